Background: an optimization exercise with open tools, aiming at small area, a short achievable clock period and few clock cycles. Do not read the settings as production practice. RTL that was checked went through simulation tests only; none was proved equivalent to the original. The runs stand in the order in which they began. Some may have run side by side, so a run need not build on the results above it, and the first need not be the original design. Some runs may be left out. An edit can pass the tests and still lose a function that they never use. For runs 5 to 9 and 19, only the layout was checked, not whether the RTL still works. Power figures rest on the tool's default switching activity, not on a simulated workload.

### design/flow/run.sh
#!/bin/bash
# synth_recipe.tcl (not shown) runs the flow's synth.tcl, then flattens the netlist and writes it again
# the make line also repeats each setting of config.mk as NAME=value (left out here)
make -C /OpenROAD-flow-scripts/flow DESIGN_CONFIG=/design/flow/config.mk WORK_HOME=/design/flow/orfs CLKGATE_MAP_FILE= SYNTH_SCRIPT=/design/flow/synth_recipe.tcl finish
### design/flow/config.mk
export PLATFORM = sky130hd
export DESIGN_NAME = int_calc
export DESIGN_NICKNAME = int_calc
export VERILOG_FILES = /design/flow/design.v
export SDC_FILE = /design/flow/constraint.sdc
export NUM_CORES = 4
export LEC_CHECK = 0
export CAP_MARGIN = 20
export CORE_MARGIN = 2
export CORE_UTILIZATION = 40
export SETUP_SLACK_MARGIN = 1.5
export SLEW_MARGIN = 20
### design/flow/constraint.sdc
create_clock -name core_clock -period 21.0 [get_ports {clk}]
set_input_delay 4.2000 -clock core_clock [delete_from_list [all_inputs] [get_ports {clk}]]
set_output_delay 4.2000 -clock core_clock [all_outputs]
set_load 0.01 [all_outputs]
### design/flow/design.v
`timescale 1ns / 1ps
module adder_1bit(a, b, ci, s, co);
	input wire a,b,ci;
	output wire s,co;
	and (c1,a,b), (c2,b,ci), (c3,a,ci);
	xor (s1,a,b), (s,s1,ci);
	or (co,c1,c2,c3);
endmodule
`timescale 1ns / 1ps
module adder_32bits(A, B, Ctr, S, Co,Cy);
	parameter size=32;
   input [size:1] A;
   input [size:1] B;
   input Ctr;
   output [size:1] S;
   output Co;
	output Cy;
	wire[size-1:1]  Ctemp;
	wire[size:1]    Bo;
	assign Bo={32{Ctr}}^B;
adder_1bit 	A1(.a(A[1]),.b(Bo[1]),.ci(Ctr),.s(S[1]),.co(Ctemp[1])),
		A2(A[2],Bo[2],Ctemp[1],S[2],Ctemp[2]),
		A3(A[3],Bo[3],Ctemp[2],S[3],Ctemp[3]),
		A4(A[4],Bo[4],Ctemp[3],S[4],Ctemp[4]),
		A5(A[5],Bo[5],Ctemp[4],S[5],Ctemp[5]),
		A6(A[6],Bo[6],Ctemp[5],S[6],Ctemp[6]),
		A7(A[7],Bo[7],Ctemp[6],S[7],Ctemp[7]),
		A8(A[8],Bo[8],Ctemp[7],S[8],Ctemp[8]),
		A9(A[9],Bo[9],Ctemp[8],S[9],Ctemp[9]),
		A10(A[10],Bo[10],Ctemp[9],S[10],Ctemp[10]),
		A11(A[11],Bo[11],Ctemp[10],S[11],Ctemp[11]),
		A12(A[12],Bo[12],Ctemp[11],S[12],Ctemp[12]),
		A13(A[13],Bo[13],Ctemp[12],S[13],Ctemp[13]),
		A14(A[14],Bo[14],Ctemp[13],S[14],Ctemp[14]),
		A15(A[15],Bo[15],Ctemp[14],S[15],Ctemp[15]),
		A16(A[16],Bo[16],Ctemp[15],S[16],Ctemp[16]),
		A17(A[17],Bo[17],Ctemp[16],S[17],Ctemp[17]),
		A18(A[18],Bo[18],Ctemp[17],S[18],Ctemp[18]),
		A19(A[19],Bo[19],Ctemp[18],S[19],Ctemp[19]),
		A20(A[20],Bo[20],Ctemp[19],S[20],Ctemp[20]),
		A21(A[21],Bo[21],Ctemp[20],S[21],Ctemp[21]),
		A22(A[22],Bo[22],Ctemp[21],S[22],Ctemp[22]),
		A23(A[23],Bo[23],Ctemp[22],S[23],Ctemp[23]),
		A24(A[24],Bo[24],Ctemp[23],S[24],Ctemp[24]),
		A25(A[25],Bo[25],Ctemp[24],S[25],Ctemp[25]),
		A26(A[26],Bo[26],Ctemp[25],S[26],Ctemp[26]),
		A27(A[27],Bo[27],Ctemp[26],S[27],Ctemp[27]),
		A28(A[28],Bo[28],Ctemp[27],S[28],Ctemp[28]),
		A29(A[29],Bo[29],Ctemp[28],S[29],Ctemp[29]),
		A30(A[30],Bo[30],Ctemp[29],S[30],Ctemp[30]),
		A31(A[31],Bo[31],Ctemp[30],S[31],Ctemp[31]),
		A32(A[32],Bo[32],Ctemp[31],S[32],Co);
		assign Cy=(!(A[32]^Bo[32]))*(A[32]^S[32]);
endmodule
module mul_32_32_64(clk, rst, start, a, b, out, idle);
   input clk;
   input rst;
   input start;
   input [31:0] a, b;
   output reg [63:0] out;
   output idle;
   reg [63:0]        out_r;
   parameter START = 1'b0, CALC = 1'b1;
   reg [4:0]         count;
   reg               state;
   reg               last;
   wire [33:0]       tmp_sum;
   wire [33:0]       a_ext;
   wire [33:0]       addend;
   wire [2:0]        booth;
   assign idle = (state == START);
   assign a_ext = {{2{a[31]}}, a};
   assign booth = {out_r[1:0], last};
   assign addend = (booth[1] ^ booth[0]) ? a_ext : {a_ext[32:0], 1'b0} & {34{booth[2] ^ booth[0]}};
   assign tmp_sum = {{2{out_r[63]}}, out_r[63:32]} + (addend ^ {34{booth[2]}}) + {33'b0, booth[2]};
   always @(posedge clk) begin
      if (rst) begin
         state <= START;
         count <= 5'b00000;
      end else begin
      case (state)
        START: begin
           if (start) begin
              out_r <= {32'b0, b};
              last <= 1'b0;
              count <= 5'b00000;
              state <= CALC;
           end
        end
        CALC: begin
           if (~count[4]) begin
              count <= count + 1;
              out_r[63:30] <= tmp_sum[33:0];
              out_r[29:0] <= out_r[31:2];
              last <= out_r[1];
           end  
           else begin
              out <= out_r;
              state <= START;
              count <= 5'b00000;
           end
        end  
        default:;
      endcase  
      end
   end  
endmodule  
module div_64_32_32(clk, rst, start, a, b, quo, mod, idle);
   input clk;
   input rst;
   input start;
   input [63:0] a;
   input [31:0] b;
   output reg [31:0] quo, mod;
   output idle;
   reg [31:0]        quo_r;
   reg [33:0]        mod_r;
   parameter START = 2'b00, CALC = 2'b01, FIN = 2'b11;
   reg [1:0]         state;
   reg [4:0]         count;
   wire [33:0]       b_ext;
   wire [33:0]       tmp_sum;
   reg               op;
   assign idle = (state == START);
   assign b_ext = {2'b00, b};
   assign tmp_sum = mod_r + (b_ext ^ {34{op}}) + {33'b0, op};
   always @(posedge clk) begin
      if (rst) begin
         state <= START;
         count <= 5'b00000;
      end else begin
      case (state)
        START: begin
           if (start) begin
              mod_r <= {1'b0, a[63:31]};
              quo_r <= {a[30:0], 1'b0};
              op <= 1;     
              count <= 5'b00000;
              state <= CALC;
           end
        end
        CALC: begin
           if (count != 5'b11111) begin
              mod_r <= {tmp_sum[32:0], quo_r[31]};
              quo_r <= {quo_r[30:0], ~tmp_sum[33]};
              op <= ~tmp_sum[33];
              count <= count + 1;
           end
           else begin
              quo_r <= {quo_r[30:0], ~tmp_sum[33]};
              mod_r <= tmp_sum[33] ? tmp_sum + b_ext : tmp_sum;
              state <= FIN;
              count <= 5'b00000;
           end
        end
        FIN: begin
           quo <= quo_r;
           mod <= mod_r[31:0];
           state <= START;
           count <= 5'b00000;
        end
        default: state <= START;
      endcase  
      end
   end  
endmodule  
module int_calc(clk, rst, start, A, B, done, int_add, int_sub, int_mul, int_div, int_mod, addCo, addCy, subCo, subCy);
   input clk;
   input rst;
   input start;
   input [63:0] A;
   input [31:0] B;
   output done;
   output [31:0] int_add;
   output [31:0] int_sub;
   output [63:0] int_mul;
   output [31:0] int_div;
   output [31:0] int_mod;
	output addCo;
	output addCy;
	output subCo;
	output subCy;
   reg [31:0] a_r;
   reg [31:0] b_r;
   reg        busy;
   wire       mul_idle;
   wire       div_idle;
   assign done = busy & mul_idle & div_idle;
   always @(posedge clk) begin
      if (start) begin
         a_r <= A[31:0];
         b_r <= B;
      end
      if (rst) busy <= 1'b0;
      else if (start) busy <= 1'b1;
      else if (done) busy <= 1'b0;
   end
   adder_32bits adder(.A(a_r),
                      .B(b_r),
                      .Ctr(1'b0),
                      .S(int_add),
                      .Co(addCo),
                      .Cy(addCy));
   adder_32bits suber(.A(a_r),
                      .B(b_r),
                      .Ctr(1'b1),
                      .S(int_sub),
                      .Co(subCo),
                      .Cy(subCy));
   mul_32_32_64 muler(.clk(clk),
                      .rst(rst),
                      .start(start),
                      .a(a_r),
                      .b(B),
                      .out(int_mul),
                      .idle(mul_idle));
   div_64_32_32 diver(.clk(clk),
                      .rst(rst),
                      .start(start),
                      .a(A),
                      .b(b_r),
                      .quo(int_div),
                      .mod(int_mod),
                      .idle(div_idle));
endmodule  
==> summary.txt, run 1 <==
run status complete, no violations; vias in the first global route 15800; initial antenna violation count 2; Async SR Flop Fraction 0%; clock root cell clkbuf_16; Worst path top cell family by delay adder cells; Net Sw Frac 35.7%; H-tree levels 2; site row count 83; Post-route DRC 0; Peak Freq 52.4 MHz; Worst Reg2Reg Path Length in Cells 19; crit share post-route 90.9%; Final Hold Viols 0; hold buffers post-CTS 0; syn nets 2192; area of the multi-input gates 9750 um^2; Top-Level Pins 296; Die H 232 um; final setup TNS 0 ns; Clk pwr share 26.6%; critical path fanouts, max 2; fill cell count 4687; Leakage Power 9.55 nW; CTS buffer count 39; hold path start muler.out_r[7]; NetSw 0.868 mW; worst setup path startpoint a_r[0]; Worst-Margin Slew 1.02 ns; Initial Utilization 40.5%; Min Clock Period, post-route 19.08 ns; YS warnings 7; Pre-antenna DRT Iters 6; fin area 25400 um^2; Required @ worst endpoint 16.80 ns; clock latency on the worst-skew pair 0.56 ns; sequential share of power 34.0%; register cell area after layout 10000 um^2; Avg Inst Size Synth 10.8 um^2; Die X 232 um; hold depth 0; Comb power frac 39.4%; Worst setup EP type output pin; Pins Over Slew Limit 0; worst clock skew 0.0267 ns; Synth cell types 76; placed inst area 24000 um^2; PortBufs 295; Peak VDD IR 53.6 uV; Int Power 1.56 mW; GRT Residual Overflow 0; DP HPWL 48.4 mm; slew margin rel. 31.6%; # diodes 0; DP Cell Count 2776; RSZ-0062 raised after global routing no; GRT Total Usage 23.8%; number of synthesized flops with an enable pin 324; Seq/Total Area, Yosys 48.2%; maxcap violations 0; startpoint types flop; Power Dens Cells 95.8 nW/um^2; vias after detailed routing 15900; Finished Layout Cells 2850; Detail Route Antenna Nets 0; slowest CP cell clkdlybuf4s50_1; Yosys reg bits 338; CP dominant cell by count fa_2; clk buf depth 3; worst path arrival time 14.88 ns; Critical R2R Launch diver.op; HP Class flop to flop; first-pass GRT wire length 96.4 mm; Die Area 53800 um^2; fin nets 2412; initial DRC count 1161; gpl congestion 0.963; CP max stage delay 0.54 ns; final WL 64.7 mm; CTS tree done; CTS Sinks 338; Via density 5.56; Primary FF master, synth edfxtp_1; Finish-stage setup viols 0; CORE AREA 51300 um^2; Gate Count Post-Synth 1926; Clk pin slew, worst setup/hold paths 0.06 ns; Netlist Area Pre-Place 20800 um^2; Setup CP Type flop to output pin; WP buf/inv 4; largest net degree at the start of global routing 62; routed length per instance 22.7 um; Crit path depth 36; P&R area growth vs syn 22.2%; ratio of cells with drive above 1 in the final layout 9.45%
## worst reg2reg max path: stages (launching register included)
cell       delay, ns
edfxtp_1        0.32
buf_4           0.48
mux2i_1         0.35
fa_1            0.49
nand2b_1        0.18
a21oi_1         0.26
o21ai_1         0.16
a2111oi_0       0.82
o211ai_1        0.26
nand3_1         0.17
xor2_1          0.33
ha_1            0.40
a21o_1          0.21
a31o_2          0.21
a221o_1         0.36
or4b_4          0.50
a31oi_2         0.23
o311ai_1        0.13
nor4bb_1        0.16
or3_1           0.37
## per-layer routing
layer	part of all wire, %	vias up	global-route usage [%]
li1	-	7426	-
met1	45	7751	33.0
met2	46	557	37.6
met3	6.6	115	4.57
met4	3.1	4	7.53
met5	0.042	-	0
## final timing paths
check | end | slack (ns)
worst max-delay path | int_add[31] | 1.92
worst min-delay path | muler.out[7] | 0.44
worst max register to register | diver.mod_r[32] | 14.33
worst min register to register | muler.out[7] | 0.44
## cells in the final DEF (no fill, tap or decap), types with 53 or more instances in the layout
cell / instances
a21oi_1: 152
clkdlybuf4s50_1: 291
edfxtp_1: 324
fa_2: 54
ha_1: 101
inv_1: 108
nand2_1: 208
nor2_1: 137
o21ai_0: 107
xnor2_1: 53
xor2_1: 59
## stage by stage
step           power, mW  setup WS, ns  hold WS [ns]  util [%]
6_report            2.43          1.92         0.440      49.5
5_1_grt             2.56          1.55         0.442      49.5
4_1_cts             2.44          1.54         0.439      49.4
3_5_place_dp        1.77         0.464         0.431      46.7
3_3_place_gp        1.77         0.757         0.426      46.7
2_1_floorplan       1.51          1.77         0.420         -
## synth_stat cells (4+ instances only)
master,instances,area [um^2]
a211oi_1,34,255
fa_1,65,1300
nor2_1,140,526
nand2b_1,16,100
o21a_1,16,120
a22oi_1,5,37.5
edfxtp_1,324,9730
o21bai_1,10,75.1
dfxtp_1,14,280
a31o_2,6,52.6
o21ai_1,5,25.0
clkbuf_1,73,274
a221oi_1,33,289
nand3_1,20,100
and3_1,13,81.3
nor3_1,23,115
o211ai_1,16,120
a211o_1,5,43.8
a21boi_0,6,45.0
or3_1,5,31.3
nor3b_1,4,30.0
and2_1,10,62.6
xor2_1,59,517
mux2i_1,6,60.1
o21ai_0,107,536
nand2_1,209,785
a21o_1,48,360
xnor2_1,54,473
a31oi_1,17,106
a21oi_1,153,766
nor2b_1,10,62.6
inv_1,108,405
o31ai_1,5,37.5
o22ai_1,22,138
buf_4,65,488
nand4_1,17,106
nand3b_1,4,30.0
a2111oi_0,4,35.0
ha_1,102,1280
mux2_2,31,349
## layout make-up
class                      instances  area share, %
sequential                       338           39.4
multi-input combinational       1334           38.4
timing repair buffer             325           12.6
clock buffer                      48           4.14
tap                              680           3.35
inverter                         108           1.60
clock inverter                    17          0.478
## state kept, by name (all words and copies together), names as in the netlist, 5 cells and up
signal and cells:
a_r 32, b_r 32, diver.count 5, diver.mod 32, diver.mod_r 34, diver.quo 32
diver.quo_r 32, muler.count 5, muler.out 64, muler.out_r 64
## power groups by stage
stage / Clock (mW) / Combinational (mW) / Sequential (mW)
global route: 0.682 / 1.05 / 0.832
finish: 0.647 / 0.958 / 0.827
detailed placement: 0 / 0.928 / 0.840
floorplan: 0 / 0.688 / 0.824
CTS: 0.663 / 0.945 / 0.827
global placement: 0 / 0.927 / 0.839
## logic make-up (layout without fill, tap and decap cells)
family                     Yosys count  after routing  share of synthesized area [%]
AOI/OAI and AO/OA                  531            531                           16.5
xor gates and xnor gates           113            113                           4.76
adders and majority gates          167            167                           12.4
muxes                               37             37                           1.97
DFF                                338            338                           48.2
buffers and inverters              254            498                           5.85
and+or+nand+nor                    486            486                           10.4
## repair_timing
| item | in CTS | in global routing |
|---|---|---|
| setup buffers | 6 | 2 |
| setup endpoints to repair | 10 | 4 |
| pin swaps | 3 | 2 |
| resized for setup | 50 | 11 |
Testbench counts, summed over its fixed seeds: cycles 108,808.
==> run 2, diff against run 1 <==
==> design/flow/design.v (replaced) <==
module int_calc(clk, rst, start, A, B, done, int_add, int_sub, int_mul, int_div, int_mod, addCo, addCy, subCo, subCy);
   input clk;
   input rst;
   input start;
   input [63:0] A;
   input [31:0] B;
   output done;
   output [31:0] int_add;
   output [31:0] int_sub;
   output [63:0] int_mul;
   output [31:0] int_div;
   output [31:0] int_mod;
   output addCo;
   output addCy;
   output subCo;
   output subCy;
   localparam K  = 4;           
   localparam M  = K / 2;       
   localparam NC = 32 / K;      
   localparam CW = 3;           
   reg [31:0] a_r;              
   reg [31:0] b_r;              
   reg [63:0] p_r;              
   reg        last;             
   reg [31:0] r_r;              
   reg [31:0] q_r;              
   reg [CW-1:0] cnt;
   reg        busy;
   reg        done_r;
   assign done = done_r;
   assign int_mul = p_r;
   assign int_div = q_r;
   assign int_mod = r_r;
   wire [32:0] s_add = {1'b0, a_r} + {1'b0, b_r};
   wire [32:0] s_sub = {1'b0, a_r} + {1'b0, ~b_r} + 33'd1;
   assign int_add = s_add[31:0];
   assign addCo   = s_add[32];
   assign addCy   = (a_r[31] == b_r[31]) & (s_add[31] ^ a_r[31]);
   assign int_sub = s_sub[31:0];
   assign subCo   = s_sub[32];
   assign subCy   = (a_r[31] ^ b_r[31]) & (s_sub[31] ^ a_r[31]);
   localparam W = 34 + 2 * M;
   wire [33:0] a_ext = {{2{a_r[31]}}, a_r};
   wire [2*M:0] bw = {p_r[2*M-1:0], last};
   reg  [W-1:0] macc;
   integer i;
   reg [2:0]  bd;
   reg [33:0] pp;
   always @(*) begin
      macc = {{(W-32){p_r[63]}}, p_r[63:32]};
      for (i = 0; i < M; i = i + 1) begin
         bd = bw[2*i +: 3];
         pp = ((bd[1] ^ bd[0]) ? a_ext : (bd[2] ^ bd[0]) ? {a_ext[32:0], 1'b0} : 34'd0)
              ^ {34{bd[2]}};
         macc = macc + ({{(W-34){pp[33]}}, pp} << (2 * i)) + ({{(W-1){1'b0}}, bd[2]} << (2 * i));
      end
   end
   wire [63:0] p_next = {macc[2*M+31:2*M], macc[2*M-1:0], p_r[31:2*M]};
   reg [31:0] r_n;
   reg [31:0] q_n;
   reg [32:0] rr;
   reg [33:0] t;
   integer j;
   always @(*) begin
      r_n = r_r;
      q_n = q_r;
      for (j = 0; j < K; j = j + 1) begin
         rr = {r_n, q_n[31]};
         t = {1'b0, rr} - {2'b00, b_r};
         q_n = {q_n[30:0], ~t[33]};
         r_n = t[33] ? rr[31:0] : t[31:0];
      end
   end
   always @(posedge clk) begin
      if (start) begin
         a_r <= A[31:0];
         b_r <= B;
      end
      if (start) begin
         p_r  <= {32'd0, B};
         last <= 1'b0;
         r_r  <= A[63:32];
         q_r  <= A[31:0];
      end else begin
         p_r  <= p_next;
         last <= p_r[2*M-1];
         r_r  <= r_n;
         q_r  <= q_n;
      end
      if (rst) begin
         busy   <= 1'b0;
         done_r <= 1'b0;
         cnt    <= 0;
      end else if (start) begin
         busy   <= 1'b1;
         done_r <= 1'b0;
         cnt    <= 0;
      end else begin
         cnt    <= cnt + 1'b1;
         done_r <= busy & (cnt == NC - 1);
         if (cnt == NC - 1) busy <= 1'b0;
      end
   end
endmodule  
==> run 2 against run 1 <==
Compared with the run above:
- still clean on timing, DRC and antenna
- utilization decreased by 2.0 points
- synthesized area increased by 9.8%
- hold slack got worse by 0.010 ns
- clock skew decreased by 0.0057 ns
- critical endpoint is now r_r[0]
- largest cell class is now multi-input combinational cells
==> summary.txt, run 2 <==
run status complete, no violations; Initial Utilization 40.5%; worst path arrival time 14.36 ns; Post-CTS Setup Inserts 0; CTS buffer count 17; Via density 5.89; final setup TNS 0 ns; count leader, synth a21oi_1; Post-route DRC 0; Min Clock Period, post-route 13.96 ns; vias in the first global route 21400; slowest CP cell edfxtp_1; Post-CTS Resized 0; CTS tree done; largest net degree at the start of global routing 131; most frequent cells after synthesis a21oi_1, nand2_1, ha_1, nor2_1, o21ai_0; Pins Over Slew Limit 0; hold buffers post-CTS 0; RSZ-0062 raised after global routing no; CTS Sinks 198; area of the multi-input gates 17000 um^2; DP HPWL 66.6 mm; vias after detailed routing 22400; routed length per instance 21.8 um; clock latency on the worst-skew pair 0.51 ns; Worst setup EP type flop; P&R area growth vs syn 17.4%; crit share post-route 66.5%; Netlist Area Pre-Place 22800 um^2; Clk pin slew, worst setup/hold paths 0.09 ns; initial DRC count 1742; gpl congestion 0.963; Synth area leaders ha_1, dfxtp_1, edfxtp_1, a21oi_1, xnor2_1; final WL 82.6 mm; max reg flops 64; Finish-stage setup viols 0; H-tree levels 4; maxcap violations 0; largest area contributor in the netlist ha_1; DP Cell Count 3761; Finished Layout Cells 3795; PortBufs 295; slew margin rel. 36.7%; Gate Count Post-Synth 2872; Synth cell types 88; Async SR Flop Fraction 0%; worst clock skew 0.0210 ns; Peak Freq 71.6 MHz; clock root cell clkbuf_16; critical path fanouts, max 55; GRT Residual Overflow 0; met3 Track Usage GR 3.56%; first-pass GRT wire length 125 mm; number of synthesized flops with an enable pin 64; Top-Level Pins 296; site row count 87; Seq/Total Area, Yosys 20.2%; Final Hold Viols 0; Pre-antenna DRT Iters 6; Die X 243 um; fill cell count 5543; ratio of cells with drive above 1 in the final layout 5.63%; largest register by flop count p_r; Yosys reg bits 198; leading cell type in the layout, fill and taps excluded a21oi_1; Primary FF master, synth dfxtp_1; CP max stage delay 0.65 ns; GR Util met2 46.6%; most frequent cells in the layout a21oi_1, clkdlybuf4s50_1, nand2_1, ha_1, nor2_1; GRT Total Usage 27.3%; most used routing layer met2; CORE AREA 56400 um^2; Detail Route Antenna Nets 0; initial antenna violation count 6; met1 Use GR 35.2%; Die Area 59000 um^2; startpoint types flop; Worst-Margin Slew 0.940 ns; Avg Inst Size Synth 7.95 um^2; Required @ worst endpoint 21.40 ns; WHS 0.430 ns; Die H 243 um; YS warnings 1; HP Class flop to flop; share of the synthesized area in the top cell type 14.3%; fin nets 3425; clk buf depth 2; syn nets 3273; register cell area after layout 4620 um^2; Setup CP Type flop to flop
[run 2: kinds of logic after synthesis]
group	after synthesis	synth area share [%]
buf+inv	315	5.49
fa+ha+maj	362	20.5
mux	109	5.29
xor+xnor	197	7.56
simple gates	754	15.1
compound gates	937	25.9
flops	198	20.2
[run 2: final timing paths]
kind              startpoint      to  slack (ns)  cells after the start
hold / removal        cnt[0]  cnt[0]        0.43                      1
setup / recovery      b_r[1]  r_r[0]        7.04                     45
setup reg to reg      b_r[1]  r_r[0]        7.04                     45
hold reg to reg       cnt[0]  cnt[0]        0.43                      1
[run 2: routing by layer]
metal / routed length, um / vias to the layer above
met1: 35900 / 10800
li1: - / 10700
met3: 4750 / 117
met5: 40 / -
met2: 39600 / 751
met4: 2370 / 6
[run 2: through the flow]
step | cell area [um^2] | worst slack (ns) | util, %
3_3_place_gp | 26100 | 7.70 | 46.3
2_1_floorplan | 22800 | 10.14 | -
6_report | 26800 | 7.04 | 47.5
4_1_cts | 26800 | 7.12 | 47.5
5_1_grt | 26800 | 6.15 | 47.5
3_5_place_dp | 26100 | 7.15 | 46.3
[run 2: final cells by class]
type	count	share of cell area, %
clock buffer	17	1.59
antenna	2	0.0187
sequential	198	17.2
inverter	136	1.91
multi-input combinational	2359	63.3
clock inverter	15	0.855
tap	756	3.53
timing repair buffer	312	11.5
[run 2: critical path, delay by kind of cell, from the launching register on]
family | cells | cell delay, ns
DFF | 1 | 0.65
and+or+nand+nor | 8 | 2.42
muxes | 4 | 1.30
adders and majority gates | 4 | 1.46
buffers and inverters | 4 | 1.35
AOI/OAI and AO/OA | 25 | 6.55
Testbench counts for the RTL of run 2, summed over its fixed seeds: cycles 28,808.
Power of run 2 is left out: the tool's default activity adds up to more than one toggle a clock period on the data nets, which glitch-free logic cannot reach.
==> run 3, diff against run 2 <==
==> design/flow/design.v (replaced) <==
module pfx_add(a, b, ci, s, co);
   parameter W = 32;
   parameter T = 1;
   input  [W-1:0] a, b;
   input          ci;
   output [W-1:0] s;
   output         co;
   reg [W-1:0] p, g, pp, gg;
   reg [W:0]   c;
   integer i, j;
   always @(*) begin
      p = a ^ b;
      g = a & b;
      g[0] = g[0] | (p[0] & ci);
      pp = p;
      gg = g;
      if (T == 0) begin
         for (i = 1; i < W; i = i + 1)
            gg[i] = g[i] | (p[i] & gg[i-1]);
      end else if (T == 1) begin
         for (i = 0; i < 7; i = i + 1)
            for (j = 2 * (1 << i) - 1; j < W; j = j + 2 * (1 << i)) begin
               gg[j] = gg[j] | (pp[j] & gg[j - (1 << i)]);
               pp[j] = pp[j] & pp[j - (1 << i)];
            end
         for (i = 6; i >= 0; i = i - 1)
            for (j = 3 * (1 << i) - 1; j < W; j = j + 2 * (1 << i)) begin
               gg[j] = gg[j] | (pp[j] & gg[j - (1 << i)]);
               pp[j] = pp[j] & pp[j - (1 << i)];
            end
      end else if (T == 2) begin
         for (i = 0; i < 7; i = i + 1)
            for (j = 0; j < W; j = j + 1)
               if ((j >> i) % 2 == 1) begin
                  gg[j] = gg[j] | (pp[j] & gg[((j >> i) << i) - 1]);
                  pp[j] = pp[j] & pp[((j >> i) << i) - 1];
               end
      end else begin
         for (i = 0; i < 7; i = i + 1)
            for (j = W - 1; j >= (1 << i); j = j - 1) begin
               gg[j] = gg[j] | (pp[j] & gg[j - (1 << i)]);
               pp[j] = pp[j] & pp[j - (1 << i)];
            end
      end
      c = {gg, ci};
   end
   assign s  = p ^ c[W-1:0];
   assign co = c[W];
endmodule
module int_calc(clk, rst, start, A, B, done, int_add, int_sub, int_mul, int_div, int_mod, addCo, addCy, subCo, subCy);
   input clk;
   input rst;
   input start;
   input [63:0] A;
   input [31:0] B;
   output done;
   output [31:0] int_add;
   output [31:0] int_sub;
   output [63:0] int_mul;
   output [31:0] int_div;
   output [31:0] int_mod;
   output addCo;
   output addCy;
   output subCo;
   output subCy;
   localparam K  = 2;           
   localparam M  = K / 2;       
   localparam NC = 32 / K;      
   localparam CW = 4;           
   localparam TD = 1;           
   localparam TM = 1;           
   localparam TA = 1;           
   reg [31:0] a_r;              
   reg [31:0] b_r;              
   reg [63:0] p_r;              
   reg        last;             
   reg [31:0] r_r;              
   reg [31:0] q_r;              
   reg [CW-1:0] cnt;
   reg        busy;
   reg        done_r;
   reg        add_co, add_cy, sub_co, sub_cy;
   wire       fin = busy & (cnt == NC - 1);    
   assign done    = done_r;
   assign int_mul = p_r;
   assign int_div = q_r;
   assign int_mod = r_r;
   wire [31:0] s_add, s_sub;
   wire        s_add_co, s_sub_co;
   pfx_add #(.W(32), .T(TA)) u_add(.a(a_r), .b(b_r),  .ci(1'b0), .s(s_add), .co(s_add_co));
   pfx_add #(.W(32), .T(TA)) u_sub(.a(a_r), .b(~b_r), .ci(1'b1), .s(s_sub), .co(s_sub_co));
   assign int_add = a_r;
   assign int_sub = b_r;
   assign addCo   = add_co;
   assign addCy   = add_cy;
   assign subCo   = sub_co;
   assign subCy   = sub_cy;
   wire [33:0] a_ext = {{2{a_r[31]}}, a_r};
   wire [31:0] mh [0:M];
   wire [2*M-1:0] ml;
   assign mh[0] = p_r[63:32];
   genvar gi;
   generate for (gi = 0; gi < M; gi = gi + 1) begin : g_mul
      wire [2:0]  bd = (gi == 0) ? {p_r[1:0], last} : {p_r[2*gi+1:2*gi-1]};
      wire [33:0] pp = ((bd[1] ^ bd[0]) ? a_ext : (bd[2] ^ bd[0]) ? {a_ext[32:0], 1'b0} : 34'd0)
                       ^ {34{bd[2]}};
      wire [33:0] t;
      wire        co_unused;
      pfx_add #(.W(34), .T(TM)) u(.a({{2{mh[gi][31]}}, mh[gi]}), .b(pp), .ci(bd[2]), .s(t), .co(co_unused));
      assign mh[gi+1] = t[33:2];
      assign ml[2*gi +: 2] = t[1:0];
   end endgenerate
   wire [63:0] p_next = {mh[M], ml, p_r[31:2*M]};
   wire [31:0] dr [0:K];
   wire [31:0] dq [0:K];
   assign dr[0] = r_r;
   assign dq[0] = q_r;
   generate for (gi = 0; gi < K; gi = gi + 1) begin : g_div
      wire [32:0] rr = {dr[gi], dq[gi][31]};
      wire [32:0] t;
      wire        nb;        
      pfx_add #(.W(33), .T(TD)) u(.a(rr), .b({1'b1, ~b_r}), .ci(1'b1), .s(t), .co(nb));
      assign dr[gi+1] = nb ? t[31:0] : rr[31:0];
      assign dq[gi+1] = {dq[gi][30:0], nb};
   end endgenerate
   always @(posedge clk) begin
      if (!busy) begin
         a_r <= A[31:0];
         b_r <= B;
      end else if (fin) begin
         a_r <= s_add;
         b_r <= s_sub;
      end
      add_co <= s_add_co;
      add_cy <= (a_r[31] == b_r[31]) & (s_add[31] ^ a_r[31]);
      sub_co <= s_sub_co;
      sub_cy <= (a_r[31] ^ b_r[31]) & (s_sub[31] ^ a_r[31]);
      if (!busy) begin
         p_r  <= {32'd0, B};
         last <= 1'b0;
         r_r  <= A[63:32];
         q_r  <= A[31:0];
      end else begin
         p_r  <= p_next;
         last <= p_r[2*M-1];
         r_r  <= dr[K];
         q_r  <= dq[K];
      end
      if (rst) begin
         busy   <= 1'b0;
         done_r <= 1'b0;
         cnt    <= 0;
      end else begin
         busy   <= start | (busy & ~fin);
         done_r <= fin;
         cnt    <= busy ? cnt + 1'b1 : 0;
      end
   end
endmodule  
==> run 3 against run 2 <==
Compared with the run above:
- still clean on timing, DRC and antenna
- register-to-register slack gained 6.9 ns
- synthesized cell count shrank 43%
- synthesized area shrank 35%
- critical path type unchanged
- critical endpoint is now r_r[31]
- largest cell class unchanged
- highest routed layer unchanged
==> summary.txt, run 3 <==
run status complete, no violations; Min Clock Period, post-route 7.07 ns; Detail Route Antenna Nets 0; fill cell count 3477; syn nets 1984; Die H 197 um; final setup margin 13.93 ns; final setup TNS 0 ns; area of the multi-input gates 9330 um^2; YS warnings 4; largest register by flop count p_r; pre-CTS setup slack 14.01 ns; max reg flops 64; GRT Total Usage 25.2%; crit share post-route 33.7%; largest area contributor in the netlist dfxtp_1; hold path start p_r[4]; most frequent cells in the layout clkdlybuf4s50_1, nand2_1, ha_1, nor2_1, dfxtp_1; Post-route DRC 0; Final Hold Viols 0; Avg Inst Size Synth 9.00 um^2; Peak Freq 141 MHz; Synth cell types 65; Critical R2R Launch b_r[0]; Die X 197 um; DP HPWL 38.5 mm; register-to-register setup slack 13.93 ns; Synth area leaders dfxtp_1, ha_1, edfxtp_1, fa_1, nand2_1; largest net degree at the start of global routing 98; initial antenna violation count 2; Worst Hold Endpoint p_r[2]; Netlist Area Pre-Place 14800 um^2; Clk pin slew, worst setup/hold paths 0.06 ns; Finish-stage setup viols 0; Via density 5.38; Worst Reg2Reg Path Length in Cells 22; most frequent cells after synthesis nand2_1, ha_1, nor2_1, dfxtp_1, inv_1; CTS tree done; CORE AREA 36500 um^2; Post-CTS Setup Inserts 0; fin nets 2238; H-tree levels 1; PortBufs 295; Async SR Flop Fraction 0%; HP Class flop to flop; Top-Level Pins 296; Yosys reg bits 203; GRT Residual Overflow 0; count leader, synth nand2_1; Worst setup EP type flop; Pre-antenna DRT Iters 5; share of the synthesized area in the top cell type 18.8%; gpl congestion 0.891; WHS 0.450 ns; clk buf depth 3; register cell area after layout 4710 um^2; RSZ-0062 raised after global routing no; number of synthesized flops with an enable pin 64; worst setup path startpoint b_r[0]; final WL 49.4 mm; Gate Count Post-Synth 1648; clock root cell clkbuf_16; hold depth 2; site row count 70; first-pass GRT wire length 75.2 mm; r2r endpoint r_r[31]; critical path fanouts, max 20; Setup CP Type flop to flop; Seq/Total Area, Yosys 31.7%; maxcap violations 0; startpoint types flop; vias in the first global route 12800; Required @ worst endpoint 21.44 ns; Worst-Margin Slew 0.988 ns; CTS Sinks 203; hold buffers post-CTS 0; Primary FF master, synth dfxtp_1; routed length per instance 20.7 um; Die Area 38600 um^2; initial DRC count 731; slew margin rel. 34.2%; worst clock skew 0.0162 ns; Initial Utilization 40.6%; worst path arrival time 7.51 ns; Post-CTS Resized 0; Pins Over Slew Limit 0; clock latency on the worst-skew pair 0.56 ns; CTS buffer count 26; ratio of cells with drive above 1 in the final layout 5.25%; P&R area growth vs syn 28.1%; vias after detailed routing 12900; leading cell type in the layout, fill and taps excluded clkdlybuf4s50_1
[run 3: per-stage QoR]
stage	cells	utilization (%)	cell area, um^2
6_report	2391	52.0	19000
5_1_grt	2391	52.0	19000
2_1_floorplan	1648	-	14800
4_1_cts	2390	52.0	19000
3_3_place_gp	2342	49.7	18200
3_5_place_dp	2342	49.7	18200
[run 3: final cells by class]
class / instances / share of cell area (%)
multi-input cells: 1231 / 49.1
clock inverters: 10 / 0.296
clock buffers: 38 / 4.09
repair buffers: 305 / 15.9
inverters: 135 / 2.68
well taps: 468 / 3.08
diodes: 1 / 0.0132
flip-flops and latches: 203 / 24.8
[run 3: metal layers]
metal | wire length [um] | track usage (%) | vias to the layer above
li1 | - | - | 6229
met2 | 24400 | 43.7 | 426
met5 | 13 | 0 | -
met4 | 1770 | 8.78 | 2
met3 | 2650 | 4.16 | 87
met1 | 20600 | 31.7 | 6131
[run 3: cell families after synthesis]
family                     count (synthesis)  share of synthesized area [%]
and+or+nand+nor                          511                           14.6
AOI/OAI and AO/OA                        367                           16.5
adders and majority gates                237                           24.2
buffers and inverters                    214                           5.55
DFF                                      203                           31.7
xor gates and xnor gates                  81                           4.79
muxes                                     35                           2.62
[run 3: worst max-delay path by stage]
stage | endpoint | slack, ns
after global placement | r_r[31] | 14.09
after floorplan | r_r[31] | 15.00
after detailed placement | r_r[31] | 14.01
final | r_r[31] | 13.93
after global routing | r_r[31] | 13.47
after CTS | r_r[31] | 13.96
[run 3: worst max-delay path: stages (launching register included)]
cell and delay, ns:
edfxtp_1 0.44, ha_1 0.18, inv_1 0.05, fa_1 0.48, a211oi_1 0.37, o211ai_1 0.17, nor4b_1 0.20, o31a_1 0.33
o21ai_4 0.60, buf_4 0.37, mux2_2 0.40, ha_1 0.32, a211oi_1 0.27, o21a_1 0.32, a2111oi_2 0.14, or2_2 0.33
a21oi_1 0.43, o21ai_0 0.32, a21o_1 0.25, a21o_1 0.19, fa_1 0.41, xnor2_1 0.14, o311ai_0 0.25
Testbench counts for the RTL of run 3, summed over its fixed seeds: cycles 54,408.
Power of run 3 is not shown: the default activity estimate is doubtful for this run.
==> run 4, diff against run 3 <==
==> design/flow/flow/run.sh (new file) <==
#!/bin/bash
# Standard synthesis, then the ORFS layout with two changes: ports are
# buffered with buf_1 cells, and timing repair aims at a larger setup slack
# margin (the clock period and all constraints are unchanged).
set -euo pipefail
W=$(pwd)
MARGIN=${MARGIN:-14}
bash standard.sh synth > synth.log 2>&1
make -C "$FLOW_HOME" DESIGN_CONFIG="$FLOW_CONFIG" WORK_HOME="$W/orfs" CLKGATE_MAP_FILE= \
  SYNTH_SCRIPT="$W/synth_recipe.tcl" CAP_MARGIN=20 CORE_MARGIN=2 CORE_UTILIZATION=40 \
  SETUP_SLACK_MARGIN=$MARGIN SLEW_MARGIN=20 \
  BUFFER_PORTS_ARGS="-buffer_cell sky130_fd_sc_hd__buf_1" finish > layout.log 2>&1
R="$W/orfs/results/$FLOW_PLATFORM/int_calc/base"
: # left out here: write the final layout as DEF
==> design/flow/standard.sh (new file) <==
#!/bin/bash
# synth_recipe.tcl (not shown) runs the flow's synth.tcl, then flattens the netlist and writes it again
# the make line also repeats each setting of config.mk as NAME=value (left out here)
make -C /OpenROAD-flow-scripts/flow DESIGN_CONFIG=/design/flow/config.mk WORK_HOME=/design/flow/orfs CLKGATE_MAP_FILE= SYNTH_SCRIPT=/design/flow/synth_recipe.tcl "${@:-finish}"
removed: design/flow/run.sh
==> run 4 against run 3 <==
Compared with the run above:
- still clean on timing, DRC and antenna
- utilization fell by 5.0 points
- die area did not move
- non-clock buffer count increased by 1
- clock skew up 0.021 ns
==> summary.txt, run 4 <==
run status complete, no violations; syn nets 1984; HP Class flop to flop; largest register by flop count p_r; Finish-stage setup viols 0; clock latency on the worst-skew pair 0.56 ns; largest area contributor in the netlist dfxtp_1; CTS Sinks 203; Synth cell types 65; Critical R2R Launch b_r[0]; fin nets 2239; leading cell type in the layout, fill and taps excluded buf_1; initial DRC count 614; RSZ-0062 raised after global routing yes; GR Util met2 41.6%; YS warnings 4; largest net degree at the start of global routing 77; worst clock skew 0.0368 ns; Async SR Flop Fraction 0%; Final Hold Viols 0; max reg flops 64; count leader, synth nand2_1; PortBufs 295; Worst-Margin Slew 0.991 ns; CTS tree done; Primary FF master, synth dfxtp_1; CTS buffer count 26; GRT Total Usage 24.5%; vias in the first global route 12500; final setup TNS 0 ns; worst path arrival time 7.09 ns; Pre-antenna DRT Iters 7; number of synthesized flops with an enable pin 64; CORE AREA 36500 um^2; most used routing layer met2; Post-CTS Setup Inserts 0; clk buf depth 3; routed length per instance 20.0 um; worst setup path startpoint b_r[0]; DP HPWL 37.6 mm; Synth area leaders dfxtp_1, ha_1, edfxtp_1, fa_1, nand2_1; Min Clock Period, post-route 6.63 ns; clock root cell clkbuf_16; final WL 47.9 mm; hold path start q_r[13]; Initial Utilization 40.6%; Required @ worst endpoint 21.46 ns; gpl congestion 0.924; initial antenna violation count 0; Die X 197 um; Top-Level Pins 296; vias after detailed routing 12800; Yosys reg bits 203; most frequent cells in the layout buf_1, nand2_1, ha_1, nor2_1, dfxtp_1; Clk pin slew, worst setup/hold paths 0.06 ns; Peak Freq 151 MHz; Worst setup EP type flop; P&R area growth vs syn 15.8%; slew margin rel. 33.9%; critical path fanouts, max 25; H-tree levels 1; Avg Inst Size Synth 9.00 um^2; met1 Use GR 31.2%; Die Area 38600 um^2; Netlist Area Pre-Place 14800 um^2; site row count 70; Detail Route Antenna Nets 0; met3 Track Usage GR 3.51%; # diodes 0; GRT Residual Overflow 0; Pins Over Slew Limit 0; Die H 197 um; first-pass GRT wire length 73.0 mm; Seq/Total Area, Yosys 31.7%; crit share post-route 31.6%; startpoint types flop; ratio of cells with drive above 1 in the final layout 5.25%; Setup CP Type flop to flop; Via density 5.36; maxcap violations 0; Post-route DRC 0; Gate Count Post-Synth 1648; most frequent cells after synthesis nand2_1, ha_1, nor2_1, dfxtp_1, inv_1; share of the synthesized area in the top cell type 18.8%
-- run 4: final timing paths --
check | endpoint | cells past startpoint | slack [ns]
min | q_r[15] | 2 | 0.45
max reg2reg | r_r[22] | 21 | 14.37
max | r_r[22] | 21 | 14.37
min reg2reg | q_r[15] | 2 | 0.45
-- run 4: metal layers --
layer / routed length, um / share of wire, %
met5: 0 / 0
met4: 2160 / 4.5
met3: 2310 / 4.8
met2: 22900 / 48
met1: 20400 / 43
-- run 4: layout make-up --
cell class	instances	area, um^2
Tap cell	468	586
Inverter	135	509
Multi-Input combinational cell	1231	9330
Fill cell	3586	19400
Sequential cell	203	4710
Timing Repair Buffer	306	1190
Clock inverter	10	53.8
Clock buffer	38	787
-- run 4: what timing repair did --
action,in CTS,in global routing
endpoints found under the hold margin,0,0
hold buffers,0,0
setup endpoints to repair,0,28
resized for setup,0,3
-- run 4: worst max-delay path, cell delays in order (launching register included) --
cell and delay (ns):
edfxtp_1 0.46, ha_1 0.19, inv_1 0.05, fa_1 0.49, a211oi_2 0.31, o211ai_1 0.14, nor4b_1 0.19, o31a_1 0.33
o21ai_4 0.41, buf_4 0.43, mux2_2 0.42, ha_1 0.31, a211oi_1 0.29, o21a_1 0.30, a2111oi_2 0.13, o311ai_0 0.57
a21boi_0 0.16, o21ai_0 0.28, a21oi_1 0.16, nor2_1 0.16, fa_1 0.44, o311ai_0 0.30
-- run 4: cells by family after synthesis --
logic type,share of synthesized area [%]
simple gates,14.6
compound gates,16.5
mux,2.62
buf+inv,5.55
fa+ha+maj,24.2
flops,31.7
xor+xnor,4.79
-- run 4: stage by stage --
step | cell area (um^2) | cells | hold WS, ns | utilization, % | setup WS (ns)
floorplan | 14800 | 1648 | 0.418 | - | 15.00
global placement | 16300 | 2343 | 0.432 | 44.7 | 14.29
detailed placement | 16300 | 2343 | 0.442 | 44.7 | 14.09
CTS | 17200 | 2391 | 0.454 | 47.0 | 14.04
global route | 17200 | 2391 | 0.464 | 47.0 | 13.91
finish | 17200 | 2391 | 0.452 | 47.0 | 14.37
Power of run 4 is not shown: the default activity estimate is doubtful for this run.
==> run 5, diff against run 4 <==
==> design/flow/design.v (replaced) <==
module pfx_add(a, b, ci, s, co);
   parameter W = 32;
   parameter T = 1;
   input  [W-1:0] a, b;
   input          ci;
   output [W-1:0] s;
   output         co;
   reg [W-1:0] p, g, pp, gg;
   reg [W:0]   c;
   integer i, j;
   always @(*) begin
      p = a ^ b;
      g = a & b;
      g[0] = g[0] | (p[0] & ci);
      pp = p;
      gg = g;
      if (T == 0) begin
         for (i = 1; i < W; i = i + 1)
            gg[i] = g[i] | (p[i] & gg[i-1]);
      end else if (T == 1) begin
         for (i = 0; i < 7; i = i + 1)
            for (j = 2 * (1 << i) - 1; j < W; j = j + 2 * (1 << i)) begin
               gg[j] = gg[j] | (pp[j] & gg[j - (1 << i)]);
               pp[j] = pp[j] & pp[j - (1 << i)];
            end
         for (i = 6; i >= 0; i = i - 1)
            for (j = 3 * (1 << i) - 1; j < W; j = j + 2 * (1 << i)) begin
               gg[j] = gg[j] | (pp[j] & gg[j - (1 << i)]);
               pp[j] = pp[j] & pp[j - (1 << i)];
            end
      end else if (T == 2) begin
         for (i = 0; i < 7; i = i + 1)
            for (j = 0; j < W; j = j + 1)
               if ((j >> i) % 2 == 1) begin
                  gg[j] = gg[j] | (pp[j] & gg[((j >> i) << i) - 1]);
                  pp[j] = pp[j] & pp[((j >> i) << i) - 1];
               end
      end else begin
         for (i = 0; i < 7; i = i + 1)
            for (j = W - 1; j >= (1 << i); j = j - 1) begin
               gg[j] = gg[j] | (pp[j] & gg[j - (1 << i)]);
               pp[j] = pp[j] & pp[j - (1 << i)];
            end
      end
      c = {gg, ci};
   end
   assign s  = p ^ c[W-1:0];
   assign co = c[W];
endmodule
module int_calc(clk, rst, start, A, B, done, int_add, int_sub, int_mul, int_div, int_mod, addCo, addCy, subCo, subCy);
   input clk;
   input rst;
   input start;
   input [63:0] A;
   input [31:0] B;
   output done;
   output [31:0] int_add;
   output [31:0] int_sub;
   output [63:0] int_mul;
   output [31:0] int_div;
   output [31:0] int_mod;
   output addCo;
   output addCy;
   output subCo;
   output subCy;
   localparam TD = 1;           
   localparam TM = 1;           
   reg [31:0] b_r;              
   reg [63:0] p_r;              
   reg        last;             
   reg [31:0] r_r;              
   reg [31:0] q_r;              
   reg [31:0] sum_r;            
   reg [31:0] dif_r;            
   reg        add_c, sub_c;     
   reg        add_v, sub_v;     
   reg [3:0]  cnt;
   reg        busy;
   reg        done_r;
   wire       fin = busy & (cnt == 4'd15);    
   assign done    = done_r;
   assign int_mul = p_r;
   assign int_div = q_r;
   assign int_mod = r_r;
   assign int_add = sum_r;
   assign int_sub = dif_r;
   assign addCo   = add_c;
   assign addCy   = add_v;
   assign subCo   = sub_c;
   assign subCy   = sub_v;
   wire [1:0] sa = p_r[1:0];                   
   wire [1:0] sb = b_r[{cnt, 1'b0} +: 2];      
   wire       ac1 = (sa[0] & sb[0]) | (sa[0] & add_c) | (sb[0] & add_c);
   wire       ac2 = (sa[1] & sb[1]) | (sa[1] & ac1) | (sb[1] & ac1);
   wire [1:0] as = {sa[1] ^ sb[1] ^ ac1, sa[0] ^ sb[0] ^ add_c};
   wire       sc1 = (sa[0] & ~sb[0]) | (sa[0] & sub_c) | (~sb[0] & sub_c);
   wire       sc2 = (sa[1] & ~sb[1]) | (sa[1] & sc1) | (~sb[1] & sc1);
   wire [1:0] ds = {sa[1] ^ ~sb[1] ^ sc1, sa[0] ^ ~sb[0] ^ sub_c};
   wire [33:0] m_ext = {{2{b_r[31]}}, b_r};
   wire [2:0]  bd = {p_r[1:0], last};
   wire [33:0] pp = ((bd[1] ^ bd[0]) ? m_ext : (bd[2] ^ bd[0]) ? {m_ext[32:0], 1'b0} : 34'd0)
                    ^ {34{bd[2]}};
   wire [33:0] mt;
   wire        mco_unused;
   pfx_add #(.W(34), .T(TM)) u_mul(.a({{2{p_r[63]}}, p_r[63:32]}), .b(pp), .ci(bd[2]), .s(mt), .co(mco_unused));
   wire [63:0] p_next = {mt, p_r[31:2]};
   wire [33:0] R = {r_r, q_r[31:30]};
   wire [33:0] s1;              
   wire        c1;              
   pfx_add #(.W(34), .T(TD)) u_d1(.a(R), .b(~{2'b00, b_r}), .ci(1'b1), .s(s1), .co(c1));
   wire [32:0] s2;              
   wire        c2;              
   pfx_add #(.W(33), .T(TD)) u_d2(.a(R[33:1]), .b(~{1'b0, b_r}), .ci(1'b1), .s(s2), .co(c2));
   wire [35:0] x3 = {2'b00, R};
   wire [35:0] y3 = ~{4'b0000, b_r};
   wire [35:0] z3 = ~{3'b000, b_r, 1'b0};
   wire [35:0] cs_s = x3 ^ y3 ^ z3;
   wire [35:0] cs_c = (x3 & y3) | (x3 & z3) | (y3 & z3);
   wire [35:0] s3;              
   wire        co3_unused;
   pfx_add #(.W(36), .T(TD)) u_d3(.a(cs_s), .b({cs_c[34:0], 1'b1}), .ci(1'b1), .s(s3), .co(co3_unused));
   wire        c3 = ~s3[35];    
   wire        sel0 = ~c1;
   wire        sel1 = c1 & ~c2;
   wire        sel2 = c2 & ~c3;
   wire        sel3 = c3;
   wire [31:0] r_n = ({32{sel0}} & R[31:0]) | ({32{sel1}} & s1[31:0]) |
                     ({32{sel2}} & {s2[30:0], R[0]}) | ({32{sel3}} & s3[31:0]);
   wire [31:0] q_n = {q_r[29:0], c2, sel1 | sel3};
   always @(posedge clk) begin
      if (!busy) begin
         b_r  <= B;
         p_r  <= {32'd0, A[31:0]};
         last <= 1'b0;
         r_r  <= A[63:32];
         q_r  <= A[31:0];
      end else begin
         p_r  <= p_next;
         last <= p_r[1];
         r_r  <= r_n;
         q_r  <= q_n;
      end
      sum_r <= {as, sum_r[31:2]};
      dif_r <= {ds, dif_r[31:2]};
      add_c <= busy ? ac2 : 1'b0;
      sub_c <= busy ? sc2 : 1'b1;
      add_v <= ac1 ^ ac2;
      sub_v <= sc1 ^ sc2;
      if (rst) begin
         busy   <= 1'b0;
         done_r <= 1'b0;
         cnt    <= 4'd0;
      end else begin
         busy   <= start | (busy & ~fin);
         done_r <= fin;
         cnt    <= busy ? cnt + 4'd1 : 4'd0;
      end
   end
endmodule  
--- a/design/flow/flow/run.sh
+++ b/design/flow/flow/run.sh
@@ -4,7 +4,7 @@
 # margin (the clock period and all constraints are unchanged).
 set -euo pipefail
 W=$(pwd)
-MARGIN=${MARGIN:-14}
+MARGIN=${MARGIN:-1.5}
 bash standard.sh synth > synth.log 2>&1
 make -C "$FLOW_HOME" DESIGN_CONFIG="$FLOW_CONFIG" WORK_HOME="$W/orfs" CLKGATE_MAP_FILE= \
   SYNTH_SCRIPT="$W/synth_recipe.tcl" CAP_MARGIN=20 CORE_MARGIN=2 CORE_UTILIZATION=40 \
==> run 5 against run 4 <==
Compared with the run above:
- still clean on timing, DRC and antenna
- final area down 0.82%
- utilization down 0.16 points
- synthesized cell count down 7.7%
- critical path depth down 20
- register-to-register slack better by 1.3 ns
- cell count down 4.6%
- die area down 1.2%
- highest routed layer is now met5
==> summary.txt, run 5 <==
CTS Sinks 235; slowest CP cell dfxtp_1; Leakage Power 7.41 nW; WP buf/inv 1; vias in the first global route 12000; gpl congestion 0.915; Detail Route Antenna Nets 0; register-to-register setup slack 15.68 ns; Worst setup EP type output pin; startpoint types flop; Die Area 38200 um^2; worst setup path startpoint p_r[0]; Avg Inst Size Synth 9.63 um^2; CP max stage delay 0.71 ns; RSZ-0062 raised after global routing no; Worst-Margin Slew 1.00 ns; Post-route DRC 0; critical path fanouts, max 16; final setup margin 15.18 ns; GRT Total Usage 22.5%; Required @ worst endpoint 16.80 ns; Yosys reg bits 235; Setup CP Type flop to output pin; initial DRC count 636; Gate Count Post-Synth 1521; largest area contributor in the netlist dfxtp_1; Die H 195 um; largest net degree at the start of global routing 88; share of the synthesized area in the top cell type 27.8%; Clk pin slew, worst setup/hold paths 0.06 ns; Worst Reg2Reg Path Length in Cells 15; Power Dens Cells 155 nW/um^2; CTS buffer count 28; Via density 5.28; leading cell type in the layout, fill and taps excluded buf_1; H-tree levels 1; syn nets 1847; hold buffers post-CTS 0; PortBufs 295; max reg flops 64; Pre-antenna DRT Iters 6; Netlist Area Pre-Place 14600 um^2; YS warnings 4; crit share post-route 27.7%; r2r endpoint p_r[62]; clock root cell clkbuf_16; Final Hold Viols 0; routed length per instance 19.0 um; hold depth 0; count leader, synth nand2_1; run status complete, no violations; Seq/Total Area, Yosys 34.3%; P&R area growth vs syn 16.3%; CP cell instances buf_1; GRT Residual Overflow 0; Top-Level Pins 296; Min Clock Period, post-route 5.82 ns; vias after detailed routing 12000; Synth cell types 65; PnR Total Power 2.65 mW; Worst Hold Endpoint sum_r[19]; pre-CTS setup slack 15.43 ns; CTS tree done; Pins Over Slew Limit 0; site row count 70; maxcap violations 0; initial antenna violation count 1; DP HPWL 33.9 mm; hold path start sum_r[21]; Worst path top cell family by delay flip-flops; CORE AREA 36300 um^2; Async SR Flop Fraction 0%; Peak VDD IR 77.5 uV; fin nets 2115; Die X 195 um; Synth area leaders dfxtp_1, fa_1, ha_1, edfxtp_1, nand2_1; worst path arrival time 1.62 ns; Post-CTS Setup Inserts 0; HP Class flop to flop; final WL 43.2 mm; Post-CTS Resized 0; ratio of cells with drive above 1 in the final layout 5.30%; Initial Utilization 40.3%; number of synthesized flops with an enable pin 32; most frequent cells after synthesis nand2_1, dfxtp_1, inv_1, ha_1, a21oi_1; largest register by flop count p_r; clock latency on the worst-skew pair 0.59 ns; Finish-stage setup viols 0; placed inst area 16100 um^2; slew margin rel. 33.1%; Critical R2R Launch last; clk buf depth 3; worst clock skew 0.0375 ns; most frequent cells in the layout buf_1, nand2_1, dfxtp_1, inv_1, ha_1; WHS 0.348 ns; Primary FF master, synth dfxtp_1; first-pass GRT wire length 66.9 mm; Peak Freq 172 MHz; final setup TNS 0 ns; fin area 17000 um^2
==> run 5: cell types whose count changed after synthesis, moves of 18 or more <==
cell and change:
dfxtp_1 +64, o21ai_0 -48, nor2_1 -47, nand2_1 -46, a21oi_1 +33, edfxtp_1 -32
a211oi_1 -31, ha_1 -27, mux2_2 -23, clkbuf_1 -22, a21o_1 +21, nand4_1 -21
xor2_1 -18
==> run 5: kinds of logic (layout without fill, tap and decap cells) <==
kind of cell / Yosys count / count (layout) / synth area share, %
AND/OR/NAND/NOR: 406 / 406 / 12.1
AO/OA/AOI/OAI: 357 / 357 / 17.1
flip-flops: 235 / 235 / 34.3
adder cells (fa/ha/maj): 227 / 227 / 24.5
buffers and inverters: 209 / 499 / 5.70
XOR/XNOR: 66 / 66 / 3.95
multiplexers: 21 / 21 / 2.32
other: 0 / 1 / 0
==> run 5: final cells by class <==
class,instances,area [um^2]
clock buffers,37,754
clock inverters,15,164
diodes,1,2.50
multi-input cells,1077,8790
well taps,468,586
repair buffers,301,1150
flip-flops and latches,235,5030
fillers,3540,19300
inverters,146,549
==> run 5: report_power, final <==
group	internal (mW)	total, mW	switching, mW
logic	0.592	1.45	0.862
clock network	0.271	0.478	0.207
registers	0.572	0.713	0.141
==> run 5: worst max-delay path by stage <==
stage                 end  cells after the start
2_1_floorplan  int_mod[0]                      0
3_3_place_gp      p_r[62]                     17
3_5_place_dp      p_r[62]                     17
4_1_cts        int_mul[0]                      1
5_1_grt        int_mul[0]                      1
6_report       int_mul[0]                      1
==> run 5: layer usage <==
| metal | vias up | track usage (%) | routed length, um |
|---|---|---|---|
| li1 | 5831 | - | - |
| met1 | 5740 | 26.7 | 17300 |
| met2 | 412 | 40.9 | 21900 |
| met3 | 61 | 4.63 | 2820 |
| met4 | 2 | 6.56 | 1180 |
| met5 | - | 0 | 13 |
==> run 5: per-stage QoR <==
stage / std cells / utilization, %
6_report: 2280 / 46.8
5_1_grt: 2279 / 46.8
4_1_cts: 2279 / 46.8
3_5_place_dp: 2227 / 44.3
3_3_place_gp: 2227 / 44.3
2_1_floorplan: 1521 / -
==> run 6, diff against run 5 <==
--- a/design/flow/flow/run.sh
+++ b/design/flow/flow/run.sh
@@ -4,7 +4,7 @@
 # margin (the clock period and all constraints are unchanged).
 set -euo pipefail
 W=$(pwd)
-MARGIN=${MARGIN:-1.5}
+MARGIN=${MARGIN:-15.5}
 bash standard.sh synth > synth.log 2>&1
 make -C "$FLOW_HOME" DESIGN_CONFIG="$FLOW_CONFIG" WORK_HOME="$W/orfs" CLKGATE_MAP_FILE= \
   SYNTH_SCRIPT="$W/synth_recipe.tcl" CAP_MARGIN=20 CORE_MARGIN=2 CORE_UTILIZATION=40 \
==> run 6 against run 5 <==
Compared with the run above:
- still clean
- utilization grew 0.32 points
- hold slack about the same
- power is 0.48% higher
- critical path depth unchanged
- combinational power hardly changed
- via count increased by 0.42%
- clock skew shrank 0.00096 ns
- clock power barely moved
- sequential cell count stayed put
- setup slack better by 0.37 ns
- critical path type unchanged
- critical endpoint is now int_mod[24]
- largest power group unchanged
==> summary.txt, run 6 <==
RSZ-0062 raised after global routing yes; CTS buffer count 28; sequential share of power 27.1%; share of the synthesized area in the top cell type 27.8%; largest net degree at the start of global routing 88; Netlist Area Pre-Place 14600 um^2; slowest CP cell dfxtp_1; Pins Over Slew Limit 0; worst clock skew 0.0365 ns; syn nets 1847; WL met1 17.6 mm; Synth area leaders dfxtp_1, fa_1, ha_1, edfxtp_1, nand2_1; GRT Residual Overflow 0; mux share of post-synthesis cell area 2.32%; vias in the first global route 12100; Synth Area in XOR/XNOR 3.95%; critical path fanouts, max 5; fill cell count 3519; clock root cell clkbuf_16; Worst-Margin Slew 0.950 ns; startpoint types flop; Int Power 1.45 mW; Gate Count Post-Synth 1521; initial antenna violation count 1; number of synthesized flops with an enable pin 32; leading cell type in the layout, fill and taps excluded buf_1; largest area contributor in the netlist dfxtp_1; CP cell instances buf_1; Async SR Flop Fraction 0%; Worst setup EP type output pin; first-pass GRT wire length 67.3 mm; Primary FF master, synth dfxtp_1; count leader, synth nand2_1; max reg flops 64; gpl congestion 0.915; vias after detailed routing 12100; largest register by flop count p_r; Peak VDD IR 77.8 uV; Comb power frac 54.9%; Detail Route met3 WL 2.70 mm; WHS 0.348 ns; GRT Total Usage 22.7%; Leakage Power 7.47 nW; Net Sw Frac 45.6%; Yosys reg bits 235; Top-Level Pins 296; WP buf/inv 1; Clk pin slew, worst setup/hold paths 0.06 ns; Initial Utilization 40.3%; area share of and/or/nand/nor cells after synthesis 12.1%; most frequent cells in the layout buf_1, nand2_1, dfxtp_1, inv_1, ha_1; complex-gate fraction of the synthesized area 17.1%; Worst path top cell family by delay flip-flops; crit share post-route 26.0%; Clk pwr share 18.0%; run status complete, no violations; Via density 5.30; Die H 195 um; CTS Sinks 235; most frequent cells after synthesis nand2_1, dfxtp_1, inv_1, ha_1, a21oi_1; CTS tree done; DP HPWL 33.9 mm; Post-route DRC 0; H-tree levels 1; Min Clock Period, post-route 5.45 ns; Setup CP Type flop to output pin; final setup TNS 0 ns; Die X 195 um; P&R area growth vs syn 17.1%; Final Hold Viols 0; worst path arrival time 1.25 ns; Pre-antenna DRT Iters 5; CORE AREA 36300 um^2; max layer used met5; Power Dens Cells 155 nW/um^2; Die Area 38200 um^2; Detail Route Antenna Nets 0; YS warnings 4; Finish-stage setup viols 0; clk buf depth 3; maxcap violations 0; PortBufs 295; NetSw 1.21 mW; site row count 70; Required @ worst endpoint 16.80 ns; ratio of cells with drive above 1 in the final layout 7.44%; fin nets 2119; largest family of logic cells by synthesized area adder cells; Synth cell types 65; Seq/Total Area, Yosys 34.3%; CP max stage delay 0.48 ns; initial DRC count 648; area share of fa/ha/maj cells after synthesis 24.5%; Avg Inst Size Synth 9.63 um^2; clock latency on the worst-skew pair 0.59 ns; Peak Freq 183 MHz; routed length per instance 19.1 um; slew margin rel. 36.6%; HP Class flop to flop; final WL 43.6 mm; met2 WL 22.0 mm
==> run 6: cell counts after synthesis <==
No cell type changed its count.
==> run 6: cell type report <==
cell class / count / area, um^2 / share of cell area (%)
Multi-Input combinational cell: 1077 / 8790 / 51.3
Sequential cell: 235 / 5070 / 29.6
Timing Repair Buffer: 305 / 1220 / 7.14
Clock buffer: 37 / 754 / 4.40
Tap cell: 468 / 586 / 3.42
Inverter: 146 / 549 / 3.20
Clock inverter: 15 / 164 / 0.956
Antenna cell: 1 / 2.50 / 0.0146
==> run 6: power groups by stage <==
stage,sequential [mW],clock [mW],combinational [mW]
floorplan,0.727,0,1.05
global placement,0.722,0,1.43
detailed placement,0.724,0,1.45
CTS,0.721,0.492,1.47
global route,0.737,0.509,1.66
finish,0.720,0.478,1.46
==> run 6: cells by family (layout without fill, tap and decap cells) <==
| group | after synthesis | count (layout) |
|---|---|---|
| xor gates and xnor gates | 66 | 66 |
| buffers and inverters | 209 | 503 |
| DFF | 235 | 235 |
| muxes | 21 | 21 |
| adders and majority gates | 227 | 227 |
| other | 0 | 1 |
| AOI/OAI and AO/OA | 357 | 357 |
| and+or+nand+nor | 406 | 406 |
==> run 6: repair_timing <==
action / 4_1_cts / 5_1_grt
gates resized for setup: 29 / 13
cloned: 1 / 0
endpoints found under the setup margin: 22 / 21
setup buffers: 1 / 2
hold buffers: 0 / 0
==> run 6: path summary, 6_finish.rpt <==
kind	startpoint	to	slack [ns]	cells past startpoint
max	r_r[24]	int_mod[24]	15.55	1
min	sum_r[21]	sum_r[19]	0.35	0
max reg2reg	last	p_r[62]	15.99	15
min reg2reg	sum_r[21]	sum_r[19]	0.35	0
==> run 6: routing by layer <==
metal  global-route usage, %  vias to the layer above
met4                    6.45                        2
met3                    4.78                       65
met1                    26.8                     5796
met5                       0                        -
li1                        -                     5836
met2                    41.3                      398
==> run 6: stage by stage <==
| step | setup WS, ns | power [mW] | util (%) | instance area (um^2) | instances |
|---|---|---|---|---|---|
| detailed placement | 15.43 | 2.18 | 44.3 | 16100 | 2227 |
| CTS | 15.50 | 2.68 | 47.1 | 17100 | 2281 |
| floorplan | 16.30 | 1.78 | - | 14600 | 1521 |
| global route | 15.47 | 2.90 | 47.2 | 17100 | 2283 |
| finish | 15.55 | 2.66 | 47.2 | 17100 | 2284 |
| global placement | 15.65 | 2.15 | 44.3 | 16100 | 2227 |
==> run 7, diff against run 6 <==
==> design/flow/flow/run.sh (replaced) <==
#!/bin/bash
# Standard synthesis, then the ORFS layout with these changes: ports are
# buffered with buf_1 cells, timing repair aims at a larger setup slack
# margin, and the settings in params.sh (the clock period and all
# constraints are unchanged).
set -euo pipefail
W=$(pwd)
MARGIN=15.5
EXTRA=()
source flow/params.sh
bash standard.sh synth > synth.log 2>&1
make -C "$FLOW_HOME" DESIGN_CONFIG="$FLOW_CONFIG" WORK_HOME="$W/orfs" CLKGATE_MAP_FILE= \
  SYNTH_SCRIPT="$W/synth_recipe.tcl" CAP_MARGIN=20 CORE_MARGIN=2 CORE_UTILIZATION=40 \
  SETUP_SLACK_MARGIN=$MARGIN SLEW_MARGIN=20 \
  BUFFER_PORTS_ARGS="-buffer_cell sky130_fd_sc_hd__buf_1" "${EXTRA[@]}" finish > layout.log 2>&1
R="$W/orfs/results/$FLOW_PLATFORM/int_calc/base"
: # left out here: write the final layout as DEF
==> design/flow/flow/params.sh (new file) <==
MARGIN=16.0
EXTRA=( )
==> run 7 against run 6 <==
Compared with the run above:
- still clean
- setup slack gained 0.10 ns
- global-route usage grew 1.6 points
- power rose by 12%
- die area stayed put
- critical path depth rose by 1
- via count rose by 5.8%
- first-iteration DRC count rose by 12%
- final area rose by 15%
- wire length up 8.5%
- sequential share of layout area fell by 2.3 points
- sequential cell count stayed put
- highest routed layer is now met4
==> summary.txt, run 7 <==
RSZ-0062 raised after global routing yes; share of the synthesized area in the top cell type 27.8%; Worst Reg2Reg Path Length in Cells 12; Yosys reg bits 235; CTS Sinks 235; fin area 19800 um^2; largest area contributor in the netlist dfxtp_1; clock latency on the worst-skew pair 0.59 ns; placed inst area 16100 um^2; Setup CP Type flop to output pin; Final Hold Viols 0; mux share of post-synthesis cell area 2.32%; Peak Freq 187 MHz; Worst setup EP type output pin; Net Sw Frac 42.8%; Finish-stage setup viols 0; fin nets 2233; register-to-register setup slack 16.37 ns; vias in the first global route 12900; Finished Layout Cells 2398; Clk pin slew, worst setup/hold paths 0.07 ns; site row count 70; Peak VDD IR 90.9 uV; CP max stage delay 0.35 ns; Gate Count Post-Synth 1521; vias after detailed routing 12800; final setup margin 15.65 ns; Pre-antenna DRT Iters 5; worst setup path startpoint p_r[1]; most frequent cells in the layout nand2_1, buf_6, inv_1, dfxtp_2, ha_1; maxcap violations 0; Synth area leaders dfxtp_1, fa_1, ha_1, edfxtp_1, nand2_1; Pins Over Slew Limit 0; worst path arrival time 1.15 ns; largest register by flop count p_r; count leader, synth nand2_1; Synth Area in XOR/XNOR 3.95%; syn nets 1847; most frequent cells after synthesis nand2_1, dfxtp_1, inv_1, ha_1, a21oi_1; Top-Level Pins 296; WP buf/inv 2; Via density 5.34; Power Dens Cells 150 nW/um^2; GRT Residual Overflow 0; crit share post-route 25.5%; CORE AREA 36300 um^2; leading cell type in the layout, fill and taps excluded nand2_1; Detail Route Antenna Nets 0; Worst path top cell family by delay flip-flops; Die X 195 um; Required @ worst endpoint 16.80 ns; HP Class flop to flop; clk buf depth 3; Seq/Total Area, Yosys 34.3%; NetSw 1.27 mW; YS warnings 4; slew margin rel. 36.1%; critical path fanouts, max 2; DP Cell Count 2227; Die H 195 um; final WL 47.3 mm; P&R area growth vs syn 35.1%; fill cell count 3143; r2r endpoint r_r[10]; Die Area 38200 um^2; gpl congestion 0.915; Post-route DRC 0; CP cell instances buf_12, buf_6; CTS buffer count 28; initial DRC count 724; register cell area after layout 5390 um^2; first-pass GRT wire length 72.1 mm; startpoint types flop; max reg flops 64; Primary FF master, synth dfxtp_1; CTS tree done; Avg Inst Size Synth 9.63 um^2; Min Clock Period, post-route 5.35 ns; Int Power 1.70 mW; clock root cell clkbuf_16; PortBufs 295; hold buffers post-CTS 0; Netlist Area Pre-Place 14600 um^2; Worst-Margin Slew 0.959 ns; Comb power frac 59.9%; Async SR Flop Fraction 0%; pre-CTS setup slack 15.43 ns; final setup TNS 0 ns; largest net degree at the start of global routing 88; GRT Total Usage 24.3%; largest family of logic cells by synthesized area adder cells; complex-gate fraction of the synthesized area 17.1%; Crit path depth 2; area share of fa/ha/maj cells after synthesis 24.5%; Initial Utilization 40.3%; run status complete, no violations; worst clock skew 0.0351 ns; routed length per instance 19.7 um; DP HPWL 33.9 mm; number of synthesized flops with an enable pin 32; area share of and/or/nand/nor cells after synthesis 12.1%; H-tree levels 1; Synth cell types 65; slowest CP cell dfxtp_4; ratio of cells with drive above 1 in the final layout 31.5%; Leakage Power 9.00 nW; initial antenna violation count 0; Critical R2R Launch b_r[8]; Critical Path End int_mul[1]; sequential share of power 23.9%; area of the multi-input gates 8810 um^2; Clk pwr share 16.2%
==> run 7: changes by cell type in the layout (fill, tap and decap cells not counted), sizes merged <==
| cell | change |
|---|---|
| clkbuf | -1 |
| buf | +114 |
| and2 | +1 |
==> run 7: worst min path at each step <==
stage                   start        end  slack, ns  cells after the start
floorplan            dif_r[2]   dif_r[0]       0.38                      0
global placement    sum_r[19]  sum_r[17]       0.33                      0
detailed placement  sum_r[19]  sum_r[17]       0.33                      0
CTS                 sum_r[19]  sum_r[17]       0.34                      0
global route        sum_r[12]  sum_r[10]       0.36                      0
finish              sum_r[19]  sum_r[17]       0.36                      0
==> run 7: cell type report <==
cell class,count,area share [%]
clock buffer,37,3.81
antenna,1,0.0127
multi-input combinational,1078,44.5
clock inverter,15,0.829
sequential,235,27.3
inverter,146,2.78
timing repair buffer,418,17.8
tap,468,2.96
==> run 7: what timing repair did <==
item | CTS | global route
pin swaps | 0 | 1
hold endpoints to repair | 0 | 0
cloned | 1 | 1
setup endpoints to repair | 208 | 199
gates resized for setup | 646 | 13
setup buffers | 90 | 26
==> run 7: power by group through the flow <==
stage               clock network [mW]  logic, mW  registers, mW
finish                           0.482       1.78          0.710
global route                     0.511       1.98          0.721
CTS                              0.492       1.76          0.706
detailed placement                   0       1.45          0.724
global placement                     0       1.43          0.722
floorplan                            0       1.05          0.727
==> run 7: cell families (layout without fill, tap and decap cells) <==
logic type | Yosys count | in the layout
flops | 235 | 235
other cells | 0 | 1
simple gates | 406 | 407
compound gates | 357 | 357
xor+xnor | 66 | 66
fa+ha+maj | 227 | 227
mux | 21 | 21
buf+inv | 209 | 616
==> run 7: metal layers <==
layer / global-route usage [%] / share of wire [%]
met3: 5.11 / 6.8
met1: 28.0 / 38
met5: 0 / 0
met4: 9.19 / 4.0
met2: 44.1 / 51
==> run 7: per-stage QoR <==
step	util (%)	power (mW)	hold slack (ns)
floorplan	-	1.78	0.382
global placement	44.3	2.15	0.330
detailed placement	44.3	2.18	0.334
CTS	53.7	2.96	0.338
global route	54.4	3.21	0.358
finish	54.4	2.97	0.356
==> run 8, diff against run 7 <==
==> design/flow/flow/params.sh (replaced) <==
MARGIN=15.5
EXTRA=( CORE_UTILIZATION=75 )
==> run 8 against run 7 <==
Compared with the run above:
- synthesized cell count unchanged
- largest cell class unchanged
- largest power group unchanged
- hold slack lost 0.014 ns
- clock skew decreased by 0.0090 ns
- highest routed layer unchanged
- still clean on timing, DRC and antenna
- final area is 16% lower
- count of clock-buffer cells in the layout decreased by 3
- non-clock buffer count shrank 117
- sequential power increased by 1%
- sequential share of layout area increased by 3.0 points
==> summary.txt, run 8 <==
fill cell count 1092; Via density 6.34; area share of fa/ha/maj cells after synthesis 24.5%; vias in the first global route 13000; P&R area growth vs syn 13.9%; Synth cell types 65; met3 Track Usage GR 10.0%; Setup CP Type flop to output pin; vias after detailed routing 13100; share of the synthesized area in the top cell type 27.8%; fin nets 2111; Int Power 1.42 mW; most frequent cells after synthesis nand2_1, dfxtp_1, inv_1, ha_1, a21oi_1; NetSw 1.24 mW; worst clock skew 0.0261 ns; critical path fanouts, max 5; Initial Utilization 75.7%; Required @ worst endpoint 16.80 ns; CP cell instances buf_1; Post-route DRC 0; Pre-antenna DRT Iters 7; pre-CTS setup slack 15.42 ns; GR Util met2 71.7%; H-tree levels 1; hold buffers post-CTS 0; WP buf/inv 1; routed length per instance 21.6 um; Detail Route Antenna Nets 0; final setup margin 15.55 ns; CP max stage delay 0.44 ns; Worst path top cell family by delay flip-flops; Gate Count Post-Synth 1521; Die X 144 um; clock latency on the worst-skew pair 0.54 ns; leading cell type in the layout, fill and taps excluded buf_1; area share of and/or/nand/nor cells after synthesis 12.1%; crit share post-route 25.9%; worst path arrival time 1.25 ns; number of synthesized flops with an enable pin 32; DP HPWL 31.5 mm; Top-Level Pins 296; syn nets 1847; HP Class flop to flop; Netlist Area Pre-Place 14600 um^2; CORE AREA 19300 um^2; Primary FF master, synth dfxtp_1; run status complete, no violations; Die H 144 um; Clk pwr share 16.3%; Peak VDD IR 123 uV; Pins Over Slew Limit 0; CTS buffer count 24; slew margin rel. 35.3%; complex-gate fraction of the synthesized area 17.1%; Die Area 20700 um^2; largest net degree at the start of global routing 93; startpoint types flop; maxcap violations 0; final WL 44.6 mm; CTS Sinks 235; Clk pin slew, worst setup/hold paths 0.07 ns; Worst-Margin Slew 0.971 ns; initial DRC count 1172; clk buf depth 3; Leakage Power 7.37 nW; CTS tree done; largest area contributor in the netlist dfxtp_1; GRT Total Usage 42.8%; Peak Freq 184 MHz; max reg flops 64; site row count 51; first-pass GRT wire length 68.2 mm; GRT Residual Overflow 0; Power Dens Cells 160 nW/um^2; Avg Inst Size Synth 9.63 um^2; ratio of cells with drive above 1 in the final layout 5.71%; most frequent cells in the layout buf_1, nand2_1, dfxtp_1, inv_1, ha_1; Worst setup EP type output pin; Synth area leaders dfxtp_1, fa_1, ha_1, edfxtp_1, nand2_1; Min Clock Period, post-route 5.45 ns; met1 Use GR 48.3%; Net Sw Frac 46.6%; gpl congestion 0.943; Async SR Flop Fraction 0%; Finish-stage setup viols 0; RSZ-0062 raised after global routing yes; Yosys reg bits 235; Synth Area in XOR/XNOR 3.95%; sequential share of power 26.9%; Post-CTS Setup Inserts 0; slowest CP cell dfxtp_1; Comb power frac 56.8%; PnR Total Power 2.67 mW; Final Hold Viols 0; initial antenna violation count 1; most used routing layer met2; largest family of logic cells by synthesized area adder cells; Seq/Total Area, Yosys 34.3%; YS warnings 4; mux share of post-synthesis cell area 2.32%; clock root cell clkbuf_16; PortBufs 295; count leader, synth nand2_1; final setup TNS 0 ns; largest register by flop count p_r
## run 8: layer usage
| metal | part of all wire, % | wire (um) |
|---|---|---|
| met5 | 0 | 0 |
| met3 | 9.9 | 4400 |
| met4 | 7.4 | 3320 |
| met2 | 48 | 21500 |
| met1 | 34 | 15300 |
## run 8: logic make-up (layout without fill, tap and decap cells)
| group | Yosys count | after routing |
|---|---|---|
| xor gates and xnor gates | 66 | 66 |
| other | 0 | 1 |
| buffers and inverters | 209 | 491 |
| adders and majority gates | 227 | 227 |
| DFF | 235 | 235 |
| AOI/OAI and AO/OA | 357 | 357 |
| muxes | 21 | 21 |
| and+or+nand+nor | 406 | 406 |
## run 8: what timing repair did
item	in CTS	in global routing
resized for setup	3	13
setup endpoints to repair	4	13
cloned	0	0
## run 8: layout make-up
cell class,instances,area [um^2],share of cell area [%]
multi-input cells,1077,8800,52.7
clock inverters,10,106,0.638
well taps,265,332,1.99
inverters,146,549,3.29
flip-flops and latches,235,5050,30.3
clock buffers,34,691,4.14
diodes,1,2.50,0.0150
repair buffers,301,1150,6.92
## run 8: final timing paths
kind | slack, ns | end | cells past startpoint | startpoint
setup / recovery | 15.55 | int_mod[29] | 1 | r_r[29]
hold / removal | 0.34 | dif_r[27] | 0 | dif_r[29]
setup reg to reg | 15.84 | p_r[62] | 15 | last
hold reg to reg | 0.34 | dif_r[27] | 0 | dif_r[29]
## run 8: worst register-to-register path: stages (launching register included)
cell and delay (ns):
dfxtp_2 0.59, xor2_1 0.16, and2_2 0.42, a221oi_1 0.52, ha_1 0.32, nor2b_1 0.13
o21a_1 0.18, o21a_1 0.17, o21ai_0 0.25, a21boi_0 0.22, a41oi_1 0.42, o21a_1 0.26
o21ai_0 0.17, a221oi_1 0.61, fa_1 0.53, nor2_1 0.12
## run 8: metrics by stage
| step | util (%) | hold WS, ns | instance area (um^2) | std cells |
|---|---|---|---|---|
| global route | 86.2 | 0.353 | 16700 | 2069 |
| CTS | 86.1 | 0.344 | 16600 | 2068 |
| global placement | 82.0 | 0.331 | 15800 | 2024 |
| detailed placement | 82.0 | 0.335 | 15800 | 2024 |
| finish | 86.2 | 0.342 | 16700 | 2069 |
| floorplan | - | 0.382 | 14600 | 1521 |
## run 8: power groups by stage
stage | clock (mW) | sequential (mW) | combinational [mW]
after floorplan | 0 | 0.727 | 1.05
after global placement | 0 | 0.708 | 1.39
after detailed placement | 0 | 0.713 | 1.46
after CTS | 0.435 | 0.708 | 1.49
after global routing | 0.453 | 0.730 | 1.67
final | 0.435 | 0.717 | 1.51
==> run 9, diff against run 8 <==
==> design/flow/flow/params.sh (replaced) <==
MARGIN=15.5
EXTRA=( CORE_UTILIZATION=65 CTS_CLUSTER_SIZE=25 CTS_CLUSTER_DIAMETER=60 )
==> run 9 against run 8 <==
Compared with the run above:
- largest power group unchanged
- synthesized area stayed put
- die area rose by 15%
- combinational power is essentially flat
- still clean
- wire length shrank 11%
- non-clock buffer count unchanged
- setup slack improved by 0.0025 ns
- first-iteration DRC count shrank 23%
- power decreased by 3.4%
==> summary.txt, run 9 <==
fill cell count 1654; hold path start dif_r[14]; CTS Sinks 235; YS warnings 4; clk buf depth 3; P&R area growth vs syn 13.3%; Gate Count Post-Synth 1521; slew margin rel. 30.8%; largest area contributor in the netlist dfxtp_1; Avg Inst Size Synth 9.63 um^2; clock latency on the worst-skew pair 0.52 ns; largest net degree at the start of global routing 89; Required @ worst endpoint 16.80 ns; hold depth 0; Die H 154 um; Async SR Flop Fraction 0%; count leader, synth nand2_1; hold buffers post-CTS 0; Die Area 23700 um^2; max reg flops 64; Pins Over Slew Limit 0; Worst Reg2Reg Path Length in Cells 15; Final Hold Viols 0; most frequent cells after synthesis nand2_1, dfxtp_1, inv_1, ha_1, a21oi_1; syn nets 1847; Finish-stage setup viols 0; fin nets 2107; Top-Level Pins 296; worst setup path startpoint r_r[29]; initial antenna violation count 0; Clk pin slew, worst setup/hold paths 0.09 ns; Netlist Area Pre-Place 14600 um^2; slowest CP cell dfxtp_1; worst clock skew 0.0230 ns; Peak VDD IR 122 uV; most frequent cells in the layout buf_1, nand2_1, dfxtp_1, inv_1, ha_1; GRT Residual Overflow 0; Worst setup EP type output pin; ratio of cells with drive above 1 in the final layout 5.07%; first-pass GRT wire length 63.3 mm; # diodes 0; site row count 54; WP buf/inv 1; CTS tree done; run status complete, no violations; met3 Track Usage GR 5.72%; critical path fanouts, max 5; GRT Total Usage 33.5%; share of the synthesized area in the top cell type 27.8%; CTS buffer count 20; initial DRC count 904; Worst Hold Endpoint dif_r[12]; worst path arrival time 1.25 ns; Critical R2R Launch last; final setup TNS 0 ns; met1 Use GR 40.6%; Worst path top cell family by delay flip-flops; GR Util met2 59.4%; CP cell instances buf_1; Synth area leaders dfxtp_1, fa_1, ha_1, edfxtp_1, nand2_1; Worst-Margin Slew 1.04 ns; maxcap violations 0; Yosys reg bits 235; gpl congestion 0.937; Post-route DRC 0; Detail Route Antenna Nets 0; Peak Freq 184 MHz; Setup CP Type flop to output pin; r2r endpoint p_r[62]; vias after detailed routing 12300; clock root cell clkbuf_16; vias in the first global route 12000; CORE AREA 22000 um^2; Initial Utilization 66.7%; routed length per instance 19.2 um; DP HPWL 30.6 mm; Die X 154 um; Power Dens Cells 155 nW/um^2; Min Clock Period, post-route 5.45 ns; startpoint types flop; Via density 5.92; leading cell type in the layout, fill and taps excluded buf_1; largest register by flop count p_r; Seq/Total Area, Yosys 34.3%; Pre-antenna DRT Iters 6; final WL 39.8 mm; Post-CTS Setup Inserts 0; register-to-register setup slack 15.93 ns; most used routing layer met2; Leakage Power 7.30 nW; HP Class flop to flop; CP max stage delay 0.47 ns; Synth cell types 65; PortBufs 295; crit share post-route 25.9%; H-tree levels 1; number of synthesized flops with an enable pin 32; RSZ-0062 raised after global routing no; Primary FF master, synth dfxtp_1; fin util 75.5%
run 9: cell families after synthesis:
logic type      synth area share [%]
xor+xnor                        3.95
mux                             2.32
compound gates                  17.1
buf+inv                         5.70
flops                           34.3
simple gates                    12.1
fa+ha+maj                       24.5
run 9: layout make-up:
class	count	area, um^2	area share (%)
multi-input cells	1077	8800	53.0
repair buffers	301	1150	6.96
clock buffers	24	541	3.26
clock inverters	11	156	0.943
well taps	280	350	2.11
flip-flops and latches	235	5040	30.4
inverters	146	549	3.31
run 9: metal layers:
metal | vias to the layer above | share of wire, %
met4 | 0 | 4.4
li1 | 5801 | -
met1 | 5840 | 38
met3 | 95 | 7.3
met5 | - | 0
met2 | 540 | 50
run 9: where the power goes:
group          internal [mW]  switching (mW)
Sequential             0.572           0.130
Combinational          0.600           0.881
Clock                  0.199           0.192
run 9: worst max path at each step:
stage | to | depth (start not counted)
floorplan | int_mod[0] | 0
global placement | p_r[62] | 17
detailed placement | p_r[62] | 17
CTS | int_mod[0] | 1
global route | p_r[62] | 15
finish | int_mod[29] | 1
run 9: what timing repair did:
item,in CTS,in global routing
gates resized for setup,4,6
setup endpoints to repair,2,12
endpoints found under the hold margin,0,0
run 9: stage by stage:
step | total power, mW | worst slack, ns | hold WS (ns) | instance area, um^2 | std cells
6_report | 2.57 | 15.55 | 0.347 | 16600 | 2074
2_1_floorplan | 1.78 | 16.30 | 0.382 | 14600 | 1521
4_1_cts | 2.57 | 15.51 | 0.346 | 16600 | 2074
3_5_place_dp | 2.17 | 15.55 | 0.334 | 15900 | 2039
3_3_place_gp | 2.12 | 15.75 | 0.331 | 15900 | 2039
5_1_grt | 2.79 | 15.50 | 0.356 | 16600 | 2074
==> run 10, diff against run 9 <==
--- a/design/flow/design.v
+++ b/design/flow/design.v
@@ -67,7 +67,7 @@
    localparam TM = 1;           
    reg [31:0] b_r;              
    reg [63:0] p_r;              
-   reg        last;             
+   reg        one_x, two_x;     
    reg [31:0] r_r;              
    reg [31:0] q_r;              
    reg [31:0] sum_r;            
@@ -97,12 +97,11 @@
    wire       sc2 = (sa[1] & ~sb[1]) | (sa[1] & sc1) | (~sb[1] & sc1);
    wire [1:0] ds = {sa[1] ^ ~sb[1] ^ sc1, sa[0] ^ ~sb[0] ^ sub_c};
    wire [33:0] m_ext = {{2{b_r[31]}}, b_r};
-   wire [2:0]  bd = {p_r[1:0], last};
-   wire [33:0] pp = ((bd[1] ^ bd[0]) ? m_ext : (bd[2] ^ bd[0]) ? {m_ext[32:0], 1'b0} : 34'd0)
-                    ^ {34{bd[2]}};
+   wire        neg = p_r[1];
+   wire [33:0] pp = (({34{one_x}} & m_ext) | ({34{two_x}} & {m_ext[32:0], 1'b0})) ^ {34{neg}};
    wire [33:0] mt;
    wire        mco_unused;
-   pfx_add #(.W(34), .T(TM)) u_mul(.a({{2{p_r[63]}}, p_r[63:32]}), .b(pp), .ci(bd[2]), .s(mt), .co(mco_unused));
+   pfx_add #(.W(34), .T(TM)) u_mul(.a({{2{p_r[63]}}, p_r[63:32]}), .b(pp), .ci(neg), .s(mt), .co(mco_unused));
    wire [63:0] p_next = {mt, p_r[31:2]};
    wire [33:0] R = {r_r, q_r[31:30]};
    wire [33:0] s1;              
@@ -131,12 +130,14 @@
       if (!busy) begin
          b_r  <= B;
          p_r  <= {32'd0, A[31:0]};
-         last <= 1'b0;
+         one_x <= A[0];
+         two_x <= A[1] & ~A[0];
          r_r  <= A[63:32];
          q_r  <= A[31:0];
       end else begin
          p_r  <= p_next;
-         last <= p_r[1];
+         one_x <= p_r[2] ^ p_r[1];
+         two_x <= (p_r[3] ^ p_r[1]) & ~(p_r[2] ^ p_r[1]);
          r_r  <= r_n;
          q_r  <= q_n;
       end
==> design/flow/flow/params.sh (replaced) <==
MARGIN=1.5
EXTRA=( CORE_UTILIZATION=65 CTS_CLUSTER_SIZE=25 CTS_CLUSTER_DIAMETER=60 )
==> run 10 against run 9 <==
Compared with the run above:
- highest routed layer unchanged
- utilization is 0.79 points higher
- synthesized area decreased by 3.4%
- die area decreased by 3.3%
- final area shrank 2.3%
- largest power group unchanged
- via count decreased by 5.6%
- wire length is 6.5% lower
==> summary.txt, run 10 <==
Seq/Total Area, Yosys 35.7%; NetSw 1.20 mW; clock root cell clkbuf_16; final setup margin 15.04 ns; Die Area 23000 um^2; Pre-antenna DRT Iters 5; pre-CTS setup slack 15.58 ns; Die X 152 um; CTS Sinks 236; Worst setup EP type output pin; final setup TNS 0 ns; largest family of logic cells by synthesized area adder cells; fill cell count 1574; largest register by flop count p_r; Primary FF master, synth dfxtp_1; Int Power 1.40 mW; Final Hold Viols 0; Finish-stage setup viols 0; maxcap violations 0; Synth Area in XOR/XNOR 6.07%; area of the multi-input gates 8370 um^2; Synth area leaders dfxtp_1, fa_1, ha_1, edfxtp_1, nand2_1; HP Class flop to flop; number of synthesized flops with an enable pin 32; Min Clock Period, post-route 5.96 ns; Gate Count Post-Synth 1446; Post-CTS Resized 0; GRT Residual Overflow 0; CTS tree done; routed length per instance 18.6 um; DP HPWL 28.3 mm; Async SR Flop Fraction 0%; CTS buffer count 21; first-pass GRT wire length 57.7 mm; CP max stage delay 1.02 ns; Die H 152 um; worst clock skew 0.0188 ns; Initial Utilization 66.7%; leading cell type in the layout, fill and taps excluded buf_1; area share of fa/ha/maj cells after synthesis 25.3%; register cell area after layout 5050 um^2; share of the synthesized area in the top cell type 28.9%; critical path fanouts, max 38; WHS 0.354 ns; largest net degree at the start of global routing 88; slowest CP cell dfxtp_2; Via density 5.79; run status complete, no violations; site row count 53; Yosys reg bits 236; clk buf depth 3; worst path arrival time 1.76 ns; PortBufs 295; Power Dens Cells 160 nW/um^2; vias in the first global route 11300; Peak Freq 168 MHz; count leader, synth dfxtp_1; initial antenna violation count 1; Top-Level Pins 296; Post-route DRC 0; H-tree levels 1; Netlist Area Pre-Place 14100 um^2; sequential share of power 27.8%; most frequent cells after synthesis dfxtp_1, nand2_1, inv_1, ha_1, fa_1; Worst path top cell family by delay flip-flops; syn nets 1772; Pins Over Slew Limit 0; RSZ-0062 raised after global routing no; WP buf/inv 1; Avg Inst Size Synth 9.78 um^2; Peak VDD IR 98.1 uV; clock latency on the worst-skew pair 0.53 ns; Required @ worst endpoint 16.80 ns; GRT Total Usage 32.0%; Clk pwr share 16.6%; max reg flops 64; hold buffers post-CTS 0; CP cell instances buf_1; Setup CP Type flop to output pin; Leakage Power 7.10 nW; final WL 37.2 mm; initial DRC count 594; gpl congestion 0.887; hold path start dif_r[9]; Net Sw Frac 46.3%; vias after detailed routing 11600; slew margin rel. 29.2%; Critical R2R Launch b_r[6]; largest area contributor in the netlist dfxtp_1; startpoint types flop; worst setup path startpoint p_r[1]; crit share post-route 28.4%; area share of and/or/nand/nor cells after synthesis 10.9%; Detail Route Antenna Nets 0; P&R area growth vs syn 14.5%; Comb power frac 55.6%; fin util 76.3%; complex-gate fraction of the synthesized area 14.9%; YS warnings 4; fin nets 2039; ratio of cells with drive above 1 in the final layout 4.11%; Synth cell types 59; mux share of post-synthesis cell area 1.89%; PnR Total Power 2.60 mW; Post-CTS Setup Inserts 0; most frequent cells in the layout buf_1, nand2_1, dfxtp_1, inv_1, ha_1; Clk pin slew, worst setup/hold paths 0.09 ns; Worst-Margin Slew 1.06 ns; CORE AREA 21200 um^2
==> run 10: cell count changes after synthesis, sizes merged, moves of 27 or more <==
cell and change:
a31oi +28, nor2 -27, a22oi +30, a21oi -37
xnor2 +33, a221oi -29
==> run 10: path summary, 6_finish.rpt <==
kind	to	slack (ns)	depth (start not counted)
max	int_mul[1]	15.04	1
min	dif_r[7]	0.35	0
max reg2reg	r_r[22]	16.39	15
min reg2reg	dif_r[7]	0.35	0
==> run 10: logic make-up (layout without fill, tap and decap cells) <==
logic type               Yosys count  count (layout)
AND/OR/NAND/NOR                  366             366
AO/OA/AOI/OAI                    319             319
flip-flops                       236             236
adder cells (fa/ha/maj)          227             227
buffers and inverters            186             467
XOR/XNOR                          98              98
multiplexers                      14              14
other                              0               1
==> run 10: metrics by stage <==
step / std cells / cell area (um^2)
floorplan: 1446 / 14100
global placement: 1965 / 15400
detailed placement: 1965 / 15400
CTS: 2002 / 16200
global route: 2003 / 16200
finish: 2003 / 16200
==> run 10: layout make-up <==
class                           count  share of cell area [%]
Multi-Input combinational cell   1024                    51.7
Sequential cell                   236                    31.2
Timing Repair Buffer              300                    7.07
Clock buffer                       22                    3.33
Inverter                          130                    3.02
Tap cell                          275                    2.12
Clock inverter                     15                    1.54
Antenna cell                        1                  0.0155
==> run 10: metal layers <==
metal / wire length [um] / part of all wire, % / global-route usage (%)
met1: 14500 / 39 / 39.3
met2: 18600 / 50 / 56.5
met3: 2610 / 7.0 / 5.21
met4: 1440 / 3.9 / 12.4
met5: 0 / 0 / 0
==> run 10: worst reg2reg max path: cells and delay by family (launching register included) <==
kind | cells | cell delay, ns
adder cells (fa/ha/maj) | 3 | 1.27
AO/OA/AOI/OAI | 8 | 1.94
buffers and inverters | 1 | 0.30
AND/OR/NAND/NOR | 3 | 0.53
flip-flops | 1 | 0.48
==> run 10: power groups by stage <==
| stage | clock network, mW | logic [mW] | registers (mW) |
|---|---|---|---|
| final | 0.432 | 1.44 | 0.721 |
| after detailed placement | 0 | 1.42 | 0.730 |
| after global placement | 0 | 1.38 | 0.726 |
| after CTS | 0.438 | 1.44 | 0.722 |
| after global routing | 0.454 | 1.63 | 0.745 |
| after floorplan | 0 | 1.01 | 0.750 |
Testbench counts for the RTL of run 10, summed over its fixed seeds: cycles 54,408.
==> run 11, diff against run 10 <==
==> design/flow/flow/params.sh (replaced) <==
MARGIN=15.5
EXTRA=( CORE_UTILIZATION=65 CTS_CLUSTER_SIZE=25 CTS_CLUSTER_DIAMETER=60 )
==> run 11 against run 10 <==
Compared with the run above:
- synthesized cell count unchanged
- synthesized area unchanged
- sequential power about the same
- die area unchanged
- global-route usage increased by 0.33 points
- hold slack about the same
- critical path type unchanged
- critical endpoint is now int_mod[28]
==> summary.txt, run 11 <==
vias after detailed routing 11600; Worst-Margin Slew 1.08 ns; Required @ worst endpoint 16.80 ns; vias in the first global route 11400; CP cell instances buf_1; fin util 76.6%; worst clock skew 0.0171 ns; DP HPWL 28.3 mm; share of the synthesized area in the top cell type 28.9%; Critical R2R Launch b_r[6]; PortBufs 295; Netlist Area Pre-Place 14100 um^2; hold depth 0; Synth Area in XOR/XNOR 6.07%; area share of fa/ha/maj cells after synthesis 25.3%; CTS buffer count 21; initial antenna violation count 1; area share of and/or/nand/nor cells after synthesis 10.9%; clock root cell clkbuf_16; YS warnings 4; Primary FF master, synth dfxtp_1; final setup TNS 0 ns; most frequent cells in the layout buf_1, nand2_1, dfxtp_1, inv_1, ha_1; slew margin rel. 28.3%; ratio of cells with drive above 1 in the final layout 4.57%; number of synthesized flops with an enable pin 32; Leakage Power 7.12 nW; GRT Total Usage 32.3%; Initial Utilization 66.7%; leading cell type in the layout, fill and taps excluded buf_1; site row count 53; hold path start dif_r[9]; Synth area leaders dfxtp_1, fa_1, ha_1, edfxtp_1, nand2_1; maxcap violations 0; most frequent cells after synthesis dfxtp_1, nand2_1, inv_1, ha_1, fa_1; Worst setup EP type output pin; clk buf depth 3; RSZ-0062 raised after global routing no; routed length per instance 18.8 um; GRT Residual Overflow 0; Final Hold Viols 0; r2r endpoint r_r[22]; Avg Inst Size Synth 9.78 um^2; Die Area 23000 um^2; final WL 37.7 mm; max reg flops 64; Power Dens Cells 160 nW/um^2; Worst Hold Endpoint dif_r[7]; H-tree levels 1; Pre-antenna DRT Iters 5; WHS 0.353 ns; slowest CP cell dfxtp_1; critical path fanouts, max 6; Peak Freq 183 MHz; initial DRC count 610; Worst path top cell family by delay flip-flops; crit share post-route 26.0%; CORE AREA 21200 um^2; Setup CP Type flop to output pin; mux share of post-synthesis cell area 1.89%; hold buffers post-CTS 0; largest family of logic cells by synthesized area adder cells; CP max stage delay 0.48 ns; first-pass GRT wire length 58.2 mm; Synth cell types 59; Yosys reg bits 236; Clk pin slew, worst setup/hold paths 0.09 ns; Top-Level Pins 296; Worst Reg2Reg Path Length in Cells 15; worst path arrival time 1.25 ns; Finish-stage setup viols 0; CTS tree done; largest net degree at the start of global routing 88; Peak VDD IR 98.0 uV; Via density 5.80; run status complete, no violations; fin nets 2041; Seq/Total Area, Yosys 35.7%; largest area contributor in the netlist dfxtp_1; startpoint types flop; Gate Count Post-Synth 1446; Die X 152 um; CTS Sinks 236; WP buf/inv 1; count leader, synth dfxtp_1; HP Class flop to flop; register-to-register setup slack 16.39 ns; P&R area growth vs syn 14.9%; syn nets 1772; Detail Route Antenna Nets 0; Die H 152 um; Pins Over Slew Limit 0; Min Clock Period, post-route 5.45 ns; Async SR Flop Fraction 0%; complex-gate fraction of the synthesized area 14.9%; Post-route DRC 0; clock latency on the worst-skew pair 0.53 ns; largest register by flop count p_r; gpl congestion 0.887
[run 11: worst max path at each step]
stage / from / endpoint / slack (ns) / depth (start not counted)
after global placement: p_r[1] / int_mul[1] / 15.59 / 1
after CTS: r_r[4] / int_mod[4] / 15.52 / 1
final: r_r[28] / int_mod[28] / 15.55 / 1
after global routing: r_r[5] / int_mod[5] / 15.50 / 1
after floorplan: r_r[0] / int_mod[0] / 16.30 / 0
after detailed placement: p_r[1] / int_mul[1] / 15.58 / 1
[run 11: layout make-up]
| type | count | area, um^2 |
|---|---|---|
| timing repair buffer | 302 | 1190 |
| multi-input combinational | 1024 | 8370 |
| tap | 275 | 344 |
| antenna | 1 | 2.50 |
| inverter | 130 | 489 |
| clock buffer | 22 | 539 |
| clock inverter | 15 | 249 |
| fill | 1558 | 4970 |
| sequential | 236 | 5060 |
[run 11: kinds of logic after synthesis]
logic type               Yosys count
XOR/XNOR                          98
flip-flops                       236
AO/OA/AOI/OAI                    319
AND/OR/NAND/NOR                  366
multiplexers                      14
adder cells (fa/ha/maj)          227
buffers and inverters            186
[run 11: layer usage]
layer / global-route usage [%] / wire, um / up-vias
li1: - / - / 5500
met1: 39.7 / 14500 / 5580
met2: 57.2 / 18800 / 468
met3: 5.36 / 2910 / 82
met4: 12.3 / 1430 / 0
met5: 0 / 0 / -
[run 11: timing repair]
item / CTS / global route
setup endpoints to repair: 1 / 6
setup buffers: 2 / 0
endpoints found under the hold margin: 0 / 0
resized for setup: 1 / 6
[run 11: metrics by stage]
step	cell area, um^2	std cells	setup slack [ns]	power [mW]
after detailed placement	15400	1965	15.58	2.15
after floorplan	14100	1446	16.30	1.76
after global placement	15400	1965	15.59	2.11
after CTS	16200	2004	15.52	2.60
final	16200	2005	15.55	2.60
after global routing	16200	2005	15.50	2.83
[run 11: where the power goes]
part	leakage (nW)	internal (mW)	switching, mW
clock network	0.379	0.221	0.212
logic	4.71	0.595	0.854
registers	2.04	0.583	0.138
[run 11: worst register-to-register path, cell delays in order (launching register included)]
cell and delay (ns):
edfxtp_1 0.48, inv_1 0.30, fa_1 0.48, ha_1 0.34
a2111o_1 0.44, o2111ai_1 0.23, and2_1 0.22, o21ai_0 0.17
nor2_1 0.20, nor2_1 0.11, a31o_2 0.26, a21boi_0 0.32
fa_1 0.45, o21ai_0 0.21, a31oi_1 0.09, a31oi_1 0.22
==> run 12, diff against run 11 <==
==> design/flow/flow/params.sh (replaced) <==
MARGIN=15.65
EXTRA=( CORE_UTILIZATION=65 CTS_CLUSTER_SIZE=25 CTS_CLUSTER_DIAMETER=60 )
==> run 12 against run 11 <==
Compared with the run above:
- power increased by 0.78%
- count of clock-buffer cells in the layout unchanged
- still clean
- die area unchanged
- wire length increased by 0.42%
- non-clock buffer count increased by 1
- synthesized area unchanged
- highest routed layer unchanged
- sequential power increased by 2%
- final area increased by 0.67%
- sequential share of layout area increased by 0.31 points
- via count decreased by 0.31%
- synthesized cell count unchanged
- largest cell class unchanged
- maximum frequency increased by 2.7%
==> summary.txt, run 12 <==
Required @ worst endpoint 16.80 ns; Worst path top cell family by delay flip-flops; ratio of cells with drive above 1 in the final layout 7.23%; share of the synthesized area in the top cell type 28.9%; Worst-Margin Slew 1.05 ns; Leakage Power 7.17 nW; Peak Freq 188 MHz; Final Hold Viols 0; Clk pin slew, worst setup/hold paths 0.09 ns; largest register by flop count p_r; hold path start sum_r[3]; Avg Inst Size Synth 9.78 um^2; Seq/Total Area, Yosys 35.7%; worst path arrival time 1.11 ns; count leader, synth dfxtp_1; WP buf/inv 1; Setup CP Type flop to output pin; Initial Utilization 66.7%; site row count 53; final setup margin 15.69 ns; Post-route DRC 0; leading cell type in the layout, fill and taps excluded buf_1; sequential share of power 28.0%; routed length per instance 18.9 um; maxcap violations 0; gpl congestion 0.887; syn nets 1772; clock latency on the worst-skew pair 0.53 ns; DP HPWL 28.3 mm; CP max stage delay 0.41 ns; run status complete, no violations; Finished Layout Cells 2006; PnR Total Power 2.62 mW; first-pass GRT wire length 58.3 mm; CP cell instances buf_2; H-tree levels 1; final setup TNS 0 ns; crit share post-route 25.3%; HP Class flop to flop; DP Cell Count 1965; Yosys reg bits 236; Synth area leaders dfxtp_1, fa_1, ha_1, edfxtp_1, nand2_1; Min Clock Period, post-route 5.31 ns; most frequent cells in the layout buf_1, nand2_1, dfxtp_1, inv_1, ha_1; PortBufs 295; worst setup path startpoint r_r[28]; slowest CP cell dfxtp_2; largest area contributor in the netlist dfxtp_1; Peak VDD IR 103 uV; Die Area 23000 um^2; largest net degree at the start of global routing 88; Via density 5.78; number of synthesized flops with an enable pin 32; Top-Level Pins 296; slew margin rel. 30.2%; initial antenna violation count 1; Comb power frac 55.5%; pre-CTS setup slack 15.58 ns; CTS tree done; critical path fanouts, max 6; fin nets 2042; P&R area growth vs syn 15.6%; Die X 152 um; GRT Residual Overflow 0; Finish-stage setup viols 0; clock root cell clkbuf_16; Pre-antenna DRT Iters 5; Pins Over Slew Limit 0; worst clock skew 0.0165 ns; Net Sw Frac 46.0%; Worst setup EP type output pin; CTS Sinks 236; Clk pwr share 16.5%; Critical R2R Launch b_r[6]; Gate Count Post-Synth 1446; initial DRC count 644; Synth cell types 59; CORE AREA 21200 um^2; Detail Route Antenna Nets 0; fill cell count 1536; GRT Total Usage 32.4%; Int Power 1.42 mW; RSZ-0062 raised after global routing no; Power Dens Cells 160 nW/um^2; YS warnings 4; clk buf depth 3; Async SR Flop Fraction 0%; vias after detailed routing 11600; max reg flops 64; NetSw 1.21 mW; Netlist Area Pre-Place 14100 um^2; Primary FF master, synth dfxtp_1; CTS buffer count 21; final WL 37.8 mm; Die H 152 um; most frequent cells after synthesis dfxtp_1, nand2_1, inv_1, ha_1, fa_1; vias in the first global route 11400; startpoint types flop
==> run 12: cell families (layout without fill, tap and decap cells) <==
| kind of cell | Yosys count | in the layout | synth area share [%] |
|---|---|---|---|
| AOI/OAI and AO/OA | 319 | 319 | 14.9 |
| other | 0 | 1 | 0 |
| buffers and inverters | 186 | 470 | 5.17 |
| DFF | 236 | 236 | 35.7 |
| adders and majority gates | 227 | 227 | 25.3 |
| and+or+nand+nor | 366 | 366 | 10.9 |
| muxes | 14 | 14 | 1.89 |
| xor gates and xnor gates | 98 | 98 | 6.07 |
==> run 12: worst paths after layout <==
check	cells past startpoint	end	slack (ns)
worst min-delay path	0	sum_r[1]	0.35
worst max register to register	15	r_r[22]	16.37
worst min register to register	0	sum_r[1]	0.35
worst max-delay path	1	int_mod[28]	15.69
==> run 12: power by group through the flow <==
stage	logic (mW)	clock network [mW]	registers [mW]
2_1_floorplan	1.01	0	0.750
3_3_place_gp	1.38	0	0.726
3_5_place_dp	1.42	0	0.730
4_1_cts	1.45	0.438	0.729
5_1_grt	1.64	0.455	0.758
6_report	1.46	0.433	0.734
==> run 12: area by class of cell <==
type                            instances  area (um^2)  area share (%)
Clock inverter                         15          249            1.52
Timing Repair Buffer                  303         1210            7.40
Clock buffer                           22          539            3.30
Antenna cell                            1         2.50          0.0153
Tap cell                              275          344            2.10
Sequential cell                       236         5150            31.5
Inverter                              130          489            2.99
Multi-Input combinational cell       1024         8370            51.2
==> run 12: through the flow <==
step                      hold slack (ns)  util [%]  instance area (um^2)
after floorplan                     0.382         -                 14100
after global placement              0.332      72.6                 15400
after detailed placement            0.335      72.6                 15400
after CTS                           0.353      76.8                 16300
after global routing                0.360      77.1                 16400
final                               0.353      77.1                 16400
==> run 12: routing by layer <==
metal / part of all wire, % / global-route usage [%] / routed length [um]
met1: 39 / 40.0 / 14600
met2: 50 / 56.7 / 18900
met3: 7.4 / 5.51 / 2810
met4: 3.9 / 12.5 / 1460
met5: 0 / 0 / 0
==> run 12: what timing repair did <==
| item | 4_1_cts | 5_1_grt |
|---|---|---|
| endpoints found under the hold margin | 0 | 0 |
| hold buffers | 0 | 0 |
| resized for setup | 43 | 27 |
| endpoints found under the setup margin | 34 | 27 |
| pin swaps | 0 | 0 |
| buffers inserted | 2 | 1 |
==> run 13, diff against run 12 <==
==> design/flow/flow/params.sh (replaced) <==
MARGIN=15.8
EXTRA=( CORE_UTILIZATION=65 CTS_CLUSTER_SIZE=25 CTS_CLUSTER_DIAMETER=60 )
==> run 13 against run 12 <==
Compared with the run above:
- cell count grew 4.4%
- clock power grew 4%
- largest cell class unchanged
- hold slack gained 0.0093 ns
- non-clock buffer count grew 85
- final area grew 13%
- die area is the same
- power grew 17%
- via count grew 16%
==> summary.txt, run 13 <==
largest net degree at the start of global routing 88; register-to-register setup slack 16.24 ns; fill cell count 1020; count leader, synth dfxtp_1; run status complete, no violations; Critical R2R Launch b_r[6]; clock root cell clkbuf_16; most frequent cells after synthesis dfxtp_1, nand2_1, inv_1, ha_1, fa_1; critical path fanouts, max 2; final setup TNS 0 ns; r2r endpoint r_r[2]; WP buf/inv 1; sequential share of power 24.1%; Required @ worst endpoint 16.80 ns; crit share post-route 25.4%; Final Hold Viols 0; Post-route DRC 0; max reg flops 64; Synth area leaders dfxtp_1, fa_1, ha_1, edfxtp_1, nand2_1; largest area contributor in the netlist dfxtp_1; initial antenna violation count 5; Clk pwr share 14.7%; maxcap violations 0; P&R area growth vs syn 30.6%; clock latency on the worst-skew pair 0.55 ns; Power Dens Cells 166 nW/um^2; leading cell type in the layout, fill and taps excluded nand2_1; Setup CP Type flop to output pin; Initial Utilization 66.7%; YS warnings 4; ratio of cells with drive above 1 in the final layout 29.8%; gpl congestion 0.887; HP Class flop to flop; hold path start sum_r[15]; Peak VDD IR 125 uV; Async SR Flop Fraction 0%; Detail Route Antenna Nets 0; fin nets 2127; fin util 87.1%; Seq/Total Area, Yosys 35.7%; Primary FF master, synth dfxtp_1; clk buf depth 3; most frequent cells in the layout nand2_1, buf_6, dfxtp_2, inv_1, ha_1; CP max stage delay 0.45 ns; syn nets 1772; hold depth 0; GRT Residual Overflow 0; Pins Over Slew Limit 0; slew margin rel. 16.5%; Worst setup EP type output pin; Comb power frac 61.2%; site row count 53; register cell area after layout 5370 um^2; Net Sw Frac 45.5%; Die Area 23000 um^2; Clk pin slew, worst setup/hold paths 0.10 ns; Peak Freq 188 MHz; hold buffers post-CTS 0; Leakage Power 8.47 nW; CORE AREA 21200 um^2; PortBufs 295; NetSw 1.39 mW; worst clock skew 0.0320 ns; area of the multi-input gates 8370 um^2; Die H 152 um; RSZ-0062 raised after global routing yes; vias after detailed routing 13500; Worst path top cell family by delay flip-flops; Avg Inst Size Synth 9.78 um^2; Synth cell types 59; Die X 152 um; Top-Level Pins 296; final WL 52.6 mm; Netlist Area Pre-Place 14100 um^2; Worst Reg2Reg Path Length in Cells 12; routed length per instance 25.1 um; worst path arrival time 1.12 ns; Worst-Margin Slew 1.25 ns; number of synthesized flops with an enable pin 32; Min Clock Period, post-route 5.32 ns; first-pass GRT wire length 63.3 mm; Pre-antenna DRT Iters 12; Yosys reg bits 236; Via density 6.44; initial DRC count 1475; CTS Sinks 236; Gate Count Post-Synth 1446; startpoint types flop; DP HPWL 28.3 mm; CP cell instances buf_6; largest register by flop count p_r; H-tree levels 1; Finish-stage setup viols 0; Int Power 1.67 mW; slowest CP cell dfxtp_2; CTS tree done; vias in the first global route 12200; share of the synthesized area in the top cell type 28.9%; GRT Total Usage 35.3%; CTS buffer count 21; Worst Hold Endpoint sum_r[13]
-- run 13: cell types whose count changed in the layout (fill, tap and decap cells not counted) --
cell | previous run | this run
buf_1 | 282 | 98
buf_6 | 0 | 161
dfxtp_1 | 162 | 15
dfxtp_2 | 22 | 153
buf_4 | 6 | 92
buf_2 | 5 | 34
dfxtp_4 | 20 | 36
clkbuf_2 | 8 | 0
diode_2 | 1 | 5
buf_8 | 1 | 2
-- run 13: repair_timing --
item | 4_1_cts | 5_1_grt
gates resized for setup | 428 | 178
buffers inserted | 63 | 24
setup endpoints to repair | 193 | 169
-- run 13: metrics by stage --
stage / hold slack [ns] / std cells / total power, mW / area (um^2) / worst slack [ns]
after detailed placement: 0.335 / 1965 / 2.15 / 15400 / 15.58
after global placement: 0.332 / 1965 / 2.11 / 15400 / 15.59
after global routing: 0.367 / 2094 / 3.24 / 18500 / 15.67
after floorplan: 0.382 / 1446 / 1.76 / 14100 / 16.30
final: 0.362 / 2095 / 3.06 / 18500 / 15.68
after CTS: 0.347 / 2065 / 2.80 / 17600 / 15.77
-- run 13: layout make-up --
| cell class | instances | area share (%) |
|---|---|---|
| Multi-Input combinational cell | 1024 | 45.3 |
| Sequential cell | 236 | 29.1 |
| Timing Repair Buffer | 388 | 16.8 |
| Clock buffer | 22 | 2.92 |
| Inverter | 130 | 2.65 |
| Tap cell | 275 | 1.86 |
| Clock inverter | 15 | 1.35 |
| Antenna cell | 5 | 0.0677 |
-- run 13: cells by family (layout without fill, tap and decap cells) --
group	Yosys count	count (layout)	share of synthesized area [%]
buf+inv	186	555	5.17
flops	236	236	35.7
mux	14	14	1.89
compound gates	319	319	14.9
other cells	0	5	0
simple gates	366	366	10.9
fa+ha+maj	227	227	25.3
xor+xnor	98	98	6.07
-- run 13: worst max-delay path by stage --
stage                     startpoint     endpoint  cells after the start
after detailed placement      p_r[1]   int_mul[1]                      1
after CTS                    p_r[42]  int_mul[42]                      1
after floorplan               r_r[0]   int_mod[0]                      0
after global placement        p_r[1]   int_mul[1]                      1
final                        q_r[12]  int_div[12]                      1
after global routing       sum_r[12]  int_add[12]                      1
-- run 13: power groups by stage --
stage | clock network, mW | logic (mW) | registers [mW]
after CTS | 0.438 | 1.67 | 0.697
after global placement | 0 | 1.38 | 0.726
after floorplan | 0 | 1.01 | 0.750
final | 0.451 | 1.87 | 0.737
after detailed placement | 0 | 1.42 | 0.730
after global routing | 0.464 | 2.03 | 0.744
-- run 13: layer usage --
layer  wire length, um  GRT usage [%]  part of all wire [%]  up-vias
met5                14              0                 0.027        -
met2             24400           64.1                    46     1094
met1             17700           41.2                    34     6344
met4              4310           15.1                   8.2        2
met3              6200           5.93                    12      365
li1                  -              -                     -     5677
==> run 14, diff against run 13 <==
==> design/flow/flow/params.sh (replaced) <==
MARGIN=15.65
EXTRA=( CORE_UTILIZATION=65 GPL_TIMING_DRIVEN=1 CTS_ARGS=-sink_clustering_enable\ -repair_clock_nets\ -sink_clustering_size\ 25\ -sink_clustering_max_diameter\ 60\ -dont_use_dummy_load )
==> run 14 against run 13 <==
Compared with the run above:
- register-to-register slack gained 0.14 ns
- critical endpoint is now int_mod[31]
- highest routed layer is now met4
- critical path depth is the same
- still clean on timing, DRC and antenna
- setup slack lost 0.0089 ns
- largest power group unchanged
- clock skew grew 0.026 ns
==> summary.txt, run 14 <==
Power Dens Cells 156 nW/um^2; Int Power 1.37 mW; first-pass GRT wire length 57.2 mm; most frequent cells in the layout buf_1, nand2_1, dfxtp_1, inv_1, ha_1; slew margin rel. 30.7%; CP cell instances buf_1; site row count 53; syn nets 1772; GRT Residual Overflow 0; H-tree levels 1; Die X 152 um; gpl congestion 0.887; Required @ worst endpoint 16.80 ns; initial antenna violation count 2; clock latency on the worst-skew pair 0.52 ns; fill cell count 1592; Gate Count Post-Synth 1446; run status complete, no violations; final setup margin 15.67 ns; most frequent cells after synthesis dfxtp_1, nand2_1, inv_1, ha_1, fa_1; pre-CTS setup slack 15.58 ns; Leakage Power 7.03 nW; Finished Layout Cells 1991; clk buf depth 3; CTS buffer count 21; ratio of cells with drive above 1 in the final layout 5.78%; Async SR Flop Fraction 0%; Pre-antenna DRT Iters 5; Min Clock Period, post-route 5.33 ns; Die H 152 um; largest net degree at the start of global routing 88; final WL 37.1 mm; leading cell type in the layout, fill and taps excluded buf_1; crit share post-route 25.4%; Peak Freq 187 MHz; Avg Inst Size Synth 9.78 um^2; Comb power frac 57.7%; sequential share of power 29.1%; YS warnings 4; startpoint types flop; Clk pwr share 13.1%; Setup CP Type flop to output pin; final setup TNS 0 ns; max reg flops 64; largest register by flop count p_r; Post-route DRC 0; register cell area after layout 5120 um^2; number of synthesized flops with an enable pin 32; CTS tree done; Net Sw Frac 45.5%; worst clock skew 0.0579 ns; Via density 5.78; Worst path top cell family by delay flip-flops; Seq/Total Area, Yosys 35.7%; CP max stage delay 0.43 ns; Peak VDD IR 109 uV; routed length per instance 18.6 um; Synth cell types 59; Primary FF master, synth dfxtp_1; Final Hold Viols 0; vias after detailed routing 11500; Synth area leaders dfxtp_1, fa_1, ha_1, edfxtp_1, nand2_1; share of the synthesized area in the top cell type 28.9%; clock root cell clkbuf_16; Worst-Margin Slew 1.04 ns; RSZ-0062 raised after global routing no; Worst setup EP type output pin; CORE AREA 21200 um^2; Top-Level Pins 296; Yosys reg bits 236; HP Class flop to flop; Finish-stage setup viols 0; vias in the first global route 11200; maxcap violations 0; NetSw 1.14 mW; Clk pin slew, worst setup/hold paths 0.09 ns; Die Area 23000 um^2; hold buffers post-CTS 0; critical path fanouts, max 5; Initial Utilization 66.7%; PnR Total Power 2.51 mW; initial DRC count 678; count leader, synth dfxtp_1; Netlist Area Pre-Place 14100 um^2; DP HPWL 28.3 mm; Detail Route Antenna Nets 0; PortBufs 295; CTS Sinks 236; fin nets 2042; DP Cell Count 1965; Pins Over Slew Limit 0; P&R area growth vs syn 13.6%; slowest CP cell dfxtp_1; worst path arrival time 1.13 ns; GRT Total Usage 31.8%; WP buf/inv 1; largest area contributor in the netlist dfxtp_1; area of the multi-input gates 8370 um^2
-- run 14: changes by cell type in the layout (fill, tap and decap cells not counted), moves of 4 or more --
cell | previous run | this run
buf_6 | 161 | 0
buf_1 | 98 | 287
buf_4 | 92 | 6
buf_2 | 34 | 3
inv_12 | 7 | 0
dfxtp_1 | 15 | 167
dfxtp_4 | 36 | 13
dfxtp_2 | 153 | 24
clkinv_8 | 4 | 0
clkbuf_2 | 0 | 5
-- run 14: what timing repair did --
item	CTS	global route
buffers inserted	2	1
gates resized for setup	33	20
setup endpoints to repair	27	20
gates cloned	0	0
-- run 14: layout make-up --
| type | count | share of cell area, % |
|---|---|---|
| inverter | 130 | 3.04 |
| antenna | 2 | 0.0312 |
| multi-input combinational | 1024 | 52.1 |
| sequential | 236 | 31.9 |
| tap | 275 | 2.14 |
| clock buffer | 21 | 3.27 |
| timing repair buffer | 303 | 7.50 |
-- run 14: cells by family (layout without fill, tap and decap cells) --
family                   count (synthesis)  count (layout)  share of synthesized area, %
AND/OR/NAND/NOR                        366             366                          10.9
multiplexers                            14              14                          1.89
buffers and inverters                  186             454                          5.17
adder cells (fa/ha/maj)                227             227                          25.3
XOR/XNOR                                98              98                          6.07
flip-flops                             236             236                          35.7
AO/OA/AOI/OAI                          319             319                          14.9
other                                    0               2                             0
-- run 14: layer usage --
metal / up-vias / track usage [%] / routed length (um)
met5: - / 0 / 0
li1: 5488 / - / -
met3: 86 / 5.36 / 2730
met1: 5524 / 39.2 / 14500
met2: 416 / 55.4 / 18100
met4: 0 / 13.7 / 1720
-- run 14: power by group through the flow --
stage / logic, mW / registers (mW) / clock network (mW)
4_1_cts: 1.44 / 0.727 / 0.336
3_3_place_gp: 1.38 / 0.726 / 0
5_1_grt: 1.64 / 0.753 / 0.350
3_5_place_dp: 1.42 / 0.730 / 0
2_1_floorplan: 1.01 / 0.750 / 0
6_report: 1.45 / 0.731 / 0.329
-- run 14: path summary, 6_finish.rpt --
path         startpoint          end  slack [ns]  depth (start not counted)
min           sum_r[13]    sum_r[11]        0.33                          0
min reg2reg   sum_r[13]    sum_r[11]        0.33                          0
max reg2reg      b_r[6]      r_r[22]       16.38                         15
max             r_r[31]  int_mod[31]       15.67                          1
-- run 14: through the flow --
| stage | util [%] | hold slack [ns] | instance area, um^2 |
|---|---|---|---|
| global placement | 72.6 | 0.332 | 15400 |
| finish | 75.7 | 0.332 | 16100 |
| detailed placement | 72.6 | 0.335 | 15400 |
| CTS | 75.5 | 0.333 | 16000 |
| floorplan | - | 0.382 | 14100 |
| global route | 75.7 | 0.347 | 16100 |
==> run 15, diff against run 14 <==
==> design/flow/flow/params.sh (replaced) <==
MARGIN=15.65
EXTRA=( CORE_UTILIZATION=75 CTS_ARGS=-sink_clustering_enable\ -repair_clock_nets\ -sink_clustering_size\ 25\ -sink_clustering_max_diameter\ 60\ -dont_use_dummy_load )
==> run 15 against run 14 <==
Compared with the run above:
- cell count shrank 2.2%
- non-clock buffer count grew 1
- sequential share of layout area grew 0.15 points
- largest power group unchanged
- critical endpoint unchanged
- largest cell class unchanged
- still clean
==> summary.txt, run 15 <==
vias in the first global route 12000; Seq/Total Area, Yosys 35.7%; largest register by flop count p_r; CP cell instances buf_1; Netlist Area Pre-Place 14100 um^2; Avg Inst Size Synth 9.78 um^2; Finish-stage setup viols 0; Net Sw Frac 46.6%; routed length per instance 19.8 um; most frequent cells in the layout buf_1, nand2_1, dfxtp_1, inv_1, ha_1; Comb power frac 59.0%; fill cell count 1072; Pins Over Slew Limit 0; clock latency on the worst-skew pair 0.51 ns; final WL 38.5 mm; vias after detailed routing 11900; Yosys reg bits 236; Synth cell types 59; Peak VDD IR 111 uV; Primary FF master, synth dfxtp_1; CTS tree done; PortBufs 295; max reg flops 64; worst clock skew 0.0545 ns; Leakage Power 6.99 nW; count leader, synth dfxtp_1; Clk pin slew, worst setup/hold paths 0.09 ns; final setup TNS 0 ns; fin nets 2040; ratio of cells with drive above 1 in the final layout 5.08%; CTS buffer count 18; DP HPWL 29.0 mm; clk buf depth 3; PnR Total Power 2.52 mW; GRT Residual Overflow 0; Worst path top cell family by delay flip-flops; initial antenna violation count 2; Die H 141 um; Required @ worst endpoint 16.80 ns; Clk pwr share 12.1%; Top-Level Pins 296; site row count 50; sequential share of power 29.0%; startpoint types flop; Die X 141 um; P&R area growth vs syn 12.5%; largest area contributor in the netlist dfxtp_1; Final Hold Viols 0; fin area 15900 um^2; crit share post-route 25.4%; slowest CP cell dfxtp_1; Post-route DRC 0; Power Dens Cells 158 nW/um^2; initial DRC count 898; CTS Sinks 236; Worst-Margin Slew 1.11 ns; Async SR Flop Fraction 0%; Pre-antenna DRT Iters 6; GRT Total Usage 38.5%; CP max stage delay 0.42 ns; most frequent cells after synthesis dfxtp_1, nand2_1, inv_1, ha_1, fa_1; slew margin rel. 26.0%; YS warnings 4; Via density 6.10; NetSw 1.17 mW; maxcap violations 0; first-pass GRT wire length 60.7 mm; critical path fanouts, max 5; number of synthesized flops with an enable pin 32; Synth area leaders dfxtp_1, fa_1, ha_1, edfxtp_1, nand2_1; leading cell type in the layout, fill and taps excluded buf_1; RSZ-0062 raised after global routing no; syn nets 1772; gpl congestion 0.940; worst path arrival time 1.13 ns; placed inst area 15300 um^2; clock root cell clkbuf_16; H-tree levels 1; largest net degree at the start of global routing 112; Setup CP Type flop to output pin; Initial Utilization 76.1%; Int Power 1.34 mW; run status complete, no violations; Gate Count Post-Synth 1446; Die Area 20000 um^2; Min Clock Period, post-route 5.33 ns; hold buffers post-CTS 0; CORE AREA 18600 um^2; Detail Route Antenna Nets 0; Worst setup EP type output pin; WP buf/inv 1; Peak Freq 188 MHz; share of the synthesized area in the top cell type 28.9%; HP Class flop to flop
[run 15: kinds of logic (layout without fill, tap and decap cells)]
family,count (synthesis),count (layout),synth area share (%)
flip-flops,236,236,35.7
buffers and inverters,186,452,5.17
multiplexers,14,14,1.89
XOR/XNOR,98,98,6.07
adder cells (fa/ha/maj),227,227,25.3
other,0,2,0
AND/OR/NAND/NOR,366,366,10.9
AO/OA/AOI/OAI,319,319,14.9
[run 15: metrics by stage]
step / cells / util, % / setup slack, ns / hold WS (ns)
finish: 1948 / 85.7 / 15.67 / 0.307
global route: 1948 / 85.7 / 15.65 / 0.314
CTS: 1944 / 85.4 / 15.59 / 0.309
detailed placement: 1924 / 82.6 / 15.57 / 0.333
global placement: 1924 / 82.6 / 15.60 / 0.333
floorplan: 1446 / - / 16.30 / 0.382
[run 15: power by group through the flow]
| stage | clock network, mW | logic (mW) | registers, mW |
|---|---|---|---|
| 2_1_floorplan | 0 | 1.01 | 0.750 |
| 3_3_place_gp | 0 | 1.37 | 0.723 |
| 3_5_place_dp | 0 | 1.44 | 0.729 |
| 4_1_cts | 0.306 | 1.47 | 0.724 |
| 5_1_grt | 0.322 | 1.65 | 0.749 |
| 6_report | 0.304 | 1.49 | 0.729 |
[run 15: final cells by class]
class / instances / area, um^2 / share of cell area, %
tap: 234 / 293 / 1.84
antenna: 2 / 5.00 / 0.0314
sequential: 236 / 5100 / 32.0
timing repair buffer: 304 / 1200 / 7.57
multi-input combinational: 1024 / 8370 / 52.6
inverter: 130 / 489 / 3.07
clock buffer: 18 / 450 / 2.83
[run 15: per-layer routing]
layer  share of wire, %  track usage, %
met2                 49            65.8
met4                6.9            23.8
met5                  0               0
met3                7.2            6.31
met1                 37            45.5
[run 15: repair_timing]
item	CTS	global route
endpoints found under the hold margin	0	0
buffers inserted	2	2
endpoints found under the setup margin	22	16
pin swaps	0	0
resized for setup	24	15
[run 15: path summary, 6_finish.rpt]
check	start	to	slack [ns]	cells past startpoint
worst max-delay path	r_r[31]	int_mod[31]	15.67	1
worst min-delay path	sum_r[8]	sum_r[6]	0.31	0
worst max register to register	one_x	p_r[53]	16.36	14
worst min register to register	sum_r[8]	sum_r[6]	0.31	0
==> run 16, diff against run 15 <==
==> design/flow/flow/params.sh (replaced) <==
MARGIN=15.65
EXTRA=( CORE_UTILIZATION=65 CTS_ARGS=-sink_clustering_enable\ -repair_clock_nets\ -sink_clustering_size\ 25\ -sink_clustering_max_diameter\ 60\ -dont_use_dummy_load )
==> run 16 against run 15 <==
Compared with the run above:
- critical path depth stayed put
- still clean
- first-iteration DRC count is 24% lower
- clock power is 8.2% higher
- critical endpoint unchanged
==> summary.txt, run 16 <==
run status complete, no violations; Detail Route Antenna Nets 0; Gate Count Post-Synth 1446; area share of and/or/nand/nor cells after synthesis 10.9%; initial antenna violation count 2; hold buffers post-CTS 0; YS warnings 4; initial DRC count 678; Setup CP Type flop to output pin; PortBufs 295; final setup TNS 0 ns; Synth area leaders dfxtp_1, fa_1, ha_1, edfxtp_1, nand2_1; WHS 0.332 ns; PnR Total Power 2.51 mW; share of the synthesized area in the top cell type 28.9%; Final Hold Viols 0; met1 Use GR 39.2%; Post-route DRC 0; H-tree levels 1; largest register by flop count p_r; Pre-antenna DRT Iters 5; DP HPWL 28.3 mm; Worst-Margin Slew 1.04 ns; hold depth 0; pre-CTS setup slack 15.58 ns; Clk pin slew, worst setup/hold paths 0.09 ns; largest area contributor in the netlist dfxtp_1; RSZ-0062 raised after global routing no; CTS buffer count 21; Leakage Power 7.03 nW; complex-gate fraction of the synthesized area 14.9%; Avg Inst Size Synth 9.78 um^2; Worst Hold Endpoint sum_r[11]; Critical R2R Launch b_r[6]; fin nets 2042; final WL 37.1 mm; Synth Area in XOR/XNOR 6.07%; Pins Over Slew Limit 0; Die H 152 um; GRT Total Usage 31.8%; HP Class flop to flop; GR Util met2 55.4%; most frequent cells after synthesis dfxtp_1, nand2_1, inv_1, ha_1, fa_1; critical path fanouts, max 5; Synth cell types 59; Peak VDD IR 109 uV; hold path start sum_r[13]; Worst setup EP type output pin; clk buf depth 3; area of the multi-input gates 8370 um^2; register-to-register setup slack 16.38 ns; crit share post-route 25.4%; site row count 53; vias in the first global route 11200; first-pass GRT wire length 57.2 mm; Power Dens Cells 156 nW/um^2; Async SR Flop Fraction 0%; Seq/Total Area, Yosys 35.7%; CTS Sinks 236; Die Area 23000 um^2; WP buf/inv 1; Netlist Area Pre-Place 14100 um^2; ratio of cells with drive above 1 in the final layout 5.78%; worst path arrival time 1.13 ns; Primary FF master, synth dfxtp_1; max reg flops 64; most frequent cells in the layout buf_1, nand2_1, dfxtp_1, inv_1, ha_1; fill cell count 1592; met3 Track Usage GR 5.36%; final setup margin 15.67 ns; clock latency on the worst-skew pair 0.52 ns; worst clock skew 0.0579 ns; mux share of post-synthesis cell area 1.89%; area share of fa/ha/maj cells after synthesis 25.3%; clock root cell clkbuf_16; vias after detailed routing 11500; CTS tree done; slowest CP cell dfxtp_1; leading cell type in the layout, fill and taps excluded buf_1; CP max stage delay 0.43 ns; Via density 5.78; Yosys reg bits 236; most used routing layer met2; number of synthesized flops with an enable pin 32; count leader, synth dfxtp_1; gpl congestion 0.887; syn nets 1772; P&R area growth vs syn 13.6%; maxcap violations 0; startpoint types flop; Worst Reg2Reg Path Length in Cells 15; routed length per instance 18.6 um; r2r endpoint r_r[22]; Initial Utilization 66.7%; Top-Level Pins 296; GRT Residual Overflow 0; CP cell instances buf_1; Worst path top cell family by delay flip-flops; largest net degree at the start of global routing 88; Die X 152 um; register cell area after layout 5120 um^2; Finish-stage setup viols 0; slew margin rel. 30.7%; Peak Freq 187 MHz; largest family of logic cells by synthesized area adder cells; Min Clock Period, post-route 5.33 ns; Required @ worst endpoint 16.80 ns; CORE AREA 21200 um^2
[run 16: cell counts after synthesis]
Identical to the previous run, type by type.
[run 16: logic make-up after synthesis]
family | after synthesis
buf+inv | 186
simple gates | 366
fa+ha+maj | 227
compound gates | 319
xor+xnor | 98
flops | 236
mux | 14
[run 16: cell type report]
cell class | instances | share of cell area, %
sequential | 236 | 31.9
tap | 275 | 2.14
antenna | 2 | 0.0312
clock buffer | 21 | 3.27
inverter | 130 | 3.04
timing repair buffer | 303 | 7.50
multi-input combinational | 1024 | 52.1
[run 16: worst register-to-register path, stage by stage (launching register included)]
cell	delay, ns
edfxtp_1	0.47
inv_1	0.30
fa_1	0.48
ha_1	0.34
a2111o_1	0.44
o2111ai_1	0.23
and2_1	0.22
o21ai_0	0.18
nor2_1	0.21
nor2_1	0.11
a31o_2	0.26
a21boi_0	0.32
fa_1	0.45
o21ai_0	0.22
a31oi_1	0.09
a31oi_1	0.22
[run 16: power breakdown]
part           internal [mW]  switching [mW]  total [mW]
combinational          0.596           0.852        1.45
clock                  0.176           0.154       0.329
sequential             0.594           0.136       0.731
total                   1.37            1.14        2.51
[run 16: stage by stage]
step           cells  area [um^2]  util [%]
2_1_floorplan   1446        14100         -
3_3_place_gp    1965        15400      72.6
3_5_place_dp    1965        15400      72.6
4_1_cts         1988        16000      75.5
5_1_grt         1991        16100      75.7
6_report        1991        16100      75.7
[run 16: how the worst max path moves through the flow]
stage / to / depth (start not counted) / slack, ns / from
after CTS: int_mul[1] / 1 / 15.63 / p_r[1]
final: int_mod[31] / 1 / 15.67 / r_r[31]
after global placement: int_mul[1] / 1 / 15.59 / p_r[1]
after global routing: int_mod[25] / 1 / 15.65 / r_r[25]
after floorplan: int_mod[0] / 0 / 16.30 / r_r[0]
after detailed placement: int_mul[1] / 1 / 15.58 / p_r[1]
[run 16: routing by layer]
layer / vias up / routed length [um]
met2: 416 / 18100
met3: 86 / 2730
met5: - / 0
li1: 5488 / -
met4: 0 / 1720
met1: 5524 / 14500
[run 16: what timing repair did]
action                     in CTS  in global routing
pin swaps                       0                  0
setup buffers                   2                  1
setup endpoints to repair      27                 20
gates resized for setup        33                 20
==> run 17, diff against run 16 <==
==> design/flow/flow/params.sh (replaced) <==
MARGIN=15.65
EXTRA=( CORE_UTILIZATION=75 CAP_MARGIN=5 SLEW_MARGIN=5 CTS_ARGS=-sink_clustering_enable\ -repair_clock_nets\ -sink_clustering_size\ 25\ -sink_clustering_max_diameter\ 60\ -dont_use_dummy_load )
==> run 17 against run 16 <==
Compared with the run above:
- still clean on timing, DRC and antenna
- sequential share of layout area up 0.15 points
- combinational power rose by 3%
- utilization grew 9.9 points
- critical path depth stayed put
- synthesized cell count unchanged
- cell count down 2.2%
- final area decreased by 0.94%
- first-iteration DRC count is 33% higher
- critical path type unchanged
- critical endpoint unchanged
- largest power group unchanged
==> summary.txt, run 17 <==
run status complete, no violations; Power Dens Cells 158 nW/um^2; Peak VDD IR 111 uV; Die X 141 um; critical path fanouts, max 5; Comb power frac 59.0%; H-tree levels 1; first-pass GRT wire length 60.7 mm; CP cell instances buf_1; Synth cell types 59; leading cell type in the layout, fill and taps excluded buf_1; Net Sw Frac 46.6%; clock root cell clkbuf_16; Die H 141 um; Avg Inst Size Synth 9.78 um^2; WHS 0.307 ns; fin area 15900 um^2; final setup margin 15.67 ns; Initial Utilization 76.1%; CTS tree done; YS warnings 4; CP max stage delay 0.42 ns; most frequent cells after synthesis dfxtp_1, nand2_1, inv_1, ha_1, fa_1; largest net degree at the start of global routing 112; Pre-antenna DRT Iters 6; largest area contributor in the netlist dfxtp_1; CTS Sinks 236; Async SR Flop Fraction 0%; slowest CP cell dfxtp_1; Primary FF master, synth dfxtp_1; worst clock skew 0.0525 ns; Netlist Area Pre-Place 14100 um^2; fin util 85.7%; Synth area leaders dfxtp_1, fa_1, ha_1, edfxtp_1, nand2_1; PnR Total Power 2.52 mW; DP Cell Count 1924; Required @ worst endpoint 16.80 ns; site row count 50; Yosys reg bits 236; Detail Route Antenna Nets 0; count leader, synth dfxtp_1; NetSw 1.17 mW; number of synthesized flops with an enable pin 32; HP Class flop to flop; Seq/Total Area, Yosys 35.7%; startpoint types flop; Finish-stage setup viols 0; initial DRC count 900; Gate Count Post-Synth 1446; final setup TNS 0 ns; Peak Freq 188 MHz; placed inst area 15300 um^2; fin nets 2040; sequential share of power 28.9%; final WL 38.6 mm; Worst setup EP type output pin; maxcap violations 0; Final Hold Viols 0; crit share post-route 25.4%; Min Clock Period, post-route 5.33 ns; ratio of cells with drive above 1 in the final layout 5.02%; CORE AREA 18600 um^2; PortBufs 295; Via density 6.12; GRT Total Usage 38.5%; Pins Over Slew Limit 0; Worst-Margin Slew 1.26 ns; Leakage Power 6.99 nW; hold buffers post-CTS 0; DP HPWL 29.0 mm; clock latency on the worst-skew pair 0.51 ns; max reg flops 64; Clk pwr share 12.0%; initial antenna violation count 2; vias after detailed routing 11900; WP buf/inv 1; Post-route DRC 0; pre-CTS setup slack 15.57 ns; syn nets 1772; Top-Level Pins 296; most frequent cells in the layout buf_1, nand2_1, dfxtp_1, inv_1, ha_1; worst path arrival time 1.13 ns; Finished Layout Cells 1948; gpl congestion 0.940; Setup CP Type flop to output pin; GRT Residual Overflow 0; routed length per instance 19.8 um; RSZ-0062 raised after global routing no; Die Area 20000 um^2; share of the synthesized area in the top cell type 28.9%; clk buf depth 3; largest register by flop count p_r; Int Power 1.35 mW; vias in the first global route 12000; P&R area growth vs syn 12.5%; CTS buffer count 18; Clk pin slew, worst setup/hold paths 0.09 ns; slew margin rel. 16.1%; Worst path top cell family by delay flip-flops
==> run 17: final cells by class <==
class / instances / area, um^2
multi-input combinational: 1024 / 8370
inverter: 130 / 489
timing repair buffer: 304 / 1200
clock buffer: 18 / 450
antenna: 2 / 5.00
sequential: 236 / 5100
tap: 234 / 293
fill: 1073 / 2670
==> run 17: power groups by stage <==
stage	clock [mW]	combinational [mW]	sequential, mW
after global routing	0.322	1.65	0.749
final	0.304	1.49	0.729
after floorplan	0	1.01	0.750
after detailed placement	0	1.44	0.729
after global placement	0	1.37	0.723
after CTS	0.306	1.47	0.724
==> run 17: path summary, 6_finish.rpt <==
path	startpoint	to	slack [ns]	depth (start not counted)
max	r_r[31]	int_mod[31]	15.67	1
min	sum_r[8]	sum_r[6]	0.31	0
max reg2reg	one_x	p_r[53]	16.36	14
min reg2reg	sum_r[8]	sum_r[6]	0.31	0
==> run 17: what timing repair did <==
item | in CTS | in global routing
resized for setup | 24 | 15
buffers inserted | 2 | 2
endpoints found under the setup margin | 22 | 16
pin swaps | 0 | 0
==> run 17: kinds of logic (layout without fill, tap and decap cells) <==
group | after synthesis | in the layout | synth area share, %
XOR/XNOR | 98 | 98 | 6.07
AO/OA/AOI/OAI | 319 | 319 | 14.9
flip-flops | 236 | 236 | 35.7
buffers and inverters | 186 | 452 | 5.17
other | 0 | 2 | 0
adder cells (fa/ha/maj) | 227 | 227 | 25.3
AND/OR/NAND/NOR | 366 | 366 | 10.9
multiplexers | 14 | 14 | 1.89
==> run 17: per-layer routing <==
| metal | wire length (um) | up-vias | global-route usage [%] |
|---|---|---|---|
| met5 | 0 | - | 0 |
| met3 | 2770 | 161 | 6.31 |
| met2 | 18800 | 563 | 65.8 |
| met1 | 14300 | 5717 | 45.5 |
| met4 | 2660 | 0 | 23.8 |
| li1 | - | 5475 | - |
==> run 17: worst reg2reg max path, cell delays in order, from the launching register on <==
cell	delay [ns]
dfxtp_1	1.05
a22oi_1	0.29
xnor2_1	0.22
fa_1	0.37
inv_1	0.10
a21o_1	0.11
a21oi_1	0.10
o21ai_0	0.41
a41o_1	0.38
a21boi_0	0.23
o41ai_1	0.45
nor2_1	0.12
fa_1	0.41
xor2_1	0.16
nor2_1	0.06
==> run 18, diff against run 17 <==
==> design/flow/flow/params.sh (replaced) <==
MARGIN=15.65
EXTRA=( CORE_UTILIZATION=85 CTS_ARGS=-sink_clustering_enable\ -repair_clock_nets\ -sink_clustering_size\ 25\ -sink_clustering_max_diameter\ 60\ -dont_use_dummy_load )
==> run 18 against run 17 <==
Compared with the run above:
- the flow now stops in 5_1_grt
- synthesized cell count is the same
- synthesized area is the same
==> summary.txt, run 18 <==
area share of fa/ha/maj cells after synthesis 25.3%; number of synthesized flops with an enable pin 32; CTS Sinks 236; share of the synthesized area in the top cell type 28.9%; syn nets 1772; Initial Utilization 86.2%; area share of and/or/nand/nor cells after synthesis 10.9%; run status did not finish; stage reached 5_1_grt; Die X 133 um; largest family of logic cells by synthesized area adder cells; site row count 47; Synth cell types 59; Gate Count Post-Synth 1446; CTS buffer count 17; Async SR Flop Fraction 0%; Run Error [ERROR GRT-0116] Global routing finished with congestion. Check the congestion regions in the DRC Viewer.; most frequent cells after synthesis dfxtp_1, nand2_1, inv_1, ha_1, fa_1; clk buf depth 3; clock root cell clkbuf_16; PortBufs 295; Netlist Area Pre-Place 14100 um^2; Primary FF master, synth dfxtp_1; Die H 133 um; DP HPWL 34.2 mm; gpl congestion 0.982; mux share of post-synthesis cell area 1.89%; vias in the first global route 18400; Top-Level Pins 296; largest net degree at the start of global routing 95; first-pass GRT wire length 120 mm; GRT Total Usage 89.9%; GRT Residual Overflow 330; count leader, synth dfxtp_1; YS warnings 4; Synth Area in XOR/XNOR 6.07%; Avg Inst Size Synth 9.78 um^2; Synth area leaders dfxtp_1, fa_1, ha_1, edfxtp_1, nand2_1; Yosys reg bits 236; largest area contributor in the netlist dfxtp_1; complex-gate fraction of the synthesized area 14.9%; H-tree levels 1; Seq/Total Area, Yosys 35.7%; hold buffers post-CTS 0
run 18: through the flow:
stage	cell area, um^2	setup WS [ns]	instances	utilization [%]	hold WS [ns]
global placement	15300	15.59	1910	93.4	0.333
floorplan	14100	16.30	1446	-	0.382
CTS	15800	15.57	1929	96.4	0.328
detailed placement	15300	15.54	1910	93.4	0.337
run 18: repair_timing:
action                     CTS
setup endpoints to repair   24
resized for setup           26
setup buffers                2
run 18: cell families after synthesis:
group	count (synthesis)
muxes	14
AOI/OAI and AO/OA	319
DFF	236
xor gates and xnor gates	98
adders and majority gates	227
and+or+nand+nor	366
buffers and inverters	186
run 18: worst max-delay path by stage:
stage | from | slack [ns] | cells after the start | to
after detailed placement | p_r[1] | 15.54 | 1 | int_mul[1]
after CTS | p_r[1] | 15.57 | 1 | int_mul[1]
after global placement | p_r[1] | 15.59 | 1 | int_mul[1]
after floorplan | r_r[0] | 16.30 | 0 | int_mod[0]
run 18: metal layers:
metal	GRT usage (%)	overflow
met1	86.4	4
met2	101	145
met3	80.5	9
met4	99.3	172
met5	39.2	0
==> run 19, diff against run 18 <==
--- a/design/flow/design.v
+++ b/design/flow/design.v
@@ -63,7 +63,7 @@
    output addCy;
    output subCo;
    output subCy;
-   localparam TD = 1;           
+   localparam TD = 3;           
    localparam TM = 1;           
    reg [31:0] b_r;              
    reg [63:0] p_r;              
@@ -103,29 +103,17 @@
    wire        mco_unused;
    pfx_add #(.W(34), .T(TM)) u_mul(.a({{2{p_r[63]}}, p_r[63:32]}), .b(pp), .ci(neg), .s(mt), .co(mco_unused));
    wire [63:0] p_next = {mt, p_r[31:2]};
-   wire [33:0] R = {r_r, q_r[31:30]};
-   wire [33:0] s1;              
-   wire        c1;              
-   pfx_add #(.W(34), .T(TD)) u_d1(.a(R), .b(~{2'b00, b_r}), .ci(1'b1), .s(s1), .co(c1));
-   wire [32:0] s2;              
-   wire        c2;              
-   pfx_add #(.W(33), .T(TD)) u_d2(.a(R[33:1]), .b(~{1'b0, b_r}), .ci(1'b1), .s(s2), .co(c2));
-   wire [35:0] x3 = {2'b00, R};
-   wire [35:0] y3 = ~{4'b0000, b_r};
-   wire [35:0] z3 = ~{3'b000, b_r, 1'b0};
-   wire [35:0] cs_s = x3 ^ y3 ^ z3;
-   wire [35:0] cs_c = (x3 & y3) | (x3 & z3) | (y3 & z3);
-   wire [35:0] s3;              
-   wire        co3_unused;
-   pfx_add #(.W(36), .T(TD)) u_d3(.a(cs_s), .b({cs_c[34:0], 1'b1}), .ci(1'b1), .s(s3), .co(co3_unused));
-   wire        c3 = ~s3[35];    
-   wire        sel0 = ~c1;
-   wire        sel1 = c1 & ~c2;
-   wire        sel2 = c2 & ~c3;
-   wire        sel3 = c3;
-   wire [31:0] r_n = ({32{sel0}} & R[31:0]) | ({32{sel1}} & s1[31:0]) |
-                     ({32{sel2}} & {s2[30:0], R[0]}) | ({32{sel3}} & s3[31:0]);
-   wire [31:0] q_n = {q_r[29:0], c2, sel1 | sel3};
+   wire [32:0] rr1 = {r_r, q_r[31]};
+   wire [32:0] t1;
+   wire        nb1;             
+   pfx_add #(.W(33), .T(TD)) u_d1(.a(rr1), .b({1'b1, ~b_r}), .ci(1'b1), .s(t1), .co(nb1));
+   wire [31:0] r1 = nb1 ? t1[31:0] : rr1[31:0];
+   wire [32:0] rr2 = {r1, q_r[30]};
+   wire [32:0] t2;
+   wire        nb2;             
+   pfx_add #(.W(33), .T(TD)) u_d2(.a(rr2), .b({1'b1, ~b_r}), .ci(1'b1), .s(t2), .co(nb2));
+   wire [31:0] r_n = nb2 ? t2[31:0] : rr2[31:0];
+   wire [31:0] q_n = {q_r[29:0], nb1, nb2};
    always @(posedge clk) begin
       if (!busy) begin
          b_r  <= B;
==> design/flow/flow/params.sh (replaced) <==
MARGIN=15.1
EXTRA=( CORE_UTILIZATION=75 CTS_ARGS=-sink_clustering_enable\ -repair_clock_nets\ -sink_clustering_size\ 25\ -sink_clustering_max_diameter\ 60\ -dont_use_dummy_load )
==> run 19 against run 18 <==
Compared with the run above:
- now clean on timing, DRC and antenna
- synthesized cell count down 1.6%
- synthesized area down 9.3%
==> summary.txt, run 19 <==
run status complete, no violations; DP HPWL 29.2 mm; RSZ-0062 raised after global routing no; worst path arrival time 6.25 ns; crit share post-route 27.9%; CTS tree done; first-pass GRT wire length 64.5 mm; routed length per instance 23.4 um; Seq/Total Area, Yosys 39.3%; Die Area 18200 um^2; Avg Inst Size Synth 9.02 um^2; YS warnings 3; worst clock skew 0.105 ns; most frequent cells in the layout buf_1, nand2_1, dfxtp_1, nor2_1, a21oi_1; Finished Layout Cells 1910; syn nets 1641; Peak Freq 171 MHz; largest area contributor in the netlist dfxtp_1; clk buf depth 3; Initial Utilization 77.1%; Clk pin slew, worst setup/hold paths 0.10 ns; ratio of cells with drive above 1 in the final layout 4.51%; final WL 44.6 mm; Yosys reg bits 236; Setup CP Type flop to flop; Final Hold Viols 0; clock latency on the worst-skew pair 0.54 ns; clock root cell clkbuf_16; most frequent cells after synthesis nand2_1, dfxtp_1, nor2_1, a21oi_1; largest register by flop count p_r; H-tree levels 1; Finish-stage setup viols 0; maxcap violations 0; Primary FF master, synth dfxtp_1; Synth cell types 74; GRT Total Usage 45.3%; fin area 14500 um^2; max layer used met4; DP Cell Count 1883; largest net degree at the start of global routing 80; Worst-Margin Slew 0.953 ns; Synth area leaders dfxtp_1, ha_1, edfxtp_1, nand2_1, xnor2_1; placed inst area 14000 um^2; Required @ worst endpoint 21.38 ns; met2 WL 20.5 mm; site row count 47; leading cell type in the layout, fill and taps excluded buf_1; CTS buffer count 16; Async SR Flop Fraction 0%; Worst setup EP type flop; number of synthesized flops with an enable pin 32; vias in the first global route 12400; fin nets 1906; Pre-antenna DRT Iters 9; PortBufs 295; Die X 135 um; GRT Residual Overflow 0; Detail Route Antenna Nets 0; hold buffers post-CTS 0; Via density 6.70; max reg flops 64; gpl congestion 0.977; fill cell count 858; Gate Count Post-Synth 1423; WL met1 14.7 mm; final setup TNS 0 ns; slew margin rel. 36.3%; Netlist Area Pre-Place 12800 um^2; share of the synthesized area in the top cell type 31.8%; HP Class flop to flop; count leader, synth nand2_1; CORE AREA 16600 um^2; CTS Sinks 236; startpoint types flop; initial DRC count 1668; Die H 135 um; Post-route DRC 0; critical path fanouts, max 19; Top-Level Pins 296; Pins Over Slew Limit 0; initial antenna violation count 3; P&R area growth vs syn 13.1%; Detail Route met3 WL 5.18 mm; vias after detailed routing 12800; Min Clock Period, post-route 5.86 ns
[run 19: cell types whose count changed after synthesis, moves of 13 or more]
cell,change
a31oi_1,-34
nand2b_1,+13
ha_1,-33
nor2_1,+37
mux2i_1,+30
a21oi_1,+35
inv_1,-35
nand2_1,+14
fa_1,-75
[run 19: layout make-up]
cell class                      count  area [um^2]  share of cell area, %
Clock buffer                       16          400                   2.76
Sequential cell                   236         5050                   34.8
Tap cell                          220          275                   1.90
Timing Repair Buffer              303         1190                   8.24
Inverter                           95          358                   2.47
Antenna cell                        4         10.0                 0.0690
Multi-Input combinational cell   1036         7210                   49.7
[run 19: metal layers]
metal | global-route usage, % | vias to the layer above
li1 | - | 5424
met1 | 51.8 | 5801
met2 | 75.9 | 1182
met3 | 10.1 | 389
met4 | 30.5 | 0
met5 | 0 | -
[run 19: kinds of logic after synthesis]
group           synth area share (%)
fa+ha+maj                       13.0
buf+inv                         4.99
mux                             3.81
simple gates                    14.7
compound gates                  16.8
flops                           39.3
xor+xnor                        7.30
[run 19: worst paths after layout]
path	slack (ns)	endpoint	from	depth (start not counted)
worst max-delay path	15.14	r_r[2]	b_r[4]	21
worst min-delay path	0.35	sum_r[9]	sum_r[11]	0
worst max register to register	15.14	r_r[2]	b_r[4]	21
worst min register to register	0.35	sum_r[9]	sum_r[11]	0
[run 19: critical path, cell delays in order (launching register included)]
cell and delay (ns):
edfxtp_1 0.47, inv_1 0.13, ha_1 0.30, a21o_1 0.22, or3_4 0.35, o21bai_4 0.18
o2111ai_2 0.21, a211oi_2 0.33, nand3b_4 0.32, mux2_2 0.40, ha_1 0.38, o211ai_1 0.31
a21o_1 0.19, a211oi_2 0.11, o21ai_1 0.32, o21ai_2 0.14, a21bo_2 0.22, and3_1 0.20
a31oi_4 0.25, buf_12 0.23, mux2i_1 0.31, a21oi_1 0.15
[run 19: through the flow]
stage	util, %	hold WS, ns	setup WS, ns
finish	87.2	0.350	15.14
global placement	83.9	0.330	15.17
CTS	86.5	0.352	15.17
floorplan	-	0.382	16.02
detailed placement	83.9	0.333	14.96
global route	87.1	0.357	15.05
[run 19: timing repair]
item,4_1_cts,5_1_grt
buffers inserted,0,3
gates cloned,2,1
pin swaps,0,2
resized for setup,4,13
endpoints found under the hold margin,0,0
endpoints found under the setup margin,33,32
Power of run 19 is not shown: the default activity estimate is doubtful for this run.
==> run 20, diff against run 19 <==
--- a/design/flow/design.v
+++ b/design/flow/design.v
@@ -63,7 +63,7 @@
    output addCy;
    output subCo;
    output subCy;
-   localparam TD = 3;           
+   localparam TD = 2;           
    localparam TM = 1;           
    reg [31:0] b_r;              
    reg [63:0] p_r;              
@@ -103,17 +103,29 @@
    wire        mco_unused;
    pfx_add #(.W(34), .T(TM)) u_mul(.a({{2{p_r[63]}}, p_r[63:32]}), .b(pp), .ci(neg), .s(mt), .co(mco_unused));
    wire [63:0] p_next = {mt, p_r[31:2]};
-   wire [32:0] rr1 = {r_r, q_r[31]};
-   wire [32:0] t1;
-   wire        nb1;             
-   pfx_add #(.W(33), .T(TD)) u_d1(.a(rr1), .b({1'b1, ~b_r}), .ci(1'b1), .s(t1), .co(nb1));
-   wire [31:0] r1 = nb1 ? t1[31:0] : rr1[31:0];
-   wire [32:0] rr2 = {r1, q_r[30]};
-   wire [32:0] t2;
-   wire        nb2;             
-   pfx_add #(.W(33), .T(TD)) u_d2(.a(rr2), .b({1'b1, ~b_r}), .ci(1'b1), .s(t2), .co(nb2));
-   wire [31:0] r_n = nb2 ? t2[31:0] : rr2[31:0];
-   wire [31:0] q_n = {q_r[29:0], nb1, nb2};
+   wire [33:0] R = {r_r, q_r[31:30]};
+   wire [33:0] s1;              
+   wire        c1;              
+   pfx_add #(.W(34), .T(TD)) u_d1(.a(R), .b(~{2'b00, b_r}), .ci(1'b1), .s(s1), .co(c1));
+   wire [32:0] s2;              
+   wire        c2;              
+   pfx_add #(.W(33), .T(TD)) u_d2(.a(R[33:1]), .b(~{1'b0, b_r}), .ci(1'b1), .s(s2), .co(c2));
+   wire [34:0] x3 = {1'b0, R};
+   wire [34:0] y3 = ~{3'b000, b_r};
+   wire [34:0] z3 = ~{2'b00, b_r, 1'b0};
+   wire [34:0] cs_s = x3 ^ y3 ^ z3;
+   wire [34:0] cs_c = (x3 & y3) | (x3 & z3) | (y3 & z3);
+   wire [34:0] s3;              
+   wire        co3_unused;
+   pfx_add #(.W(35), .T(TD)) u_d3(.a(cs_s), .b({cs_c[33:0], 1'b1}), .ci(1'b1), .s(s3), .co(co3_unused));
+   wire        c3 = ~s3[34];    
+   wire        sel0 = ~c1;
+   wire        sel1 = c1 & ~c2;
+   wire        sel2 = c2 & ~c3;
+   wire        sel3 = c3;
+   wire [31:0] r_n = ({32{sel0}} & R[31:0]) | ({32{sel1}} & s1[31:0]) |
+                     ({32{sel2}} & {s2[30:0], R[0]}) | ({32{sel3}} & s3[31:0]);
+   wire [31:0] q_n = {q_r[29:0], c2, sel1 | sel3};
    always @(posedge clk) begin
       if (!busy) begin
          b_r  <= B;
==> design/flow/flow/params.sh (replaced) <==
MARGIN=15.65
EXTRA=( CORE_UTILIZATION=75 CTS_ARGS=-sink_clustering_enable\ -repair_clock_nets\ -sink_clustering_size\ 25\ -sink_clustering_max_diameter\ 60\ -dont_use_dummy_load )
==> run 20 against run 19 <==
Compared with the run above:
- clock skew is 0.042 ns lower
- via count is 2.3% lower
- synthesized cell count is 1.5% higher
- maximum frequency is 10% higher
- wire length is 7.6% lower
- hold slack worse by 0.026 ns
- non-clock buffer count stayed put
- count of clock-buffer cells in the layout is 3 higher
- critical path depth is 20 lower
- sequential cell count stayed put
- die area is 8.7% higher
- largest cell class unchanged
- highest routed layer unchanged
==> summary.txt, run 20 <==
run status complete, no violations; worst clock skew 0.0636 ns; number of synthesized flops with an enable pin 32; DP HPWL 30.8 mm; CP cell instances buf_1; worst path arrival time 1.13 ns; gpl congestion 0.985; ratio of cells with drive above 1 in the final layout 5.82%; RSZ-0062 raised after global routing no; H-tree levels 1; slowest CP cell dfxtp_2; Pre-antenna DRT Iters 6; fin util 86.7%; max reg flops 64; Post-CTS Setup Inserts 0; clock root cell clkbuf_16; maxcap violations 0; Top-Level Pins 296; max layer used met4; Required @ worst endpoint 16.80 ns; largest area contributor in the netlist dfxtp_1; Net Sw Frac 47.2%; startpoint types flop; Final Hold Viols 0; met2 WL 19.1 mm; WL met1 15.5 mm; placed inst area 15200 um^2; Synth cell types 72; largest register by flop count p_r; Initial Utilization 77.1%; Finish-stage setup viols 0; Peak Freq 188 MHz; clock latency on the worst-skew pair 0.52 ns; Critical R2R Launch b_r[4]; clk buf depth 3; Post-CTS Resized 16; WHS 0.323 ns; Yosys reg bits 236; GRT Total Usage 41.1%; vias in the first global route 12300; final setup TNS 0 ns; Synth area leaders dfxtp_1, ha_1, fa_1, edfxtp_1, nand2_1; share of the synthesized area in the top cell type 29.2%; CTS Sinks 236; Crit path depth 1; NetSw 1.25 mW; CTS tree done; Leakage Power 6.84 nW; WP buf/inv 1; Pins Over Slew Limit 0; most frequent cells in the layout buf_1, nand2_1, dfxtp_1, ha_1, nor2_1; Worst Reg2Reg Path Length in Cells 13; register-to-register setup slack 16.09 ns; critical path fanouts, max 3; Via density 6.42; r2r endpoint r_r[28]; worst setup path startpoint q_r[30]; Power Dens Cells 168 nW/um^2; P&R area growth vs syn 12.6%; final WL 41.2 mm; Seq/Total Area, Yosys 36.1%; sequential share of power 27.0%; Async SR Flop Fraction 0%; slew margin rel. 32.3%; CP max stage delay 0.44 ns; Detail Route Antenna Nets 0; Peak VDD IR 107 uV; routed length per instance 21.2 um; YS warnings 5; # diodes 0; area of the multi-input gates 8360 um^2; Min Clock Period, post-route 5.33 ns; fill cell count 981; Post-route DRC 0; Critical Path End int_div[30]; fin nets 2014; initial antenna violation count 0; Int Power 1.40 mW; crit share post-route 25.4%; vias after detailed routing 12500; Comb power frac 61.0%; final setup margin 15.67 ns; Die Area 19800 um^2; syn nets 1738; hold buffers post-CTS 0; Die H 141 um; initial DRC count 1168; most frequent cells after synthesis dfxtp_1, nand2_1, ha_1, nor2_1, inv_1; Setup CP Type flop to output pin; PortBufs 295; site row count 49; Netlist Area Pre-Place 14000 um^2; largest net degree at the start of global routing 83; HP Class flop to flop; Avg Inst Size Synth 9.68 um^2; first-pass GRT wire length 64.7 mm; Die X 141 um; Worst path top cell family by delay flip-flops; pre-CTS setup slack 16.08 ns; leading cell type in the layout, fill and taps excluded buf_1; count leader, synth dfxtp_1; CTS buffer count 19; fin area 15700 um^2; GRT Residual Overflow 0; register cell area after layout 5080 um^2; Worst setup EP type output pin; Primary FF master, synth dfxtp_1; Gate Count Post-Synth 1445; Clk pwr share 12.0%; CORE AREA 18100 um^2; Detail Route met3 WL 4.37 mm; Clk pin slew, worst setup/hold paths 0.09 ns; Worst-Margin Slew 1.01 ns
==> run 20: cell types whose count changed after synthesis, sizes merged, moves of 16 or more <==
cell | before | now
a22oi | 33 | 55
fa | 24 | 66
mux2i | 32 | 1
nor2 | 115 | 99
nand2 | 218 | 201
a221oi | 2 | 23
o21ai | 64 | 38
ha | 95 | 128
a21oi | 106 | 90
==> run 20: kinds of logic (layout without fill, tap and decap cells) <==
group | Yosys count | after routing | synth area share (%)
buf+inv | 145 | 419 | 4.17
flops | 236 | 236 | 36.1
compound gates | 340 | 340 | 17.1
mux | 13 | 13 | 1.84
xor+xnor | 116 | 116 | 7.27
fa+ha+maj | 194 | 194 | 20.9
simple gates | 401 | 401 | 12.6
==> run 20: power by group through the flow <==
stage / Combinational, mW / Sequential [mW] / Clock [mW]
floorplan: 1.11 / 0.740 / 0
global placement: 1.50 / 0.703 / 0
detailed placement: 1.56 / 0.713 / 0
CTS: 1.58 / 0.707 / 0.316
global route: 1.77 / 0.729 / 0.333
finish: 1.62 / 0.715 / 0.318
==> run 20: layer usage <==
| metal | vias up | GRT usage, % |
|---|---|---|
| met5 | - | 0 |
| met4 | 0 | 18.5 |
| met3 | 189 | 8.55 |
| met2 | 787 | 67.8 |
| met1 | 5910 | 52.7 |
| li1 | 5611 | - |
==> run 20: layout make-up <==
type,count,share of cell area [%]
clock buffer,19,3.02
inverter,97,2.33
multi-input combinational,1064,53.1
sequential,236,32.3
tap,229,1.82
timing repair buffer,303,7.48
==> run 20: stage by stage <==
stage                     power, mW  std cells
final                          2.65       1948
after global routing           2.83       1948
after CTS                      2.60       1948
after detailed placement       2.27       1929
after global placement         2.20       1929
after floorplan                1.85       1445
==> run 20: how the worst min path moves through the flow <==
stage | startpoint | to | slack, ns | cells past startpoint
6_report | dif_r[25] | dif_r[23] | 0.32 | 0
3_3_place_gp | dif_r[4] | dif_r[2] | 0.33 | 0
5_1_grt | sum_r[24] | sum_r[22] | 0.33 | 0
4_1_cts | dif_r[25] | dif_r[23] | 0.32 | 0
2_1_floorplan | dif_r[2] | dif_r[0] | 0.38 | 0
3_5_place_dp | sum_r[19] | sum_r[17] | 0.34 | 0
Testbench counts for the RTL of run 20, summed over its fixed seeds: cycles 54,408.
==> run 21, diff against run 20 <==
==> design/flow/flow/params.sh (replaced) <==
MARGIN=15.75
EXTRA=( CORE_UTILIZATION=75 CTS_ARGS=-sink_clustering_enable\ -repair_clock_nets\ -sink_clustering_size\ 25\ -sink_clustering_max_diameter\ 60\ -dont_use_dummy_load )
==> run 21 against run 20 <==
Compared with the run above:
- utilization up 1.8 points
- still clean on timing, DRC and antenna
- register-to-register slack worse by 0.14 ns
- clock power about the same
- sequential cell count unchanged
- cell count up 0.67%
- hold slack better by 0.0038 ns
- final area up 2.1%
- highest routed layer unchanged
- first-iteration DRC count up 5.5%
- combinational power up 5%
==> summary.txt, run 21 <==
clock root cell clkbuf_16; Die X 141 um; worst clock skew 0.0571 ns; Setup CP Type flop to output pin; worst path arrival time 1.09 ns; P&R area growth vs syn 15.0%; most frequent cells after synthesis dfxtp_1, nand2_1, ha_1, nor2_1, inv_1; Power Dens Cells 171 nW/um^2; number of synthesized flops with an enable pin 32; most frequent cells in the layout nand2_1, buf_1, dfxtp_1, ha_1, nor2_1; final WL 44.6 mm; area of the multi-input gates 8360 um^2; CTS tree done; Worst-Margin Slew 1.02 ns; Worst Reg2Reg Path Length in Cells 13; routed length per instance 22.7 um; CP max stage delay 0.35 ns; sequential share of power 26.5%; CP cell instances buf_1; Peak Freq 189 MHz; crit share post-route 25.2%; worst setup path startpoint dif_r[27]; CORE AREA 18100 um^2; clock latency on the worst-skew pair 0.52 ns; clk buf depth 3; largest register by flop count p_r; Pins Over Slew Limit 0; HP Class flop to flop; register-to-register setup slack 15.95 ns; startpoint types flop; initial antenna violation count 0; Int Power 1.45 mW; GRT Total Usage 42.7%; CTS buffer count 19; maxcap violations 0; Post-route DRC 0; DP HPWL 30.8 mm; slew margin rel. 31.9%; Yosys reg bits 236; fill cell count 896; DP Cell Count 1929; Initial Utilization 77.1%; Min Clock Period, post-route 5.29 ns; WHS 0.327 ns; vias after detailed routing 12900; site row count 49; leading cell type in the layout, fill and taps excluded nand2_1; max reg flops 64; Worst path top cell family by delay flip-flops; register cell area after layout 5180 um^2; Peak VDD IR 105 uV; YS warnings 5; Worst setup EP type output pin; Primary FF master, synth dfxtp_1; Comb power frac 61.8%; Crit path depth 1; gpl congestion 0.985; critical path fanouts, max 2; CTS Sinks 236; PortBufs 295; WP buf/inv 1; initial DRC count 1232; share of the synthesized area in the top cell type 29.2%; fin area 16100 um^2; Clk pin slew, worst setup/hold paths 0.10 ns; Leakage Power 7.22 nW; Synth area leaders dfxtp_1, ha_1, fa_1, edfxtp_1, nand2_1; Via density 6.55; Net Sw Frac 47.3%; largest area contributor in the netlist dfxtp_1; Finished Layout Cells 1961; r2r endpoint r_r[28]; Critical Path End int_sub[27]; final setup TNS 0 ns; GRT Residual Overflow 0; Pre-antenna DRT Iters 7; Required @ worst endpoint 16.80 ns; vias in the first global route 12500; Die H 141 um; Gate Count Post-Synth 1445; RSZ-0062 raised after global routing yes; Finish-stage setup viols 0; Netlist Area Pre-Place 14000 um^2; H-tree levels 1; ratio of cells with drive above 1 in the final layout 14.2%; Detail Route Antenna Nets 0; count leader, synth dfxtp_1; largest net degree at the start of global routing 83; syn nets 1738; Final Hold Viols 0; Avg Inst Size Synth 9.68 um^2; placed inst area 15200 um^2; Synth cell types 72; slowest CP cell dfxtp_1; Die Area 19800 um^2; PnR Total Power 2.75 mW; run status complete, no violations; Seq/Total Area, Yosys 36.1%; NetSw 1.30 mW; hold buffers post-CTS 0; Top-Level Pins 296; Async SR Flop Fraction 0%; first-pass GRT wire length 66.9 mm; Clk pwr share 11.7%; Critical R2R Launch b_r[4]; fin nets 2025
==> run 21: final cells by class <==
cell class	count	share of cell area (%)
inverters	97	2.28
multi-input cells	1064	52.0
clock buffers	19	2.96
well taps	229	1.78
repair buffers	314	8.78
flip-flops and latches	236	32.2
diodes	2	0.0311
==> run 21: how the worst min path moves through the flow <==
stage	from	to	slack, ns	depth (start not counted)
global route	sum_r[24]	sum_r[22]	0.32	0
CTS	dif_r[25]	dif_r[23]	0.32	0
global placement	dif_r[4]	dif_r[2]	0.33	0
floorplan	dif_r[2]	dif_r[0]	0.38	0
detailed placement	sum_r[19]	sum_r[17]	0.34	0
finish	sum_r[24]	sum_r[22]	0.33	0
==> run 21: cells by family (layout without fill, tap and decap cells) <==
family	after synthesis	after routing	synth area share, %
flip-flops	236	236	36.1
other	0	2	0
AO/OA/AOI/OAI	340	340	17.1
buffers and inverters	145	430	4.17
multiplexers	13	13	1.84
adder cells (fa/ha/maj)	194	194	20.9
AND/OR/NAND/NOR	401	401	12.6
XOR/XNOR	116	116	7.27
==> run 21: power groups by stage <==
stage	clock, mW	sequential [mW]	combinational, mW
floorplan	0	0.740	1.11
global placement	0	0.703	1.50
detailed placement	0	0.713	1.56
CTS	0.316	0.716	1.59
global route	0.334	0.739	1.84
finish	0.321	0.728	1.70
==> run 21: through the flow <==
| step | worst slack [ns] | utilization [%] |
|---|---|---|
| detailed placement | 16.08 | 83.9 |
| CTS | 15.68 | 87.3 |
| global placement | 16.08 | 83.9 |
| global route | 15.67 | 88.6 |
| floorplan | 16.31 | - |
| finish | 15.71 | 88.6 |
==> run 21: routing by layer <==
| metal | routed length [um] | up-vias | GRT usage, % |
|---|---|---|---|
| li1 | - | 5639 | - |
| met5 | 0 | - | 0 |
| met2 | 20900 | 1039 | 70.2 |
| met3 | 5160 | 234 | 9.40 |
| met1 | 15800 | 5940 | 53.7 |
| met4 | 2720 | 0 | 21.5 |
==> run 21: repair_timing <==
item	CTS	global route
endpoints found under the setup margin	64	91
gates resized for setup	101	97
setup buffers	0	11
==> run 22, diff against run 21 <==
==> design/flow/flow/params.sh (replaced) <==
MARGIN=15.65
EXTRA=( CORE_UTILIZATION=80 CTS_ARGS=-sink_clustering_enable\ -repair_clock_nets\ -sink_clustering_size\ 25\ -sink_clustering_max_diameter\ 60\ -dont_use_dummy_load )
==> run 22 against run 21 <==
Compared with the run above:
- maximum frequency fell by 1.5%
- critical path depth stayed put
- setup slack worse by 0.079 ns
- largest cell class unchanged
- non-clock buffer count is 11 lower
==> summary.txt, run 22 <==
run status complete, no violations; site row count 48; share of the synthesized area in the top cell type 29.2%; met3 Track Usage GR 23.2%; slowest CP cell dfxtp_1; Comb power frac 63.1%; Min Clock Period, post-route 5.37 ns; Finish-stage setup viols 0; crit share post-route 25.6%; fin area 15700 um^2; Synth area leaders dfxtp_1, ha_1, fa_1, edfxtp_1, nand2_1; Clk pwr share 10.6%; GRT Total Usage 54.4%; slew margin rel. 37.0%; Critical R2R Launch one_x; fin nets 2011; count leader, synth dfxtp_1; Avg Inst Size Synth 9.68 um^2; Net Sw Frac 50.0%; syn nets 1738; NetSw 1.39 mW; Pre-antenna DRT Iters 9; pre-CTS setup slack 15.59 ns; hold buffers post-CTS 0; register cell area after layout 5090 um^2; P&R area growth vs syn 12.3%; H-tree levels 1; Top-Level Pins 296; Pins Over Slew Limit 0; final setup TNS 0 ns; Peak Freq 186 MHz; final setup margin 15.63 ns; vias in the first global route 14200; critical path fanouts, max 3; Die Area 18600 um^2; worst setup path startpoint p_r[38]; Final Hold Viols 0; RSZ-0062 raised after global routing yes; Clk pin slew, worst setup/hold paths 0.09 ns; CTS Sinks 236; Setup CP Type flop to output pin; WP buf/inv 1; sequential share of power 26.3%; Worst-Margin Slew 0.945 ns; DP Cell Count 1922; met1 Use GR 58.0%; area of the multi-input gates 8360 um^2; Worst setup EP type output pin; Via density 7.16; clock latency on the worst-skew pair 0.52 ns; ratio of cells with drive above 1 in the final layout 6.24%; Finished Layout Cells 1941; leading cell type in the layout, fill and taps excluded buf_1; Leakage Power 6.82 nW; clk buf depth 3; Die X 136 um; Initial Utilization 81.4%; Async SR Flop Fraction 0%; HP Class flop to flop; max reg flops 64; DP HPWL 32.1 mm; maxcap violations 0; routed length per instance 26.1 um; Int Power 1.39 mW; initial DRC count 2317; placed inst area 15200 um^2; number of synthesized flops with an enable pin 32; hold path start dif_r[23]; Primary FF master, synth dfxtp_1; YS warnings 5; clock root cell clkbuf_16; fin util 91.4%; Power Dens Cells 177 nW/um^2; CP cell instances buf_1; startpoint types flop; fill cell count 682; CP max stage delay 0.47 ns; Worst path top cell family by delay flip-flops; Seq/Total Area, Yosys 36.1%; GRT Residual Overflow 0; worst clock skew 0.0379 ns; Post-route DRC 0; Netlist Area Pre-Place 14000 um^2; most used routing layer met2; Detail Route Antenna Nets 0; CTS buffer count 16; Required @ worst endpoint 16.80 ns; most frequent cells in the layout buf_1, nand2_1, dfxtp_1, ha_1, nor2_1; PortBufs 295; worst path arrival time 1.17 ns; gpl congestion 0.940; Synth cell types 72; largest net degree at the start of global routing 78; initial antenna violation count 1; vias after detailed routing 13900; largest area contributor in the netlist dfxtp_1; first-pass GRT wire length 76.7 mm; Yosys reg bits 236; CTS tree done; largest register by flop count p_r; most frequent cells after synthesis dfxtp_1, nand2_1, ha_1, nor2_1, inv_1; Die H 136 um; final WL 50.7 mm; # diodes 0; GR Util met2 84.5%; Peak VDD IR 154 uV; Gate Count Post-Synth 1445; CORE AREA 17200 um^2
[run 22: worst paths after layout]
check,endpoint,slack (ns),cells after the start
min,dif_r[21],0.32,0
max,int_mul[38],15.63,1
min reg2reg,dif_r[21],0.32,0
max reg2reg,p_r[62],15.76,14
[run 22: power by group through the flow]
stage | Combinational [mW] | Clock [mW] | Sequential [mW]
6_report | 1.76 | 0.296 | 0.732
5_1_grt | 1.86 | 0.304 | 0.741
4_1_cts | 1.64 | 0.284 | 0.716
3_5_place_dp | 1.57 | 0 | 0.722
3_3_place_gp | 1.47 | 0 | 0.708
2_1_floorplan | 1.11 | 0 | 0.740
[run 22: area by class of cell]
class                      count  share of cell area (%)
multi-input combinational   1064                    53.2
sequential                   236                    32.4
timing repair buffer         303                    7.66
clock buffer                  16                    2.55
inverter                      97                    2.33
tap                          225                    1.79
[run 22: cell families (layout without fill, tap and decap cells)]
kind of cell / Yosys count / in the layout / share of synthesized area, %
AO/OA/AOI/OAI: 340 / 340 / 17.1
XOR/XNOR: 116 / 116 / 7.27
AND/OR/NAND/NOR: 401 / 401 / 12.6
adder cells (fa/ha/maj): 194 / 194 / 20.9
flip-flops: 236 / 236 / 36.1
multiplexers: 13 / 13 / 1.84
buffers and inverters: 145 / 416 / 4.17
[run 22: metrics by stage]
stage                     hold WS [ns]  power, mW
final                            0.321       2.78
after global routing             0.323       2.90
after CTS                        0.323       2.64
after detailed placement         0.335       2.29
after global placement           0.330       2.18
after floorplan                  0.382       1.85
[run 22: routing by layer]
metal  part of all wire [%]  vias up
li1                       -     5602
met1                     31     6300
met2                     45     1491
met3                     14      501
met4                     10        0
met5                      0        -
[run 22: timing repair]
| action | CTS | global route |
|---|---|---|
| resized for setup | 14 | 29 |
| setup buffers | 2 | 1 |
| setup endpoints to repair | 14 | 32 |
==> run 23, diff against run 22 <==
==> design/flow/flow/params.sh (replaced) <==
MARGIN=15.6
EXTRA=( CORE_UTILIZATION=75 CTS_ARGS=-sink_clustering_enable\ -repair_clock_nets\ -sink_clustering_size\ 25\ -sink_clustering_max_diameter\ 60\ -dont_use_dummy_load )
==> run 23 against run 22 <==
Compared with the run above:
- synthesized area unchanged
- via count decreased by 11%
- setup slack got worse by 0.032 ns
- first-iteration DRC count decreased by 48%
- register-to-register slack improved by 0.35 ns
- critical path depth unchanged
- critical path type unchanged
- still clean on timing, DRC and antenna
- wire length decreased by 19%
- sequential cell count unchanged
- utilization decreased by 4.8 points
- clock skew increased by 0.026 ns
==> summary.txt, run 23 <==
run status complete, no violations; final WL 41.0 mm; HP Class flop to flop; Power Dens Cells 168 nW/um^2; Detail Route Antenna Nets 0; Pre-antenna DRT Iters 5; syn nets 1738; ratio of cells with drive above 1 in the final layout 4.54%; WHS 0.326 ns; Gate Count Post-Synth 1445; first-pass GRT wire length 64.7 mm; Initial Utilization 77.1%; WP buf/inv 1; Top-Level Pins 296; Clk pin slew, worst setup/hold paths 0.09 ns; Synth cell types 72; hold buffers post-CTS 0; initial antenna violation count 0; Final Hold Viols 0; clock latency on the worst-skew pair 0.52 ns; Worst path top cell family by delay flip-flops; critical path fanouts, max 5; leading cell type in the layout, fill and taps excluded buf_1; count leader, synth dfxtp_1; Leakage Power 6.83 nW; largest register by flop count p_r; r2r endpoint r_r[13]; Finished Layout Cells 1948; YS warnings 5; Seq/Total Area, Yosys 36.1%; number of synthesized flops with an enable pin 32; worst setup path startpoint r_r[17]; Post-CTS Resized 2; DP Cell Count 1929; Post-route DRC 0; P&R area growth vs syn 12.4%; vias in the first global route 12300; Worst setup EP type output pin; Die X 141 um; fin util 86.6%; Worst Hold Endpoint dif_r[23]; final setup TNS 0 ns; Setup CP Type flop to output pin; most frequent cells in the layout buf_1, nand2_1, dfxtp_1, ha_1, nor2_1; GRT Total Usage 41.1%; CP cell instances buf_1; register-to-register setup slack 16.11 ns; share of the synthesized area in the top cell type 29.2%; CTS buffer count 19; # diodes 0; most frequent cells after synthesis dfxtp_1, nand2_1, ha_1, nor2_1, inv_1; Critical R2R Launch b_r[4]; site row count 49; CTS Sinks 236; startpoint types flop; max reg flops 64; PnR Total Power 2.64 mW; H-tree levels 1; Post-CTS Setup Inserts 0; Async SR Flop Fraction 0%; Yosys reg bits 236; CP max stage delay 0.46 ns; gpl congestion 0.985; maxcap violations 0; Peak VDD IR 107 uV; Die Area 19800 um^2; CORE AREA 18100 um^2; Peak Freq 185 MHz; Pins Over Slew Limit 0; initial DRC count 1210; slew margin rel. 31.7%; worst clock skew 0.0643 ns; Die H 141 um; CTS tree done; clock root cell clkbuf_16; Worst Reg2Reg Path Length in Cells 13; vias after detailed routing 12400; Worst-Margin Slew 1.02 ns; worst path arrival time 1.20 ns; crit share post-route 25.7%; clk buf depth 3; hold depth 0; routed length per instance 21.0 um; largest net degree at the start of global routing 83; Netlist Area Pre-Place 14000 um^2; PortBufs 295; fin nets 2014; Synth area leaders dfxtp_1, ha_1, fa_1, edfxtp_1, nand2_1; Primary FF master, synth dfxtp_1; Required @ worst endpoint 16.80 ns; slowest CP cell dfxtp_1; hold path start dif_r[25]; DP HPWL 30.8 mm; RSZ-0062 raised after global routing no; Avg Inst Size Synth 9.68 um^2; GRT Residual Overflow 0; Finish-stage setup viols 0; Min Clock Period, post-route 5.40 ns; Via density 6.36; largest area contributor in the netlist dfxtp_1; fill cell count 985
-- run 23: cell counts after synthesis --
No cell type changed its count.
-- run 23: worst max-delay path by stage --
stage	endpoint	slack (ns)	cells past startpoint
6_report	int_mod[17]	15.60	1
5_1_grt	int_mod[28]	15.60	1
4_1_cts	int_mod[0]	15.61	1
3_5_place_dp	int_div[30]	16.08	1
3_3_place_gp	int_div[30]	16.08	1
2_1_floorplan	int_mod[0]	16.31	0
-- run 23: metal layers --
| metal | GRT usage (%) | vias up | wire length, um |
|---|---|---|---|
| met2 | 67.5 | 792 | 19100 |
| met3 | 8.34 | 177 | 4140 |
| li1 | - | 5609 | - |
| met1 | 53.1 | 5820 | 15600 |
| met4 | 18.6 | 0 | 2180 |
| met5 | 0 | - | 0 |
-- run 23: area by class of cell --
class	instances	area, um^2	share of cell area [%]
clock buffers	19	475	3.03
inverters	97	367	2.33
multi-input cells	1064	8360	53.2
flip-flops and latches	236	5060	32.2
well taps	229	287	1.82
repair buffers	303	1170	7.45
-- run 23: report_power, final --
part | internal, mW | total [mW] | switching [mW]
clock network | 0.160 | 0.318 | 0.158
logic | 0.651 | 1.61 | 0.964
registers | 0.583 | 0.710 | 0.127
total | 1.39 | 2.64 | 1.25
-- run 23: kinds of logic after synthesis --
family                   Yosys count  share of synthesized area, %
AO/OA/AOI/OAI                    340                          17.1
adder cells (fa/ha/maj)          194                          20.9
flip-flops                       236                          36.1
AND/OR/NAND/NOR                  401                          12.6
XOR/XNOR                         116                          7.27
multiplexers                      13                          1.84
buffers and inverters            145                          4.17
-- run 23: stage by stage --
stage	setup slack, ns	area (um^2)
2_1_floorplan	16.31	14000
3_3_place_gp	16.08	15200
3_5_place_dp	16.08	15200
4_1_cts	15.61	15700
5_1_grt	15.60	15700
6_report	15.60	15700
==> run 24, diff against run 23 <==
==> design/flow/flow/params.sh (replaced) <==
MARGIN=15.65
EXTRA=( CORE_UTILIZATION=75 PLACE_DENSITY=0.85 CTS_ARGS=-sink_clustering_enable\ -repair_clock_nets\ -sink_clustering_size\ 25\ -sink_clustering_max_diameter\ 60\ -dont_use_dummy_load )
==> run 24 against run 23 <==
Compared with the run above:
- synthesized cell count unchanged
- non-clock buffer count increased by 1
- synthesized area unchanged
- sequential power about the same
- clock power decreased by 4%
- first-iteration DRC count decreased by 2.1%
- cell count about the same
- global-route usage decreased by 3.1 points
- critical path depth unchanged
- clock skew increased by 0.025 ns
==> summary.txt, run 24 <==
largest net degree at the start of global routing 88; largest register by flop count p_r; fill cell count 989; Detail Route Antenna Nets 0; Worst path top cell family by delay flip-flops; CP max stage delay 0.39 ns; max reg flops 64; share of the synthesized area in the top cell type 29.2%; Setup CP Type flop to output pin; Peak Freq 187 MHz; max layer used met4; Power Dens Cells 165 nW/um^2; Peak VDD IR 110 uV; Via density 6.27; Initial Utilization 77.1%; Pins Over Slew Limit 0; initial DRC count 1184; Die H 141 um; Final Hold Viols 0; YS warnings 5; first-pass GRT wire length 60.7 mm; GRT Total Usage 38.1%; Synth area leaders dfxtp_1, ha_1, fa_1, edfxtp_1, nand2_1; routed length per instance 19.5 um; Yosys reg bits 236; Critical R2R Launch one_x; CTS Sinks 236; HP Class flop to flop; most frequent cells in the layout buf_1, nand2_1, dfxtp_1, ha_1, nor2_1; register-to-register setup slack 16.05 ns; Min Clock Period, post-route 5.35 ns; Top-Level Pins 296; PnR Total Power 2.60 mW; Avg Inst Size Synth 9.68 um^2; fin nets 2014; worst clock skew 0.0889 ns; WP buf/inv 1; slowest CP cell dfxtp_1; Synth cell types 72; crit share post-route 25.5%; Leakage Power 6.83 nW; site row count 49; number of synthesized flops with an enable pin 32; leading cell type in the layout, fill and taps excluded buf_1; vias after detailed routing 12200; critical path fanouts, max 3; maxcap violations 0; most frequent cells after synthesis dfxtp_1, nand2_1, ha_1, nor2_1, inv_1; met2 WL 18.4 mm; initial antenna violation count 1; clock root cell clkbuf_16; Finished Layout Cells 1949; PortBufs 295; H-tree levels 1; Die Area 19800 um^2; hold buffers post-CTS 0; worst setup path startpoint p_r[60]; syn nets 1738; CTS buffer count 18; Seq/Total Area, Yosys 36.1%; final WL 38.1 mm; count leader, synth dfxtp_1; gpl congestion 0.958; Netlist Area Pre-Place 14000 um^2; CTS tree done; Async SR Flop Fraction 0%; Pre-antenna DRT Iters 5; fin util 86.8%; clk buf depth 3; WHS 0.335 ns; ratio of cells with drive above 1 in the final layout 5.70%; Worst-Margin Slew 1.13 ns; run status complete, no violations; Clk pin slew, worst setup/hold paths 0.09 ns; GRT Residual Overflow 0; Primary FF master, synth dfxtp_1; clock latency on the worst-skew pair 0.53 ns; final setup TNS 0 ns; P&R area growth vs syn 12.6%; CORE AREA 18100 um^2; CP cell instances buf_1; Detail Route met3 WL 3.92 mm; slew margin rel. 24.9%; Required @ worst endpoint 16.80 ns; startpoint types flop; Gate Count Post-Synth 1445; vias in the first global route 12100; worst path arrival time 1.15 ns; largest area contributor in the netlist dfxtp_1; Finish-stage setup viols 0; DP Cell Count 1927; hold path start dif_r[7]; WL met1 14.4 mm; RSZ-0062 raised after global routing no; Worst setup EP type output pin; Post-route DRC 0; DP HPWL 28.0 mm; Die X 141 um
[run 24: metrics by stage]
stage               area, um^2  setup WS (ns)
floorplan                14000          16.31
CTS                      15700          15.58
finish                   15700          15.65
global route             15700          15.65
global placement         15200          15.58
detailed placement       15200          15.56
[run 24: layout make-up]
class / count / area [um^2] / area share [%]
diodes: 1 / 2.50 / 0.0159
clock buffers: 18 / 450 / 2.86
inverters: 97 / 365 / 2.32
multi-input cells: 1064 / 8360 / 53.1
flip-flops and latches: 236 / 5080 / 32.3
well taps: 229 / 287 / 1.82
repair buffers: 304 / 1200 / 7.65
[run 24: worst reg2reg max path, delay by kind of cell (launching register included)]
family                     cells  cell delay, ns
adders and majority gates      2            0.74
AOI/OAI and AO/OA              8            2.19
DFF                            1            1.06
xor gates and xnor gates       1            0.41
and+or+nand+nor                3            0.48
[run 24: cell families after synthesis]
logic type	after synthesis	share of synthesized area, %
simple gates	401	12.6
mux	13	1.84
xor+xnor	116	7.27
buf+inv	145	4.17
fa+ha+maj	194	20.9
flops	236	36.1
compound gates	340	17.1
[run 24: timing repair]
action                                  in CTS  in global routing
endpoints found under the setup margin      11                 21
setup buffers                                2                  1
endpoints found under the hold margin        0                  0
resized for setup                           11                 20
[run 24: path summary, 6_finish.rpt]
kind | end | cells past startpoint
worst max register to register | p_r[62] | 14
worst min register to register | dif_r[5] | 0
worst max-delay path | int_mul[60] | 1
worst min-delay path | dif_r[5] | 0
[run 24: per-layer routing]
| metal | up-vias | global-route usage [%] |
|---|---|---|
| li1 | 5606 | - |
| met2 | 692 | 64.9 |
| met5 | - | 0 |
| met1 | 5796 | 48.4 |
| met3 | 127 | 7.90 |
| met4 | 0 | 13.6 |
[run 24: power breakdown]
group	total, mW	switching, mW	internal (mW)
registers	0.712	0.125	0.587
clock network	0.306	0.154	0.152
logic	1.58	0.935	0.649
==> run 25, diff against run 24 <==
==> design/flow/flow/params.sh (replaced) <==
MARGIN=15.65
EXTRA=( CORE_UTILIZATION=75 CTS_ARGS=-sink_clustering_enable\ -repair_clock_nets\ -sink_clustering_size\ 20\ -sink_clustering_max_diameter\ 50\ -dont_use_dummy_load\ -root_buf\ sky130_fd_sc_hd__clkbuf_16\ -buf_list\ sky130_fd_sc_hd__clkbuf_8\ sky130_fd_sc_hd__clkbuf_16 )
==> run 25 against run 24 <==
Compared with the run above:
- the run now fails in 4_1_cts
- synthesized area is the same
- synthesized cell count stayed put
==> summary.txt, run 25 <==
syn nets 1738; Yosys reg bits 236; placed inst area 15200 um^2; Top-Level Pins 296; most frequent cells after synthesis dfxtp_1, nand2_1, ha_1, nor2_1, inv_1; Die X 141 um; number of synthesized flops with an enable pin 32; stage reached 4_1_cts; Synth area leaders dfxtp_1, ha_1, fa_1, edfxtp_1, nand2_1; YS warnings 5; Gate Count Post-Synth 1445; DP HPWL 30.8 mm; DP Cell Count 1929; count leader, synth dfxtp_1; Seq/Total Area, Yosys 36.1%; Avg Inst Size Synth 9.68 um^2; Primary FF master, synth dfxtp_1; Async SR Flop Fraction 0%; Synth cell types 72; Netlist Area Pre-Place 14000 um^2; Initial Utilization 77.1%; PortBufs 295; largest area contributor in the netlist dfxtp_1; site row count 49; Die H 141 um; run status did not finish; gpl congestion 0.985; Run Error [ERROR STA-0564] clock_tree_synthesis positional arguments not supported.; share of the synthesized area in the top cell type 29.2%
==> run 25: cell counts after synthesis <==
No cell type changed its count.
==> run 25: stage by stage <==
step,setup slack (ns),hold WS (ns)
after detailed placement,16.08,0.336
after global placement,16.08,0.332
after floorplan,16.31,0.382
==> run 25: how the worst min path moves through the flow <==
stage	from	to	slack, ns	depth (start not counted)
2_1_floorplan	dif_r[2]	dif_r[0]	0.38	0
3_3_place_gp	dif_r[4]	dif_r[2]	0.33	0
3_5_place_dp	sum_r[19]	sum_r[17]	0.34	0
==> run 25: cell families after synthesis <==
family                     after synthesis  share of synthesized area, %
and+or+nand+nor                        401                          12.6
adders and majority gates              194                          20.9
muxes                                   13                          1.84
buffers and inverters                  145                          4.17
AOI/OAI and AO/OA                      340                          17.1
xor gates and xnor gates               116                          7.27
DFF                                    236                          36.1
==> run 26, diff against run 25 <==
==> design/flow/flow/params.sh (replaced) <==
MARGIN=15.65
EXTRA=( CORE_UTILIZATION=75 CTS_ARGS=-sink_clustering_enable\ -repair_clock_nets\ -sink_clustering_size\ 15\ -sink_clustering_max_diameter\ 45\ -dont_use_dummy_load\ -root_buf\ sky130_fd_sc_hd__clkbuf_16\ -buf_list\ sky130_fd_sc_hd__clkbuf_8 )
==> run 26 against run 25 <==
Compared with the run above:
- the run now finishes clean
- synthesized cell count is the same
- synthesized area stayed put
==> summary.txt, run 26 <==
vias in the first global route 12300; Via density 6.33; max reg flops 64; most frequent cells after synthesis dfxtp_1, nand2_1, ha_1, nor2_1, inv_1; fin area 15700 um^2; r2r endpoint r_r[13]; Primary FF master, synth dfxtp_1; maxcap violations 0; largest net degree at the start of global routing 83; gpl congestion 0.985; CTS tree done; RSZ-0062 raised after global routing no; clock root cell clkbuf_16; Netlist Area Pre-Place 14000 um^2; Worst setup EP type output pin; vias after detailed routing 12400; first-pass GRT wire length 64.1 mm; Power Dens Cells 167 nW/um^2; hold path start dif_r[25]; number of synthesized flops with an enable pin 32; Synth Area in XOR/XNOR 7.27%; largest register by flop count p_r; site row count 49; hold depth 0; Detail Route Antenna Nets 0; Peak Freq 187 MHz; Die Area 19800 um^2; Initial Utilization 77.1%; final WL 40.5 mm; Finished Layout Cells 1958; Worst Hold Endpoint dif_r[23]; Final Hold Viols 0; Finish-stage setup viols 0; WP buf/inv 1; clk buf depth 3; CP cell instances buf_1; register cell area after layout 5080 um^2; Worst-Margin Slew 1.01 ns; Synth area leaders dfxtp_1, ha_1, fa_1, edfxtp_1, nand2_1; register-to-register setup slack 16.10 ns; placed inst area 15200 um^2; most frequent cells in the layout buf_1, nand2_1, dfxtp_1, ha_1, nor2_1; # diodes 0; GRT Total Usage 40.7%; mux share of post-synthesis cell area 1.84%; P&R area growth vs syn 12.3%; fin nets 2024; Die X 141 um; initial antenna violation count 0; Synth cell types 72; CORE AREA 18100 um^2; share of the synthesized area in the top cell type 29.2%; area of the multi-input gates 8360 um^2; Die H 141 um; Required @ worst endpoint 16.80 ns; Min Clock Period, post-route 5.34 ns; Pre-antenna DRT Iters 6; Setup CP Type flop to output pin; Leakage Power 6.82 nW; GRT Residual Overflow 0; Async SR Flop Fraction 0%; critical path fanouts, max 5; clock latency on the worst-skew pair 0.52 ns; DP Cell Count 1929; CP max stage delay 0.43 ns; initial DRC count 1146; DP HPWL 30.8 mm; syn nets 1738; Critical R2R Launch b_r[4]; YS warnings 5; Worst path top cell family by delay flip-flops; slew margin rel. 32.4%; Post-route DRC 0; CTS Sinks 236; ratio of cells with drive above 1 in the final layout 6.25%; Yosys reg bits 236; Gate Count Post-Synth 1445; HP Class flop to flop; leading cell type in the layout, fill and taps excluded buf_1; slowest CP cell dfxtp_1; area share of fa/ha/maj cells after synthesis 20.9%; Worst Reg2Reg Path Length in Cells 13; H-tree levels 1; worst path arrival time 1.14 ns; routed length per instance 20.7 um; Avg Inst Size Synth 9.68 um^2; Top-Level Pins 296; final setup TNS 0 ns; CTS buffer count 29; fill cell count 984; complex-gate fraction of the synthesized area 17.1%; run status complete, no violations; startpoint types flop; Pins Over Slew Limit 0; largest area contributor in the netlist dfxtp_1; PortBufs 295; worst clock skew 0.0572 ns; Peak VDD IR 123 uV; crit share post-route 25.4%; Clk pin slew, worst setup/hold paths 0.09 ns; count leader, synth dfxtp_1; Seq/Total Area, Yosys 36.1%; area share of and/or/nand/nor cells after synthesis 12.6%; largest family of logic cells by synthesized area adder cells
==> run 26: cell families (layout without fill, tap and decap cells) <==
logic type	Yosys count	in the layout
compound gates	340	340
buf+inv	145	429
fa+ha+maj	194	194
mux	13	13
flops	236	236
xor+xnor	116	116
simple gates	401	401
==> run 26: worst max-delay path by stage <==
stage            start     endpoint  slack (ns)  cells after the start
2_1_floorplan   r_r[0]   int_mod[0]       16.31                      0
3_3_place_gp   q_r[30]  int_div[30]       16.08                      1
3_5_place_dp   q_r[30]  int_div[30]       16.08                      1
4_1_cts        q_r[30]  int_div[30]       15.65                      1
5_1_grt        p_r[32]  int_mul[32]       15.65                      1
6_report       r_r[17]  int_mod[17]       15.66                      1
==> run 26: metrics by stage <==
| stage | util [%] | total power, mW | setup WS, ns | hold slack [ns] |
|---|---|---|---|---|
| final | 86.5 | 2.62 | 15.66 | 0.308 |
| after global routing | 86.5 | 2.80 | 15.65 | 0.317 |
| after CTS | 86.4 | 2.58 | 15.65 | 0.309 |
| after detailed placement | 83.9 | 2.27 | 16.08 | 0.336 |
| after global placement | 83.9 | 2.20 | 16.08 | 0.332 |
| after floorplan | - | 1.85 | 16.31 | 0.382 |
==> run 26: timing repair <==
action	CTS	global route
setup buffers	0	0
cloned	0	0
hold buffers	0	0
setup endpoints to repair	14	16
resized for setup	14	17
==> run 26: per-layer routing <==
layer	track usage, %	part of all wire (%)	vias up	wire, um
met5	0	0	-	0
met4	18.9	5.5	0	2230
met3	8.27	11	171	4310
met2	67.0	47	779	18800
met1	52.1	37	5820	15100
li1	-	-	5621	-
==> run 26: final cells by class <==
cell class | instances | share of cell area, %
Clock buffer | 29 | 2.76
Inverter | 97 | 2.34
Multi-Input combinational cell | 1064 | 53.2
Sequential cell | 236 | 32.4
Tap cell | 229 | 1.83
Timing Repair Buffer | 303 | 7.48
==> run 26: report_power, final <==
part | internal, mW | switching, mW | leakage (nW)
Clock | 0.135 | 0.154 | 0.224
Combinational | 0.653 | 0.963 | 4.57
Sequential | 0.587 | 0.126 | 2.03
==> run 27, diff against run 26 <==
==> design/flow/flow/params.sh (replaced) <==
MARGIN=15.65
EXTRA=( CORE_UTILIZATION=75 CTS_ARGS=-sink_clustering_enable\ -repair_clock_nets\ -sink_clustering_size\ 20\ -sink_clustering_max_diameter\ 50\ -dont_use_dummy_load\ -root_buf\ sky130_fd_sc_hd__clkbuf_16\ -buf_list\ \{sky130_fd_sc_hd__clkbuf_8\ sky130_fd_sc_hd__clkbuf_16\} )
==> run 27 against run 26 <==
Compared with the run above:
- still clean on timing, DRC and antenna
- non-clock buffer count is the same
- utilization increased by 1.5 points
- setup slack got worse by 0.0051 ns
- critical path depth unchanged
- cell count down 0.10%
- power rose by 5.1%
- wire length is 4.1% higher
- clock skew grew 0.0083 ns
- clock power grew 36%
- first-iteration DRC count increased by 9.1%
- synthesized area unchanged
- hold slack better by 0.010 ns
- highest routed layer unchanged
==> summary.txt, run 27 <==
slowest CP cell dfxtp_1; number of synthesized flops with an enable pin 32; Netlist Area Pre-Place 14000 um^2; Synth cell types 72; HP Class flop to flop; RSZ-0062 raised after global routing no; site row count 49; Die H 141 um; Post-CTS Setup Inserts 0; Finish-stage setup viols 0; WL met1 15.7 mm; mux share of post-synthesis cell area 1.84%; Avg Inst Size Synth 9.68 um^2; CTS tree done; Synth Area in XOR/XNOR 7.27%; Leakage Power 6.95 nW; maxcap violations 0; WP buf/inv 1; slew margin rel. 32.0%; Via density 6.42; Pre-antenna DRT Iters 9; P&R area growth vs syn 14.2%; Die X 141 um; pre-CTS setup slack 16.08 ns; largest register by flop count p_r; Power Dens Cells 172 nW/um^2; YS warnings 5; GRT Residual Overflow 0; count leader, synth dfxtp_1; final setup TNS 0 ns; area share of fa/ha/maj cells after synthesis 20.9%; Top-Level Pins 296; max layer used met4; PnR Total Power 2.75 mW; CTS buffer count 27; Setup CP Type flop to output pin; startpoint types flop; initial antenna violation count 0; CP cell instances clkbuf_2; worst clock skew 0.0655 ns; GRT Total Usage 42.1%; fin nets 2022; ratio of cells with drive above 1 in the final layout 7.01%; Post-route DRC 0; Peak Freq 187 MHz; leading cell type in the layout, fill and taps excluded buf_1; complex-gate fraction of the synthesized area 17.1%; run status complete, no violations; Synth area leaders dfxtp_1, ha_1, fa_1, edfxtp_1, nand2_1; Seq/Total Area, Yosys 36.1%; Initial Utilization 77.1%; syn nets 1738; Post-CTS Resized 29; Worst path top cell family by delay flip-flops; Async SR Flop Fraction 0%; final WL 42.1 mm; Primary FF master, synth dfxtp_1; gpl congestion 0.985; first-pass GRT wire length 66.1 mm; clock latency on the worst-skew pair 0.56 ns; Gate Count Post-Synth 1445; worst path arrival time 1.14 ns; Detail Route Antenna Nets 0; met2 WL 19.6 mm; CORE AREA 18100 um^2; largest area contributor in the netlist dfxtp_1; fin util 88.0%; clock root cell clkbuf_16; CTS Sinks 236; area of the multi-input gates 8360 um^2; Worst-Margin Slew 1.02 ns; Clk pin slew, worst setup/hold paths 0.07 ns; area share of and/or/nand/nor cells after synthesis 12.6%; Pins Over Slew Limit 0; final setup margin 15.66 ns; DP HPWL 30.8 mm; initial DRC count 1250; # diodes 0; routed length per instance 21.5 um; CP max stage delay 0.43 ns; crit share post-route 25.4%; max reg flops 64; clk buf depth 3; largest net degree at the start of global routing 83; vias after detailed routing 12600; Required @ worst endpoint 16.80 ns; Peak VDD IR 111 uV; Worst setup EP type output pin; fill cell count 915; Yosys reg bits 236; Final Hold Viols 0; hold buffers post-CTS 0; Detail Route met3 WL 4.52 mm; PortBufs 295; most frequent cells after synthesis dfxtp_1, nand2_1, ha_1, nor2_1, inv_1; critical path fanouts, max 2; Die Area 19800 um^2; most frequent cells in the layout buf_1, nand2_1, dfxtp_1, ha_1, nor2_1; largest family of logic cells by synthesized area adder cells; register cell area after layout 5100 um^2; H-tree levels 1; vias in the first global route 12600; Min Clock Period, post-route 5.34 ns; share of the synthesized area in the top cell type 29.2%
[run 27: cell count changes in the layout (fill, tap and decap cells not counted), sizes merged]
| cell | before | now |
|---|---|---|
| clkbuf | 32 | 30 |
[run 27: path summary, 6_finish.rpt]
check | start | endpoint | slack, ns | depth (start not counted)
worst max-delay path | dif_r[30] | int_sub[30] | 15.66 | 1
worst min-delay path | dif_r[25] | dif_r[23] | 0.32 | 0
worst max register to register | p_r[1] | p_r[62] | 16.10 | 15
worst min register to register | dif_r[25] | dif_r[23] | 0.32 | 0
[run 27: report_power, final]
part	total (mW)	leakage [nW]	internal (mW)	switching, mW
sequential	0.718	2.03	0.590	0.129
clock	0.393	0.333	0.223	0.170
combinational	1.64	4.58	0.657	0.985
[run 27: layer usage]
layer,vias up,GRT usage [%]
li1,5614,-
met1,5845,53.8
met2,906,69.3
met3,200,8.89
met4,0,19.5
met5,-,0
[run 27: cell families (layout without fill, tap and decap cells)]
logic type / after synthesis / count (layout)
xor+xnor: 116 / 116
buf+inv: 145 / 427
mux: 13 / 13
simple gates: 401 / 401
flops: 236 / 236
fa+ha+maj: 194 / 194
compound gates: 340 / 340
[run 27: cell type report]
type | count | share of cell area (%)
clock buffers | 27 | 4.23
inverters | 97 | 2.30
multi-input cells | 1064 | 52.3
flip-flops and latches | 236 | 31.9
well taps | 229 | 1.79
repair buffers | 303 | 7.41
[run 27: per-stage QoR]
stage | hold WS [ns] | std cells | cell area [um^2]
3_5_place_dp | 0.336 | 1929 | 15200
6_report | 0.319 | 1956 | 16000
3_3_place_gp | 0.332 | 1929 | 15200
5_1_grt | 0.322 | 1956 | 16000
4_1_cts | 0.318 | 1956 | 15900
2_1_floorplan | 0.382 | 1445 | 14000

## afterwards: timing with drivers on the ports
The flow's constraints put no driver on any port. The routed layouts listed below were extracted and timed again, unchanged, in two steps. Step 1 (the two cells are an assumption about what drives the block):
set clk [get_ports {clk}]
set_driving_cell -lib_cell sky130_fd_sc_hd__clkbuf_16 $clk
set_driving_cell -lib_cell sky130_fd_sc_hd__buf_2 [delete_from_list [all_inputs] $clk]
Step 2 also shifts input and output timing later by t, the mid clock arrival at the registers, as if the neighbouring blocks saw the same clock. Slacks: ideal / step 1 / step 2; pairs: ideal / step 1.
run	shift t [ns]	setup WS [ns]	latest minus earliest clock arrival (ns)
run 1	0.609	1.916 / 1.859 / 2.467	0.027 / 0.027
run 2	0.558	7.040 / 7.040 / 7.040	0.021 / 0.022
run 3	0.599	13.932 / 13.932 / 13.932	0.016 / 0.016
run 4	0.593	14.372 / 14.372 / 14.372	0.037 / 0.037
run 5	0.631	15.182 / 15.122 / 15.683	0.038 / 0.038
run 6	0.631	15.549 / 15.489 / 15.991	0.036 / 0.037
run 7	0.633	15.652 / 15.594 / 16.209	0.035 / 0.035
run 8	0.571	15.551 / 15.507 / 15.844	0.026 / 0.026
run 9	0.558	15.553 / 15.505 / 15.926	0.023 / 0.023
run 10	0.568	15.035 / 14.986 / 15.554	0.020 / 0.020
run 11	0.567	15.549 / 15.499 / 16.066	0.018 / 0.018
run 12	0.567	15.692 / 15.642 / 16.197	0.018 / 0.018
run 13	0.585	15.675 / 15.626 / 15.994	0.032 / 0.032
run 14	0.545	15.666 / 15.617 / 16.162	0.058 / 0.059
run 15	0.536	15.671 / 15.622 / 16.158	0.055 / 0.055
run 16	0.545	15.666 / 15.617 / 16.162	0.058 / 0.059
run 17	0.536	15.670 / 15.620 / 16.156	0.053 / 0.052
run 19	0.531	15.137 / 15.137 / 15.137	0.106 / 0.105
run 20	0.542	15.668 / 15.617 / 16.093	0.063 / 0.064
run 21	0.545	15.711 / 15.661 / 15.954	0.057 / 0.057
run 22	0.546	15.632 / 15.582 / 15.758	0.038 / 0.038
run 23	0.542	15.600 / 15.550 / 16.092	0.064 / 0.065
run 24	0.532	15.645 / 15.602 / 16.053	0.092 / 0.091
run 26	0.539	15.662 / 15.614 / 16.098	0.058 / 0.057
run 27	0.577	15.657 / 15.607 / 16.096	0.066 / 0.065
After both steps setup and hold are still met in every run listed.
